Background: an optimization exercise with open tools, aiming at small area. Do not read the settings as production practice. Only simulation tests tie the RTL to the original design; equivalence was not proved. Order is by start time. A run may have started before the one above it ended, and the first run may already hold edits. Some runs may be left out. An edit can pass the tests and still lose a function that they never use. Power figures rest on the tool's default switching activity, not on a simulated workload.

[flow/constraint.sdc]
create_clock -name core_clock -period 14.0 [get_ports {ap_clk}]
set_input_delay 2.8000 -clock core_clock [delete_from_list [all_inputs] [get_ports {ap_clk}]]
set_output_delay 2.8000 -clock core_clock [all_outputs]
set_load 0.01 [all_outputs]
[flow/config.mk]
export PLATFORM = sky130hd
export DESIGN_NAME = Modulators
export DESIGN_NICKNAME = Modulators
export VERILOG_FILES = /design/flow/design.v
export SDC_FILE = /design/flow/constraint.sdc
export NUM_CORES = 4
export LEC_CHECK = 0
export CAP_MARGIN = 20
export CORE_MARGIN = 2
export CORE_UTILIZATION = 40
export SLEW_MARGIN = 20
[flow/run.sh]
#!/bin/bash
# synth_recipe.tcl (not shown) runs the flow's synth.tcl, then flattens the netlist and writes it again
# the make line also repeats each setting of config.mk as NAME=value (left out here)
make -C /OpenROAD-flow-scripts/flow DESIGN_CONFIG=/design/flow/config.mk WORK_HOME=/design/flow/orfs CLKGATE_MAP_FILE= SYNTH_SCRIPT=/design/flow/synth_recipe.tcl finish
[flow/design.v]
module qpsk_mem(
	input wire clk,
	input wire rst,
	input wire [15:0] rd_addr,
	output reg [7:0] i,
	output reg [7:0] q
);
	localparam NUM_SYMBOLS = 144;
	reg [7:0] mem_i [0:NUM_SYMBOLS-1];
	reg [7:0] mem_q [0:NUM_SYMBOLS-1];
	wire [15:0] rd_addr_mod = (rd_addr % NUM_SYMBOLS);
	always @ (posedge clk) begin
		if (rst) begin
			i <= 0;
			q <= 0;
		end else begin
			i <= mem_i[rd_addr_mod];
			q <= mem_q[rd_addr_mod];
		end
	end
	initial begin
		mem_i[0] = $signed(1); mem_q[0] = $signed(1);
		mem_i[1] = $signed(1); mem_q[1] = $signed(1);
		mem_i[2] = $signed(-1); mem_q[2] = $signed(-1);
		mem_i[3] = $signed(1); mem_q[3] = $signed(-1);
		mem_i[4] = $signed(1); mem_q[4] = $signed(-1);
		mem_i[5] = $signed(1); mem_q[5] = $signed(-1);
		mem_i[6] = $signed(-1); mem_q[6] = $signed(1);
		mem_i[7] = $signed(1); mem_q[7] = $signed(-1);
		mem_i[8] = $signed(-1); mem_q[8] = $signed(-1);
		mem_i[9] = $signed(1); mem_q[9] = $signed(-1);
		mem_i[10] = $signed(-1); mem_q[10] = $signed(-1);
		mem_i[11] = $signed(-1); mem_q[11] = $signed(1);
		mem_i[12] = $signed(-1); mem_q[12] = $signed(-1);
		mem_i[13] = $signed(1); mem_q[13] = $signed(1);
		mem_i[14] = $signed(-1); mem_q[14] = $signed(1);
		mem_i[15] = $signed(1); mem_q[15] = $signed(1);
		mem_i[16] = $signed(1); mem_q[16] = $signed(-1);
		mem_i[17] = $signed(-1); mem_q[17] = $signed(-1);
		mem_i[18] = $signed(1); mem_q[18] = $signed(-1);
		mem_i[19] = $signed(-1); mem_q[19] = $signed(1);
		mem_i[20] = $signed(1); mem_q[20] = $signed(-1);
		mem_i[21] = $signed(-1); mem_q[21] = $signed(1);
		mem_i[22] = $signed(-1); mem_q[22] = $signed(1);
		mem_i[23] = $signed(-1); mem_q[23] = $signed(-1);
		mem_i[24] = $signed(-1); mem_q[24] = $signed(1);
		mem_i[25] = $signed(1); mem_q[25] = $signed(-1);
		mem_i[26] = $signed(1); mem_q[26] = $signed(-1);
		mem_i[27] = $signed(1); mem_q[27] = $signed(-1);
		mem_i[28] = $signed(-1); mem_q[28] = $signed(-1);
		mem_i[29] = $signed(1); mem_q[29] = $signed(1);
		mem_i[30] = $signed(-1); mem_q[30] = $signed(-1);
		mem_i[31] = $signed(1); mem_q[31] = $signed(-1);
		mem_i[32] = $signed(-1); mem_q[32] = $signed(1);
		mem_i[33] = $signed(1); mem_q[33] = $signed(1);
		mem_i[34] = $signed(-1); mem_q[34] = $signed(1);
		mem_i[35] = $signed(1); mem_q[35] = $signed(1);
		mem_i[36] = $signed(1); mem_q[36] = $signed(-1);
		mem_i[37] = $signed(-1); mem_q[37] = $signed(-1);
		mem_i[38] = $signed(1); mem_q[38] = $signed(1);
		mem_i[39] = $signed(1); mem_q[39] = $signed(-1);
		mem_i[40] = $signed(1); mem_q[40] = $signed(1);
		mem_i[41] = $signed(-1); mem_q[41] = $signed(1);
		mem_i[42] = $signed(-1); mem_q[42] = $signed(1);
		mem_i[43] = $signed(1); mem_q[43] = $signed(1);
		mem_i[44] = $signed(1); mem_q[44] = $signed(-1);
		mem_i[45] = $signed(-1); mem_q[45] = $signed(1);
		mem_i[46] = $signed(-1); mem_q[46] = $signed(-1);
		mem_i[47] = $signed(-1); mem_q[47] = $signed(-1);
		mem_i[48] = $signed(1); mem_q[48] = $signed(-1);
		mem_i[49] = $signed(-1); mem_q[49] = $signed(1);
		mem_i[50] = $signed(1); mem_q[50] = $signed(-1);
		mem_i[51] = $signed(-1); mem_q[51] = $signed(-1);
		mem_i[52] = $signed(-1); mem_q[52] = $signed(1);
		mem_i[53] = $signed(-1); mem_q[53] = $signed(1);
		mem_i[54] = $signed(-1); mem_q[54] = $signed(-1);
		mem_i[55] = $signed(-1); mem_q[55] = $signed(-1);
		mem_i[56] = $signed(-1); mem_q[56] = $signed(1);
		mem_i[57] = $signed(-1); mem_q[57] = $signed(1);
		mem_i[58] = $signed(-1); mem_q[58] = $signed(-1);
		mem_i[59] = $signed(1); mem_q[59] = $signed(1);
		mem_i[60] = $signed(1); mem_q[60] = $signed(1);
		mem_i[61] = $signed(1); mem_q[61] = $signed(1);
		mem_i[62] = $signed(1); mem_q[62] = $signed(1);
		mem_i[63] = $signed(-1); mem_q[63] = $signed(-1);
		mem_i[64] = $signed(-1); mem_q[64] = $signed(1);
		mem_i[65] = $signed(-1); mem_q[65] = $signed(-1);
		mem_i[66] = $signed(-1); mem_q[66] = $signed(1);
		mem_i[67] = $signed(1); mem_q[67] = $signed(1);
		mem_i[68] = $signed(1); mem_q[68] = $signed(1);
		mem_i[69] = $signed(-1); mem_q[69] = $signed(-1);
		mem_i[70] = $signed(1); mem_q[70] = $signed(-1);
		mem_i[71] = $signed(1); mem_q[71] = $signed(1);
		mem_i[72] = $signed(-1); mem_q[72] = $signed(1);
		mem_i[73] = $signed(1); mem_q[73] = $signed(1);
		mem_i[74] = $signed(1); mem_q[74] = $signed(-1);
		mem_i[75] = $signed(1); mem_q[75] = $signed(-1);
		mem_i[76] = $signed(1); mem_q[76] = $signed(-1);
		mem_i[77] = $signed(1); mem_q[77] = $signed(-1);
		mem_i[78] = $signed(1); mem_q[78] = $signed(-1);
		mem_i[79] = $signed(1); mem_q[79] = $signed(-1);
		mem_i[80] = $signed(-1); mem_q[80] = $signed(-1);
		mem_i[81] = $signed(1); mem_q[81] = $signed(1);
		mem_i[82] = $signed(-1); mem_q[82] = $signed(1);
		mem_i[83] = $signed(-1); mem_q[83] = $signed(-1);
		mem_i[84] = $signed(-1); mem_q[84] = $signed(1);
		mem_i[85] = $signed(1); mem_q[85] = $signed(-1);
		mem_i[86] = $signed(1); mem_q[86] = $signed(1);
		mem_i[87] = $signed(-1); mem_q[87] = $signed(1);
		mem_i[88] = $signed(-1); mem_q[88] = $signed(1);
		mem_i[89] = $signed(-1); mem_q[89] = $signed(-1);
		mem_i[90] = $signed(1); mem_q[90] = $signed(1);
		mem_i[91] = $signed(1); mem_q[91] = $signed(-1);
		mem_i[92] = $signed(-1); mem_q[92] = $signed(-1);
		mem_i[93] = $signed(1); mem_q[93] = $signed(1);
		mem_i[94] = $signed(1); mem_q[94] = $signed(-1);
		mem_i[95] = $signed(-1); mem_q[95] = $signed(-1);
		mem_i[96] = $signed(-1); mem_q[96] = $signed(1);
		mem_i[97] = $signed(1); mem_q[97] = $signed(-1);
		mem_i[98] = $signed(1); mem_q[98] = $signed(-1);
		mem_i[99] = $signed(1); mem_q[99] = $signed(-1);
		mem_i[100] = $signed(1); mem_q[100] = $signed(-1);
		mem_i[101] = $signed(1); mem_q[101] = $signed(1);
		mem_i[102] = $signed(1); mem_q[102] = $signed(-1);
		mem_i[103] = $signed(1); mem_q[103] = $signed(1);
		mem_i[104] = $signed(1); mem_q[104] = $signed(1);
		mem_i[105] = $signed(-1); mem_q[105] = $signed(-1);
		mem_i[106] = $signed(1); mem_q[106] = $signed(1);
		mem_i[107] = $signed(-1); mem_q[107] = $signed(1);
		mem_i[108] = $signed(-1); mem_q[108] = $signed(1);
		mem_i[109] = $signed(1); mem_q[109] = $signed(-1);
		mem_i[110] = $signed(-1); mem_q[110] = $signed(1);
		mem_i[111] = $signed(1); mem_q[111] = $signed(-1);
		mem_i[112] = $signed(-1); mem_q[112] = $signed(1);
		mem_i[113] = $signed(-1); mem_q[113] = $signed(-1);
		mem_i[114] = $signed(-1); mem_q[114] = $signed(1);
		mem_i[115] = $signed(1); mem_q[115] = $signed(1);
		mem_i[116] = $signed(-1); mem_q[116] = $signed(1);
		mem_i[117] = $signed(1); mem_q[117] = $signed(-1);
		mem_i[118] = $signed(-1); mem_q[118] = $signed(1);
		mem_i[119] = $signed(-1); mem_q[119] = $signed(1);
		mem_i[120] = $signed(1); mem_q[120] = $signed(1);
		mem_i[121] = $signed(-1); mem_q[121] = $signed(-1);
		mem_i[122] = $signed(-1); mem_q[122] = $signed(1);
		mem_i[123] = $signed(1); mem_q[123] = $signed(-1);
		mem_i[124] = $signed(1); mem_q[124] = $signed(1);
		mem_i[125] = $signed(-1); mem_q[125] = $signed(-1);
		mem_i[126] = $signed(1); mem_q[126] = $signed(-1);
		mem_i[127] = $signed(-1); mem_q[127] = $signed(1);
		mem_i[128] = $signed(1); mem_q[128] = $signed(-1);
		mem_i[129] = $signed(1); mem_q[129] = $signed(1);
		mem_i[130] = $signed(-1); mem_q[130] = $signed(1);
		mem_i[131] = $signed(1); mem_q[131] = $signed(1);
		mem_i[132] = $signed(1); mem_q[132] = $signed(1);
		mem_i[133] = $signed(-1); mem_q[133] = $signed(-1);
		mem_i[134] = $signed(-1); mem_q[134] = $signed(1);
		mem_i[135] = $signed(-1); mem_q[135] = $signed(-1);
		mem_i[136] = $signed(-1); mem_q[136] = $signed(-1);
		mem_i[137] = $signed(1); mem_q[137] = $signed(1);
		mem_i[138] = $signed(-1); mem_q[138] = $signed(1);
		mem_i[139] = $signed(-1); mem_q[139] = $signed(1);
		mem_i[140] = $signed(-1); mem_q[140] = $signed(-1);
		mem_i[141] = $signed(1); mem_q[141] = $signed(1);
		mem_i[142] = $signed(-1); mem_q[142] = $signed(1);
		mem_i[143] = $signed(1); mem_q[143] = $signed(-1);
	end
endmodule
module bpsk_mem(
	input wire clk,
	input wire rst,
	input wire [15:0] rd_addr,
	output reg [7:0] i,
	output reg [7:0] q
);
	localparam NUM_SYMBOLS = 288;
	reg [7:0] mem_i [0:NUM_SYMBOLS-1];
	reg [7:0] mem_q [0:NUM_SYMBOLS-1];
	wire [15:0] rd_addr_mod = (rd_addr % NUM_SYMBOLS);
	always @ (posedge clk) begin
		if (rst) begin
			i <= 0;
			q <= 0;
		end else begin
			i <= mem_i[rd_addr_mod];
			q <= mem_q[rd_addr_mod];
		end
	end
	initial begin
		mem_i[0] = $signed(-1); mem_q[0] = $signed(0);
		mem_i[1] = $signed(-1); mem_q[1] = $signed(0);
		mem_i[2] = $signed(-1); mem_q[2] = $signed(0);
		mem_i[3] = $signed(-1); mem_q[3] = $signed(0);
		mem_i[4] = $signed(1); mem_q[4] = $signed(0);
		mem_i[5] = $signed(1); mem_q[5] = $signed(0);
		mem_i[6] = $signed(1); mem_q[6] = $signed(0);
		mem_i[7] = $signed(-1); mem_q[7] = $signed(0);
		mem_i[8] = $signed(1); mem_q[8] = $signed(0);
		mem_i[9] = $signed(-1); mem_q[9] = $signed(0);
		mem_i[10] = $signed(1); mem_q[10] = $signed(0);
		mem_i[11] = $signed(-1); mem_q[11] = $signed(0);
		mem_i[12] = $signed(-1); mem_q[12] = $signed(0);
		mem_i[13] = $signed(1); mem_q[13] = $signed(0);
		mem_i[14] = $signed(1); mem_q[14] = $signed(0);
		mem_i[15] = $signed(-1); mem_q[15] = $signed(0);
		mem_i[16] = $signed(1); mem_q[16] = $signed(0);
		mem_i[17] = $signed(1); mem_q[17] = $signed(0);
		mem_i[18] = $signed(1); mem_q[18] = $signed(0);
		mem_i[19] = $signed(-1); mem_q[19] = $signed(0);
		mem_i[20] = $signed(1); mem_q[20] = $signed(0);
		mem_i[21] = $signed(1); mem_q[21] = $signed(0);
		mem_i[22] = $signed(-1); mem_q[22] = $signed(0);
		mem_i[23] = $signed(1); mem_q[23] = $signed(0);
		mem_i[24] = $signed(1); mem_q[24] = $signed(0);
		mem_i[25] = $signed(1); mem_q[25] = $signed(0);
		mem_i[26] = $signed(-1); mem_q[26] = $signed(0);
		mem_i[27] = $signed(-1); mem_q[27] = $signed(0);
		mem_i[28] = $signed(-1); mem_q[28] = $signed(0);
		mem_i[29] = $signed(1); mem_q[29] = $signed(0);
		mem_i[30] = $signed(-1); mem_q[30] = $signed(0);
		mem_i[31] = $signed(-1); mem_q[31] = $signed(0);
		mem_i[32] = $signed(1); mem_q[32] = $signed(0);
		mem_i[33] = $signed(-1); mem_q[33] = $signed(0);
		mem_i[34] = $signed(1); mem_q[34] = $signed(0);
		mem_i[35] = $signed(1); mem_q[35] = $signed(0);
		mem_i[36] = $signed(1); mem_q[36] = $signed(0);
		mem_i[37] = $signed(-1); mem_q[37] = $signed(0);
		mem_i[38] = $signed(-1); mem_q[38] = $signed(0);
		mem_i[39] = $signed(1); mem_q[39] = $signed(0);
		mem_i[40] = $signed(1); mem_q[40] = $signed(0);
		mem_i[41] = $signed(-1); mem_q[41] = $signed(0);
		mem_i[42] = $signed(-1); mem_q[42] = $signed(0);
		mem_i[43] = $signed(1); mem_q[43] = $signed(0);
		mem_i[44] = $signed(-1); mem_q[44] = $signed(0);
		mem_i[45] = $signed(1); mem_q[45] = $signed(0);
		mem_i[46] = $signed(1); mem_q[46] = $signed(0);
		mem_i[47] = $signed(1); mem_q[47] = $signed(0);
		mem_i[48] = $signed(-1); mem_q[48] = $signed(0);
		mem_i[49] = $signed(1); mem_q[49] = $signed(0);
		mem_i[50] = $signed(1); mem_q[50] = $signed(0);
		mem_i[51] = $signed(-1); mem_q[51] = $signed(0);
		mem_i[52] = $signed(1); mem_q[52] = $signed(0);
		mem_i[53] = $signed(-1); mem_q[53] = $signed(0);
		mem_i[54] = $signed(1); mem_q[54] = $signed(0);
		mem_i[55] = $signed(-1); mem_q[55] = $signed(0);
		mem_i[56] = $signed(1); mem_q[56] = $signed(0);
		mem_i[57] = $signed(1); mem_q[57] = $signed(0);
		mem_i[58] = $signed(-1); mem_q[58] = $signed(0);
		mem_i[59] = $signed(-1); mem_q[59] = $signed(0);
		mem_i[60] = $signed(1); mem_q[60] = $signed(0);
		mem_i[61] = $signed(1); mem_q[61] = $signed(0);
		mem_i[62] = $signed(1); mem_q[62] = $signed(0);
		mem_i[63] = $signed(-1); mem_q[63] = $signed(0);
		mem_i[64] = $signed(-1); mem_q[64] = $signed(0);
		mem_i[65] = $signed(1); mem_q[65] = $signed(0);
		mem_i[66] = $signed(-1); mem_q[66] = $signed(0);
		mem_i[67] = $signed(-1); mem_q[67] = $signed(0);
		mem_i[68] = $signed(-1); mem_q[68] = $signed(0);
		mem_i[69] = $signed(1); mem_q[69] = $signed(0);
		mem_i[70] = $signed(-1); mem_q[70] = $signed(0);
		mem_i[71] = $signed(-1); mem_q[71] = $signed(0);
		mem_i[72] = $signed(1); mem_q[72] = $signed(0);
		mem_i[73] = $signed(-1); mem_q[73] = $signed(0);
		mem_i[74] = $signed(1); mem_q[74] = $signed(0);
		mem_i[75] = $signed(1); mem_q[75] = $signed(0);
		mem_i[76] = $signed(-1); mem_q[76] = $signed(0);
		mem_i[77] = $signed(-1); mem_q[77] = $signed(0);
		mem_i[78] = $signed(1); mem_q[78] = $signed(0);
		mem_i[79] = $signed(-1); mem_q[79] = $signed(0);
		mem_i[80] = $signed(-1); mem_q[80] = $signed(0);
		mem_i[81] = $signed(-1); mem_q[81] = $signed(0);
		mem_i[82] = $signed(-1); mem_q[82] = $signed(0);
		mem_i[83] = $signed(1); mem_q[83] = $signed(0);
		mem_i[84] = $signed(-1); mem_q[84] = $signed(0);
		mem_i[85] = $signed(1); mem_q[85] = $signed(0);
		mem_i[86] = $signed(-1); mem_q[86] = $signed(0);
		mem_i[87] = $signed(-1); mem_q[87] = $signed(0);
		mem_i[88] = $signed(1); mem_q[88] = $signed(0);
		mem_i[89] = $signed(-1); mem_q[89] = $signed(0);
		mem_i[90] = $signed(-1); mem_q[90] = $signed(0);
		mem_i[91] = $signed(1); mem_q[91] = $signed(0);
		mem_i[92] = $signed(1); mem_q[92] = $signed(0);
		mem_i[93] = $signed(1); mem_q[93] = $signed(0);
		mem_i[94] = $signed(1); mem_q[94] = $signed(0);
		mem_i[95] = $signed(1); mem_q[95] = $signed(0);
		mem_i[96] = $signed(1); mem_q[96] = $signed(0);
		mem_i[97] = $signed(-1); mem_q[97] = $signed(0);
		mem_i[98] = $signed(-1); mem_q[98] = $signed(0);
		mem_i[99] = $signed(1); mem_q[99] = $signed(0);
		mem_i[100] = $signed(1); mem_q[100] = $signed(0);
		mem_i[101] = $signed(-1); mem_q[101] = $signed(0);
		mem_i[102] = $signed(1); mem_q[102] = $signed(0);
		mem_i[103] = $signed(1); mem_q[103] = $signed(0);
		mem_i[104] = $signed(-1); mem_q[104] = $signed(0);
		mem_i[105] = $signed(1); mem_q[105] = $signed(0);
		mem_i[106] = $signed(-1); mem_q[106] = $signed(0);
		mem_i[107] = $signed(1); mem_q[107] = $signed(0);
		mem_i[108] = $signed(1); mem_q[108] = $signed(0);
		mem_i[109] = $signed(1); mem_q[109] = $signed(0);
		mem_i[110] = $signed(1); mem_q[110] = $signed(0);
		mem_i[111] = $signed(1); mem_q[111] = $signed(0);
		mem_i[112] = $signed(-1); mem_q[112] = $signed(0);
		mem_i[113] = $signed(1); mem_q[113] = $signed(0);
		mem_i[114] = $signed(-1); mem_q[114] = $signed(0);
		mem_i[115] = $signed(1); mem_q[115] = $signed(0);
		mem_i[116] = $signed(1); mem_q[116] = $signed(0);
		mem_i[117] = $signed(1); mem_q[117] = $signed(0);
		mem_i[118] = $signed(-1); mem_q[118] = $signed(0);
		mem_i[119] = $signed(-1); mem_q[119] = $signed(0);
		mem_i[120] = $signed(-1); mem_q[120] = $signed(0);
		mem_i[121] = $signed(-1); mem_q[121] = $signed(0);
		mem_i[122] = $signed(-1); mem_q[122] = $signed(0);
		mem_i[123] = $signed(-1); mem_q[123] = $signed(0);
		mem_i[124] = $signed(-1); mem_q[124] = $signed(0);
		mem_i[125] = $signed(-1); mem_q[125] = $signed(0);
		mem_i[126] = $signed(1); mem_q[126] = $signed(0);
		mem_i[127] = $signed(1); mem_q[127] = $signed(0);
		mem_i[128] = $signed(-1); mem_q[128] = $signed(0);
		mem_i[129] = $signed(1); mem_q[129] = $signed(0);
		mem_i[130] = $signed(1); mem_q[130] = $signed(0);
		mem_i[131] = $signed(1); mem_q[131] = $signed(0);
		mem_i[132] = $signed(-1); mem_q[132] = $signed(0);
		mem_i[133] = $signed(1); mem_q[133] = $signed(0);
		mem_i[134] = $signed(-1); mem_q[134] = $signed(0);
		mem_i[135] = $signed(-1); mem_q[135] = $signed(0);
		mem_i[136] = $signed(-1); mem_q[136] = $signed(0);
		mem_i[137] = $signed(-1); mem_q[137] = $signed(0);
		mem_i[138] = $signed(1); mem_q[138] = $signed(0);
		mem_i[139] = $signed(1); mem_q[139] = $signed(0);
		mem_i[140] = $signed(1); mem_q[140] = $signed(0);
		mem_i[141] = $signed(-1); mem_q[141] = $signed(0);
		mem_i[142] = $signed(-1); mem_q[142] = $signed(0);
		mem_i[143] = $signed(-1); mem_q[143] = $signed(0);
		mem_i[144] = $signed(-1); mem_q[144] = $signed(0);
		mem_i[145] = $signed(1); mem_q[145] = $signed(0);
		mem_i[146] = $signed(-1); mem_q[146] = $signed(0);
		mem_i[147] = $signed(-1); mem_q[147] = $signed(0);
		mem_i[148] = $signed(1); mem_q[148] = $signed(0);
		mem_i[149] = $signed(-1); mem_q[149] = $signed(0);
		mem_i[150] = $signed(1); mem_q[150] = $signed(0);
		mem_i[151] = $signed(-1); mem_q[151] = $signed(0);
		mem_i[152] = $signed(1); mem_q[152] = $signed(0);
		mem_i[153] = $signed(-1); mem_q[153] = $signed(0);
		mem_i[154] = $signed(1); mem_q[154] = $signed(0);
		mem_i[155] = $signed(-1); mem_q[155] = $signed(0);
		mem_i[156] = $signed(1); mem_q[156] = $signed(0);
		mem_i[157] = $signed(-1); mem_q[157] = $signed(0);
		mem_i[158] = $signed(1); mem_q[158] = $signed(0);
		mem_i[159] = $signed(-1); mem_q[159] = $signed(0);
		mem_i[160] = $signed(1); mem_q[160] = $signed(0);
		mem_i[161] = $signed(1); mem_q[161] = $signed(0);
		mem_i[162] = $signed(-1); mem_q[162] = $signed(0);
		mem_i[163] = $signed(-1); mem_q[163] = $signed(0);
		mem_i[164] = $signed(-1); mem_q[164] = $signed(0);
		mem_i[165] = $signed(1); mem_q[165] = $signed(0);
		mem_i[166] = $signed(1); mem_q[166] = $signed(0);
		mem_i[167] = $signed(1); mem_q[167] = $signed(0);
		mem_i[168] = $signed(-1); mem_q[168] = $signed(0);
		mem_i[169] = $signed(1); mem_q[169] = $signed(0);
		mem_i[170] = $signed(1); mem_q[170] = $signed(0);
		mem_i[171] = $signed(-1); mem_q[171] = $signed(0);
		mem_i[172] = $signed(-1); mem_q[172] = $signed(0);
		mem_i[173] = $signed(-1); mem_q[173] = $signed(0);
		mem_i[174] = $signed(-1); mem_q[174] = $signed(0);
		mem_i[175] = $signed(1); mem_q[175] = $signed(0);
		mem_i[176] = $signed(-1); mem_q[176] = $signed(0);
		mem_i[177] = $signed(1); mem_q[177] = $signed(0);
		mem_i[178] = $signed(1); mem_q[178] = $signed(0);
		mem_i[179] = $signed(1); mem_q[179] = $signed(0);
		mem_i[180] = $signed(-1); mem_q[180] = $signed(0);
		mem_i[181] = $signed(-1); mem_q[181] = $signed(0);
		mem_i[182] = $signed(1); mem_q[182] = $signed(0);
		mem_i[183] = $signed(-1); mem_q[183] = $signed(0);
		mem_i[184] = $signed(1); mem_q[184] = $signed(0);
		mem_i[185] = $signed(1); mem_q[185] = $signed(0);
		mem_i[186] = $signed(-1); mem_q[186] = $signed(0);
		mem_i[187] = $signed(-1); mem_q[187] = $signed(0);
		mem_i[188] = $signed(1); mem_q[188] = $signed(0);
		mem_i[189] = $signed(-1); mem_q[189] = $signed(0);
		mem_i[190] = $signed(1); mem_q[190] = $signed(0);
		mem_i[191] = $signed(1); mem_q[191] = $signed(0);
		mem_i[192] = $signed(-1); mem_q[192] = $signed(0);
		mem_i[193] = $signed(1); mem_q[193] = $signed(0);
		mem_i[194] = $signed(1); mem_q[194] = $signed(0);
		mem_i[195] = $signed(-1); mem_q[195] = $signed(0);
		mem_i[196] = $signed(1); mem_q[196] = $signed(0);
		mem_i[197] = $signed(-1); mem_q[197] = $signed(0);
		mem_i[198] = $signed(1); mem_q[198] = $signed(0);
		mem_i[199] = $signed(-1); mem_q[199] = $signed(0);
		mem_i[200] = $signed(1); mem_q[200] = $signed(0);
		mem_i[201] = $signed(-1); mem_q[201] = $signed(0);
		mem_i[202] = $signed(-1); mem_q[202] = $signed(0);
		mem_i[203] = $signed(-1); mem_q[203] = $signed(0);
		mem_i[204] = $signed(1); mem_q[204] = $signed(0);
		mem_i[205] = $signed(-1); mem_q[205] = $signed(0);
		mem_i[206] = $signed(-1); mem_q[206] = $signed(0);
		mem_i[207] = $signed(-1); mem_q[207] = $signed(0);
		mem_i[208] = $signed(-1); mem_q[208] = $signed(0);
		mem_i[209] = $signed(-1); mem_q[209] = $signed(0);
		mem_i[210] = $signed(1); mem_q[210] = $signed(0);
		mem_i[211] = $signed(1); mem_q[211] = $signed(0);
		mem_i[212] = $signed(-1); mem_q[212] = $signed(0);
		mem_i[213] = $signed(-1); mem_q[213] = $signed(0);
		mem_i[214] = $signed(-1); mem_q[214] = $signed(0);
		mem_i[215] = $signed(1); mem_q[215] = $signed(0);
		mem_i[216] = $signed(-1); mem_q[216] = $signed(0);
		mem_i[217] = $signed(1); mem_q[217] = $signed(0);
		mem_i[218] = $signed(1); mem_q[218] = $signed(0);
		mem_i[219] = $signed(-1); mem_q[219] = $signed(0);
		mem_i[220] = $signed(-1); mem_q[220] = $signed(0);
		mem_i[221] = $signed(1); mem_q[221] = $signed(0);
		mem_i[222] = $signed(1); mem_q[222] = $signed(0);
		mem_i[223] = $signed(-1); mem_q[223] = $signed(0);
		mem_i[224] = $signed(-1); mem_q[224] = $signed(0);
		mem_i[225] = $signed(1); mem_q[225] = $signed(0);
		mem_i[226] = $signed(1); mem_q[226] = $signed(0);
		mem_i[227] = $signed(1); mem_q[227] = $signed(0);
		mem_i[228] = $signed(-1); mem_q[228] = $signed(0);
		mem_i[229] = $signed(1); mem_q[229] = $signed(0);
		mem_i[230] = $signed(-1); mem_q[230] = $signed(0);
		mem_i[231] = $signed(-1); mem_q[231] = $signed(0);
		mem_i[232] = $signed(-1); mem_q[232] = $signed(0);
		mem_i[233] = $signed(1); mem_q[233] = $signed(0);
		mem_i[234] = $signed(1); mem_q[234] = $signed(0);
		mem_i[235] = $signed(-1); mem_q[235] = $signed(0);
		mem_i[236] = $signed(-1); mem_q[236] = $signed(0);
		mem_i[237] = $signed(1); mem_q[237] = $signed(0);
		mem_i[238] = $signed(-1); mem_q[238] = $signed(0);
		mem_i[239] = $signed(1); mem_q[239] = $signed(0);
		mem_i[240] = $signed(-1); mem_q[240] = $signed(0);
		mem_i[241] = $signed(-1); mem_q[241] = $signed(0);
		mem_i[242] = $signed(1); mem_q[242] = $signed(0);
		mem_i[243] = $signed(1); mem_q[243] = $signed(0);
		mem_i[244] = $signed(-1); mem_q[244] = $signed(0);
		mem_i[245] = $signed(1); mem_q[245] = $signed(0);
		mem_i[246] = $signed(1); mem_q[246] = $signed(0);
		mem_i[247] = $signed(-1); mem_q[247] = $signed(0);
		mem_i[248] = $signed(-1); mem_q[248] = $signed(0);
		mem_i[249] = $signed(-1); mem_q[249] = $signed(0);
		mem_i[250] = $signed(1); mem_q[250] = $signed(0);
		mem_i[251] = $signed(1); mem_q[251] = $signed(0);
		mem_i[252] = $signed(1); mem_q[252] = $signed(0);
		mem_i[253] = $signed(-1); mem_q[253] = $signed(0);
		mem_i[254] = $signed(-1); mem_q[254] = $signed(0);
		mem_i[255] = $signed(1); mem_q[255] = $signed(0);
		mem_i[256] = $signed(1); mem_q[256] = $signed(0);
		mem_i[257] = $signed(-1); mem_q[257] = $signed(0);
		mem_i[258] = $signed(-1); mem_q[258] = $signed(0);
		mem_i[259] = $signed(-1); mem_q[259] = $signed(0);
		mem_i[260] = $signed(-1); mem_q[260] = $signed(0);
		mem_i[261] = $signed(1); mem_q[261] = $signed(0);
		mem_i[262] = $signed(-1); mem_q[262] = $signed(0);
		mem_i[263] = $signed(-1); mem_q[263] = $signed(0);
		mem_i[264] = $signed(-1); mem_q[264] = $signed(0);
		mem_i[265] = $signed(-1); mem_q[265] = $signed(0);
		mem_i[266] = $signed(1); mem_q[266] = $signed(0);
		mem_i[267] = $signed(1); mem_q[267] = $signed(0);
		mem_i[268] = $signed(-1); mem_q[268] = $signed(0);
		mem_i[269] = $signed(1); mem_q[269] = $signed(0);
		mem_i[270] = $signed(1); mem_q[270] = $signed(0);
		mem_i[271] = $signed(1); mem_q[271] = $signed(0);
		mem_i[272] = $signed(1); mem_q[272] = $signed(0);
		mem_i[273] = $signed(1); mem_q[273] = $signed(0);
		mem_i[274] = $signed(-1); mem_q[274] = $signed(0);
		mem_i[275] = $signed(-1); mem_q[275] = $signed(0);
		mem_i[276] = $signed(-1); mem_q[276] = $signed(0);
		mem_i[277] = $signed(1); mem_q[277] = $signed(0);
		mem_i[278] = $signed(-1); mem_q[278] = $signed(0);
		mem_i[279] = $signed(1); mem_q[279] = $signed(0);
		mem_i[280] = $signed(1); mem_q[280] = $signed(0);
		mem_i[281] = $signed(1); mem_q[281] = $signed(0);
		mem_i[282] = $signed(-1); mem_q[282] = $signed(0);
		mem_i[283] = $signed(-1); mem_q[283] = $signed(0);
		mem_i[284] = $signed(-1); mem_q[284] = $signed(0);
		mem_i[285] = $signed(1); mem_q[285] = $signed(0);
		mem_i[286] = $signed(1); mem_q[286] = $signed(0);
		mem_i[287] = $signed(-1); mem_q[287] = $signed(0);
	end
endmodule
module M8psk_mem(
	input wire clk,
	input wire rst,
	input wire [15:0] rd_addr,
	output reg [7:0] i,
	output reg [7:0] q
);
	localparam NUM_SYMBOLS = 96;
	reg [7:0] mem_i [0:NUM_SYMBOLS-1];
	reg [7:0] mem_q [0:NUM_SYMBOLS-1];
	wire [15:0] rd_addr_mod = (rd_addr % NUM_SYMBOLS);
	always @ (posedge clk) begin
		if (rst) begin
			i <= 0;
			q <= 0;
		end else begin
			i <= mem_i[rd_addr_mod];
			q <= mem_q[rd_addr_mod];
		end
	end
	initial begin
		mem_i[0] = $signed(1); mem_q[0] = $signed(0);
		mem_i[1] = $signed(0); mem_q[1] = $signed(1);
		mem_i[2] = $signed(-1); mem_q[2] = $signed(0);
		mem_i[3] = $signed(1); mem_q[3] = $signed(-1);
		mem_i[4] = $signed(0); mem_q[4] = $signed(1);
		mem_i[5] = $signed(0); mem_q[5] = $signed(1);
		mem_i[6] = $signed(-1); mem_q[6] = $signed(0);
		mem_i[7] = $signed(-1); mem_q[7] = $signed(0);
		mem_i[8] = $signed(0); mem_q[8] = $signed(-1);
		mem_i[9] = $signed(1); mem_q[9] = $signed(1);
		mem_i[10] = $signed(1); mem_q[10] = $signed(1);
		mem_i[11] = $signed(0); mem_q[11] = $signed(1);
		mem_i[12] = $signed(-1); mem_q[12] = $signed(-1);
		mem_i[13] = $signed(0); mem_q[13] = $signed(-1);
		mem_i[14] = $signed(1); mem_q[14] = $signed(-1);
		mem_i[15] = $signed(-1); mem_q[15] = $signed(1);
		mem_i[16] = $signed(0); mem_q[16] = $signed(1);
		mem_i[17] = $signed(1); mem_q[17] = $signed(-1);
		mem_i[18] = $signed(-1); mem_q[18] = $signed(0);
		mem_i[19] = $signed(-1); mem_q[19] = $signed(-1);
		mem_i[20] = $signed(-1); mem_q[20] = $signed(1);
		mem_i[21] = $signed(1); mem_q[21] = $signed(1);
		mem_i[22] = $signed(1); mem_q[22] = $signed(0);
		mem_i[23] = $signed(-1); mem_q[23] = $signed(-1);
		mem_i[24] = $signed(-1); mem_q[24] = $signed(0);
		mem_i[25] = $signed(-1); mem_q[25] = $signed(-1);
		mem_i[26] = $signed(-1); mem_q[26] = $signed(-1);
		mem_i[27] = $signed(1); mem_q[27] = $signed(1);
		mem_i[28] = $signed(1); mem_q[28] = $signed(-1);
		mem_i[29] = $signed(1); mem_q[29] = $signed(-1);
		mem_i[30] = $signed(0); mem_q[30] = $signed(1);
		mem_i[31] = $signed(-1); mem_q[31] = $signed(1);
		mem_i[32] = $signed(-1); mem_q[32] = $signed(-1);
		mem_i[33] = $signed(0); mem_q[33] = $signed(-1);
		mem_i[34] = $signed(0); mem_q[34] = $signed(-1);
		mem_i[35] = $signed(-1); mem_q[35] = $signed(0);
		mem_i[36] = $signed(-1); mem_q[36] = $signed(1);
		mem_i[37] = $signed(-1); mem_q[37] = $signed(0);
		mem_i[38] = $signed(0); mem_q[38] = $signed(1);
		mem_i[39] = $signed(-1); mem_q[39] = $signed(-1);
		mem_i[40] = $signed(1); mem_q[40] = $signed(0);
		mem_i[41] = $signed(1); mem_q[41] = $signed(0);
		mem_i[42] = $signed(0); mem_q[42] = $signed(-1);
		mem_i[43] = $signed(-1); mem_q[43] = $signed(1);
		mem_i[44] = $signed(1); mem_q[44] = $signed(-1);
		mem_i[45] = $signed(1); mem_q[45] = $signed(0);
		mem_i[46] = $signed(-1); mem_q[46] = $signed(1);
		mem_i[47] = $signed(1); mem_q[47] = $signed(0);
		mem_i[48] = $signed(1); mem_q[48] = $signed(-1);
		mem_i[49] = $signed(1); mem_q[49] = $signed(-1);
		mem_i[50] = $signed(-1); mem_q[50] = $signed(0);
		mem_i[51] = $signed(1); mem_q[51] = $signed(-1);
		mem_i[52] = $signed(-1); mem_q[52] = $signed(0);
		mem_i[53] = $signed(0); mem_q[53] = $signed(1);
		mem_i[54] = $signed(1); mem_q[54] = $signed(0);
		mem_i[55] = $signed(-1); mem_q[55] = $signed(1);
		mem_i[56] = $signed(0); mem_q[56] = $signed(1);
		mem_i[57] = $signed(1); mem_q[57] = $signed(0);
		mem_i[58] = $signed(1); mem_q[58] = $signed(-1);
		mem_i[59] = $signed(-1); mem_q[59] = $signed(1);
		mem_i[60] = $signed(1); mem_q[60] = $signed(1);
		mem_i[61] = $signed(0); mem_q[61] = $signed(1);
		mem_i[62] = $signed(1); mem_q[62] = $signed(1);
		mem_i[63] = $signed(0); mem_q[63] = $signed(1);
		mem_i[64] = $signed(0); mem_q[64] = $signed(1);
		mem_i[65] = $signed(1); mem_q[65] = $signed(-1);
		mem_i[66] = $signed(-1); mem_q[66] = $signed(0);
		mem_i[67] = $signed(1); mem_q[67] = $signed(0);
		mem_i[68] = $signed(-1); mem_q[68] = $signed(-1);
		mem_i[69] = $signed(1); mem_q[69] = $signed(0);
		mem_i[70] = $signed(0); mem_q[70] = $signed(-1);
		mem_i[71] = $signed(1); mem_q[71] = $signed(1);
		mem_i[72] = $signed(0); mem_q[72] = $signed(1);
		mem_i[73] = $signed(1); mem_q[73] = $signed(1);
		mem_i[74] = $signed(-1); mem_q[74] = $signed(-1);
		mem_i[75] = $signed(-1); mem_q[75] = $signed(1);
		mem_i[76] = $signed(1); mem_q[76] = $signed(-1);
		mem_i[77] = $signed(1); mem_q[77] = $signed(1);
		mem_i[78] = $signed(-1); mem_q[78] = $signed(-1);
		mem_i[79] = $signed(-1); mem_q[79] = $signed(0);
		mem_i[80] = $signed(1); mem_q[80] = $signed(1);
		mem_i[81] = $signed(-1); mem_q[81] = $signed(0);
		mem_i[82] = $signed(-1); mem_q[82] = $signed(-1);
		mem_i[83] = $signed(0); mem_q[83] = $signed(1);
		mem_i[84] = $signed(-1); mem_q[84] = $signed(-1);
		mem_i[85] = $signed(0); mem_q[85] = $signed(-1);
		mem_i[86] = $signed(1); mem_q[86] = $signed(0);
		mem_i[87] = $signed(-1); mem_q[87] = $signed(-1);
		mem_i[88] = $signed(1); mem_q[88] = $signed(1);
		mem_i[89] = $signed(-1); mem_q[89] = $signed(0);
		mem_i[90] = $signed(-1); mem_q[90] = $signed(1);
		mem_i[91] = $signed(-1); mem_q[91] = $signed(-1);
		mem_i[92] = $signed(1); mem_q[92] = $signed(-1);
		mem_i[93] = $signed(-1); mem_q[93] = $signed(1);
		mem_i[94] = $signed(1); mem_q[94] = $signed(0);
		mem_i[95] = $signed(0); mem_q[95] = $signed(-1);
	end
endmodule
module qam16_mem(
	input wire clk,
	input wire rst,
	input wire [15:0] rd_addr,
	output reg [7:0] i,
	output reg [7:0] q
);
	localparam NUM_SYMBOLS = 72;
	reg [7:0] mem_i [0:NUM_SYMBOLS-1];
	reg [7:0] mem_q [0:NUM_SYMBOLS-1];
	wire [15:0] rd_addr_mod = (rd_addr % NUM_SYMBOLS);
	always @ (posedge clk) begin
		if (rst) begin
			i <= 0;
			q <= 0;
		end else begin
			i <= mem_i[rd_addr_mod];
			q <= mem_q[rd_addr_mod];
		end
	end
	initial begin
		mem_i[0] = $signed(-2); mem_q[0] = $signed(-2);
		mem_i[1] = $signed(2); mem_q[1] = $signed(1);
		mem_i[2] = $signed(2); mem_q[2] = $signed(2);
		mem_i[3] = $signed(2); mem_q[3] = $signed(-1);
		mem_i[4] = $signed(2); mem_q[4] = $signed(1);
		mem_i[5] = $signed(-1); mem_q[5] = $signed(1);
		mem_i[6] = $signed(-2); mem_q[6] = $signed(1);
		mem_i[7] = $signed(-2); mem_q[7] = $signed(-1);
		mem_i[8] = $signed(1); mem_q[8] = $signed(2);
		mem_i[9] = $signed(-1); mem_q[9] = $signed(2);
		mem_i[10] = $signed(-1); mem_q[10] = $signed(2);
		mem_i[11] = $signed(1); mem_q[11] = $signed(-1);
		mem_i[12] = $signed(2); mem_q[12] = $signed(-1);
		mem_i[13] = $signed(2); mem_q[13] = $signed(2);
		mem_i[14] = $signed(-2); mem_q[14] = $signed(1);
		mem_i[15] = $signed(2); mem_q[15] = $signed(1);
		mem_i[16] = $signed(-2); mem_q[16] = $signed(-1);
		mem_i[17] = $signed(-2); mem_q[17] = $signed(-1);
		mem_i[18] = $signed(1); mem_q[18] = $signed(2);
		mem_i[19] = $signed(2); mem_q[19] = $signed(-2);
		mem_i[20] = $signed(-1); mem_q[20] = $signed(-2);
		mem_i[21] = $signed(-2); mem_q[21] = $signed(-1);
		mem_i[22] = $signed(-1); mem_q[22] = $signed(2);
		mem_i[23] = $signed(1); mem_q[23] = $signed(1);
		mem_i[24] = $signed(-1); mem_q[24] = $signed(2);
		mem_i[25] = $signed(1); mem_q[25] = $signed(2);
		mem_i[26] = $signed(-1); mem_q[26] = $signed(-1);
		mem_i[27] = $signed(1); mem_q[27] = $signed(1);
		mem_i[28] = $signed(-1); mem_q[28] = $signed(-1);
		mem_i[29] = $signed(-2); mem_q[29] = $signed(1);
		mem_i[30] = $signed(-2); mem_q[30] = $signed(-2);
		mem_i[31] = $signed(1); mem_q[31] = $signed(-2);
		mem_i[32] = $signed(1); mem_q[32] = $signed(-1);
		mem_i[33] = $signed(-2); mem_q[33] = $signed(-1);
		mem_i[34] = $signed(1); mem_q[34] = $signed(-2);
		mem_i[35] = $signed(-2); mem_q[35] = $signed(2);
		mem_i[36] = $signed(-2); mem_q[36] = $signed(-1);
		mem_i[37] = $signed(2); mem_q[37] = $signed(2);
		mem_i[38] = $signed(2); mem_q[38] = $signed(2);
		mem_i[39] = $signed(2); mem_q[39] = $signed(2);
		mem_i[40] = $signed(-2); mem_q[40] = $signed(1);
		mem_i[41] = $signed(1); mem_q[41] = $signed(-1);
		mem_i[42] = $signed(2); mem_q[42] = $signed(-1);
		mem_i[43] = $signed(-1); mem_q[43] = $signed(-2);
		mem_i[44] = $signed(1); mem_q[44] = $signed(-1);
		mem_i[45] = $signed(2); mem_q[45] = $signed(-2);
		mem_i[46] = $signed(-2); mem_q[46] = $signed(1);
		mem_i[47] = $signed(1); mem_q[47] = $signed(2);
		mem_i[48] = $signed(2); mem_q[48] = $signed(-1);
		mem_i[49] = $signed(2); mem_q[49] = $signed(2);
		mem_i[50] = $signed(-2); mem_q[50] = $signed(2);
		mem_i[51] = $signed(-2); mem_q[51] = $signed(2);
		mem_i[52] = $signed(1); mem_q[52] = $signed(-2);
		mem_i[53] = $signed(-1); mem_q[53] = $signed(-2);
		mem_i[54] = $signed(2); mem_q[54] = $signed(-1);
		mem_i[55] = $signed(2); mem_q[55] = $signed(-1);
		mem_i[56] = $signed(1); mem_q[56] = $signed(-1);
		mem_i[57] = $signed(-2); mem_q[57] = $signed(-1);
		mem_i[58] = $signed(2); mem_q[58] = $signed(-1);
		mem_i[59] = $signed(-1); mem_q[59] = $signed(-1);
		mem_i[60] = $signed(1); mem_q[60] = $signed(-2);
		mem_i[61] = $signed(2); mem_q[61] = $signed(-1);
		mem_i[62] = $signed(1); mem_q[62] = $signed(-2);
		mem_i[63] = $signed(-1); mem_q[63] = $signed(2);
		mem_i[64] = $signed(-2); mem_q[64] = $signed(2);
		mem_i[65] = $signed(-2); mem_q[65] = $signed(-1);
		mem_i[66] = $signed(1); mem_q[66] = $signed(-2);
		mem_i[67] = $signed(1); mem_q[67] = $signed(-1);
		mem_i[68] = $signed(-2); mem_q[68] = $signed(1);
		mem_i[69] = $signed(-1); mem_q[69] = $signed(-1);
		mem_i[70] = $signed(-2); mem_q[70] = $signed(1);
		mem_i[71] = $signed(2); mem_q[71] = $signed(-1);
	end
endmodule
module Modulators #(
    parameter IQ_BW = 16
) (
    ap_clk,
    ap_rst,
    amplitude,
    samples_per_symbol,
    mod_type,
    start,
    i_out_TVALID,
    i_out_TREADY,
    i_out_TDATA,
    q_out_TVALID,
    q_out_TREADY,
    q_out_TDATA
);
    input ap_clk;
    input ap_rst;
    input [31:0] amplitude;
    input [31:0] samples_per_symbol;
    input start;
    input [2:0] mod_type;
    output reg i_out_TVALID;
    input i_out_TREADY;
    output reg [IQ_BW-1:0] i_out_TDATA;
    output reg q_out_TVALID;
    input q_out_TREADY;
    output reg [IQ_BW-1:0] q_out_TDATA;
    reg [15:0] qpsk_rd_addr;
    wire [7:0] qpsk_symbol_i, qpsk_symbol_q;
    qpsk_mem qpsk_mem_inst (
        .clk(ap_clk),
        .rst(ap_rst),
        .rd_addr(qpsk_rd_addr),
        .i(qpsk_symbol_i),
        .q(qpsk_symbol_q)
    );
    reg [15:0] bpsk_rd_addr;
    wire [7:0] bpsk_symbol_i, bpsk_symbol_q;
    bpsk_mem bpsk_mem_inst (
        .clk(ap_clk),
        .rst(ap_rst),
        .rd_addr(bpsk_rd_addr),
        .i(bpsk_symbol_i),
        .q(bpsk_symbol_q)
    );
    reg [15:0] M8psk_rd_addr;
    wire [7:0] M8psk_symbol_i, M8psk_symbol_q;
    M8psk_mem M8psk_mem_inst (
        .clk(ap_clk),
        .rst(ap_rst),
        .rd_addr(M8psk_rd_addr),
        .i(M8psk_symbol_i),
        .q(M8psk_symbol_q)
    );
    reg [15:0] qam16_rd_addr;
    wire [7:0] qam16_symbol_i, qam16_symbol_q;
    qam16_mem qam16_mem_inst (
        .clk(ap_clk),
        .rst(ap_rst),
        .rd_addr(qam16_rd_addr),
        .i(qam16_symbol_i),
        .q(qam16_symbol_q)
    );
    wire force_start = 1'b0;
    wire use_mod_type_hook = 1'b0;
    wire [2:0] mod_type_hook = 3'b000;
    wire [2:0] mod_type_v = use_mod_type_hook ? mod_type_hook : mod_type;
    reg [2:0] mod_type_last;
    wire reset_sps = (mod_type_last != mod_type_v);
    wire [31:0] qpsk_nps = reset_sps ? 0 : (qpsk_sps+1);
    wire [31:0] bpsk_nps = reset_sps ? 0 : (bpsk_sps+1);
    wire [31:0] M8psk_nps = reset_sps ? 0 : (M8psk_sps+1);
    wire [31:0] qam16_nps = reset_sps ? 0 : (qam16_sps+1);
    reg [31:0] qpsk_sps, bpsk_sps, M8psk_sps, qam16_sps;
    always @ (posedge ap_clk) begin
        if (ap_rst) begin
            i_out_TDATA <= 0; i_out_TVALID <= 0;
            q_out_TDATA <= 0; q_out_TVALID <= 0;
            qpsk_rd_addr <= 0;
            bpsk_rd_addr <= 0;
            M8psk_rd_addr <= 0;
            qam16_rd_addr <= 0;
            qpsk_sps <= 0; bpsk_sps <= 0; M8psk_sps <= 0; qam16_sps <= 0;
            mod_type_last <= mod_type_v;
        end else begin
            if (start | force_start) begin
                mod_type_last <= mod_type_v;
                if (mod_type_last != mod_type_v) begin  
                    qpsk_sps <= 0; bpsk_sps <= 0; M8psk_sps <= 0; qam16_sps <= 0;
                end
                i_out_TVALID <= 1; q_out_TVALID <= 1;
                if (mod_type_v == 3'b000) begin  
                    i_out_TDATA <= $signed( $signed(qpsk_symbol_i) * $signed(amplitude) );
                    q_out_TDATA <= $signed( $signed(qpsk_symbol_q) * $signed(amplitude) );
                    if (i_out_TREADY && q_out_TREADY) begin
                        if (qpsk_nps == samples_per_symbol) begin
                            qpsk_rd_addr <= qpsk_rd_addr + 1;
                            qpsk_sps <= 0;
                        end else begin
                            qpsk_sps <= qpsk_sps + 1;
                        end
                    end
                end else if (mod_type_v == 3'b001) begin  
                    i_out_TDATA <= $signed( $signed(bpsk_symbol_i) * $signed(amplitude) );
                    q_out_TDATA <= $signed( $signed(bpsk_symbol_q) * $signed(amplitude) );
                    if (i_out_TREADY && q_out_TREADY) begin
                        if (bpsk_nps == samples_per_symbol) begin
                            bpsk_rd_addr <= bpsk_rd_addr + 1;
                            bpsk_sps <= 0;
                        end else begin
                            bpsk_sps <= bpsk_sps + 1;
                        end
                    end
                end else if (mod_type_v == 3'b010) begin  
                    i_out_TDATA <= $signed( $signed(qam16_symbol_i) * $signed(amplitude) );
                    q_out_TDATA <= $signed( $signed(qam16_symbol_q) * $signed(amplitude) );
                    if (i_out_TREADY && q_out_TREADY) begin
                        if (qam16_nps == samples_per_symbol) begin
                            qam16_rd_addr <= qam16_rd_addr + 1;
                            qam16_sps <= 0;
                        end else begin
                            qam16_sps <= qam16_sps + 1;
                        end
                    end
                end else begin  
                    i_out_TDATA <= $signed( $signed(M8psk_symbol_i) * $signed(amplitude) );
                    q_out_TDATA <= $signed( $signed(M8psk_symbol_q) * $signed(amplitude) );
                    if (i_out_TREADY && q_out_TREADY) begin
                        if (M8psk_nps == samples_per_symbol) begin
                            M8psk_rd_addr <= M8psk_rd_addr + 1;
                            M8psk_sps <= 0;
                        end else begin
                            M8psk_sps <= M8psk_sps + 1;
                        end
                    end
                end
            end else begin  
                qpsk_rd_addr <= 0; bpsk_rd_addr <= 0; M8psk_rd_addr <= 0; qam16_rd_addr <= 0;
                qpsk_sps <= 0; bpsk_sps <= 0; M8psk_sps <= 0; qam16_sps <= 0;
            end
        end
    end
endmodule
==> results of run 1 <==
cell usage after synthesis (all sizes together), types with 14 or more instances:
cell	n	area (sq um)
a22oi	58	435
o22ai	34	219
o21ai	293	1470
and3	68	425
dfxtp	239	4780
nor3b	28	210
or2	27	171
o32ai	26	228
a211oi	66	521
nor3	113	612
fa	427	8550
o31ai	31	251
o21bai	32	240
a2111oi	19	230
nand2	370	1390
ha	272	3400
xor2	125	1090
or3	45	287
a21o	41	308
nand3b	39	293
o211ai	32	245
mux2i	67	674
nor4	32	234
nor4b	15	146
clkbuf	249	935
mux2	18	206
nand2b	88	551
o21a	14	105
or4	18	143
nor2b	36	225
nand3	141	706
a31oi	52	325
xnor2	323	2840
nor2	560	2120
o221ai	14	129
nand4	44	275
a21oi	332	1670
a21boi	17	131
and2	152	951
buf	46	220
inv	707	2650
power breakdown:
group	switching (mW)	leakage (nW)	internal, mW
registers	0.0129	1.96	0.701
logic	0.672	17.4	0.486
clock network	0.374	0.594	0.568
cell type report:
| cell class | count | area share, % |
|---|---|---|
| clock buffers | 45 | 2.10 |
| clock inverters | 15 | 0.497 |
| inverters | 713 | 5.79 |
| multi-input cells | 4294 | 74.2 |
| flip-flops and latches | 242 | 10.5 |
| well taps | 1403 | 3.79 |
| repair buffers | 163 | 3.09 |
registers in the layout, indices dropped and copies added (netlist names), 3 cells and up:
| name | flops |
|---|---|
| M8psk_rd_addr | 16 |
| qam16_mem_inst.q | 3 |
| qpsk_sps | 32 |
| q_out_TDATA | 16 |
| mod_type_last | 3 |
| qam16_sps | 32 |
| qam16_mem_inst.i | 3 |
| qpsk_rd_addr | 16 |
| bpsk_sps | 32 |
| bpsk_rd_addr | 16 |
| M8psk_sps | 32 |
| i_out_TDATA | 16 |
| qam16_rd_addr | 16 |
critical path, delay by kind of cell, from the launching register on:
| family | cells | cell delay [ps] |
|---|---|---|
| AND/OR/NAND/NOR | 12 | 3840 |
| multiplexers | 5 | 1570 |
| flip-flops | 1 | 370 |
| AO/OA/AOI/OAI | 18 | 5100 |
| XOR/XNOR | 2 | 830 |
| adder cells (fa/ha/maj) | 2 | 670 |
| buffers and inverters | 3 | 740 |
cell usage in the layout (no fill, tap or decap), types with 67 or more instances in the layout:
master,synthesis,final
nand3_1,141,140
dfxtp_1,239,239
fa_1,427,427
buf_4,5,74
and3_1,68,67
xnor2_1,322,321
xor2_1,125,125
a21oi_1,330,330
nor2_1,554,551
inv_1,706,705
nand2_1,369,368
clkdlybuf4s50_1,0,86
o21ai_0,277,276
and2_1,150,150
nand2b_1,88,88
nor3_1,105,105
ha_1,272,272
per-stage QoR:
| stage | worst slack (ps) | instance area (sq um) | utilization, % | setup TNS [ps] |
|---|---|---|---|---|
| after floorplan | 2450 | 42900 | - | 0 |
| after global placement | 716 | 45000 | 42.2 | 0 |
| after detailed placement | 583 | 45000 | 42.2 | 0 |
| after CTS | 515 | 46200 | 43.3 | 0 |
| after global routing | -19.5 | 46300 | 43.4 | -19.5 |
| final | 811 | 46300 | 43.4 | 0 |
cells by family after synthesis:
| logic type | after synthesis |
|---|---|
| buffers and inverters | 1008 |
| and+or+nand+nor | 1803 |
| xor gates and xnor gates | 448 |
| DFF | 242 |
| muxes | 94 |
| adders and majority gates | 708 |
| AOI/OAI and AO/OA | 1241 |
final timing paths:
check                         from  depth (start not counted)  slack, ps                  end
setup / recovery  qam16_rd_addr[2]                         42        810  qam16_mem_inst.i[6]
hold / removal      i_out_TDATA[5]                          2        450       i_out_TDATA[5]
setup reg to reg  qam16_rd_addr[2]                         42        810  qam16_mem_inst.i[6]
hold reg to reg     i_out_TDATA[5]                          2        450       i_out_TDATA[5]
metal layers:
layer / GRT usage, % / wire length, microns
met2: 35.3 / 55600
met5: 0 / 13
met1: 29.8 / 55500
met4: 4.53 / 2410
met3: 2.55 / 6280
==> results by group, run 1 <==
Floorplanning
  • Initial Util: 40.2%
  • Core area: 107000 sq um
  • Die Ht: 332 microns
  • Die area: 110000 sq um
  • Chip Width: 332 microns
  • Row cnt: 120
  • Ports: 106

Detailed routing
  • Number of vias per cell: 5.53
  • DR iter-0 viols: 2595
  • Final WL: 120000 microns
  • DRC Markers: 0
  • Drt wl/cell: 17.4 microns
  • Post-route ant nets: 0
  • Vias: 38000
  • Drt pass-1 iters: 6

CTS
  • CTS Root Cell: clkbuf_16
  • Worst skew pair latency: 580 ps
  • H-tree depth: 2
  • CTS buffer count: 34
  • CTS sink count: 242
  • CTS tree: done
  • Setup bufs post-CTS: 0
  • Clock-pin slew on the worst setup and hold paths: 60 ps
  • CTS Hold Bufs: 0
  • Post-cts sizing count: 0
  • Max Buffers Root-to-Sink: 3

Power and ir drop
  • Leak Pwr: 20.0 nW
  • Power Density: 60.8 nW/um^2
  • Worst vdd ir: 0.0000778 V
  • Total power draw: 2.81 mW

Placement
  • GPL Wtd Cong: 0.879
  • HPWL after DPL: 90600 microns
  • Placed insts: 6815
  • Port bufs: 89

Synth
  • Post-synth EDFFs: 3
  • Post-synthesis xor/xnor area fraction: 9.15%
  • Compound-Gate Fraction of Synth Area: 19.1%
  • Top_reg_cell synth: dfxtp_1
  • Area share of fa/ha/maj cells after synthesis: 28.0%
  • Cell variety after synth: 127
  • Synthesized instance count: 5544
  • Proportion of synthesized area in mux cells: 2.52%
  • Largest family of logic cells by synthesized area: adder cells
  • Ys Warns: 5
  • Syn nets: 6315
  • Post-Synth Simple-Gate Area: 20.9%
  • Syn_area_per_cell: 7.75 sq um
  • Post-synth ARST share: 0%
  • Post-synthesis sequential area ratio: 11.3%
  • FF+latch count, synth: 242
  • Post-synthesis instance area: 42900 sq um

Timing
  • Least-Margin Pin Slew: 1100 ps
  • Fin crit share: 94.2%
  • Endpoints failing setup: 0
  • Max Fclk: 75.8 MHz
  • Hold slack: 449 ps
  • Clk_skew: 39.2 ps
  • Fin crit period: 13190 ps
  • Max_slew headroom: 26.4%
  • Final hold vios: 0
  • Max-slew violations: 0

Global routing
  • GRT Util Overall: 21.3%
  • Number of global-route vias before repair: 36200
  • Remaining global-route overflow: 0
  • Antenna violations before repair: 3
  • Largest net degree at the start of global routing: 87
  • First-pass GRT wire length: 194000 microns

Worst setup path
  • CP Capture Type: flip-flop
  • Setup CP Type: flip-flop to flip-flop
  • Startpoint Class: flip-flop
  • CP max stage delay: 670 ps
  • Data required time of the worst path: 14500 ps
  • Arr. time, crit path: 13690 ps
  • Crit-path max FO: 16
  • Critical-path cell with the highest stage delay: or4_1
  • Cell repeated most along the worst path: mux2i_1

Status
  • Status: finished clean

Cells and area
  • Area of the multi-input gates: 34400 sq um
  • N_diodes: 0
  • Register area: 4870 sq um
  • Share of cells above drive strength 1: 4.82%
  • Final Non-Filler Cells: 6875
  • P&R area growth vs syn: 7.79%
  • Final #Nets: 6219
  • Fillcell total: 10700

Hold path
  • Hold Path Class: flip-flop to flip-flop

Run
  • Max Cap Violations: 0
==> run 2, diff against run 1 <==
==> flow/design.v (replaced) <==
module qpsk_rom (
	input wire [7:0] r,
	output reg [1:0] c
);
	always @(*) begin
		case (r)
			8'd0: c = 2'b00;
			8'd1: c = 2'b00;
			8'd2: c = 2'b11;
			8'd3: c = 2'b01;
			8'd4: c = 2'b01;
			8'd5: c = 2'b01;
			8'd6: c = 2'b10;
			8'd7: c = 2'b01;
			8'd8: c = 2'b11;
			8'd9: c = 2'b01;
			8'd10: c = 2'b11;
			8'd11: c = 2'b10;
			8'd12: c = 2'b11;
			8'd13: c = 2'b00;
			8'd14: c = 2'b10;
			8'd15: c = 2'b00;
			8'd16: c = 2'b01;
			8'd17: c = 2'b11;
			8'd18: c = 2'b01;
			8'd19: c = 2'b10;
			8'd20: c = 2'b01;
			8'd21: c = 2'b10;
			8'd22: c = 2'b10;
			8'd23: c = 2'b11;
			8'd24: c = 2'b10;
			8'd25: c = 2'b01;
			8'd26: c = 2'b01;
			8'd27: c = 2'b01;
			8'd28: c = 2'b11;
			8'd29: c = 2'b00;
			8'd30: c = 2'b11;
			8'd31: c = 2'b01;
			8'd32: c = 2'b10;
			8'd33: c = 2'b00;
			8'd34: c = 2'b10;
			8'd35: c = 2'b00;
			8'd36: c = 2'b01;
			8'd37: c = 2'b11;
			8'd38: c = 2'b00;
			8'd39: c = 2'b01;
			8'd40: c = 2'b00;
			8'd41: c = 2'b10;
			8'd42: c = 2'b10;
			8'd43: c = 2'b00;
			8'd44: c = 2'b01;
			8'd45: c = 2'b10;
			8'd46: c = 2'b11;
			8'd47: c = 2'b11;
			8'd48: c = 2'b01;
			8'd49: c = 2'b10;
			8'd50: c = 2'b01;
			8'd51: c = 2'b11;
			8'd52: c = 2'b10;
			8'd53: c = 2'b10;
			8'd54: c = 2'b11;
			8'd55: c = 2'b11;
			8'd56: c = 2'b10;
			8'd57: c = 2'b10;
			8'd58: c = 2'b11;
			8'd59: c = 2'b00;
			8'd60: c = 2'b00;
			8'd61: c = 2'b00;
			8'd62: c = 2'b00;
			8'd63: c = 2'b11;
			8'd64: c = 2'b10;
			8'd65: c = 2'b11;
			8'd66: c = 2'b10;
			8'd67: c = 2'b00;
			8'd68: c = 2'b00;
			8'd69: c = 2'b11;
			8'd70: c = 2'b01;
			8'd71: c = 2'b00;
			8'd72: c = 2'b10;
			8'd73: c = 2'b00;
			8'd74: c = 2'b01;
			8'd75: c = 2'b01;
			8'd76: c = 2'b01;
			8'd77: c = 2'b01;
			8'd78: c = 2'b01;
			8'd79: c = 2'b01;
			8'd80: c = 2'b11;
			8'd81: c = 2'b00;
			8'd82: c = 2'b10;
			8'd83: c = 2'b11;
			8'd84: c = 2'b10;
			8'd85: c = 2'b01;
			8'd86: c = 2'b00;
			8'd87: c = 2'b10;
			8'd88: c = 2'b10;
			8'd89: c = 2'b11;
			8'd90: c = 2'b00;
			8'd91: c = 2'b01;
			8'd92: c = 2'b11;
			8'd93: c = 2'b00;
			8'd94: c = 2'b01;
			8'd95: c = 2'b11;
			8'd96: c = 2'b10;
			8'd97: c = 2'b01;
			8'd98: c = 2'b01;
			8'd99: c = 2'b01;
			8'd100: c = 2'b01;
			8'd101: c = 2'b00;
			8'd102: c = 2'b01;
			8'd103: c = 2'b00;
			8'd104: c = 2'b00;
			8'd105: c = 2'b11;
			8'd106: c = 2'b00;
			8'd107: c = 2'b10;
			8'd108: c = 2'b10;
			8'd109: c = 2'b01;
			8'd110: c = 2'b10;
			8'd111: c = 2'b01;
			8'd112: c = 2'b10;
			8'd113: c = 2'b11;
			8'd114: c = 2'b10;
			8'd115: c = 2'b00;
			8'd116: c = 2'b10;
			8'd117: c = 2'b01;
			8'd118: c = 2'b10;
			8'd119: c = 2'b10;
			8'd120: c = 2'b00;
			8'd121: c = 2'b11;
			8'd122: c = 2'b10;
			8'd123: c = 2'b01;
			8'd124: c = 2'b00;
			8'd125: c = 2'b11;
			8'd126: c = 2'b01;
			8'd127: c = 2'b10;
			8'd128: c = 2'b01;
			8'd129: c = 2'b00;
			8'd130: c = 2'b10;
			8'd131: c = 2'b00;
			8'd132: c = 2'b00;
			8'd133: c = 2'b11;
			8'd134: c = 2'b10;
			8'd135: c = 2'b11;
			8'd136: c = 2'b11;
			8'd137: c = 2'b00;
			8'd138: c = 2'b10;
			8'd139: c = 2'b10;
			8'd140: c = 2'b11;
			8'd141: c = 2'b00;
			8'd142: c = 2'b10;
			8'd143: c = 2'b01;
			default: c = 2'b00;
		endcase
	end
endmodule
module bpsk_rom (
	input wire [8:0] r,
	output reg [0:0] c
);
	always @(*) begin
		case (r)
			9'd0: c = 1'b1;
			9'd1: c = 1'b1;
			9'd2: c = 1'b1;
			9'd3: c = 1'b1;
			9'd4: c = 1'b0;
			9'd5: c = 1'b0;
			9'd6: c = 1'b0;
			9'd7: c = 1'b1;
			9'd8: c = 1'b0;
			9'd9: c = 1'b1;
			9'd10: c = 1'b0;
			9'd11: c = 1'b1;
			9'd12: c = 1'b1;
			9'd13: c = 1'b0;
			9'd14: c = 1'b0;
			9'd15: c = 1'b1;
			9'd16: c = 1'b0;
			9'd17: c = 1'b0;
			9'd18: c = 1'b0;
			9'd19: c = 1'b1;
			9'd20: c = 1'b0;
			9'd21: c = 1'b0;
			9'd22: c = 1'b1;
			9'd23: c = 1'b0;
			9'd24: c = 1'b0;
			9'd25: c = 1'b0;
			9'd26: c = 1'b1;
			9'd27: c = 1'b1;
			9'd28: c = 1'b1;
			9'd29: c = 1'b0;
			9'd30: c = 1'b1;
			9'd31: c = 1'b1;
			9'd32: c = 1'b0;
			9'd33: c = 1'b1;
			9'd34: c = 1'b0;
			9'd35: c = 1'b0;
			9'd36: c = 1'b0;
			9'd37: c = 1'b1;
			9'd38: c = 1'b1;
			9'd39: c = 1'b0;
			9'd40: c = 1'b0;
			9'd41: c = 1'b1;
			9'd42: c = 1'b1;
			9'd43: c = 1'b0;
			9'd44: c = 1'b1;
			9'd45: c = 1'b0;
			9'd46: c = 1'b0;
			9'd47: c = 1'b0;
			9'd48: c = 1'b1;
			9'd49: c = 1'b0;
			9'd50: c = 1'b0;
			9'd51: c = 1'b1;
			9'd52: c = 1'b0;
			9'd53: c = 1'b1;
			9'd54: c = 1'b0;
			9'd55: c = 1'b1;
			9'd56: c = 1'b0;
			9'd57: c = 1'b0;
			9'd58: c = 1'b1;
			9'd59: c = 1'b1;
			9'd60: c = 1'b0;
			9'd61: c = 1'b0;
			9'd62: c = 1'b0;
			9'd63: c = 1'b1;
			9'd64: c = 1'b1;
			9'd65: c = 1'b0;
			9'd66: c = 1'b1;
			9'd67: c = 1'b1;
			9'd68: c = 1'b1;
			9'd69: c = 1'b0;
			9'd70: c = 1'b1;
			9'd71: c = 1'b1;
			9'd72: c = 1'b0;
			9'd73: c = 1'b1;
			9'd74: c = 1'b0;
			9'd75: c = 1'b0;
			9'd76: c = 1'b1;
			9'd77: c = 1'b1;
			9'd78: c = 1'b0;
			9'd79: c = 1'b1;
			9'd80: c = 1'b1;
			9'd81: c = 1'b1;
			9'd82: c = 1'b1;
			9'd83: c = 1'b0;
			9'd84: c = 1'b1;
			9'd85: c = 1'b0;
			9'd86: c = 1'b1;
			9'd87: c = 1'b1;
			9'd88: c = 1'b0;
			9'd89: c = 1'b1;
			9'd90: c = 1'b1;
			9'd91: c = 1'b0;
			9'd92: c = 1'b0;
			9'd93: c = 1'b0;
			9'd94: c = 1'b0;
			9'd95: c = 1'b0;
			9'd96: c = 1'b0;
			9'd97: c = 1'b1;
			9'd98: c = 1'b1;
			9'd99: c = 1'b0;
			9'd100: c = 1'b0;
			9'd101: c = 1'b1;
			9'd102: c = 1'b0;
			9'd103: c = 1'b0;
			9'd104: c = 1'b1;
			9'd105: c = 1'b0;
			9'd106: c = 1'b1;
			9'd107: c = 1'b0;
			9'd108: c = 1'b0;
			9'd109: c = 1'b0;
			9'd110: c = 1'b0;
			9'd111: c = 1'b0;
			9'd112: c = 1'b1;
			9'd113: c = 1'b0;
			9'd114: c = 1'b1;
			9'd115: c = 1'b0;
			9'd116: c = 1'b0;
			9'd117: c = 1'b0;
			9'd118: c = 1'b1;
			9'd119: c = 1'b1;
			9'd120: c = 1'b1;
			9'd121: c = 1'b1;
			9'd122: c = 1'b1;
			9'd123: c = 1'b1;
			9'd124: c = 1'b1;
			9'd125: c = 1'b1;
			9'd126: c = 1'b0;
			9'd127: c = 1'b0;
			9'd128: c = 1'b1;
			9'd129: c = 1'b0;
			9'd130: c = 1'b0;
			9'd131: c = 1'b0;
			9'd132: c = 1'b1;
			9'd133: c = 1'b0;
			9'd134: c = 1'b1;
			9'd135: c = 1'b1;
			9'd136: c = 1'b1;
			9'd137: c = 1'b1;
			9'd138: c = 1'b0;
			9'd139: c = 1'b0;
			9'd140: c = 1'b0;
			9'd141: c = 1'b1;
			9'd142: c = 1'b1;
			9'd143: c = 1'b1;
			9'd144: c = 1'b1;
			9'd145: c = 1'b0;
			9'd146: c = 1'b1;
			9'd147: c = 1'b1;
			9'd148: c = 1'b0;
			9'd149: c = 1'b1;
			9'd150: c = 1'b0;
			9'd151: c = 1'b1;
			9'd152: c = 1'b0;
			9'd153: c = 1'b1;
			9'd154: c = 1'b0;
			9'd155: c = 1'b1;
			9'd156: c = 1'b0;
			9'd157: c = 1'b1;
			9'd158: c = 1'b0;
			9'd159: c = 1'b1;
			9'd160: c = 1'b0;
			9'd161: c = 1'b0;
			9'd162: c = 1'b1;
			9'd163: c = 1'b1;
			9'd164: c = 1'b1;
			9'd165: c = 1'b0;
			9'd166: c = 1'b0;
			9'd167: c = 1'b0;
			9'd168: c = 1'b1;
			9'd169: c = 1'b0;
			9'd170: c = 1'b0;
			9'd171: c = 1'b1;
			9'd172: c = 1'b1;
			9'd173: c = 1'b1;
			9'd174: c = 1'b1;
			9'd175: c = 1'b0;
			9'd176: c = 1'b1;
			9'd177: c = 1'b0;
			9'd178: c = 1'b0;
			9'd179: c = 1'b0;
			9'd180: c = 1'b1;
			9'd181: c = 1'b1;
			9'd182: c = 1'b0;
			9'd183: c = 1'b1;
			9'd184: c = 1'b0;
			9'd185: c = 1'b0;
			9'd186: c = 1'b1;
			9'd187: c = 1'b1;
			9'd188: c = 1'b0;
			9'd189: c = 1'b1;
			9'd190: c = 1'b0;
			9'd191: c = 1'b0;
			9'd192: c = 1'b1;
			9'd193: c = 1'b0;
			9'd194: c = 1'b0;
			9'd195: c = 1'b1;
			9'd196: c = 1'b0;
			9'd197: c = 1'b1;
			9'd198: c = 1'b0;
			9'd199: c = 1'b1;
			9'd200: c = 1'b0;
			9'd201: c = 1'b1;
			9'd202: c = 1'b1;
			9'd203: c = 1'b1;
			9'd204: c = 1'b0;
			9'd205: c = 1'b1;
			9'd206: c = 1'b1;
			9'd207: c = 1'b1;
			9'd208: c = 1'b1;
			9'd209: c = 1'b1;
			9'd210: c = 1'b0;
			9'd211: c = 1'b0;
			9'd212: c = 1'b1;
			9'd213: c = 1'b1;
			9'd214: c = 1'b1;
			9'd215: c = 1'b0;
			9'd216: c = 1'b1;
			9'd217: c = 1'b0;
			9'd218: c = 1'b0;
			9'd219: c = 1'b1;
			9'd220: c = 1'b1;
			9'd221: c = 1'b0;
			9'd222: c = 1'b0;
			9'd223: c = 1'b1;
			9'd224: c = 1'b1;
			9'd225: c = 1'b0;
			9'd226: c = 1'b0;
			9'd227: c = 1'b0;
			9'd228: c = 1'b1;
			9'd229: c = 1'b0;
			9'd230: c = 1'b1;
			9'd231: c = 1'b1;
			9'd232: c = 1'b1;
			9'd233: c = 1'b0;
			9'd234: c = 1'b0;
			9'd235: c = 1'b1;
			9'd236: c = 1'b1;
			9'd237: c = 1'b0;
			9'd238: c = 1'b1;
			9'd239: c = 1'b0;
			9'd240: c = 1'b1;
			9'd241: c = 1'b1;
			9'd242: c = 1'b0;
			9'd243: c = 1'b0;
			9'd244: c = 1'b1;
			9'd245: c = 1'b0;
			9'd246: c = 1'b0;
			9'd247: c = 1'b1;
			9'd248: c = 1'b1;
			9'd249: c = 1'b1;
			9'd250: c = 1'b0;
			9'd251: c = 1'b0;
			9'd252: c = 1'b0;
			9'd253: c = 1'b1;
			9'd254: c = 1'b1;
			9'd255: c = 1'b0;
			9'd256: c = 1'b0;
			9'd257: c = 1'b1;
			9'd258: c = 1'b1;
			9'd259: c = 1'b1;
			9'd260: c = 1'b1;
			9'd261: c = 1'b0;
			9'd262: c = 1'b1;
			9'd263: c = 1'b1;
			9'd264: c = 1'b1;
			9'd265: c = 1'b1;
			9'd266: c = 1'b0;
			9'd267: c = 1'b0;
			9'd268: c = 1'b1;
			9'd269: c = 1'b0;
			9'd270: c = 1'b0;
			9'd271: c = 1'b0;
			9'd272: c = 1'b0;
			9'd273: c = 1'b0;
			9'd274: c = 1'b1;
			9'd275: c = 1'b1;
			9'd276: c = 1'b1;
			9'd277: c = 1'b0;
			9'd278: c = 1'b1;
			9'd279: c = 1'b0;
			9'd280: c = 1'b0;
			9'd281: c = 1'b0;
			9'd282: c = 1'b1;
			9'd283: c = 1'b1;
			9'd284: c = 1'b1;
			9'd285: c = 1'b0;
			9'd286: c = 1'b0;
			9'd287: c = 1'b1;
			default: c = 1'b0;
		endcase
	end
endmodule
module m8psk_rom (
	input wire [6:0] r,
	output reg [3:0] c
);
	always @(*) begin
		case (r)
			7'd0: c = 4'b0010;
			7'd1: c = 4'b1000;
			7'd2: c = 4'b0110;
			7'd3: c = 4'b0001;
			7'd4: c = 4'b1000;
			7'd5: c = 4'b1000;
			7'd6: c = 4'b0110;
			7'd7: c = 4'b0110;
			7'd8: c = 4'b1001;
			7'd9: c = 4'b0000;
			7'd10: c = 4'b0000;
			7'd11: c = 4'b1000;
			7'd12: c = 4'b0101;
			7'd13: c = 4'b1001;
			7'd14: c = 4'b0001;
			7'd15: c = 4'b0100;
			7'd16: c = 4'b1000;
			7'd17: c = 4'b0001;
			7'd18: c = 4'b0110;
			7'd19: c = 4'b0101;
			7'd20: c = 4'b0100;
			7'd21: c = 4'b0000;
			7'd22: c = 4'b0010;
			7'd23: c = 4'b0101;
			7'd24: c = 4'b0110;
			7'd25: c = 4'b0101;
			7'd26: c = 4'b0101;
			7'd27: c = 4'b0000;
			7'd28: c = 4'b0001;
			7'd29: c = 4'b0001;
			7'd30: c = 4'b1000;
			7'd31: c = 4'b0100;
			7'd32: c = 4'b0101;
			7'd33: c = 4'b1001;
			7'd34: c = 4'b1001;
			7'd35: c = 4'b0110;
			7'd36: c = 4'b0100;
			7'd37: c = 4'b0110;
			7'd38: c = 4'b1000;
			7'd39: c = 4'b0101;
			7'd40: c = 4'b0010;
			7'd41: c = 4'b0010;
			7'd42: c = 4'b1001;
			7'd43: c = 4'b0100;
			7'd44: c = 4'b0001;
			7'd45: c = 4'b0010;
			7'd46: c = 4'b0100;
			7'd47: c = 4'b0010;
			7'd48: c = 4'b0001;
			7'd49: c = 4'b0001;
			7'd50: c = 4'b0110;
			7'd51: c = 4'b0001;
			7'd52: c = 4'b0110;
			7'd53: c = 4'b1000;
			7'd54: c = 4'b0010;
			7'd55: c = 4'b0100;
			7'd56: c = 4'b1000;
			7'd57: c = 4'b0010;
			7'd58: c = 4'b0001;
			7'd59: c = 4'b0100;
			7'd60: c = 4'b0000;
			7'd61: c = 4'b1000;
			7'd62: c = 4'b0000;
			7'd63: c = 4'b1000;
			7'd64: c = 4'b1000;
			7'd65: c = 4'b0001;
			7'd66: c = 4'b0110;
			7'd67: c = 4'b0010;
			7'd68: c = 4'b0101;
			7'd69: c = 4'b0010;
			7'd70: c = 4'b1001;
			7'd71: c = 4'b0000;
			7'd72: c = 4'b1000;
			7'd73: c = 4'b0000;
			7'd74: c = 4'b0101;
			7'd75: c = 4'b0100;
			7'd76: c = 4'b0001;
			7'd77: c = 4'b0000;
			7'd78: c = 4'b0101;
			7'd79: c = 4'b0110;
			7'd80: c = 4'b0000;
			7'd81: c = 4'b0110;
			7'd82: c = 4'b0101;
			7'd83: c = 4'b1000;
			7'd84: c = 4'b0101;
			7'd85: c = 4'b1001;
			7'd86: c = 4'b0010;
			7'd87: c = 4'b0101;
			7'd88: c = 4'b0000;
			7'd89: c = 4'b0110;
			7'd90: c = 4'b0100;
			7'd91: c = 4'b0101;
			7'd92: c = 4'b0001;
			7'd93: c = 4'b0100;
			7'd94: c = 4'b0010;
			7'd95: c = 4'b1001;
			default: c = 4'b0000;
		endcase
	end
endmodule
module qam16_rom (
	input wire [6:0] r,
	output reg [3:0] c
);
	always @(*) begin
		case (r)
			7'd0: c = 4'b1111;
			7'd1: c = 4'b0100;
			7'd2: c = 4'b0101;
			7'd3: c = 4'b0110;
			7'd4: c = 4'b0100;
			7'd5: c = 4'b1000;
			7'd6: c = 4'b1100;
			7'd7: c = 4'b1110;
			7'd8: c = 4'b0001;
			7'd9: c = 4'b1001;
			7'd10: c = 4'b1001;
			7'd11: c = 4'b0010;
			7'd12: c = 4'b0110;
			7'd13: c = 4'b0101;
			7'd14: c = 4'b1100;
			7'd15: c = 4'b0100;
			7'd16: c = 4'b1110;
			7'd17: c = 4'b1110;
			7'd18: c = 4'b0001;
			7'd19: c = 4'b0111;
			7'd20: c = 4'b1011;
			7'd21: c = 4'b1110;
			7'd22: c = 4'b1001;
			7'd23: c = 4'b0000;
			7'd24: c = 4'b1001;
			7'd25: c = 4'b0001;
			7'd26: c = 4'b1010;
			7'd27: c = 4'b0000;
			7'd28: c = 4'b1010;
			7'd29: c = 4'b1100;
			7'd30: c = 4'b1111;
			7'd31: c = 4'b0011;
			7'd32: c = 4'b0010;
			7'd33: c = 4'b1110;
			7'd34: c = 4'b0011;
			7'd35: c = 4'b1101;
			7'd36: c = 4'b1110;
			7'd37: c = 4'b0101;
			7'd38: c = 4'b0101;
			7'd39: c = 4'b0101;
			7'd40: c = 4'b1100;
			7'd41: c = 4'b0010;
			7'd42: c = 4'b0110;
			7'd43: c = 4'b1011;
			7'd44: c = 4'b0010;
			7'd45: c = 4'b0111;
			7'd46: c = 4'b1100;
			7'd47: c = 4'b0001;
			7'd48: c = 4'b0110;
			7'd49: c = 4'b0101;
			7'd50: c = 4'b1101;
			7'd51: c = 4'b1101;
			7'd52: c = 4'b0011;
			7'd53: c = 4'b1011;
			7'd54: c = 4'b0110;
			7'd55: c = 4'b0110;
			7'd56: c = 4'b0010;
			7'd57: c = 4'b1110;
			7'd58: c = 4'b0110;
			7'd59: c = 4'b1010;
			7'd60: c = 4'b0011;
			7'd61: c = 4'b0110;
			7'd62: c = 4'b0011;
			7'd63: c = 4'b1001;
			7'd64: c = 4'b1101;
			7'd65: c = 4'b1110;
			7'd66: c = 4'b0011;
			7'd67: c = 4'b0010;
			7'd68: c = 4'b1100;
			7'd69: c = 4'b1010;
			7'd70: c = 4'b1100;
			7'd71: c = 4'b0110;
			default: c = 4'b0000;
		endcase
	end
endmodule
module pos_cnt #(
    parameter N = 144,
    parameter RW = 8,
    parameter QW = 9
) (
    input wire clk,
    input wire clr,
    input wire adv,
    output reg [RW-1:0] r
);
    localparam QMAX = 65535 / N;
    localparam RLAST = 65535 % N;
    reg [QW-1:0] q;
    wire r_end = (r == N - 1);
    wire wrap = (q == QMAX) && (r == RLAST);
    always @(posedge clk) begin
        if (clr) begin
            r <= 0; q <= 0;
        end else if (adv) begin
            if (wrap) begin
                r <= 0; q <= 0;
            end else if (r_end) begin
                r <= 0; q <= q + 1;
            end else begin
                r <= r + 1;
            end
        end
    end
endmodule
module Modulators #(
    parameter IQ_BW = 16
) (
    ap_clk,
    ap_rst,
    amplitude,
    samples_per_symbol,
    mod_type,
    start,
    i_out_TVALID,
    i_out_TREADY,
    i_out_TDATA,
    q_out_TVALID,
    q_out_TREADY,
    q_out_TDATA
);
    input ap_clk;
    input ap_rst;
    input [31:0] amplitude;
    input [31:0] samples_per_symbol;
    input start;
    input [2:0] mod_type;
    output i_out_TVALID;
    input i_out_TREADY;
    output [IQ_BW-1:0] i_out_TDATA;
    output q_out_TVALID;
    input q_out_TREADY;
    output [IQ_BW-1:0] q_out_TDATA;
    function [1:0] cls;
        input [2:0] m;
        cls = (m[2] | (m[1] & m[0])) ? 2'd3 : m[1:0];
    endfunction
    reg vld;
    reg [2:0] mod_type_last;
    reg zf, rf, incf;
    reg [31:0] nps;
    wire acc = i_out_TREADY & q_out_TREADY;
    wire reset_sps = (mod_type_last != mod_type);
    wire same_cls = (cls(mod_type_last) == cls(mod_type));
    wire match = !reset_sps && (nps[31:11] == 0) && (nps[10:0] == samples_per_symbol[10:0]);
    always @(posedge ap_clk) begin
        zf <= ap_rst;
        rf <= ap_rst | ~start;
        incf <= ~ap_rst & start & acc & match;
        if (ap_rst) begin
            vld <= 1'b0;
            mod_type_last <= mod_type;
        end else if (start) begin
            vld <= 1'b1;
            mod_type_last <= mod_type;
        end
        if (ap_rst | ~start)
            nps <= 32'd1;
        else if (acc) begin
            if (match) nps <= 32'd1;
            else if (reset_sps & ~same_cls) nps <= 32'd2;
            else nps <= nps + 32'd1;
        end else if (reset_sps)
            nps <= 32'd1;
    end
    wire [1:0] cl = cls(mod_type_last);
    wire [7:0] r_qpsk;
    wire [8:0] r_bpsk;
    wire [6:0] r_qam16, r_m8psk;
    pos_cnt #(.N(144), .RW(8), .QW(9))  p_qpsk  (.clk(ap_clk), .clr(rf), .adv(incf & (cl == 2'd0)), .r(r_qpsk));
    pos_cnt #(.N(288), .RW(9), .QW(8))  p_bpsk  (.clk(ap_clk), .clr(rf), .adv(incf & (cl == 2'd1)), .r(r_bpsk));
    pos_cnt #(.N(72),  .RW(7), .QW(10)) p_qam16 (.clk(ap_clk), .clr(rf), .adv(incf & (cl == 2'd2)), .r(r_qam16));
    pos_cnt #(.N(96),  .RW(7), .QW(10)) p_m8psk (.clk(ap_clk), .clr(rf), .adv(incf & (cl == 2'd3)), .r(r_m8psk));
    wire [1:0] c_qpsk;
    wire [0:0] c_bpsk;
    wire [3:0] c_qam16, c_m8psk;
    qpsk_rom  t_qpsk  (.r(r_qpsk),  .c(c_qpsk));
    bpsk_rom  t_bpsk  (.r(r_bpsk),  .c(c_bpsk));
    qam16_rom t_qam16 (.r(r_qam16), .c(c_qam16));
    m8psk_rom t_m8psk (.r(r_m8psk), .c(c_m8psk));
    reg [2:0] ni, nq;
    always @(*) begin
        if (zf) begin
            ni = 3'b100; nq = 3'b100;
        end else case (cls(mod_type))
            2'd0: begin ni = {1'b0, c_qpsk[1], 1'b0}; nq = {1'b0, c_qpsk[0], 1'b0}; end
            2'd1: begin ni = {1'b0, c_bpsk[0], 1'b0}; nq = 3'b100; end
            2'd2: begin ni = {1'b0, c_qam16[3:2]}; nq = {1'b0, c_qam16[1:0]}; end
            default: begin ni = {c_m8psk[3:2], 1'b0}; nq = {c_m8psk[1:0], 1'b0}; end
        endcase
    end
    reg [2:0] ci, cq;
    reg [15:0] amp;
    always @(posedge ap_clk) begin
        if (ap_rst) begin
            ci <= 3'b100; cq <= 3'b100;
        end else if (start) begin
            ci <= ni; cq <= nq;
        end
        if (start) amp <= amplitude[15:0];
    end
    wire [15:0] nz;    
    assign nz[0] = 1'b0;
    genvar k;
    generate
        for (k = 1; k < 16; k = k + 1) begin : g_nz
            assign nz[k] = nz[k-1] | amp[k-1];
        end
    endgenerate
    wire [15:0] mi = amp ^ ({16{ci[1]}} & nz);
    wire [15:0] mq = amp ^ ({16{cq[1]}} & nz);
    assign i_out_TDATA = ci[2] ? 16'd0 : ci[0] ? {mi[14:0], 1'b0} : mi;
    assign q_out_TDATA = cq[2] ? 16'd0 : cq[0] ? {mq[14:0], 1'b0} : mq;
    assign i_out_TVALID = vld;
    assign q_out_TVALID = vld;
endmodule
==> run 2 against run 1 <==
Still clean on timing, DRC and antenna. Register-to-register slack better by 8800 ps. Wire length fell by 76%. Design area down 74%. Final cell count is 73% lower. Worst hold slack lost 20 ps. Via count shrank 72%. Sequential cell count shrank 102. Critical path type is now flip-flop to primary output. Largest cell class unchanged. Largest power group is now the clock network.
==> results by group, run 2 <==
Worst setup path
  • Worst reg2reg startpoint: mod_type_last[0]
  • Cell Chain, Critical Path: or3_1 -> or3_1 -> nor4_2 -> and2b_1 -> and2b_1 -> o21ai_1 -> a2111oi_0 -> clkdlybuf4s50_1
  • Setup CP Type: flip-flop to primary output
  • Worst R2R Path Depth: 13
  • CP Capture Type: primary output
  • Crit-path max FO: 11
  • R2r setup slk: 9600 ps
  • Startpoint Class: flip-flop
  • Worst R2R End: c_qpsk[1]
  • Arr. time, crit path: 4410 ps
  • CP endpoint: q_out_TDATA[15]
  • Data required time of the worst path: 11200 ps
  • Critical-path cell with the highest stage delay: clkdlybuf4s50_1
  • CP max stage delay: 670 ps
  • Critical Path Start: amp[1]

CTS
  • Post-cts sizing count: 0
  • CTS Hold Bufs: 0
  • CTS sink count: 140
  • Clock-pin slew on the worst setup and hold paths: 70 ps
  • H-tree depth: 4
  • Max Buffers Root-to-Sink: 2
  • CTS buffer count: 17
  • Worst skew pair latency: 440 ps
  • CTS tree: done
  • CTS Root Cell: clkbuf_16
  • Setup bufs post-CTS: 0

Synth
  • Most common cell in the netlist: nor2_1
  • Post-synth EDFFs: 19
  • Post-synthesis sequential area ratio: 27.5%
  • Synthesized instance count: 1477
  • Synth area leader: dfxtp_1
  • Area contributors post-synth: dfxtp_1, nor2_1, a21oi_1
  • Top_reg_cell synth: dfxtp_1
  • Area share of the largest cell type after synthesis: 22.2%
  • Post-synth top cells: nor2_1, nand2_1, dfxtp_1
  • Syn nets: 1589
  • Cell variety after synth: 91
  • Syn_area_per_cell: 7.37 sq um
  • Post-synth ARST share: 0%
  • Ys Warns: 9
  • FF+latch count, synth: 140
  • Post-synthesis instance area: 10900 sq um

Timing
  • Max_slew headroom: 27.1%
  • Fin crit share: 51.5%
  • Total negative slack: 0 ps
  • RSZ-0062 raised after global routing: false
  • Least-Margin Pin Slew: 1080 ps
  • Hold slack: 428 ps
  • Endpoints failing setup: 0
  • Max-slew violations: 0
  • Clk_skew: 12.5 ps
  • Fin crit period: 7210 ps
  • Max Fclk: 139 MHz
  • Final hold vios: 0

Floorplanning
  • Core area: 26900 sq um
  • Ports: 106
  • Chip Width: 169 microns
  • Die area: 28600 sq um
  • Die Ht: 169 microns
  • Initial Util: 40.5%
  • Row cnt: 60

Cells and area
  • P&R area growth vs syn: 12.1%
  • Max reg flops: 32
  • Most frequent cells in the layout: nor2_1, nand2_1, dfxtp_1, a21oi_1, o21ai_0
  • Post-route cell area: 12200 sq um
  • Top flop regs: nps (32), amp (16)
  • N_diodes: 0
  • Reg with most FFs: nps
  • Area of the multi-input gates: 7280 sq um
  • Commonest non-fill, non-tap cell in the layout: nor2_1
  • Final #Nets: 1580
  • Share of cells above drive strength 1: 5.33%
  • Fillcell total: 2684
  • Register area: 2990 sq um

Detailed routing
  • DRC Markers: 0
  • DR iter-0 viols: 1301
  • Drt wl/cell: 15.5 microns
  • Vias: 10600
  • Number of vias per cell: 5.84
  • Drt pass-1 iters: 7
  • Post-route ant nets: 0
  • Final WL: 28200 microns

Placement
  • HPWL after DPL: 19000 microns
  • GPL Wtd Cong: 0.918
  • Port bufs: 68
  • Placement-stage cell area: 11600 sq um

Global routing
  • Number of global-route vias before repair: 9728
  • First-pass GRT wire length: 47500 microns
  • GRT Util Overall: 19.7%
  • Antenna violations before repair: 0
  • Largest net degree at the start of global routing: 38
  • Remaining global-route overflow: 0

Run
  • Max Cap Violations: 0

Status
  • Status: finished clean

Hold path
  • Worst hold stages: 1
  • Hold Path Class: flip-flop to flip-flop

Power and ir drop
  • Leak Pwr: 4.31 nW
  • Worst vdd ir: 0.0000584 V
  • Power Density: 77.8 nW/um^2
[run 2: cell count changes after synthesis, moves of 61 or more]
| cell | delta |
|---|---|
| xor2_1 | -83 |
| nor2_1 | -348 |
| clkbuf_1 | -178 |
| nand2b_1 | -61 |
| xnor2_1 | -291 |
| a21oi_1 | -211 |
| and2_1 | -137 |
| inv_1 | -668 |
| dfxtp_1 | -118 |
| fa_1 | -427 |
| o21ai_0 | -206 |
| ha_1 | -232 |
| nand3_1 | -105 |
| nand2_1 | -230 |
[run 2: layer usage]
metal	track usage (%)	vias up	routed length (microns)
li1	-	5353	-
met1	27.2	4961	13700
met2	31.5	304	12700
met3	3.46	23	1410
met4	5.65	0	345
met5	0	-	0
[run 2: kinds of logic after synthesis]
| logic type | synth area share [%] |
|---|---|
| simple gates | 29.9 |
| compound gates | 24.2 |
| buf+inv | 5.68 |
| flops | 27.5 |
| xor+xnor | 5.87 |
| fa+ha+maj | 4.60 |
| mux | 2.21 |
[run 2: how the worst min path moves through the flow]
stage	to	startpoint	slack, ps
2_1_floorplan	ci[0]	c_qam16[2]	420
3_3_place_gp	ci[0]	c_qam16[2]	420
3_5_place_dp	cq[0]	c_qam16[0]	430
4_1_cts	cq[0]	c_qam16[0]	430
5_1_grt	cq[0]	c_qam16[0]	450
6_report	cq[0]	c_qam16[0]	430
[run 2: critical path: cells and delay by family (launching register included)]
| kind | cells | cell delay, ps |
|---|---|---|
| AND/OR/NAND/NOR | 5 | 2050 |
| AO/OA/AOI/OAI | 2 | 730 |
| buffers and inverters | 1 | 670 |
| flip-flops | 1 | 530 |
[run 2: report_power, final]
part | switching (mW) | internal (mW)
sequential | 0.0161 | 0.414
combinational | 0.0418 | 0.0359
clock | 0.196 | 0.247
total | 0.254 | 0.696
[run 2: per-stage QoR]
stage	power, mW	worst slack [ps]	cells	utilization (%)
CTS	0.963	6860	1821	45.4
finish	0.950	6790	1822	45.4
global placement	0.513	7290	1789	43.2
detailed placement	0.515	7350	1789	43.2
floorplan	0.484	8320	1477	-
global route	0.991	6490	1822	45.4
[run 2: layout make-up]
cell class,instances,area share (%)
timing repair buffer,77,6.16
sequential,140,24.5
clock inverter,12,0.851
inverter,47,1.45
tap,341,3.50
multi-input combinational,1185,59.7
clock buffer,20,3.84
==> run 3, diff against run 2 <==
--- a/flow/config.mk
+++ b/flow/config.mk
@@ -5,7 +5,8 @@
 export SDC_FILE = /design/flow/constraint.sdc
 export NUM_CORES = 4
 export LEC_CHECK = 0
+export ABC_AREA = 1
 export CAP_MARGIN = 20
 export CORE_MARGIN = 2
-export CORE_UTILIZATION = 40
+export CORE_UTILIZATION = 60
 export SLEW_MARGIN = 20
==> run 3 against run 2 <==
Still clean on timing, DRC and antenna. Sequential cell count is the same. Wire length is 8.5% lower. Power rose by 3.1%. Die area down 34%. Sequential share of layout area grew 0.33 points. Largest cell class unchanged. Largest power group unchanged. Highest routed layer unchanged.
==> results by group, run 3 <==
Hold path
  • Hold Path Class: flip-flop to flip-flop
  • Hold Startpoint: c_qam16[0]
  • Hold Path End: cq[0]
  • Worst hold stages: 2

CTS
  • Max Buffers Root-to-Sink: 2
  • CTS tree: done
  • Worst skew pair latency: 430 ps
  • CTS sink count: 140
  • CTS buffer count: 17
  • CTS Hold Bufs: 0
  • H-tree depth: 4
  • Setup bufs post-CTS: 0
  • Clock-pin slew on the worst setup and hold paths: 60 ps
  • Post-cts sizing count: 0
  • CTS Root Cell: clkbuf_16

Global routing
  • Number of global-route vias before repair: 9481
  • GRT met1 Usage: 37.7%
  • Antenna violations before repair: 0
  • M2 GR Usage: 45.2%
  • Grt peak-use layer: met2
  • Met3 usage: 3.61%
  • Remaining global-route overflow: 0
  • Largest net degree at the start of global routing: 34
  • GRT Util Overall: 27.6%
  • First-pass GRT wire length: 43100 microns

Floorplanning
  • Ports: 106
  • Die area: 18900 sq um
  • Die Ht: 137 microns
  • Initial Util: 61.5%
  • Row cnt: 48
  • Core area: 17400 sq um
  • Chip Width: 137 microns

Synth
  • Cell variety after synth: 53
  • Most common cell in the netlist: nand2_1
  • Syn_area_per_cell: 6.50 sq um
  • Post-synth ARST share: 0%
  • Post-synth EDFFs: 19
  • Area contributors post-synth: dfxtp_1, nand2_1, nand3_1
  • Post-synthesis sequential area ratio: 28.0%
  • Top_reg_cell synth: dfxtp_1
  • Synth area leader: dfxtp_1
  • Area share of the largest cell type after synthesis: 22.7%
  • Synthesized instance count: 1644
  • FF+latch count, synth: 140
  • Post-synthesis instance area: 10700 sq um
  • Post-synth top cells: nand2_1, inv_1, nand3_1
  • Syn nets: 1756
  • Ys Warns: 9

Worst setup path
  • Cell family with most CP delay: simple AND/OR/NAND/NOR gates
  • Worst R2R End: c_qpsk[1]
  • Setup CP Type: flip-flop to primary output
  • Worst R2R Path Depth: 15
  • CP Capture Type: primary output
  • Crit-path max FO: 7
  • Cell Chain, Critical Path: inv_2 -> nand3_2 -> nor2_2 -> nand4_2 -> nor2_2 -> nand4_2 -> nor2_1 -> nand2_1 -> nor2_2 -> nand2_1 -> a21oi_1 -> nor2_1 -> nor2_1 -> clkdlybuf4s50_1
  • Worst reg2reg startpoint: rf
  • CP max stage delay: 550 ps
  • Data required time of the worst path: 11200 ps
  • R2r setup slk: 10790 ps
  • Crit path buf inv count: 2
  • Arr. time, crit path: 3240 ps
  • Startpoint Class: flip-flop
  • Critical-path cell with the highest stage delay: clkdlybuf4s50_1

Placement
  • Pre-CTS setup slack: 8420 ps
  • Placed insts: 1897
  • GPL Wtd Cong: 0.957
  • HPWL after DPL: 18900 microns
  • Port bufs: 68

Timing
  • Total negative slack: 0 ps
  • Fin crit share: 43.2%
  • Hold slack: 455 ps
  • Clk_skew: 14.2 ps
  • Max Fclk: 166 MHz
  • Max_slew headroom: 27.3%
  • Least-Margin Pin Slew: 1090 ps
  • Setup ws final: 7960 ps
  • Endpoints failing setup: 0
  • RSZ-0062 raised after global routing: false
  • Fin crit period: 6040 ps
  • Max-slew violations: 0
  • Final hold vios: 0

Cells and area
  • Final Non-Filler Cells: 1929
  • Max reg flops: 32
  • P&R area growth vs syn: 12.6%
  • Reg with most FFs: nps
  • Top flop regs: nps (32), amp (16)
  • Commonest non-fill, non-tap cell in the layout: nand2_1
  • Final #Nets: 1803
  • N_diodes: 0
  • Share of cells above drive strength 1: 7.45%
  • Most frequent cells in the layout: nand2_1, inv_1, nand3_1, nor2_1, dfxtp_1

Power and ir drop
  • Power Density: 81.4 nW/um^2
  • Total power draw: 980 uW
  • Worst vdd ir: 0.0000916 V
  • Leak Pwr: 5.08 nW

Detailed routing
  • Number of vias per cell: 5.53
  • DR iter-0 viols: 802
  • Post-route ant nets: 0
  • Drt pass-1 iters: 6
  • Vias: 10700
  • Final WL: 25800 microns
  • Drt wl/cell: 13.4 microns
  • DRC Markers: 0

Status
  • Status: finished clean

Run
  • Max Cap Violations: 0
[run 3: worst register-to-register path: stages (launching register included)]
cell	delay, ps
dfxtp_1	300
buf_4	200
inv_1	430
buf_4	360
o21ai_0	160
nor2_2	510
inv_2	250
ha_1	340
nand2_1	60
o21ai_0	70
nand2_1	60
nand3_1	90
nand2_1	80
nand2_1	50
nand3_1	80
nand2_1	60
[run 3: how the worst max path moves through the flow]
stage | cells past startpoint | from | endpoint
after CTS | 14 | amp[0] | q_out_TDATA[15]
after detailed placement | 14 | amp[0] | q_out_TDATA[15]
final | 14 | amp[0] | q_out_TDATA[15]
after floorplan | 13 | amp[0] | i_out_TDATA[15]
after global routing | 14 | amp[0] | q_out_TDATA[15]
after global placement | 14 | amp[0] | i_out_TDATA[15]
[run 3: cell families (layout without fill, tap and decap cells)]
group                      Yosys count  count (layout)  synth area share, %
and+or+nand+nor                    920             920                 40.4
buffers and inverters              258             318                 10.2
AOI/OAI and AO/OA                  222             222                 11.4
DFF                                140             140                 28.0
xor gates and xnor gates            64              64                 5.25
adders and majority gates           40              40                 4.68
[run 3: per-stage QoR]
step,area (sq um),utilization (%)
CTS,12000,69.3
global route,12000,69.3
floorplan,10700,-
finish,12000,69.3
global placement,11400,65.7
detailed placement,11400,65.7
[run 3: area by class of cell]
class                      instances  area [sq um]
multi-input combinational       1246          6600
clock buffer                      19           464
timing repair buffer              72           711
tap                              225           282
fill                            1548          5320
sequential                       140          2990
clock inverter                    13           175
inverter                         214           811
[run 3: report_power, final]
part           total, mW  leakage (nW)  internal (mW)  switching, mW
logic             0.0704          3.60         0.0286         0.0418
registers          0.420          1.16          0.413        0.00621
clock network      0.490         0.317          0.300          0.189
[run 3: routing by layer]
| metal | vias up | share of wire (%) |
|---|---|---|
| met5 | - | 0 |
| met2 | 306 | 45 |
| met4 | 0 | 1.5 |
| li1 | 5491 | - |
| met3 | 43 | 5.3 |
| met1 | 4836 | 48 |
==> run 4, diff against run 3 <==
==> flow/flow/run.sh (new file) <==
#!/bin/bash
# Own layout flow: the standard synthesis, then the combinational logic between the
# standard synthesis's registers re-mapped for area (registers, their names and cells kept),
# then the standard ORFS layout steps with smaller port buffers and no CTS dummy loads.
set -euo pipefail
W=$PWD
F=$W/flow
R=$W/orfs/results/$FLOW_PLATFORM/Modulators/base
LIB=$FLOW_HOME/platforms/$FLOW_PLATFORM/lib/sky130_fd_sc_hd__tt_025C_1v80.lib

bash standard.sh synth > $W/log_1_standard_synth.log 2>&1
cp $R/1_2_yosys.v $W/std_1_2_yosys.v

sed -e "s#@LIB@#$LIB#g" -e "s#@IN@#$W/std_1_2_yosys.v#" -e "s#@OUT@#$W/remapped.v#" \
    -e "s#@TOP@#$FLOW_TOP#g" -e "s#@SCRIPT@#$F/remap.abc#" $F/remap.ys.in > $W/remap.ys
yosys -q $W/remap.ys > $W/log_2_remap.log 2>&1

cp $W/remapped.v $R/1_2_yosys.v
rm -f $R/1_synth.odb $R/1_synth.sdc
touch $R/1_2_yosys.v
bash standard.sh "BUFFER_PORTS_ARGS=-buffer_cell sky130_fd_sc_hd__buf_1" \
    "CTS_ARGS=-sink_clustering_enable -repair_clock_nets -dont_use_dummy_load" \
    finish > $W/log_3_layout.log 2>&1
==> flow/flow/remap.abc (new file) <==
strash
&get -n
&deepsyn -T 60
&put
dch
map -a
topo
==> flow/flow/remap.ys.in (new file) <==
read_liberty -ignore_miss_func @LIB@
read_verilog @IN@
hierarchy -top @TOP@
setattr -mod -set keep_hierarchy 1 *__df* *__edf* *__sdf* *__sedf* *__dl*
flatten
opt_clean -purge
abc -liberty @LIB@ -dont_use *probe* -dont_use *lpflow* -script @SCRIPT@
opt_clean -purge
hilomap -singleton -hicell sky130_fd_sc_hd__conb_1 HI -locell sky130_fd_sc_hd__conb_1 LO
insbuf -buf sky130_fd_sc_hd__buf_1 A X
opt_clean -purge
select @TOP@
write_verilog -noattr -selected @OUT@
==> flow/standard.sh (new file) <==
#!/bin/bash
# synth_recipe.tcl (not shown) runs the flow's synth.tcl, then flattens the netlist and writes it again
# the make line also repeats each setting of config.mk as NAME=value (left out here)
make -C /OpenROAD-flow-scripts/flow DESIGN_CONFIG=/design/flow/config.mk WORK_HOME=/design/flow/orfs CLKGATE_MAP_FILE= SYNTH_SCRIPT=/design/flow/synth_recipe.tcl "${@:-finish}"
removed: flow/run.sh
==> run 4 against run 3 <==
Final cell count fell by 24%. Non-clock buffer count grew 1. Critical path depth increased by 6. Critical endpoint unchanged. Via count fell by 22%.
==> results by group, run 4 <==
Placement
  • HPWL after DPL: 14300 microns
  • Port bufs: 68
  • Pre-CTS setup slack: 7680 ps
  • GPL Wtd Cong: 0.982

Power and ir drop
  • Power Density: 90.9 nW/um^2
  • Switching share of power: 21.8%
  • Part of the power in the clock network: 43.3%
  • Psw: 178 uW
  • Comb pwr share: 5.3%
  • Worst vdd ir: 0.0000934 V
  • Sequential Power Share: 51.4%
  • Leak Pwr: 2.96 nW
  • Int Pwr: 639 uW

Detailed routing
  • Drt wl/cell: 13.2 microns
  • DRC Markers: 0
  • Post-route ant nets: 0
  • Vias: 8328
  • Drt pass-1 iters: 5
  • DR iter-0 viols: 819
  • Final WL: 19400 microns
  • Number of vias per cell: 5.66

Timing
  • Endpoints failing setup: 0
  • Fin crit share: 48.2%
  • Max_slew headroom: 38.1%
  • Total negative slack: 0 ps
  • Fin crit period: 6750 ps
  • Final hold vios: 0
  • Max-slew violations: 0
  • Max Fclk: 148 MHz
  • Clk_skew: 17.3 ps
  • RSZ-0062 raised after global routing: false
  • Setup ws final: 7250 ps
  • Least-Margin Pin Slew: 919 ps

CTS
  • CTS sink count: 140
  • CTS Root Cell: clkbuf_16
  • Setup bufs post-CTS: 0
  • Max Buffers Root-to-Sink: 2
  • Post-cts sizing count: 0
  • Worst skew pair latency: 430 ps
  • Clock-pin slew on the worst setup and hold paths: 50 ps
  • H-tree depth: 4
  • CTS buffer count: 17
  • CTS tree: done
  • CTS Hold Bufs: 0

Cells and area
  • Final #Nets: 1370
  • Max reg flops: 32
  • Register area: 2990 sq um
  • Top flop regs: nps (32), amp (16)
  • Commonest non-fill, non-tap cell in the layout: nor2_1
  • N_diodes: 0
  • Area of the multi-input gates: 4250 sq um
  • Fillcell total: 1207
  • P&R area growth vs syn: 11.6%
  • Most frequent cells in the layout: nor2_1, clkinv_1, nand2_1, dfxtp_1, o21ai_0
  • Share of cells above drive strength 1: 2.39%
  • Reg with most FFs: nps

Worst setup path
  • Startpoint Class: flip-flop
  • Crit-path max FO: 5
  • Arr. time, crit path: 3950 ps
  • Data required time of the worst path: 11200 ps
  • CP Capture Type: primary output
  • Setup CP Type: flip-flop to primary output
  • R2r setup slk: 8750 ps

Global routing
  • GRT Util Overall: 27.6%
  • Met3 usage: 6.61%
  • M2 GR Usage: 45.1%
  • First-pass GRT wire length: 32900 microns
  • GRT met1 Usage: 36.6%
  • Antenna violations before repair: 0
  • Largest net degree at the start of global routing: 28
  • Number of global-route vias before repair: 7517
  • Remaining global-route overflow: 0
  • Grt peak-use layer: met2

Floorplanning
  • Ports: 106
  • Core area: 13200 sq um
  • Row cnt: 42
  • Die area: 14400 sq um
  • Initial Util: 61.0%
  • Chip Width: 120 microns
  • Die Ht: 120 microns

Synth
  • Synthesized instance count: 1207
  • Syn_area_per_cell: 6.67 sq um
  • Ys Warns: 9
  • Syn nets: 1279
  • Post-synthesis instance area: 8050 sq um

Hold path
  • Hold Path Class: flip-flop to flip-flop

Run
  • Max Cap Violations: 0

Status
  • Status: finished clean
## run 4: layout make-up
class | instances | share of cell area [%]
Sequential cell | 140 | 33.3
Tap cell | 176 | 2.45
Clock buffer | 17 | 4.74
Inverter | 213 | 8.90
Multi-Input combinational cell | 853 | 47.3
Timing Repair Buffer | 73 | 3.26
## run 4: worst paths after layout
path	from	end	depth (start not counted)
hold reg to reg	p_qpsk.q[2]	p_qpsk.q[2]	2
setup / recovery	amp[1]	q_out_TDATA[15]	20
setup reg to reg	nps[0]	nps[26]	29
hold / removal	p_qpsk.q[2]	p_qpsk.q[2]	2
## run 4: per-stage QoR
stage          hold slack, ps  total power [mW]  cell area [sq um]  util, %  instances
2_1_floorplan             416             0.455               8050        -       1207
3_3_place_gp              430             0.470               8560     64.9       1455
3_5_place_dp              429             0.470               8560     64.9       1455
4_1_cts                   436             0.823               8980     68.1       1472
5_1_grt                   444             0.845               8980     68.1       1472
6_report                  436             0.817               8980     68.1       1472
## run 4: power groups by stage
stage	combinational [mW]	clock [mW]	sequential [mW]
5_1_grt	0.0488	0.377	0.420
6_report	0.0435	0.354	0.419
4_1_cts	0.0433	0.361	0.419
2_1_floorplan	0.0278	0	0.427
3_5_place_dp	0.0430	0	0.427
3_3_place_gp	0.0422	0	0.427
## run 4: critical path: stages, from the launching register on
cell,delay [ps]
edfxtp_1,460
nor3_1,320
nand2_1,150
nor2_1,200
clkinv_1,80
nor2_1,170
clkinv_1,110
nor3_1,270
nand2_1,140
nor2_1,200
clkinv_1,80
nor2_1,170
clkinv_1,80
nor2_1,160
nand2_1,120
nor2_1,180
nand2_1,130
nand2_1,80
nor2_1,40
o32ai_1,210
buf_1,180
## run 4: layer usage
metal | vias to the layer above | part of all wire [%]
met3 | 60 | 6.3
met1 | 3645 | 47
li1 | 4309 | -
met2 | 314 | 44
met4 | 0 | 2.1
met5 | - | 0
==> run 5, diff against run 4 <==
==> flow/design.v (replaced) <==
module qpsk_sym (
    input wire clk,
    input wire clr,
    input wire adv,
    output wire [1:0] c
);
    reg [7:0] r;
    reg [8:0] q;
    wire [7:0] r_nx = r + 1'b1;
    wire [8:0] q_nx = {q[7:0], ~(^{q[8], q[6]})};
    wire r_end = (r == 8'd143);
    wire wrap = (q == 9'd153) && (r == 8'd15);
    always @(posedge clk) begin
        if (clr | (adv & wrap)) begin
            r <= 0; q <= 0;
        end else if (adv) begin
            if (r_end) begin
                r <= 0; q <= q_nx;
            end else begin
                r <= r_nx;
            end
        end
    end
    localparam [511:0] TAB = 512'b00000000000000000000000000000000000000000000000000000000000000000000000000000000000000000000000000000000000000000000000000000000000000000000000000000000000000000000000000000000000000000000000000000000000000000000000000000000011000111010001111101100001000011001110001101100101001100010111001100110100011000001000101010110110100110100111010000110111000110101010101010010000111000010111011000000001110101111101011011001111110010010100001001101001000100111001101010110111010011001110100100011101101110110010101110000;
    assign c = TAB[r * 2 +: 2];
endmodule
module bpsk_sym (
    input wire clk,
    input wire clr,
    input wire adv,
    output wire [0:0] c
);
    reg [8:0] r;
    reg [7:0] q;
    wire [8:0] r_nx = r + 1'b1;
    wire [7:0] q_nx = {q[6:0], ~(^{q[7], q[6], q[5]})};
    wire r_end = (r == 9'd287);
    wire wrap = (q == 8'd71) && (r == 9'd159);
    always @(posedge clk) begin
        if (clr | (adv & wrap)) begin
            r <= 0; q <= 0;
        end else if (adv) begin
            if (r_end) begin
                r <= 0; q <= q_nx;
            end else begin
                r <= r_nx;
            end
        end
    end
    localparam [511:0] TAB = 512'b00000000000000000000000000000000000000000000000000000000000000000000000000000000000000000000000000000000000000000000000000000000000000000000000000000000000000000000000000000000000000000000000000000000000000000000000000000000100111000101110000010011110111100110001110010011010110011101000110011001011100111110111010101001001011001011000101111001000111001010101010101101111000111101000100111111110001010000010100100110000001101101011110110010110111011000110010101001000101100110001011011100010010001001101010001111;
    assign c = TAB[r * 1 +: 1];
endmodule
module qam16_sym (
    input wire clk,
    input wire clr,
    input wire adv,
    output wire [3:0] c
);
    reg [6:0] r;
    reg [9:0] q;
    wire [6:0] r_nx = r + 1'b1;
    wire [9:0] q_nx = {q[8:0], ~(^{q[9], q[6]})};
    wire r_end = (r == 7'd71);
    wire wrap = (q == 10'd404) && (r == 7'd15);
    always @(posedge clk) begin
        if (clr | (adv & wrap)) begin
            r <= 0; q <= 0;
        end else if (adv) begin
            if (r_end) begin
                r <= 0; q <= q_nx;
            end else begin
                r <= r_nx;
            end
        end
    end
    localparam [511:0] TAB = 512'b00000000000000000000000000000000000000000000000000000000000000000000000000000000000000000000000000000000000000000000000000000000000000000000000000000000000000000000000000000000000000000000000000000000000000000000000000000000011011001010110000100011111011011001001101100011101001101110001001100110101100111101110101010110000111000111001010110110001011000101010101011110110100111110001000111111110010100000101000011001000010011110101101110001111011100100110001010110001010011001000111101100100001000110010101001111;
    assign c = TAB[r * 4 +: 4];
endmodule
module m8psk_sym (
    input wire clk,
    input wire clr,
    input wire adv,
    output wire [2:0] c
);
    reg [6:0] r;
    reg [9:0] q;
    wire [6:0] r_nx = r + 1'b1;
    wire [9:0] q_nx = {q[8:0], ~(^{q[9], q[8]})};
    wire r_end = (r == 7'd95);
    wire wrap = (q == 10'd851) && (r == 7'd63);
    always @(posedge clk) begin
        if (clr | (adv & wrap)) begin
            r <= 0; q <= 0;
        end else if (adv) begin
            if (r_end) begin
                r <= 0; q <= q_nx;
            end else begin
                r <= r_nx;
            end
        end
    end
    localparam [383:0] TAB = 384'b000000000000000000000000000000000000000000000000000000000000000000000000000000000000000000000000111100010001011010101000011100111011110011101000101011000001010011000110000111100011100101001110110000110000010001100110010100110101001101001001100010100001010111100100011110101010101111111011010110001001000011011101011100000010011101001110010001111011110000000111101101110110001101110100;
    assign c = TAB[r * 3 +: 3];
endmodule
module Modulators #(
    parameter IQ_BW = 16
) (
    ap_clk,
    ap_rst,
    amplitude,
    samples_per_symbol,
    mod_type,
    start,
    i_out_TVALID,
    i_out_TREADY,
    i_out_TDATA,
    q_out_TVALID,
    q_out_TREADY,
    q_out_TDATA
);
    input ap_clk;
    input ap_rst;
    input [31:0] amplitude;
    input [31:0] samples_per_symbol;
    input start;
    input [2:0] mod_type;
    output i_out_TVALID;
    input i_out_TREADY;
    output [IQ_BW-1:0] i_out_TDATA;
    output q_out_TVALID;
    input q_out_TREADY;
    output [IQ_BW-1:0] q_out_TDATA;
    function [1:0] cls;
        input [2:0] m;
        cls = (m[2] | (m[1] & m[0])) ? 2'd3 : m[1:0];
    endfunction
    reg vld;
    reg [2:0] mod_type_last;
    reg zf, rf, incf;
    reg [10:0] nps_lo;
    reg [20:0] nps_hi;
    wire hi_low0 = (nps_hi[19:0] == 0);
    wire hi_zero = hi_low0 & ~nps_hi[20];
    wire [20:0] hi_nx = {nps_hi[19:0], nps_hi[20] ^ nps_hi[18] ^ hi_low0};
    wire acc = i_out_TREADY & q_out_TREADY;
    wire reset_sps = (mod_type_last != mod_type);
    wire same_cls = (cls(mod_type_last) == cls(mod_type));
    wire match = !reset_sps && hi_zero && (nps_lo == samples_per_symbol[10:0]);
    always @(posedge ap_clk) begin
        zf <= ap_rst;
        rf <= ap_rst | ~start;
        incf <= ~ap_rst & start & acc & match;
        if (ap_rst) begin
            vld <= 1'b0;
            mod_type_last <= mod_type;
        end else if (start) begin
            vld <= 1'b1;
            mod_type_last <= mod_type;
        end
        if (ap_rst | ~start | (acc & match) | (~acc & reset_sps)) begin
            nps_lo <= 11'd1; nps_hi <= 21'd0;
        end else if (acc) begin
            if (reset_sps & ~same_cls) begin
                nps_lo <= 11'd2; nps_hi <= 21'd0;
            end else begin
                nps_lo <= nps_lo + 11'd1;
                if (&nps_lo) nps_hi <= hi_nx;
            end
        end
    end
    wire [1:0] cl = cls(mod_type_last);
    wire [1:0] c_qpsk;
    wire [0:0] c_bpsk;
    wire [3:0] c_qam16;
    wire [2:0] c_m8psk;
    qpsk_sym  t_qpsk  (.clk(ap_clk), .clr(rf), .adv(incf & (cl == 2'd0)), .c(c_qpsk));
    bpsk_sym  t_bpsk  (.clk(ap_clk), .clr(rf), .adv(incf & (cl == 2'd1)), .c(c_bpsk));
    qam16_sym t_qam16 (.clk(ap_clk), .clr(rf), .adv(incf & (cl == 2'd2)), .c(c_qam16));
    m8psk_sym t_m8psk (.clk(ap_clk), .clr(rf), .adv(incf & (cl == 2'd3)), .c(c_m8psk));
    reg [2:0] ni, nq;
    always @(*) begin
        if (zf) begin
            ni = 3'b100; nq = 3'b100;
        end else case (cls(mod_type))
            2'd0: begin ni = {1'b0, c_qpsk[1], 1'b0}; nq = {1'b0, c_qpsk[0], 1'b0}; end
            2'd1: begin ni = {1'b0, c_bpsk[0], 1'b0}; nq = 3'b100; end
            2'd2: begin ni = {1'b0, c_qam16[3:2]}; nq = {1'b0, c_qam16[1:0]}; end
            default: begin
                ni = {c_m8psk[2] & c_m8psk[1], c_m8psk[2] ? c_m8psk[0] : c_m8psk[1], 1'b0};
                nq = {c_m8psk[2] & ~c_m8psk[1], c_m8psk[0], 1'b0};
            end
        endcase
    end
    reg [2:0] ci, cq;
    reg [15:0] amp;
    always @(posedge ap_clk) begin
        if (ap_rst) begin
            ci <= 3'b100; cq <= 3'b100;
        end else if (start) begin
            ci <= ni; cq <= nq;
        end
        if (start) amp <= amplitude[15:0];
    end
    wire [15:0] nz;    
    assign nz[0] = 1'b0;
    genvar k;
    generate
        for (k = 1; k < 16; k = k + 1) begin : g_nz
            assign nz[k] = nz[k-1] | amp[k-1];
        end
    endgenerate
    wire [15:0] mi = amp ^ ({16{ci[1]}} & nz);
    wire [15:0] mq = amp ^ ({16{cq[1]}} & nz);
    assign i_out_TDATA = ci[2] ? 16'd0 : ci[0] ? {mi[14:0], 1'b0} : mi;
    assign q_out_TDATA = cq[2] ? 16'd0 : cq[0] ? {mq[14:0], 1'b0} : mq;
    assign i_out_TVALID = vld;
    assign q_out_TVALID = vld;
endmodule
--- a/flow/flow/run.sh
+++ b/flow/flow/run.sh
@@ -19,5 +19,5 @@
 rm -f $R/1_synth.odb $R/1_synth.sdc
 touch $R/1_2_yosys.v
 bash standard.sh "BUFFER_PORTS_ARGS=-buffer_cell sky130_fd_sc_hd__buf_1" \
-    "CTS_ARGS=-sink_clustering_enable -repair_clock_nets -dont_use_dummy_load" \
+    "CTS_ARGS=-sink_clustering_enable -repair_clock_nets -dont_use_dummy_load -buf_list sky130_fd_sc_hd__clkbuf_8" \
     finish > $W/log_3_layout.log 2>&1
==> flow/flow/remap.abc (replaced) <==
strash
&get -n
&deepsyn -T 60
&put
dch
map -a
strash
dch
map -a
strash
dch
map -a
topo
==> run 5 against run 4 <==
Clock skew increased by 12 ps. Via count shrank 12%. Sequential share of layout area is 2.2 points higher. Critical endpoint is now i_out_TDATA[15]. Largest power group unchanged.
==> results by group, run 5 <==
Placement
  • Placed insts: 1229
  • Port bufs: 68
  • GPL Wtd Cong: 1.02
  • HPWL after DPL: 12900 microns

Worst setup path
  • Crit path buf inv count: 5
  • Cell repeated most along the worst path: nor2_1
  • Critical-path cell with the highest stage delay: edfxtp_1
  • Cell Chain, Critical Path: nor2_1 -> nand2_1 -> nor3_1 -> nand2_1 -> nor2_1 -> clkinv_1 -> nor3_1 -> clkinv_1 -> nor3_1 -> nand2_1 -> nor2_1 -> clkinv_1 -> nor2_1 -> clkinv_1 -> nor2_1 -> a21oi_1 -> o21ai_0 -> o311ai_0 -> buf_1
  • Worst reg2reg startpoint: t_m8psk.r[1]
  • Startpoint Class: flip-flop
  • Data required time of the worst path: 11200 ps
  • Critical Path Start: amp[0]
  • CP Capture Type: primary output
  • Setup CP Type: flip-flop to primary output
  • Cell family with most CP delay: simple AND/OR/NAND/NOR gates
  • Crit-path max FO: 7
  • CP max stage delay: 480 ps
  • Arr. time, crit path: 4310 ps

Timing
  • Endpoints failing setup: 0
  • Least-Margin Pin Slew: 724 ps
  • Fin crit period: 7110 ps
  • Fin crit share: 50.8%
  • RSZ-0062 raised after global routing: false
  • Max Fclk: 141 MHz
  • Max-slew violations: 0
  • Clk_skew: 29.5 ps
  • Total negative slack: 0 ps
  • Max_slew headroom: 50.5%
  • Final hold vios: 0

Detailed routing
  • Drt pass-1 iters: 16
  • Drt wl/cell: 13.9 microns
  • DRC Markers: 0
  • DR iter-0 viols: 757
  • Post-route ant nets: 0
  • Final WL: 17300 microns
  • Vias: 7365
  • Number of vias per cell: 5.91

Global routing
  • GRT Util Overall: 27.7%
  • Number of global-route vias before repair: 6485
  • Largest net degree at the start of global routing: 23
  • First-pass GRT wire length: 29400 microns
  • Remaining global-route overflow: 0
  • Antenna violations before repair: 0

Cells and area
  • Max reg flops: 21
  • Final Non-Filler Cells: 1246
  • N_diodes: 0
  • Commonest non-fill, non-tap cell in the layout: nor2_1
  • Share of cells above drive strength 1: 1.99%
  • P&R area growth vs syn: 9.54%
  • Most frequent cells in the layout: nor2_1, clkinv_1, dfxtp_1, o22ai_1, nand2_1
  • Top flop regs: nps_hi (21), amp (16), nps_lo (11)
  • Final #Nets: 1177
  • Reg with most FFs: nps_hi
  • Fillcell total: 1005

Run
  • Max Cap Violations: 0

Power and ir drop
  • Worst vdd ir: 0.0000833 V
  • Total power draw: 659 uW
  • Leak Pwr: 2.49 nW
  • Power Density: 84.5 nW/um^2

CTS
  • CTS sink count: 129
  • CTS tree: done
  • Post-cts sizing count: 0
  • CTS buffer count: 17
  • CTS Hold Bufs: 0
  • H-tree depth: 4
  • Worst skew pair latency: 440 ps
  • CTS Root Cell: clkbuf_8
  • Max Buffers Root-to-Sink: 2
  • Clock-pin slew on the worst setup and hold paths: 70 ps
  • Setup bufs post-CTS: 0

Status
  • Status: finished clean

Synth
  • Synthesized instance count: 1017
  • Syn nets: 1089
  • Ys Warns: 5
  • Syn_area_per_cell: 7.00 sq um
  • Post-synthesis instance area: 7120 sq um

Hold path
  • Hold Path Class: flip-flop to flip-flop
  • Hold Startpoint: nps_hi[14]

Floorplanning
  • Core area: 11500 sq um
  • Initial Util: 61.9%
  • Row cnt: 39
  • Die Ht: 113 microns
  • Chip Width: 113 microns
  • Ports: 106
  • Die area: 12800 sq um
==> run 5: path summary, 6_finish.rpt <==
path / end / slack (ps) / cells past startpoint
worst max-delay path: i_out_TDATA[15] / 6890 / 19
worst min-delay path: nps_hi[15] / 470 / 2
worst max register to register: t_m8psk.q[5] / 10950 / 11
worst min register to register: nps_hi[15] / 470 / 2
==> run 5: metal layers <==
layer  wire (microns)  global-route usage, %  part of all wire, %  vias to the layer above
met4              300                   8.37                  1.7                        0
met2             7700                   44.1                   45                      354
li1                 -                      -                    -                     3764
met5                0                      0                    0                        -
met3             1400                   5.84                  8.1                       43
met1             7870                   38.2                   46                     3204
==> run 5: layout make-up <==
cell class | count | area, sq um | share of cell area (%)
clock buffers | 17 | 234 | 3.00
multi-input cells | 698 | 3640 | 46.6
repair buffers | 70 | 270 | 3.46
flip-flops and latches | 129 | 2770 | 35.5
inverters | 189 | 709 | 9.09
well taps | 143 | 179 | 2.29
==> run 5: power by group <==
| part | total [mW] | switching (mW) | internal, mW |
|---|---|---|---|
| registers | 0.389 | 0.00648 | 0.382 |
| logic | 0.0432 | 0.0281 | 0.0151 |
| clock network | 0.227 | 0.121 | 0.106 |
| total | 0.659 | 0.155 | 0.504 |
==> run 5: worst register-to-register path: stages (launching register included) <==
cell and delay, ps:
dfxtp_1 500, clkinv_1 350, nor2_1 280, clkinv_1 120, nor2_1 150, clkinv_1 100, nor2_1 140, nand2_1 110
nor3_1 240, clkinv_1 310, o21ai_1 460, o22ai_1 160
==> run 5: through the flow <==
stage / area [sq um] / util [%] / setup slack [ps] / hold slack [ps]
4_1_cts: 7800 / 67.8 / 6960 / 472
6_report: 7800 / 67.8 / 6890 / 469
3_5_place_dp: 7570 / 65.7 / 7460 / 468
5_1_grt: 7800 / 67.8 / 6390 / 489
2_1_floorplan: 7120 / - / 8080 / 447
3_3_place_gp: 7570 / 65.7 / 7510 / 462
==> run 6, diff against run 5 <==
==> flow/design.v (replaced) <==
module qpsk_pos (
    input wire clk,
    input wire clr,
    input wire adv,
    output reg [7:0] r
);
    reg [8:0] q;
    wire r_end = (r == 8'd143);
    wire wrap = (q == 9'd153) && (r == 8'd15);
    always @(posedge clk) begin
        if (clr | (adv & wrap)) begin
            r <= 0; q <= 0;
        end else if (adv) begin
            if (r_end) begin
                r <= 0; q <= {q[7:0], ~(^{q[8], q[6]})};
            end else begin
                r <= r + 1'b1;
            end
        end
    end
endmodule
module bpsk_pos (
    input wire clk,
    input wire clr,
    input wire adv,
    output reg [8:0] r
);
    reg [7:0] q;
    wire r_end = (r == 9'd287);
    wire wrap = (q == 8'd71) && (r == 9'd159);
    always @(posedge clk) begin
        if (clr | (adv & wrap)) begin
            r <= 0; q <= 0;
        end else if (adv) begin
            if (r_end) begin
                r <= 0; q <= {q[6:0], ~(^{q[7], q[6], q[5]})};
            end else begin
                r <= r + 1'b1;
            end
        end
    end
endmodule
module qam16_pos (
    input wire clk,
    input wire clr,
    input wire adv,
    output reg [6:0] r
);
    reg [9:0] q;
    wire r_end = (r == 7'd71);
    wire wrap = (q == 10'd404) && (r == 7'd15);
    always @(posedge clk) begin
        if (clr | (adv & wrap)) begin
            r <= 0; q <= 0;
        end else if (adv) begin
            if (r_end) begin
                r <= 0; q <= {q[8:0], ~(^{q[9], q[6]})};
            end else begin
                r <= r + 1'b1;
            end
        end
    end
endmodule
module m8psk_pos (
    input wire clk,
    input wire clr,
    input wire adv,
    output reg [6:0] u,
    output reg [1:0] o
);
    reg [9:0] q;
    wire r_end = (u == 7'd71) && (o == 2'd1);
    wire wrap = (q == 10'd851) && (u == 7'd47) && (o == 2'd1);
    always @(posedge clk) begin
        if (clr | (adv & wrap)) begin
            u <= 0; o <= 0; q <= 0;
        end else if (adv) begin
            if (r_end) begin
                u <= 0; o <= 0; q <= {q[8:0], ~(^{q[9], q[8]})};
            end else if (o == 2'd0) begin
                o <= 2'd3;
            end else begin
                u <= u + 1'b1; o <= o - 1'b1;
            end
        end
    end
endmodule
module sym_rom (
    input wire [6:0] u,
    output wire [5:0] w
);
    localparam [767:0] TAB = 768'b000000000000000000000000000000000000000000000000000000000000000000000000000000000000000000000000000000000000000000000000000000000000000000000000000000000000000000000000000000000000000000000000000000000000000000000000000000000000000000000000000000000000000000000000000000000000000000000000000000000000000000000000000000000000000000000000001001011100000101011100000001010011111101011110100110100011111001010011110101011001011101010001011001011001010111110011111110101110101010101001010010101100001011110001010111111001010001011100001010101010101010101101011110100011111101010001010011111111111100000101010000000101010010100110100000000110101101010111111011110010101101011101011000001100001010101001010001010110100110100010101101011100000100001000001001011010101000001111;
    assign w = TAB[u * 6 +: 6];
endmodule
module Modulators #(
    parameter IQ_BW = 16
) (
    ap_clk,
    ap_rst,
    amplitude,
    samples_per_symbol,
    mod_type,
    start,
    i_out_TVALID,
    i_out_TREADY,
    i_out_TDATA,
    q_out_TVALID,
    q_out_TREADY,
    q_out_TDATA
);
    input ap_clk;
    input ap_rst;
    input [31:0] amplitude;
    input [31:0] samples_per_symbol;
    input start;
    input [2:0] mod_type;
    output i_out_TVALID;
    input i_out_TREADY;
    output [IQ_BW-1:0] i_out_TDATA;
    output q_out_TVALID;
    input q_out_TREADY;
    output [IQ_BW-1:0] q_out_TDATA;
    function [1:0] cls;
        input [2:0] m;
        cls = (m[2] | (m[1] & m[0])) ? 2'd3 : m[1:0];
    endfunction
    reg vld;
    reg [2:0] mod_type_last;
    reg zf, rf, incf;
    reg [10:0] nps_lo;
    reg [20:0] nps_hi;
    wire hi_low0 = (nps_hi[19:0] == 0);
    wire hi_zero = hi_low0 & ~nps_hi[20];
    wire [20:0] hi_nx = {nps_hi[19:0], nps_hi[20] ^ nps_hi[18] ^ hi_low0};
    wire acc = i_out_TREADY & q_out_TREADY;
    wire reset_sps = (mod_type_last != mod_type);
    wire same_cls = (cls(mod_type_last) == cls(mod_type));
    wire match = !reset_sps && hi_zero && (nps_lo == samples_per_symbol[10:0]);
    always @(posedge ap_clk) begin
        zf <= ap_rst;
        rf <= ap_rst | ~start;
        incf <= ~ap_rst & start & acc & match;
        if (ap_rst) begin
            vld <= 1'b0;
            mod_type_last <= mod_type;
        end else if (start) begin
            vld <= 1'b1;
            mod_type_last <= mod_type;
        end
        if (ap_rst | ~start | (acc & match) | (~acc & reset_sps)) begin
            nps_lo <= 11'd1; nps_hi <= 21'd0;
        end else if (acc) begin
            if (reset_sps & ~same_cls) begin
                nps_lo <= 11'd2; nps_hi <= 21'd0;
            end else begin
                nps_lo <= nps_lo + 11'd1;
                if (&nps_lo) nps_hi <= hi_nx;
            end
        end
    end
    wire [1:0] cl = cls(mod_type_last);
    wire [7:0] r_qpsk;
    wire [8:0] r_bpsk;
    wire [6:0] r_qam16, u_m8psk;
    wire [1:0] o_m8psk;
    qpsk_pos  p_qpsk  (.clk(ap_clk), .clr(rf), .adv(incf & (cl == 2'd0)), .r(r_qpsk));
    bpsk_pos  p_bpsk  (.clk(ap_clk), .clr(rf), .adv(incf & (cl == 2'd1)), .r(r_bpsk));
    qam16_pos p_qam16 (.clk(ap_clk), .clr(rf), .adv(incf & (cl == 2'd2)), .r(r_qam16));
    m8psk_pos p_m8psk (.clk(ap_clk), .clr(rf), .adv(incf & (cl == 2'd3)), .u(u_m8psk), .o(o_m8psk));
    reg [6:0] u;
    reg [1:0] o;
    always @(*) begin
        case (cls(mod_type))
            2'd0: begin u = r_qpsk[7:1]; o = {r_qpsk[0], 1'b0}; end
            2'd1: begin u = r_bpsk[8:2]; o = r_bpsk[1:0]; end
            2'd2: begin u = r_qam16; o = 2'd0; end
            default: begin u = u_m8psk; o = o_m8psk; end
        endcase
    end
    wire [5:0] w;
    sym_rom rom (.u(u), .w(w));
    wire [3:0] b = w >> o;    
    reg [2:0] ni, nq;
    always @(*) begin
        if (zf) begin
            ni = 3'b100; nq = 3'b100;
        end else case (cls(mod_type))
            2'd0: begin ni = {1'b0, ~b[1], 1'b0}; nq = {1'b0, ~b[0], 1'b0}; end
            2'd1: begin ni = {1'b0, b[0], 1'b0}; nq = 3'b100; end
            2'd2: begin ni = {1'b0, b[2], b[3]}; nq = {1'b0, b[0], b[1]}; end
            default: case (b[2:0])    
                3'b000: begin ni = 3'b010; nq = 3'b000; end  
                3'b100: begin ni = 3'b100; nq = 3'b010; end  
                3'b010: begin ni = 3'b010; nq = 3'b100; end  
                3'b110: begin ni = 3'b010; nq = 3'b010; end  
                3'b001: begin ni = 3'b100; nq = 3'b000; end  
                3'b101: begin ni = 3'b000; nq = 3'b010; end  
                3'b011: begin ni = 3'b000; nq = 3'b000; end  
                default: begin ni = 3'b000; nq = 3'b100; end  
            endcase
        endcase
    end
    reg [2:0] ci, cq;
    reg [15:0] amp;
    always @(posedge ap_clk) begin
        if (ap_rst) begin
            ci <= 3'b100; cq <= 3'b100;
        end else if (start) begin
            ci <= ni; cq <= nq;
        end
        if (start) amp <= amplitude[15:0];
    end
    wire [15:0] nz;    
    assign nz[0] = 1'b0;
    genvar k;
    generate
        for (k = 1; k < 16; k = k + 1) begin : g_nz
            assign nz[k] = nz[k-1] | amp[k-1];
        end
    endgenerate
    wire [15:0] mi = amp ^ ({16{ci[1]}} & nz);
    wire [15:0] mq = amp ^ ({16{cq[1]}} & nz);
    assign i_out_TDATA = ci[2] ? 16'd0 : ci[0] ? {mi[14:0], 1'b0} : mi;
    assign q_out_TDATA = cq[2] ? 16'd0 : cq[0] ? {mq[14:0], 1'b0} : mq;
    assign i_out_TVALID = vld;
    assign q_out_TVALID = vld;
endmodule
==> run 6 against run 5 <==
Still clean on timing, DRC and antenna. Final cell count fell by 9.7%. Die area fell by 8.1%. Critical path depth up 5. Maximum frequency is 6.8% lower. Clock power about the same. Combinational power is 72% higher. Global-route usage up 0.63 points. Power up 5.5%. Critical endpoint unchanged. Largest cell class unchanged. Largest power group unchanged.
==> results by group, run 6 <==
Status
  • Status: finished clean

Synth
  • Post-synthesis instance area: 6530 sq um
  • Synthesized instance count: 898
  • Ys Warns: 5
  • Syn_area_per_cell: 7.27 sq um
  • Syn nets: 970

Worst setup path
  • Startpoint Class: flip-flop
  • CP endpoint: i_out_TDATA[15]
  • Cell Chain, Critical Path: nor2_1 -> clkinv_1 -> nor2_1 -> clkinv_1 -> nor2_1 -> clkinv_1 -> nor2_1 -> clkinv_1 -> nor2_1 -> clkinv_1 -> nor3_1 -> nand2_1 -> nor2_1 -> nand2_1 -> nor3_1 -> clkinv_1 -> nor2_1 -> clkinv_1 -> a21oi_1 -> o32ai_1 -> o21ai_0 -> nor3_1 -> a21o_2 -> buf_1
  • R2r setup slk: 9790 ps
  • Worst R2R Path Depth: 20
  • Arr. time, crit path: 4830 ps
  • Worst R2R End: ci[1]
  • Crit-path max FO: 4
  • Data required time of the worst path: 11200 ps
  • CP max stage delay: 450 ps
  • CP Capture Type: primary output
  • Setup CP Type: flip-flop to primary output
  • Critical-path cell with the highest stage delay: edfxtp_1
  • Worst reg2reg startpoint: p_qam16.r[1]
  • Critical Path Start: amp[1]

Timing
  • Endpoints failing setup: 0
  • Fin crit period: 7630 ps
  • Least-Margin Pin Slew: 626 ps
  • Max Fclk: 131 MHz
  • RSZ-0062 raised after global routing: false
  • Fin crit share: 54.5%
  • Max_slew headroom: 58.1%
  • Total negative slack: 0 ps
  • Clk_skew: 30.3 ps
  • Max-slew violations: 0
  • Final hold vios: 0

Detailed routing
  • Number of vias per cell: 5.76
  • DR iter-0 viols: 548
  • Drt wl/cell: 14.5 microns
  • Post-route ant nets: 0
  • Drt pass-1 iters: 5
  • Vias: 6478
  • DRC Markers: 0
  • Final WL: 16300 microns

CTS
  • CTS buffer count: 17
  • CTS Root Cell: clkbuf_8
  • CTS Hold Bufs: 0
  • H-tree depth: 4
  • Clock-pin slew on the worst setup and hold paths: 80 ps
  • CTS tree: done
  • Max Buffers Root-to-Sink: 2
  • Post-cts sizing count: 0
  • Worst skew pair latency: 450 ps
  • Setup bufs post-CTS: 0
  • CTS sink count: 131

Floorplanning
  • Ports: 106
  • Core area: 10700 sq um
  • Chip Width: 108 microns
  • Initial Util: 60.7%
  • Row cnt: 38
  • Die area: 11700 sq um
  • Die Ht: 108 microns

Power and ir drop
  • Switching share of power: 25.3%
  • Total power draw: 695 uW
  • Psw: 176 uW
  • Int Pwr: 519 uW
  • Worst vdd ir: 0.0000876 V
  • Part of the power in the clock network: 32.5%
  • Power Density: 96.4 nW/um^2
  • Sequential Power Share: 56.8%
  • Comb pwr share: 10.7%
  • Leak Pwr: 2.33 nW

Cells and area
  • P&R area growth vs syn: 10.5%
  • Reg with most FFs: nps_hi
  • Post-route cell area: 7210 sq um
  • N_diodes: 0
  • Top flop regs: nps_hi (21), amp (16), nps_lo (11)
  • Share of cells above drive strength 1: 2.84%
  • Most frequent cells in the layout: clkinv_1, nor2_1, dfxtp_1, o22ai_1, nand2_1
  • Final #Nets: 1059
  • Max reg flops: 21
  • Commonest non-fill, non-tap cell in the layout: clkinv_1

Global routing
  • GRT met1 Usage: 36.7%
  • First-pass GRT wire length: 26400 microns
  • Largest net degree at the start of global routing: 23
  • Met3 usage: 6.93%
  • Remaining global-route overflow: 0
  • Number of global-route vias before repair: 5996
  • GRT Util Overall: 28.3%
  • M2 GR Usage: 45.7%
  • Grt peak-use layer: met2
  • Antenna violations before repair: 0

Placement
  • GPL Wtd Cong: 0.950
  • Placement-stage cell area: 6980 sq um
  • Port bufs: 68
  • HPWL after DPL: 12300 microns

Run
  • Max Cap Violations: 0

Hold path
  • Hold Path Class: flip-flop to flip-flop
## run 6: power by group through the flow
| stage | Clock (mW) | Sequential, mW | Combinational [mW] |
|---|---|---|---|
| 2_1_floorplan | 0 | 0.401 | 0.0503 |
| 3_3_place_gp | 0 | 0.403 | 0.0705 |
| 3_5_place_dp | 0 | 0.403 | 0.0722 |
| 4_1_cts | 0.231 | 0.395 | 0.0726 |
| 5_1_grt | 0.246 | 0.396 | 0.0818 |
| 6_report | 0.226 | 0.395 | 0.0743 |
## run 6: how the worst min path moves through the flow
stage	start	to	slack, ps	depth (start not counted)
global route	rf	p_m8psk.o[0]	440	1
finish	rf	p_m8psk.o[0]	440	1
detailed placement	rf	p_m8psk.o[0]	420	1
CTS	rf	p_m8psk.o[0]	430	1
floorplan	rf	p_m8psk.o[0]	400	1
global placement	rf	p_m8psk.o[0]	400	1
## run 6: through the flow
stage,hold slack (ps),utilization (%),instances,worst slack [ps]
4_1_cts,431,67.1,1125,6390
6_report,435,67.1,1125,6370
3_3_place_gp,402,64.9,1108,6450
5_1_grt,436,67.1,1125,5740
3_5_place_dp,424,64.9,1108,6450
2_1_floorplan,396,-,898,7410
## run 6: area by class of cell
class | instances | area (sq um)
timing repair buffer | 71 | 278
tap | 140 | 175
multi-input combinational | 583 | 3020
inverter | 183 | 687
fill | 965 | 3540
clock buffer | 17 | 234
sequential | 131 | 2810
## run 6: worst max-delay path, delay by kind of cell, from the launching register on
family,cells,cell delay (ps)
and+or+nand+nor,12,2300
AOI/OAI and AO/OA,4,730
buffers and inverters,8,930
DFF,1,450
## run 6: layer usage
| metal | share of wire, % | vias to the layer above |
|---|---|---|
| li1 | - | 3246 |
| met1 | 45 | 2941 |
| met2 | 46 | 241 |
| met3 | 6.7 | 50 |
| met4 | 2.5 | 0 |
| met5 | 0 | - |
==> run 7, diff against run 6 <==
--- a/flow/design.v
+++ b/flow/design.v
@@ -89,7 +89,7 @@
     input wire [6:0] u,
     output wire [5:0] w
 );
-    localparam [767:0] TAB = 768'b000000000000000000000000000000000000000000000000000000000000000000000000000000000000000000000000000000000000000000000000000000000000000000000000000000000000000000000000000000000000000000000000000000000000000000000000000000000000000000000000000000000000000000000000000000000000000000000000000000000000000000000000000000000000000000000000001001011100000101011100000001010011111101011110100110100011111001010011110101011001011101010001011001011001010111110011111110101110101010101001010010101100001011110001010111111001010001011100001010101010101010101101011110100011111101010001010011111111111100000101010000000101010010100110100000000110101101010111111011110010101101011101011000001100001010101001010001010110100110100010101101011100000100001000001001011010101000001111;
+    localparam [767:0] TAB = 768'b100110100011111001010011110101011001011101010001011001011001010111110011111110101110101010101001010010101100001011110001010111111001010001011100001010101010101010101101011110100011111101010001010011111111111100000101010000000101010010100110100000000110101101010111111011110010101101011101011000001100001010101001010001010110100110100010001001011100000101011100000001010011111101011110100110100011111001010011110101011001011101010001011001011001010111110011111110101110101010101001010010101100001011110001010111111001010001011100001010101010101010101101011110100011111101010001010011111111111100000101010000000101010010100110100000000110101101010111111011110010101101011101011000001100001010101001010001010110100110100010101101011100000100001000001001011010101000001111;
     assign w = TAB[u * 6 +: 6];
 endmodule
 module Modulators #(
==> flow/flow/run.sh (replaced) <==
#!/bin/bash
# Own layout flow: the standard synthesis, then the combinational logic between the
# standard synthesis's registers re-mapped for area (registers, their names and cells
# kept; three ABC runs with different seeds, the smallest kept), then the standard ORFS
# layout steps with smaller port buffers and clock buffers and no CTS dummy loads.
set -euo pipefail
W=$PWD
F=$W/flow
R=$W/orfs/results/$FLOW_PLATFORM/Modulators/base
LIB=$FLOW_HOME/platforms/$FLOW_PLATFORM/lib/sky130_fd_sc_hd__tt_025C_1v80.lib

bash standard.sh synth > $W/log_1_standard_synth.log 2>&1
cp $R/1_2_yosys.v $W/std_1_2_yosys.v

for s in 1 2 3; do
    sed -e "s#@SEED@#$s#" $F/remap.abc.in > $W/remap_$s.abc
    sed -e "s#@LIB@#$LIB#g" -e "s#@IN@#$W/std_1_2_yosys.v#" -e "s#@OUT@#$W/remapped_$s.v#" \
        -e "s#@TOP@#$FLOW_TOP#g" -e "s#@SCRIPT@#$W/remap_$s.abc#" $F/remap.ys.in > $W/remap_$s.ys
    yosys -q $W/remap_$s.ys > $W/log_2_remap_$s.log 2>&1 &
done
wait
best=""
for s in 1 2 3; do
    a=$(python3 $F/area.py $LIB $W/remapped_$s.v)
    echo "remap seed $s: area $a" >> $W/log_2_remap_pick.log
    if [[ -z "$best" ]] || python3 -c "import sys; sys.exit(0 if $a < $besta else 1)"; then best=$s; besta=$a; fi
done
echo "picked seed $best" >> $W/log_2_remap_pick.log
cp $W/remapped_$best.v $W/remapped.v

cp $W/remapped.v $R/1_2_yosys.v
rm -f $R/1_synth.odb $R/1_synth.sdc
touch $R/1_2_yosys.v
bash standard.sh "BUFFER_PORTS_ARGS=-buffer_cell sky130_fd_sc_hd__buf_1" \
    "CTS_ARGS=-sink_clustering_enable -repair_clock_nets -dont_use_dummy_load -buf_list sky130_fd_sc_hd__clkbuf_4" \
    finish > $W/log_3_layout.log 2>&1
==> flow/flow/area.py (new file) <==
# area.py LIB netlist.v: total cell area of a mapped netlist
import re, sys
lib = open(sys.argv[1]).read()
A = {}
for c in re.split(r'\n\s*cell\s*\(', lib)[1:]:
    n = re.match(r'\s*"?(\w+)"?', c).group(1)
    A[n] = float(re.search(r'area\s*:\s*([\d.]+)', c).group(1))
print(sum(A[m] for m in re.findall(r'^\s*(sky130_fd_sc_hd__\w+)\s', open(sys.argv[2]).read(), re.M)))
==> flow/flow/remap.abc.in (new file) <==
strash
&get -n
&deepsyn -T 150 -S @SEED@
&put
dch
map -a
strash
dch
map -a
strash
dch
map -a
topo
removed: flow/flow/remap.abc
==> run 7 against run 6 <==
Sequential share of layout area up 1.4 points. Non-clock buffer count down 1. Combinational power up 3.9%. Clock-buffer cell count unchanged. Area after synthesis down 2.1%. Critical path depth up 3. Highest routed layer unchanged. Maximum frequency up 7.6%. First-iteration DRC count up 14%. Wire length down 6.2%. Design area down 3.6%.
==> results by group, run 7 <==
CTS
  • Setup bufs post-CTS: 0
  • Post-cts sizing count: 0
  • CTS tree: done
  • Worst skew pair latency: 540 ps
  • CTS sink count: 131
  • CTS Hold Bufs: 0
  • CTS Root Cell: clkbuf_4
  • H-tree depth: 4
  • CTS buffer count: 17
  • Max Buffers Root-to-Sink: 2
  • Clock-pin slew on the worst setup and hold paths: 100 ps

Cells and area
  • Share of cells above drive strength 1: 2.75%
  • P&R area growth vs syn: 8.83%
  • N_diodes: 0
  • Final Non-Filler Cells: 1080
  • Max reg flops: 21
  • Commonest non-fill, non-tap cell in the layout: clkinv_1
  • Reg with most FFs: nps_hi
  • Top flop regs: nps_hi (21), amp (16), nps_lo (11)
  • Most frequent cells in the layout: clkinv_1, nor2_1, dfxtp_1, o22ai_1, nand2_1
  • Final #Nets: 1018

Power and ir drop
  • Leak Pwr: 2.28 nW
  • Part of the power in the clock network: 25.8%
  • Comb pwr share: 12.1%
  • Power Density: 91.4 nW/um^2
  • Switching share of power: 26.2%
  • Psw: 167 uW
  • Worst vdd ir: 0.0000729 V
  • Total power draw: 636 uW
  • Int Pwr: 469 uW
  • Sequential Power Share: 62.1%

Placement
  • Port bufs: 68
  • Placed insts: 1063
  • HPWL after DPL: 11700 microns
  • GPL Wtd Cong: 0.893

Timing
  • Endpoints failing setup: 0
  • Max-slew violations: 0
  • Max_slew headroom: 43.6%
  • Max Fclk: 141 MHz
  • Fin crit period: 7090 ps
  • Least-Margin Pin Slew: 846 ps
  • Clk_skew: 35.9 ps
  • Fin crit share: 50.6%
  • RSZ-0062 raised after global routing: false
  • Total negative slack: 0 ps
  • Final hold vios: 0

Detailed routing
  • Final WL: 15300 microns
  • Met1 WL: 6470 microns
  • DRC Markers: 0
  • Number of vias per cell: 5.81
  • Top sig layer: met4
  • Met2 wire len: 7400 microns
  • DR iter-0 viols: 622
  • Post-route ant nets: 0
  • Wire length on met3: 1040 microns
  • Drt wl/cell: 14.2 microns
  • Drt pass-1 iters: 6
  • Vias: 6276

Synth
  • Syn nets: 930
  • Syn_area_per_cell: 7.44 sq um
  • Ys Warns: 5
  • Post-synthesis instance area: 6390 sq um
  • Synthesized instance count: 858

Global routing
  • Number of global-route vias before repair: 5927
  • GRT Util Overall: 28.2%
  • Antenna violations before repair: 0
  • First-pass GRT wire length: 26000 microns
  • Remaining global-route overflow: 0
  • Largest net degree at the start of global routing: 23

Worst setup path
  • Startpoint Class: primary input
  • CP Capture Type: flip-flop
  • Arr. time, crit path: 7500 ps
  • Data required time of the worst path: 14410 ps
  • Setup CP Type: primary input to flip-flop
  • Crit-path max FO: 8

Hold path
  • Hold Path Class: flip-flop to flip-flop

Floorplanning
  • Initial Util: 61.9%
  • Ports: 106
  • Die area: 11500 sq um
  • Row cnt: 37
  • Chip Width: 107 microns
  • Die Ht: 107 microns
  • Core area: 10300 sq um

Run
  • Max Cap Violations: 0

Status
  • Status: finished clean
==> run 7: cell types whose count changed in the layout (fill, tap and decap cells not counted), sizes merged, moves of 6 or more <==
cell	delta
nor2	-28
nor3	-19
clkinv	-17
o21ai	+13
o22ai	+9
nand3	-6
nor4	+6
==> run 7: worst max-delay path, cell delays in order <==
cell and delay, ps:
buf_1 170, nor2_1 310, clkinv_1 210, nor2_1 390, clkinv_1 260, nor2_1 160, clkinv_1 70, nand3_1 260
clkinv_1 310, nor2_1 280, clkinv_1 130, nor2_1 170, clkinv_1 80, nor2_1 150, clkinv_1 90, nand3_1 110
nor2_1 60, a21oi_1 140, nor2_1 50, a21oi_1 170, a21oi_1 90, nand2_1 60, o21ai_0 180, xor2_1 230
o311a_2 370, o21ai_0 90, o22ai_1 90
==> run 7: final timing paths <==
kind,from,end,slack (ps),cells past startpoint
min,p_qpsk.q[2],p_qpsk.q[3],470,2
max reg2reg,p_qpsk.r[3],cq[1],10100,22
max,mod_type[0],cq[1],6910,27
min reg2reg,p_qpsk.q[2],p_qpsk.q[3],470,2
==> run 7: layout make-up <==
| cell class | count | area (sq um) |
|---|---|---|
| Fill cell | 903 | 3370 |
| Tap cell | 136 | 170 |
| Timing Repair Buffer | 70 | 270 |
| Sequential cell | 131 | 2810 |
| Clock buffer | 17 | 128 |
| Multi-Input combinational cell | 560 | 2950 |
| Inverter | 166 | 623 |
==> run 7: stage by stage <==
step	setup WS, ps	area, sq um	utilization (%)	hold WS [ps]
global placement	6670	6820	66.1	455
finish	6910	6950	67.3	471
global route	6480	6950	67.3	495
CTS	7150	6950	67.3	472
detailed placement	6590	6820	66.1	460
floorplan	7730	6390	-	432
==> run 7: metal layers <==
layer  vias to the layer above  track usage, %
met5                         -               0
met4                         0            12.1
met3                        46            7.60
met2                       225            47.8
met1                      2852            33.7
li1                       3153               -
==> run 7: power groups by stage <==
stage	clock (mW)	combinational [mW]	sequential, mW
3_3_place_gp	0	0.0732	0.403
5_1_grt	0.183	0.0853	0.396
6_report	0.164	0.0772	0.395
3_5_place_dp	0	0.0750	0.403
2_1_floorplan	0	0.0525	0.402
4_1_cts	0.169	0.0754	0.394
==> run 8, diff against run 7 <==
==> flow/flow/remap.abc.in (replaced) <==
strash
&get -n
&deepsyn -T 150 -S @SEED@
&put
dch
amap
strash
dch
amap
strash
dch
amap
topo
==> run 8 against run 7 <==
Still clean on timing, DRC and antenna. Combinational power is 0.6% lower. Design area decreased by 2.0%. Final cell count decreased by 3.8%. Critical path depth decreased by 4. Critical endpoint unchanged.
==> results by group, run 8 <==
Worst setup path
  • Arr. time, crit path: 7460 ps
  • Setup CP Type: primary input to flip-flop
  • Data required time of the worst path: 14440 ps
  • CP Capture Type: flip-flop
  • Crit-path max FO: 10
  • Startpoint Class: primary input

Cells and area
  • Fillcell total: 899
  • N_diodes: 0
  • Share of cells above drive strength 1: 2.55%
  • Commonest non-fill, non-tap cell in the layout: nor2_1
  • P&R area growth vs syn: 9.56%
  • Register area: 2810 sq um
  • Final #Nets: 977
  • Max reg flops: 21
  • Area of the multi-input gates: 2930 sq um
  • Most frequent cells in the layout: nor2_1, clkinv_1, dfxtp_1, o22ai_1, buf_1
  • Top flop regs: nps_hi (21), amp (16), nps_lo (11)
  • Reg with most FFs: nps_hi

CTS
  • Setup bufs post-CTS: 0
  • CTS sink count: 131
  • Clock-pin slew on the worst setup and hold paths: 120 ps
  • CTS Hold Bufs: 0
  • Post-cts sizing count: 0
  • Worst skew pair latency: 540 ps
  • CTS Root Cell: clkbuf_4
  • Max Buffers Root-to-Sink: 2
  • CTS tree: done
  • H-tree depth: 4
  • CTS buffer count: 17

Power and ir drop
  • Worst vdd ir: 0.0000809 V
  • Part of the power in the clock network: 26.1%
  • Power Density: 93.4 nW/um^2
  • Int Pwr: 469 uW
  • Switching share of power: 26.3%
  • Sequential Power Share: 61.9%
  • Comb pwr share: 12.1%
  • Psw: 168 uW
  • Leak Pwr: 2.14 nW

Detailed routing
  • Number of vias per cell: 6.02
  • DRC Markers: 0
  • Vias: 6256
  • Drt wl/cell: 14.6 microns
  • Drt pass-1 iters: 5
  • Post-route ant nets: 0
  • DR iter-0 viols: 596
  • Final WL: 15200 microns

Timing
  • Final hold vios: 0
  • RSZ-0062 raised after global routing: false
  • Endpoints failing setup: 0
  • Max_slew headroom: 33.6%
  • Clk_skew: 48.4 ps
  • Least-Margin Pin Slew: 995 ps
  • Total negative slack: 0 ps
  • Hold slack: 454 ps
  • Max Fclk: 142 MHz
  • Fin crit period: 7020 ps
  • Max-slew violations: 0
  • Fin crit share: 50.1%

Floorplanning
  • Row cnt: 37
  • Core area: 10200 sq um
  • Ports: 106
  • Die area: 11200 sq um
  • Die Ht: 106 microns
  • Chip Width: 106 microns
  • Initial Util: 61.1%

Global routing
  • GRT Util Overall: 27.5%
  • Remaining global-route overflow: 0
  • Antenna violations before repair: 0
  • Number of global-route vias before repair: 5623
  • First-pass GRT wire length: 25100 microns
  • Largest net degree at the start of global routing: 23

Synth
  • Post-synthesis instance area: 6220 sq um
  • Syn_area_per_cell: 7.65 sq um
  • Syn nets: 885
  • Synthesized instance count: 813
  • Ys Warns: 5

Placement
  • GPL Wtd Cong: 0.916
  • HPWL after DPL: 11300 microns
  • Port bufs: 68

Hold path
  • Hold Path Class: flip-flop to flip-flop

Status
  • Status: finished clean

Run
  • Max Cap Violations: 0
-- run 8: area by class of cell --
| type | instances | area share [%] |
|---|---|---|
| Multi-Input combinational cell | 556 | 43.0 |
| Sequential cell | 131 | 41.3 |
| Inverter | 125 | 6.89 |
| Timing Repair Buffer | 74 | 4.41 |
| Tap cell | 136 | 2.50 |
| Clock buffer | 17 | 1.87 |
-- run 8: final timing paths --
path | start | cells after the start | to | slack, ps
worst max-delay path | mod_type[0] | 23 | cq[1] | 6980
worst min-delay path | p_qpsk.q[3] | 2 | p_qpsk.q[4] | 450
worst max register to register | p_bpsk.r[2] | 19 | cq[1] | 9710
worst min register to register | p_qpsk.q[3] | 2 | p_qpsk.q[4] | 450
-- run 8: routing by layer --
metal	GRT usage [%]	vias up	part of all wire, %
met4	10.9	0	2.5
met2	46.3	243	48
met1	34.8	2820	43
met3	5.13	44	6.5
met5	0	-	0
li1	-	3149	-
-- run 8: worst max-delay path: stages --
cell	delay (ps)
buf_1	190
nor2_1	290
clkinv_1	180
nor2_1	390
clkinv_1	260
o22ai_1	210
a221oi_1	70
buf_4	220
clkinv_1	170
nor2_1	100
clkinv_1	100
o21ai_0	130
or3_1	350
a31oi_1	210
nor3_1	100
o22ai_1	180
nor2_1	60
o32ai_1	520
nor2_1	100
a21oi_1	190
nor3_1	70
or3_1	380
o22ai_1	170
-- run 8: power groups by stage --
stage	Sequential (mW)	Combinational (mW)	Clock, mW
finish	0.394	0.0767	0.166
CTS	0.393	0.0751	0.172
floorplan	0.401	0.0522	0
detailed placement	0.402	0.0747	0
global route	0.395	0.0852	0.184
global placement	0.402	0.0724	0
-- run 8: per-stage QoR --
stage	std cells	util, %	cell area (sq um)	total power [mW]	setup slack, ps
floorplan	813	-	6220	0.453	7100
global placement	1022	65.6	6690	0.474	6690
detailed placement	1022	65.6	6690	0.477	6570
CTS	1039	66.9	6810	0.640	7130
global route	1039	66.9	6810	0.664	6590
finish	1039	66.9	6810	0.636	6980
==> run 9, diff against run 8 <==
==> flow/flow/run.sh (replaced) <==
#!/bin/bash
# Own layout flow: the standard synthesis, then the combinational logic between the
# standard synthesis's registers re-mapped for area (registers, their names and cells
# kept; several ABC runs with different seeds, the smallest kept), then the standard ORFS
# layout steps with smaller port buffers and clock buffers and no CTS dummy loads.
set -euo pipefail
W=$PWD
F=$W/flow
R=$W/orfs/results/$FLOW_PLATFORM/Modulators/base
LIB=$FLOW_HOME/platforms/$FLOW_PLATFORM/lib/sky130_fd_sc_hd__tt_025C_1v80.lib

bash standard.sh synth > $W/log_1_standard_synth.log 2>&1
cp $R/1_2_yosys.v $W/std_1_2_yosys.v

# two rounds of four ABC runs with different seeds; each round starts from the
# smallest netlist so far, and the smallest of all is kept
remap_round() {   # $1 round, $2 input netlist
    for s in 1 2 3 4; do
        t=$1_$s
        sed -e "s#@SEED@#$((s + 4 * $1))#" $F/remap.abc.in > $W/remap_$t.abc
        sed -e "s#@LIB@#$LIB#g" -e "s#@IN@#$2#" -e "s#@OUT@#$W/remapped_$t.v#" \
            -e "s#@TOP@#$FLOW_TOP#g" -e "s#@SCRIPT@#$W/remap_$t.abc#" $F/remap.ys.in > $W/remap_$t.ys
        yosys -q $W/remap_$t.ys > $W/log_2_remap_$t.log 2>&1 &
    done
    wait
    for s in 1 2 3 4; do
        t=$1_$s
        [[ -s $W/remapped_$t.v ]] || continue
        a=$(python3 $F/area.py $LIB $W/remapped_$t.v)
        echo "remap $t: area $a" >> $W/log_2_remap_pick.log
        if [[ -z "$best" ]] || python3 -c "import sys; sys.exit(0 if $a < $besta else 1)"; then best=$t; besta=$a; fi
    done
}
best=""; besta=""
remap_round 0 $W/std_1_2_yosys.v
remap_round 1 $W/remapped_$best.v
echo "picked $best" >> $W/log_2_remap_pick.log
cp $W/remapped_$best.v $W/remapped.v

cp $W/remapped.v $R/1_2_yosys.v
rm -f $R/1_synth.odb $R/1_synth.sdc
touch $R/1_2_yosys.v
bash standard.sh "BUFFER_PORTS_ARGS=-buffer_cell sky130_fd_sc_hd__buf_1" \
    "CTS_ARGS=-sink_clustering_enable -repair_clock_nets -dont_use_dummy_load -buf_list sky130_fd_sc_hd__clkbuf_4" \
    finish > $W/log_3_layout.log 2>&1
==> flow/flow/remap.abc.in (replaced) <==
strash
&get -n
&deepsyn -T 120 -S @SEED@
&put
dch
amap
strash
dch
amap
strash
dch
amap
topo
==> run 9 against run 8 <==
Still clean. Die area is 1.1% lower. First-iteration DRC count up 1.3%. Non-clock buffer count increased by 1. Worst hold slack got worse by 19 ps. Sequential power is essentially flat. Power decreased by 1.4%. Global-route usage decreased by 1.0 points. Critical endpoint unchanged. Largest cell class unchanged.
==> results by group, run 9 <==
CTS
  • Setup bufs post-CTS: 0
  • CTS Root Cell: clkbuf_4
  • Worst skew pair latency: 510 ps
  • CTS Hold Bufs: 0
  • CTS buffer count: 17
  • Post-cts sizing count: 0
  • Clock-pin slew on the worst setup and hold paths: 120 ps
  • Max Buffers Root-to-Sink: 2
  • H-tree depth: 4
  • CTS sink count: 131
  • CTS tree: done

Detailed routing
  • Final WL: 14600 microns
  • Number of vias per cell: 5.99
  • Vias: 6131
  • DR iter-0 viols: 604
  • DRC Markers: 0
  • Drt pass-1 iters: 5
  • Drt wl/cell: 14.2 microns
  • Post-route ant nets: 0

Cells and area
  • Top flop regs: nps_hi (21), amp (16), nps_lo (11)
  • N_diodes: 0
  • Most frequent cells in the layout: nor2_1, clkinv_1, dfxtp_1, o22ai_1, buf_1
  • Share of cells above drive strength 1: 2.70%
  • Fillcell total: 839
  • Reg with most FFs: nps_hi
  • Commonest non-fill, non-tap cell in the layout: nor2_1
  • Max reg flops: 21
  • Final #Nets: 964
  • P&R area growth vs syn: 9.69%

Power and ir drop
  • Total power draw: 627 uW
  • Worst vdd ir: 0.0000704 V
  • Power Density: 93.0 nW/um^2
  • Leak Pwr: 2.17 nW

Placement
  • Port bufs: 68
  • HPWL after DPL: 10900 microns
  • GPL Wtd Cong: 0.907

Global routing
  • Number of global-route vias before repair: 5491
  • Largest net degree at the start of global routing: 23
  • Remaining global-route overflow: 0
  • GRT Util Overall: 26.4%
  • Antenna violations before repair: 0
  • First-pass GRT wire length: 24400 microns

Timing
  • Max_slew headroom: 31.1%
  • Endpoints failing setup: 0
  • Fin crit period: 7870 ps
  • Final hold vios: 0
  • Least-Margin Pin Slew: 1030 ps
  • Total negative slack: 0 ps
  • Max-slew violations: 0
  • Fin crit share: 56.2%
  • Max Fclk: 127 MHz
  • RSZ-0062 raised after global routing: false
  • Clk_skew: 37.1 ps

Worst setup path
  • Data required time of the worst path: 14400 ps
  • Critical-path cell with the highest stage delay: a221oi_1
  • Worst R2R Path Depth: 19
  • Cell Chain, Critical Path: buf_1 -> nor2_1 -> nand2_1 -> clkinv_1 -> nand2_1 -> o21ai_0 -> a221oi_1 -> clkbuf_2 -> clkinv_1 -> nor2_1 -> clkinv_1 -> o22ai_1 -> nor4_1 -> nor2_1 -> o21ai_0 -> nor4_1 -> a2111oi_0 -> o32ai_1 -> clkinv_1 -> a21oi_1 -> nor3_1 -> or3_1 -> o32ai_1
  • Arr. time, crit path: 8270 ps
  • CP Capture Type: flip-flop
  • Worst reg2reg startpoint: p_qpsk.r[5]
  • Worst R2R End: cq[1]
  • Crit-path max FO: 13
  • CP max stage delay: 650 ps
  • Cell repeated most along the worst path: clkinv_1
  • Critical Path Start: mod_type[2]
  • Setup CP Type: primary input to flip-flop
  • Startpoint Class: primary input
  • R2r setup slk: 8870 ps

Floorplanning
  • Die area: 11100 sq um
  • Core area: 9860 sq um
  • Ports: 106
  • Initial Util: 62.3%
  • Row cnt: 36
  • Die Ht: 105 microns
  • Chip Width: 105 microns

Synth
  • Syn nets: 871
  • Synthesized instance count: 799
  • Post-synthesis instance area: 6150 sq um
  • Syn_area_per_cell: 7.69 sq um
  • Ys Warns: 5

Hold path
  • Hold Path End: nps_hi[15]
  • Worst hold stages: 2
  • Hold Startpoint: nps_hi[14]
  • Hold Path Class: flip-flop to flip-flop

Run
  • Max Cap Violations: 0

Status
  • Status: finished clean
## run 9: area by class of cell
class                      instances  area (sq um)  share of cell area (%)
clock buffer                      17           128                    1.89
tap                              133           166                    2.47
inverter                         118           443                    6.57
multi-input combinational        549          2890                    42.8
sequential                       131          2810                    41.7
timing repair buffer              75           305                    4.53
## run 9: worst max path at each step
stage / endpoint / slack [ps]
detailed placement: cq[1] / 5560
floorplan: cq[1] / 7000
CTS: cq[1] / 6040
finish: cq[1] / 6130
global route: cq[1] / 5890
global placement: cq[1] / 5520
## run 9: critical path, delay by kind of cell
family / cells / cell delay, ps
AND/OR/NAND/NOR: 9 / 1890
buffers and inverters: 6 / 1380
AO/OA/AOI/OAI: 8 / 2190
## run 9: per-layer routing
metal / global-route usage, % / wire length (microns) / up-vias
met5: 0 / 0 / -
met4: 10.0 / 336 / 0
met3: 5.13 / 892 / 42
met2: 43.5 / 6930 / 240
met1: 34.4 / 6410 / 2760
li1: - / - / 3089
## run 9: power by group
| part | switching (mW) | internal [mW] |
|---|---|---|
| Clock | 0.109 | 0.0555 |
| Sequential | 0.00571 | 0.388 |
| Combinational | 0.0459 | 0.0233 |
## run 9: per-stage QoR
stage | setup slack (ps) | area [sq um] | cells | hold slack (ps) | util [%]
2_1_floorplan | 7000 | 6150 | 799 | 440 | -
3_3_place_gp | 5520 | 6610 | 1005 | 451 | 67.0
3_5_place_dp | 5560 | 6610 | 1005 | 464 | 67.0
4_1_cts | 6040 | 6740 | 1022 | 445 | 68.3
5_1_grt | 5890 | 6740 | 1023 | 477 | 68.4
6_report | 6130 | 6740 | 1023 | 435 | 68.4
==> run 10, diff against run 9 <==
--- a/flow/flow/run.sh
+++ b/flow/flow/run.sh
@@ -12,18 +12,18 @@
 bash standard.sh synth > $W/log_1_standard_synth.log 2>&1
 cp $R/1_2_yosys.v $W/std_1_2_yosys.v
 
-# two rounds of four ABC runs with different seeds; each round starts from the
+# three rounds of six ABC runs with different seeds; each round starts from the
 # smallest netlist so far, and the smallest of all is kept
 remap_round() {   # $1 round, $2 input netlist
-    for s in 1 2 3 4; do
+    for s in 1 2 3 4 5 6; do
         t=$1_$s
-        sed -e "s#@SEED@#$((s + 4 * $1))#" $F/remap.abc.in > $W/remap_$t.abc
+        sed -e "s#@SEED@#$((s + 6 * $1))#" $F/remap.abc.in > $W/remap_$t.abc
         sed -e "s#@LIB@#$LIB#g" -e "s#@IN@#$2#" -e "s#@OUT@#$W/remapped_$t.v#" \
             -e "s#@TOP@#$FLOW_TOP#g" -e "s#@SCRIPT@#$W/remap_$t.abc#" $F/remap.ys.in > $W/remap_$t.ys
         yosys -q $W/remap_$t.ys > $W/log_2_remap_$t.log 2>&1 &
     done
     wait
-    for s in 1 2 3 4; do
+    for s in 1 2 3 4 5 6; do
         t=$1_$s
         [[ -s $W/remapped_$t.v ]] || continue
         a=$(python3 $F/area.py $LIB $W/remapped_$t.v)
@@ -34,6 +34,7 @@
 best=""; besta=""
 remap_round 0 $W/std_1_2_yosys.v
 remap_round 1 $W/remapped_$best.v
+remap_round 2 $W/remapped_$best.v
 echo "picked $best" >> $W/log_2_remap_pick.log
 cp $W/remapped_$best.v $W/remapped.v
 
==> run 10 against run 9 <==
Die area decreased by 0.20%. Critical path type unchanged. Register-to-register slack improved by 410 ps. Sequential power about the same. Global-route usage increased by 0.81 points. Final cell count decreased by 1.7%. Combinational power decreased by 22%. Synthesized cell count decreased by 1.9%. Power decreased by 1.9%. Largest cell class unchanged. Largest power group unchanged. First-iteration DRC count decreased by 13%.
==> results by group, run 10 <==
Status
  • Status: finished clean

Global routing
  • Antenna violations before repair: 0
  • Remaining global-route overflow: 0
  • First-pass GRT wire length: 24600 microns
  • GRT Util Overall: 27.2%
  • Number of global-route vias before repair: 5537
  • Largest net degree at the start of global routing: 23

CTS
  • H-tree depth: 4
  • Max Buffers Root-to-Sink: 2
  • Post-cts sizing count: 0
  • CTS Root Cell: clkbuf_4
  • Worst skew pair latency: 530 ps
  • CTS Hold Bufs: 0
  • CTS buffer count: 17
  • CTS tree: done
  • Setup bufs post-CTS: 0
  • Clock-pin slew on the worst setup and hold paths: 80 ps
  • CTS sink count: 131

Floorplanning
  • Initial Util: 62.2%
  • Row cnt: 36
  • Core area: 9860 sq um
  • Ports: 106
  • Die area: 11000 sq um
  • Chip Width: 105 microns
  • Die Ht: 105 microns

Cells and area
  • Final #Nets: 947
  • Max reg flops: 21
  • Reg with most FFs: nps_hi
  • N_diodes: 0
  • Register area: 2810 sq um
  • Commonest non-fill, non-tap cell in the layout: clkinv_1
  • Share of cells above drive strength 1: 2.52%
  • P&R area growth vs syn: 9.50%
  • Fillcell total: 835
  • Top flop regs: nps_hi (21), amp (16), nps_lo (11)
  • Area of the multi-input gates: 2830 sq um
  • Most frequent cells in the layout: clkinv_1, nor2_1, o22ai_1, dfxtp_1, buf_1

Timing
  • Fin crit period: 7460 ps
  • Fin crit share: 53.3%
  • Hold slack: 466 ps
  • Clk_skew: 31.8 ps
  • Max-slew violations: 0
  • Total negative slack: 0 ps
  • Max Fclk: 134 MHz
  • Max_slew headroom: 35.1%
  • RSZ-0062 raised after global routing: false
  • Endpoints failing setup: 0
  • Final hold vios: 0
  • Least-Margin Pin Slew: 974 ps

Power and ir drop
  • Leak Pwr: 2.08 nW
  • Total power draw: 615 uW
  • Power Density: 91.5 nW/um^2
  • Worst vdd ir: 0.0000765 V

Detailed routing
  • Post-route ant nets: 0
  • DRC Markers: 0
  • Drt pass-1 iters: 5
  • Drt wl/cell: 14.6 microns
  • Number of vias per cell: 6.03
  • Final WL: 14700 microns
  • DR iter-0 viols: 526
  • Vias: 6065

Worst setup path
  • Critical-path cell with the highest stage delay: a221oi_1
  • Crit-path max FO: 12
  • Cell Chain, Critical Path: buf_1 -> nor2_1 -> nor2_1 -> clkinv_1 -> o22ai_1 -> a221oi_1 -> clkinv_1 -> nor2_1 -> clkinv_1 -> nor2_1 -> nor2_1 -> a211oi_1 -> nor2_1 -> a211oi_1 -> a211oi_1 -> o21ai_0 -> clkinv_1 -> o22ai_1 -> nor3_1 -> or3_1 -> o32ai_1
  • Cell repeated most along the worst path: nor2_1
  • Data required time of the worst path: 14420 ps
  • Startpoint Class: primary input
  • CP Capture Type: flip-flop
  • Crit path buf inv count: 5
  • Setup CP Type: primary input to flip-flop
  • R2r setup slk: 9280 ps
  • Cell family with most CP delay: compound AO/OA/AOI/OAI gates
  • CP max stage delay: 630 ps
  • Arr. time, crit path: 7880 ps

Synth
  • Syn_area_per_cell: 7.82 sq um
  • Ys Warns: 5
  • Synthesized instance count: 784
  • Post-synthesis instance area: 6130 sq um
  • Syn nets: 856

Placement
  • GPL Wtd Cong: 0.888
  • Port bufs: 68
  • HPWL after DPL: 11000 microns

Hold path
  • Hold Path Class: flip-flop to flip-flop

Run
  • Max Cap Violations: 0
run 10: worst paths after layout:
kind | from | depth (start not counted) | endpoint
setup / recovery | mod_type[0] | 21 | cq[1]
setup reg to reg | p_m8psk.u[4] | 18 | cq[1]
hold reg to reg | p_bpsk.r[8] | 1 | p_bpsk.r[8]
hold / removal | p_bpsk.r[8] | 1 | p_bpsk.r[8]
run 10: power breakdown:
part	switching, mW	internal, mW
clock network	0.112	0.0554
registers	0.00575	0.388
logic	0.0365	0.0177
run 10: final cells by class:
class / count / area share, %
clock buffers: 17 / 1.90
inverters: 130 / 7.26
multi-input cells: 522 / 42.1
flip-flops and latches: 131 / 41.9
well taps: 133 / 2.48
repair buffers: 73 / 4.36
run 10: per-stage QoR:
step                instance area [sq um]  utilization (%)  setup WS (ps)  cells
global route                         6720             68.1           6280   1006
finish                               6720             68.1           6540   1006
global placement                     6590             66.8           6220    989
detailed placement                   6590             66.8           6210    989
CTS                                  6720             68.1           6710   1006
floorplan                            6130                -           7230    784
run 10: routing by layer:
metal	track usage (%)	part of all wire [%]	vias up
met4	9.43	1.7	0
li1	-	-	3050
met3	7.49	6.7	35
met1	33.8	42	2742
met2	45.6	49	238
met5	0	0	-

==> what the ideal ports hide <==
In the flow no input, the clock included, has a driving cell. The finished layouts below were timed again as built, in two steps.
Step 1 assumes that a clkbuf_16 drives the clock port and a buf_2 every other input.
Step 2 times the ports against the registers' clock, not the clock port: input delays grow and output delays shrink by t, the midpoint of the rising clock arrivals with the driver on.
Three values: no drivers, after step 1, after step 2; two values: the first two.
run	t (ns)	setup WS [ns]	hold WS [ns]	latest minus earliest clock arrival (ns)	worst data-port slew with drivers (ns)
run 1	0.625	0.811 / 0.811 / 0.811	0.449 / 0.449 / 0.449	0.040 / 0.040	0.09
run 2	0.475	6.794 / 6.748 / 7.223	0.428 / 0.428 / 0.428	0.013 / 0.013	0.06
run 3	0.464	7.958 / 7.915 / 8.379	0.455 / 0.455 / 0.455	0.015 / 0.014	0.06
run 4	0.468	7.248 / 7.201 / 7.669	0.436 / 0.436 / 0.436	0.018 / 0.018	0.05
run 5	0.461	6.891 / 6.855 / 7.315	0.469 / 0.469 / 0.469	0.029 / 0.029	0.05
run 6	0.469	6.370 / 6.332 / 6.252	0.435 / 0.435 / 0.435	0.030 / 0.030	0.06
run 7	0.560	6.910 / 6.914 / 6.354	0.471 / 0.471 / 0.471	0.036 / 0.036	0.04
run 8	0.548	6.982 / 6.997 / 6.448	0.454 / 0.454 / 0.454	0.049 / 0.049	0.05
run 9	0.522	6.126 / 6.108 / 5.586	0.435 / 0.435 / 0.435	0.042 / 0.042	0.05
run 10	0.545	6.542 / 6.540 / 5.995	0.466 / 0.466 / 0.466	0.032 / 0.032	0.05
After both steps every run listed still meets setup and hold. For run 7, which loses most, drivers alone change the setup slack by +0.004 ns; drivers and shift together by -0.556 ns.
